Context: an optimization exercise on an open-source flow, tuned for a short achievable clock period and few clock cycles. The choices shown serve that exercise and are no tape-out recipe. Where RTL was checked, it was by simulation tests only, not by an equivalence proof against the original. The runs stand in the order in which they began. Some may have run side by side, so a run need not build on the results above it, and the first need not be the original design. Some runs may be left out. An edit can pass the tests and still lose a function that they never use. For runs 1 to 3, only the layout was checked, not whether the RTL still works. Power figures rest on the tool's default switching activity, not on a simulated workload.

$ cat config.mk
export PLATFORM = sky130hd
export DESIGN_NAME = MULTI_CYCLE_PROCESSOR
export DESIGN_NICKNAME = MULTI_CYCLE_PROCESSOR
export VERILOG_FILES = /design/flow/design.v
export SDC_FILE = /design/flow/constraint.sdc
export NUM_CORES = 4
export LEC_CHECK = 0
export CAP_MARGIN = 20
export CORE_MARGIN = 2
export CORE_UTILIZATION = 40
export SLEW_MARGIN = 20
$ cat constraint.sdc
create_clock -name core_clock -period 8.0 [get_ports {clk}]
set_input_delay 1.6000 -clock core_clock [delete_from_list [all_inputs] [get_ports {clk}]]
set_output_delay 1.6000 -clock core_clock [all_outputs]
set_load 0.01 [all_outputs]
$ cat design.v
module ALU#(parameter DATA_LEN = 16)(input clk, input rst, input [1:0] ALU_OP, input tr1_wr_en, input alu_en, input tr2_wr_en, input [DATA_LEN-1:0] data_1, input [DATA_LEN-1:0] data_2, output [DATA_LEN-1:0] tr1_out, output [DATA_LEN-1:0] tr2_out, output reg [DATA_LEN-1:0] alu_out, output negative);
	localparam add = 0;
	localparam sub = 1;
	localparam or_op = 2;
	localparam and_op = 3;
	reg [DATA_LEN-1:0] tr1;
	reg [DATA_LEN-1:0] tr2;
	assign tr1_out = tr1;
	assign tr2_out = tr2;
	assign negative = alu_out[DATA_LEN-1];
	always@(posedge clk or negedge rst)begin
		if(~rst)begin
			tr1 <= 'b0;
			tr2 <= 'b0;
		end
		else begin
			if(tr1_wr_en)begin
				tr1 <= data_1;
			end
			if(tr2_wr_en)begin
				tr2 <= data_2;
			end
		end
	end
	always@*begin
		case(ALU_OP)
			add: alu_out = tr1 + tr2;
			sub: alu_out = tr1 - tr2;
			or_op: alu_out = tr1 | tr2;
			default: alu_out = tr1 & tr2;
		endcase
	end
endmodule
module REGISTER_FILE#(parameter ADDRESS_LEN = 4, DATA_LEN = 16)(input clk, input rst, input rf_wr_en, input [ADDRESS_LEN-1:0] rd_addr, input [ADDRESS_LEN-1:0] wr_addr, input [DATA_LEN-1:0] wr_data, output [DATA_LEN-1:0] rd_data);
	wire [DATA_LEN-1:0] mem [(2**ADDRESS_LEN)-1:0];
	assign rd_data = mem[rd_addr];
	genvar g;
	generate
		for(g=0; g<(2**ADDRESS_LEN); g=g+1)begin : regs
			reg [DATA_LEN-1:0] r;
			assign mem[g] = r;
			if(g == 0)begin : r0
				always@(posedge clk or negedge rst)begin
					if(~rst)begin
						r <= 'b0;
					end
					else if(rf_wr_en && (wr_addr == g))begin
						r <= wr_data;
					end
				end
			end
			else begin : rn
				always@(posedge clk)begin
					if(rst && rf_wr_en && (wr_addr == g))begin
						r <= wr_data;
					end
				end
			end
		end
	endgenerate
endmodule
module PROGRAM_COUNTER#(parameter POINTER_LEN = 16, DATA_LEN = 16)(input clk, input rst, input pc_src, input pc_wr_en, input [DATA_LEN-1:0] data, output [POINTER_LEN-1:0] instruction_ptr);
	reg [POINTER_LEN-1:0] next_instruction_ptr;
	reg [POINTER_LEN-1:0] present_instruction_ptr;
	always@* begin
		if(pc_src)begin
			next_instruction_ptr = data;
		end
		else begin
			next_instruction_ptr = present_instruction_ptr + 1'b1;
		end
	end
	always@(posedge clk or negedge rst)begin
		if(~rst)begin
			present_instruction_ptr <= 'b0;
		end
		else if(pc_wr_en)begin
			present_instruction_ptr <= next_instruction_ptr;
		end
	end
	assign instruction_ptr = present_instruction_ptr;
endmodule
module INSTRUCTION_REGISTER#(parameter INSTRUCTION_LEN = 16)(input clk, input rst, input ir_wr_en, input [INSTRUCTION_LEN-1:0] instruction_in, output [INSTRUCTION_LEN-1:0] instruction);
	reg [INSTRUCTION_LEN-1:0] instruction_reg;
	assign instruction = instruction_reg;
	always@(posedge clk or negedge rst)begin
		if(~rst)begin
			instruction_reg <= 'b0;
		end
		else if(ir_wr_en)begin
			instruction_reg <= instruction_in;
		end
	end
endmodule
	module INSTRUCTION_MEM_#(parameter INSTRUCTION_LEN = 16, INSTRUCTION_MEM_SIZE = 8, IPR_SIZE = 8)(input clk, input rst, input ipr_write, input [INSTRUCTION_MEM_SIZE-1:0] instruction_ptr, output [INSTRUCTION_LEN-1:0] instruction,
	output [INSTRUCTION_MEM_SIZE-1:0] imem_addr, input [INSTRUCTION_LEN-1:0] imem_data);
	localparam IPR_PTR_SIZE = $clog2(IPR_SIZE);
	reg [INSTRUCTION_LEN-1:0] ipr_mem [IPR_SIZE-1:0];	 
	reg [INSTRUCTION_MEM_SIZE-IPR_PTR_SIZE-1:0] ipr_mem_offset [IPR_SIZE-1:0];	 
	reg [IPR_SIZE-1:0] ipr_mem_valid;	 
	wire [INSTRUCTION_LEN-1:0] instruction_ipr, instruction_i_mem;
	wire [INSTRUCTION_LEN-1:0] spo;
	reg [INSTRUCTION_MEM_SIZE-1:0] instruction_mem_rd_ptr;
	wire [INSTRUCTION_MEM_SIZE-1:0] a;
	wire valid;
	reg a_sel;
	reg [15:0] count,total;
	assign imem_addr = a;
	assign spo = imem_data;
	integer i,j;
	wire [IPR_PTR_SIZE-1:0] ipr_rd_ptr;
	wire [INSTRUCTION_MEM_SIZE-IPR_PTR_SIZE-1:0] offset_addr, ins_ptr_msb;
	wire [IPR_PTR_SIZE-1:0] ipr_wr_ptr;
	assign offset_addr = ipr_mem_offset[instruction_ptr[IPR_PTR_SIZE-1:0]];
	assign ins_ptr_msb = instruction_ptr[INSTRUCTION_MEM_SIZE-1:IPR_PTR_SIZE];
	assign ipr_rd_ptr = instruction_ptr[IPR_PTR_SIZE-1:0];
	assign ipr_wr_ptr = instruction_mem_rd_ptr[IPR_PTR_SIZE-1:0];
	assign a = ipr_write?instruction_mem_rd_ptr:instruction_ptr;
	always@(posedge clk or negedge rst)begin
		if(~rst)begin
			count <= 'b0;
		end
		else if(valid)begin
			count<=count+1'b1;
		end
	end
	always@(posedge clk or negedge rst)begin
		if(~rst)begin
			total <= 'b0;
		end
		else begin
			total<=total+1'b1;
		end
	end
	always@(posedge clk or negedge rst)begin
		if(~rst)begin
			a_sel <= 1'b0;
			ipr_mem_valid <= 'b0;
			instruction_mem_rd_ptr <= 'b0;
		end
		else if(ipr_write)begin
			a_sel <= 1'b0;
			ipr_mem_valid[ipr_wr_ptr] <= 1'b1;
			if(valid)begin
				instruction_mem_rd_ptr <= instruction_mem_rd_ptr+1'b1;
			end
			else begin
				instruction_mem_rd_ptr <= instruction_ptr+1'b1;
			end
		end
		else begin
			a_sel <= 1'b1;
		end
	end
	always@(posedge clk)begin
		if(rst & ipr_write)begin
			ipr_mem[ipr_wr_ptr] <= spo;
			ipr_mem_offset[ipr_wr_ptr] <= instruction_mem_rd_ptr[INSTRUCTION_MEM_SIZE-1:IPR_PTR_SIZE];
		end
	end
	assign instruction_i_mem = spo;
	assign instruction_ipr = ipr_mem[ipr_rd_ptr];
	assign valid = (ipr_mem_valid[ipr_rd_ptr] && (offset_addr == ins_ptr_msb))?1'b1:1'b0;
	assign instruction = valid?instruction_ipr:instruction_i_mem;
endmodule
module CONTROLLER_#(parameter INSTRUCTION_LEN = 16)(input clk, input rst, input neg, input [INSTRUCTION_LEN-1:0] instruction, output reg pc_wr_en, output reg pc_src, output reg ir_wr_en, output reg ipr_wr_en, output reg rf_wr_en, output reg tr1_wr_en, output reg tr2_wr_en, output reg alu_en, output reg [3:0] db_0_s, output reg [3:0] db_1_s, output reg [1:0] alu_op, output reg dm_wr_en);
	localparam reset_state = 50;
	localparam s0 = 0;
	localparam s1 = 1;
	localparam s1_ = 23;
	localparam s2 = 2;
	localparam s2_ = 24;
	localparam s3 = 3;
	localparam s4 = 4;
	localparam s4_ = 27;
	localparam s5 = 5;
	localparam s6 = 6;
	localparam s7 = 7;
	localparam s8 = 8;
	localparam s7_ = 25;
	localparam s8_ = 26;
	localparam s9 = 9;
	localparam s10 = 10;
	localparam s11 = 11;
	localparam s12 = 12;
	localparam s13 = 13;
	localparam s14 = 14;
	localparam s15 = 15;
	localparam s16 = 16;
	localparam s17 = 17;
	localparam s18 = 18;
	localparam s19 = 19;
	localparam s20 = 20;
	localparam s21 = 21;
	localparam s22 = 22;
	localparam r_format = 0;
	localparam beq = 1;
	localparam ld = 2;
	localparam sd = 3;
	localparam add = 0;
	localparam sub = 1;
	localparam or_op = 2;
	localparam and_op = 3;
	wire [1:0] opcode;
	wire [1:0] alu_op_ins;
	wire [3:0] rd;
	wire [3:0] rs1;
	wire [3:0] rs2;
	wire [3:0] offset;
	reg [5:0] present_state, next_state;
	assign opcode = instruction[INSTRUCTION_LEN-1:INSTRUCTION_LEN-2];
	assign alu_op_ins = instruction[INSTRUCTION_LEN-3:INSTRUCTION_LEN-4];
	assign rd = ((opcode == r_format) | (opcode == ld))?instruction[INSTRUCTION_LEN-5:INSTRUCTION_LEN-8] : 'b0;
	assign rs1 = ((opcode == r_format) | (opcode == beq) | (opcode == sd))?instruction[INSTRUCTION_LEN-9:INSTRUCTION_LEN-12] : instruction[INSTRUCTION_LEN-13:INSTRUCTION_LEN-16];
	assign rs2 = ((opcode == r_format) | (opcode == beq) | (opcode == sd))?instruction[INSTRUCTION_LEN-13:INSTRUCTION_LEN-16] : 'b0;
	assign offset = ((opcode == beq) | (opcode == ld) | (opcode == sd))?(((opcode == beq) | (opcode == sd))?instruction[INSTRUCTION_LEN-5:INSTRUCTION_LEN-8] : instruction[INSTRUCTION_LEN-9:INSTRUCTION_LEN-12]) : 'b0;
	always@* begin
		case(present_state)
			reset_state: begin
					pc_wr_en = 1'b0;
					pc_src = 'b0;
					ipr_wr_en = 1'b1;
					ir_wr_en = 1'b0;
					rf_wr_en = 1'b0;
					tr1_wr_en = 1'b0;
					tr2_wr_en = 1'b0;
					alu_en = 1'b0;
					db_0_s = 4'b0000;
					db_1_s = 4'b0000;
					alu_op = 'b0;
					dm_wr_en = 1'b0;
				end
			s0: begin
					pc_wr_en = 1'b0;
					pc_src = 'b0;
					ipr_wr_en = 1'b0;
					ir_wr_en = 1'b1;
					rf_wr_en = 1'b0;
					tr1_wr_en = 1'b0;
					tr2_wr_en = 1'b0;
					alu_en = 1'b0;
					db_0_s = 4'b0000; 
					db_1_s = 4'b0001; 
					alu_op = 'b0;
					dm_wr_en = 1'b0;
				end
			s1: begin
					pc_wr_en = 1'b0;
					pc_src = 'b0;
					ipr_wr_en = 1'b0;
					ir_wr_en = 1'b0;
					rf_wr_en = 1'b0;
					tr1_wr_en = 1'b0;
					tr2_wr_en = 1'b0;
					alu_en = 1'b0;
					db_0_s = 4'b0010; 
					db_1_s = 4'b0000;
					alu_op = 'b0;
					dm_wr_en = 1'b0;
				end
			s2: begin
					pc_wr_en = 1'b0;
					pc_src = 'b0;
					ipr_wr_en = 1'b0;
					ir_wr_en = 1'b0;
					rf_wr_en = 1'b0;
					tr1_wr_en = 1'b1;
					tr2_wr_en = 1'b0;
					alu_en = 1'b0;
					db_0_s = 4'b0000;
					db_1_s = 4'b0010; 
					alu_op = 'b0;
					dm_wr_en = 1'b0;
				end
			s1_: begin
					pc_wr_en = 1'b0;
					pc_src = 'b0;
					ipr_wr_en = 1'b0;
					ir_wr_en = 1'b0;
					rf_wr_en = 1'b0;
					tr1_wr_en = 1'b0;
					tr2_wr_en = 1'b0;
					alu_en = 1'b0;
					db_0_s = 4'b0011; 
					db_1_s = 4'b0000;
					alu_op = 'b0;
					dm_wr_en = 1'b0;
				end
			s2_: begin
					pc_wr_en = 1'b0;
					pc_src = 'b0;
					ipr_wr_en = 1'b0;
					ir_wr_en = 1'b0;
					rf_wr_en = 1'b0;
					tr1_wr_en = 1'b0;
					tr2_wr_en = 1'b1;
					alu_en = 1'b0;
					db_0_s = 4'b0000;
					db_1_s = 4'b0011; 
					alu_op = 'b0;
					dm_wr_en = 1'b0;
				end
			s3: begin
					pc_wr_en = 1'b0;
					pc_src = 'b0;
					ipr_wr_en = 1'b0;
					ir_wr_en = 1'b0;
					rf_wr_en = 1'b0;
					tr1_wr_en = 1'b0;
					tr2_wr_en = 1'b0;
					alu_en = 1'b1;
					db_0_s = 4'b0000;
					db_1_s = 4'b0000;
					alu_op = sub;
					dm_wr_en = 1'b0;
				end
			s4: begin
					pc_wr_en = 1'b0;
					pc_src = 'b0;
					ipr_wr_en = 1'b0;
					ir_wr_en = 1'b0;
					rf_wr_en = 1'b0;
					tr1_wr_en = 1'b1;
					tr2_wr_en = 1'b0;
					alu_en = 1'b0;
					db_0_s = 4'b0000;
					db_1_s = 4'b0000; 
					alu_op = 'b0;
					dm_wr_en = 1'b0;
				end
			s4_: begin
					pc_wr_en = 1'b0;
					pc_src = 'b0;
					ipr_wr_en = 1'b0;
					ir_wr_en = 1'b0;
					rf_wr_en = 1'b0;
					tr1_wr_en = 1'b0;
					tr2_wr_en = 1'b1;
					alu_en = 1'b0;
					db_0_s = 4'b0000;
					db_1_s = 4'b0100; 
					alu_op = 'b0;
					dm_wr_en = 1'b0;
				end
			s5: begin
					pc_wr_en = 1'b1;
					pc_src = 1'b1;
					ipr_wr_en = 1'b1;
					ir_wr_en = 1'b0;
					rf_wr_en = 1'b0;
					tr1_wr_en = 1'b0;
					tr2_wr_en = 1'b1;
					alu_en = 1'b1;
					db_0_s = 4'b0110; 
					db_1_s = 4'b0101; 
					alu_op = alu_op_ins;
					dm_wr_en = 1'b0;
				end
			s6: begin
					pc_wr_en = 1'b1;
					pc_src = 1'b0;
					ipr_wr_en = 1'b1;
					ir_wr_en = 1'b0;
					rf_wr_en = 1'b0;
					tr1_wr_en = 1'b0;
					tr2_wr_en = 1'b0;
					alu_en = 1'b0;
					db_0_s = 4'b0110; 
					db_1_s = 4'b0000; 
					alu_op = 'b0;
					dm_wr_en = 1'b0;
				end
			s7: begin
					pc_wr_en = 1'b0;
					pc_src = 'b0;
					ipr_wr_en = 1'b0;
					ir_wr_en = 1'b0;
					rf_wr_en = 1'b0;
					tr1_wr_en = 1'b0;
					tr2_wr_en = 1'b0;
					alu_en = 1'b0;
					db_0_s = 4'b0010; 
					db_1_s = 4'b0000;
					alu_op = 'b0;
					dm_wr_en = 1'b0;
				end
			s8: begin
					pc_wr_en = 1'b0;
					pc_src = 'b0;
					ipr_wr_en = 1'b0;
					ir_wr_en = 1'b0;
					rf_wr_en = 1'b0;
					tr1_wr_en = 1'b1;
					tr2_wr_en = 1'b0;
					alu_en = 1'b0;
					db_0_s = 4'b0000;
					db_1_s = 4'b0010; 
					alu_op = 'b0;
					dm_wr_en = 1'b0;
				end
			s7_: begin
					pc_wr_en = 1'b0;
					pc_src = 'b0;
					ipr_wr_en = 1'b0;
					ir_wr_en = 1'b0;
					rf_wr_en = 1'b0;
					tr1_wr_en = 1'b0;
					tr2_wr_en = 1'b0;
					alu_en = 1'b0;
					db_0_s = 4'b0011; 
					db_1_s = 4'b0000;
					alu_op = 'b0;
					dm_wr_en = 1'b0;
				end
			s8_: begin
					pc_wr_en = 1'b0;
					pc_src = 'b0;
					ipr_wr_en = 1'b0;
					ir_wr_en = 1'b0;
					rf_wr_en = 1'b0;
					tr1_wr_en = 1'b0;
					tr2_wr_en = 1'b1;
					alu_en = 1'b0;
					db_0_s = 4'b0000;
					db_1_s = 4'b0011; 
					alu_op = 'b0;
					dm_wr_en = 1'b0;
				end
			s9: begin
					pc_wr_en = 1'b0;
					pc_src = 'b0;
					ipr_wr_en = 1'b0;
					ir_wr_en = 1'b0;
					rf_wr_en = 1'b0;
					tr1_wr_en = 1'b0;
					tr2_wr_en = 1'b1;
					alu_en = 1'b1;
					db_0_s = 4'b0111; 
					db_1_s = 4'b0101; 
					alu_op = alu_op_ins;
					dm_wr_en = 1'b0;
				end
			s10: begin
					pc_wr_en = 1'b0;
					pc_src = 'b0;
					ipr_wr_en = 1'b0;
					ir_wr_en = 1'b0;
					rf_wr_en = 1'b1;
					tr1_wr_en = 1'b0;
					tr2_wr_en = 1'b0;
					alu_en = 1'b0;
					db_0_s = 4'b0000;
					db_1_s = 4'b1010; 
					alu_op = 'b0;
					dm_wr_en = 1'b0;
				end
			s11: begin
					pc_wr_en = 1'b0;
					pc_src = 'b0;
					ipr_wr_en = 1'b0;
					ir_wr_en = 1'b0;
					rf_wr_en = 1'b0;
					tr1_wr_en = 1'b1;
					tr2_wr_en = 1'b0;
					alu_en = 1'b0;
					db_0_s = 4'b0000;
					db_1_s = 4'b0100; 
					alu_op = 'b0;
					dm_wr_en = 1'b0;
				end
			s12: begin
					pc_wr_en = 1'b0;
					pc_src = 'b0;
					ipr_wr_en = 1'b0;
					ir_wr_en = 1'b0;
					rf_wr_en = 1'b0;
					tr1_wr_en = 1'b0;
					tr2_wr_en = 1'b0;
					alu_en = 1'b0;
					db_0_s = 4'b0010; 
					db_1_s = 4'b0000;
					alu_op = 'b0;
					dm_wr_en = 1'b0;
				end
			s13: begin
					pc_wr_en = 1'b0;
					pc_src = 'b0;
					ipr_wr_en = 1'b0;
					ir_wr_en = 1'b0;
					rf_wr_en = 1'b0;
					tr1_wr_en = 1'b0;
					tr2_wr_en = 1'b1;
					alu_en = 1'b0;
					db_0_s = 4'b0000;
					db_1_s = 4'b0010; 
					alu_op = 'b0;
					dm_wr_en = 1'b0;
				end
			s14: begin
					pc_wr_en = 1'b0;
					pc_src = 'b0;
					ipr_wr_en = 1'b0;
					ir_wr_en = 1'b0;
					rf_wr_en = 1'b0;
					tr1_wr_en = 1'b0;
					tr2_wr_en = 1'b1;
					alu_en = 1'b1;
					db_0_s = 4'b0101; 
					db_1_s = 4'b0000; 
					alu_op = alu_op_ins;
					dm_wr_en = 1'b0;
				end
			s15: begin
					pc_wr_en = 1'b0;
					pc_src = 'b0;
					ipr_wr_en = 1'b0;
					ir_wr_en = 1'b0;
					rf_wr_en = 1'b0;
					tr1_wr_en = 1'b1;
					tr2_wr_en = 1'b0;
					alu_en = 1'b0;
					db_0_s = 4'b0000;
					db_1_s = 4'b1110; 
					alu_op = 'b0;
					dm_wr_en = 1'b0;
				end
			s16: begin
					pc_wr_en = 1'b0;
					pc_src = 'b0;
					ipr_wr_en = 1'b0;
					ir_wr_en = 1'b0;
					rf_wr_en = 1'b0;
					tr1_wr_en = 1'b0;
					tr2_wr_en = 1'b0;
					alu_en = 1'b0;
					db_0_s = 4'b0111; 
					db_1_s = 4'b0000;
					alu_op = 'b0;
					dm_wr_en = 1'b0;
				end
			s17: begin
					pc_wr_en = 1'b0;
					pc_src = 'b0;
					ipr_wr_en = 1'b0;
					ir_wr_en = 1'b0;
					rf_wr_en = 1'b1;
					tr1_wr_en = 1'b0;
					tr2_wr_en = 1'b0;
					alu_en = 1'b0;
					db_0_s = 4'b0000; 
					db_1_s = 4'b1011; 
					alu_op = 'b0;
					dm_wr_en = 1'b0;
				end
			s18: begin
					pc_wr_en = 1'b0;
					pc_src = 'b0;
					ipr_wr_en = 1'b0;
					ir_wr_en = 1'b0;
					rf_wr_en = 1'b0;
					tr1_wr_en = 1'b1;
					tr2_wr_en = 1'b0;
					alu_en = 1'b1;
					db_0_s = 4'b0000;
					db_1_s = 4'b0101; 
					alu_op = alu_op_ins;
					dm_wr_en = 1'b0;
				end
			s19: begin
					pc_wr_en = 1'b0;
					pc_src = 'b0;
					ipr_wr_en = 1'b0;
					ir_wr_en = 1'b0;
					rf_wr_en = 1'b0;
					tr1_wr_en = 1'b0;
					tr2_wr_en = 1'b0;
					alu_en = 1'b0;
					db_0_s = 4'b0011; 
					db_1_s = 4'b0000;
					alu_op = 'b0;
					dm_wr_en = 1'b0;
				end
			s20: begin
					pc_wr_en = 1'b0;
					pc_src = 'b0;
					ipr_wr_en = 1'b0;
					ir_wr_en = 1'b0;
					rf_wr_en = 1'b0;
					tr1_wr_en = 1'b0;
					tr2_wr_en = 1'b1;
					alu_en = 1'b0;
					db_0_s = 4'b0000;
					db_1_s = 4'b0011; 
					alu_op = 'b0;
					dm_wr_en = 1'b0;
				end
			s21: begin
					pc_wr_en = 1'b0;
					pc_src = 'b0;
					ipr_wr_en = 1'b0;
					ir_wr_en = 1'b0;
					rf_wr_en = 1'b0;
					tr1_wr_en = 1'b1;
					tr2_wr_en = 1'b0;
					alu_en = 1'b1;
					db_0_s = 4'b1011;
					db_1_s = 4'b0000; 
					alu_op = 'b0;
					dm_wr_en = 1'b0;
				end
			s22: begin
					pc_wr_en = 1'b0;
					pc_src = 'b0;
					ipr_wr_en = 1'b0;
					ir_wr_en = 1'b0;
					rf_wr_en = 1'b0;
					tr1_wr_en = 1'b0;
					tr2_wr_en = 1'b1;
					alu_en = 1'b0;
					db_0_s = 4'b0000; 
					db_1_s = 4'b1010; 
					alu_op = 'b0;
					dm_wr_en = 1'b1;
				end
			default: begin
					pc_wr_en = 1'b0;
					pc_src = 'b0;
					ipr_wr_en = 1'b0;
					ir_wr_en = 1'b0;
					rf_wr_en = 1'b0;
					tr1_wr_en = 1'b0;
					tr2_wr_en = 1'b0;
					alu_en = 1'b0;
					db_0_s = 4'b0000;
					db_1_s = 4'b0000;
					alu_op = 'b0;
					dm_wr_en = 1'b0;
				end
		endcase
	end
	always@* begin
		case(present_state)
			reset_state: next_state = s0;
			s0: begin
				case(opcode)
					beq: next_state = s1;
					r_format: next_state = s7;
					ld: next_state = s11;
					sd: next_state = s11;
					default: next_state = reset_state;
				endcase
				end
			s1: next_state = s2;
			s2: next_state = s1_;
			s1_: next_state = s2_;
			s2_: next_state = s3;
			s3: begin
					if(neg)begin
						next_state = s4;
					end
					else begin
						next_state = s6;
					end
				end
			s4: next_state = s4_;
			s4_: next_state = s5;
			s5: next_state = s0;
			s6: next_state = s0;
			s7: next_state = s8;
			s8: next_state = s7_;
			s7_: next_state = s8_;
			s8_: next_state = s9;
			s9: next_state = s10;
			s10: next_state = s6;
			s11: next_state = s12;
			s12: next_state = s13;
			s13: begin
					if(opcode == ld)begin
						next_state = s14;
					end
					else if(opcode==sd)begin
						next_state = s18;
					end
					else begin
						next_state = reset_state;
					end
				end
			s14: next_state = s15;
			s15: next_state = s16;
			s16: next_state = s17;
			s17: next_state = s6;
			s18: next_state = s19;
			s19: next_state = s20;
			s20: next_state = s21;
			s21: next_state = s22;
			s22: next_state = s6;
			default: next_state = reset_state;
		endcase
	end
	always@(posedge clk or negedge rst)begin
		if(~rst)begin
			present_state <= reset_state;
		end
		else begin
			present_state <= next_state;
		end
	end
endmodule
module MULTI_CYCLE_PROCESSOR#(parameter INSTRUCTION_LEN = 16, INSTRUCTION_MEM_SIZE = 8, DATA_LEN = 16)(input clk ,input reset, output reg [DATA_LEN-1:0] res,
	output [INSTRUCTION_MEM_SIZE-1:0] imem_addr, input [INSTRUCTION_LEN-1:0] imem_data,
	output [4:0] dmem_addr, input [DATA_LEN-1:0] dmem_rdata, output [DATA_LEN-1:0] dmem_wdata, output dmem_we);
	localparam IPR_SIZE = 8;
	localparam ADDRESS_LEN = 4;
	localparam DATA_MEM_SIZE = 5;
	localparam r_format = 0;
	localparam beq = 1;
	localparam ld = 2;
	localparam sd = 3;
	localparam add = 0;
	localparam sub = 1;
	localparam or_op = 2;
	localparam and_op = 3;
	wire [1:0] opcode;
	wire [1:0] alu_op_ins;
	wire [3:0] rd;
	wire [3:0] rs1;
	wire [3:0] rs2;
	wire [3:0] offset;
	reg [1:0] reset_sync;
	reg [DATA_LEN-1:0] data_bus_0;
	reg [DATA_LEN-1:0] data_bus_1;
	wire [DATA_LEN-1:0] data_1;
	wire [DATA_LEN-1:0] data_2;
	reg [DATA_MEM_SIZE-1:0] dm_rd_ptr;
	reg [DATA_MEM_SIZE-1:0] dm_wr_ptr;
	reg [ADDRESS_LEN-1:0] rf_rd_addr;
	reg [ADDRESS_LEN-1:0] rf_wr_addr;
	wire [DATA_LEN-1:0] rf_wr_data;
	wire [DATA_LEN-1:0] dm_wr_data;
	wire rst;
	wire [DATA_LEN-1:0] alu_out;
	wire [INSTRUCTION_MEM_SIZE-1:0] instruction_ptr;
	wire [INSTRUCTION_LEN-1:0] instruction;
	wire [INSTRUCTION_LEN-1:0] instruction_ir;
	wire if_zero;
	wire pc_wr_en;
	wire pc_src;
	wire ir_wr_en;
	wire ipr_wr_en;
	wire rf_wr_en;
	wire tr1_wr_en;
	wire tr2_wr_en;
	wire alu_en;
	wire [3:0] db_0_s;
	wire [3:0] db_1_s;
	wire [1:0] alu_op;
	wire dm_wr_en;
	wire negative;
	wire [DATA_LEN-1:0] rf_rd_data;
	wire [DATA_LEN-1:0] dm_rd_data;
	wire [DATA_LEN-1:0] tr1;
	wire [DATA_LEN-1:0] tr2;
	wire [INSTRUCTION_LEN-1:0] instruction_ctrl;
	assign instruction_ctrl = ir_wr_en ? instruction : instruction_ir;
	assign if_zero = (alu_out=='b0)?1'b0:1'b1;
	assign rst = reset_sync[0];
	assign opcode = instruction_ir[INSTRUCTION_LEN-1:INSTRUCTION_LEN-2];
	assign alu_op_ins = instruction_ir[INSTRUCTION_LEN-3:INSTRUCTION_LEN-4];
	assign rd = ((opcode == r_format) | (opcode == ld))?instruction_ir[INSTRUCTION_LEN-5:INSTRUCTION_LEN-8] : 'b0;
	assign rs1 = ((opcode == r_format) | (opcode == beq) | (opcode == sd))?instruction_ir[INSTRUCTION_LEN-9:INSTRUCTION_LEN-12] : instruction_ir[INSTRUCTION_LEN-13:INSTRUCTION_LEN-16];
	assign rs2 = ((opcode == r_format) | (opcode == beq) | (opcode == sd))?instruction_ir[INSTRUCTION_LEN-13:INSTRUCTION_LEN-16] : 'b0;
	assign offset = ((opcode == beq) | (opcode == ld) | (opcode == sd))?(((opcode == beq) | (opcode == sd))?instruction_ir[INSTRUCTION_LEN-5:INSTRUCTION_LEN-8] : instruction_ir[INSTRUCTION_LEN-9:INSTRUCTION_LEN-12]) : 'b0;
	assign data_1 = data_bus_1;
	assign data_2 = data_bus_1;
	assign rf_wr_data = data_bus_1;
	assign dm_wr_data = data_bus_1;
	always@(posedge clk or negedge rst)begin
		if(~rst)begin
			rf_rd_addr <= 'b0;
			rf_wr_addr <= 'b0;
			dm_rd_ptr <= 'b0;
			dm_wr_ptr <= 'b0;
		end
		else begin
			rf_rd_addr <= data_bus_0;
			rf_wr_addr <= data_bus_0;
			dm_rd_ptr <= data_bus_0;
			dm_wr_ptr <= data_bus_0;
		end
	end
	always@(posedge clk or negedge reset)begin
		if(~reset)begin
			reset_sync <= 'b0;
		end
		else begin
			reset_sync[1] <= 1'b1;
			reset_sync[0] <= reset_sync[1];
		end
	end
	always@(posedge clk or negedge rst)begin
		if(~rst)begin
			res <= 'b0;
		end
		else if((opcode == r_format) && alu_en)begin
			res <= alu_out;
		end
	end
	always@*begin
		case(db_0_s)
			4'b0000: data_bus_0 = instruction_ptr;
			4'b0001: data_bus_0 = instruction;
			4'b0010: data_bus_0 = rs1;
			4'b0011: data_bus_0 = rs2;
			4'b0100: data_bus_0 = offset;
			4'b0101: data_bus_0 = alu_out;
			4'b0110: data_bus_0 = instruction_ptr;  
			4'b0111: data_bus_0 = rd;
			4'b1110: data_bus_0 = dm_rd_data;
			4'b1011: data_bus_0 = tr1;
			4'b1010: data_bus_0 = tr2;
			default: data_bus_0 = 'b0;
		endcase
		case(db_1_s)
			4'b0000: data_bus_1 = instruction_ptr;
			4'b0001: data_bus_1 = instruction;
			4'b0010: data_bus_1 = rf_rd_data;
			4'b0011: data_bus_1 = rf_rd_data;
			4'b0100: data_bus_1 = offset;
			4'b0101: data_bus_1 = alu_out;
			4'b0110: data_bus_1 = instruction_ptr;  
			4'b0111: data_bus_1 = rd;
			4'b1110: data_bus_1 = dm_rd_data;
			4'b1011: data_bus_1 = tr1;
			4'b1010: data_bus_1 = tr2;
			default: data_bus_1 = 'b0;
		endcase
	end			
	PROGRAM_COUNTER#(.POINTER_LEN(INSTRUCTION_MEM_SIZE), .DATA_LEN(DATA_LEN)) program_counter(.clk(clk),.rst(rst),.pc_src(pc_src),.pc_wr_en(pc_wr_en),.data(data_bus_1),.instruction_ptr(instruction_ptr));
	INSTRUCTION_MEM_#(.INSTRUCTION_LEN(INSTRUCTION_LEN),.INSTRUCTION_MEM_SIZE(INSTRUCTION_MEM_SIZE),.IPR_SIZE(IPR_SIZE)) instruction_memory(.clk(clk),.rst(rst),.ipr_write(ipr_wr_en),.instruction_ptr(instruction_ptr),.instruction(instruction),.imem_addr(imem_addr),.imem_data(imem_data));
	INSTRUCTION_REGISTER#(.INSTRUCTION_LEN(INSTRUCTION_LEN)) instruction_register(.clk(clk),.rst(rst),.ir_wr_en(ir_wr_en),.instruction_in(instruction),.instruction(instruction_ir));
	CONTROLLER_#(.INSTRUCTION_LEN(INSTRUCTION_LEN)) controller(.clk(clk),.rst(rst),.neg(negative),.instruction(instruction_ctrl),.pc_wr_en(pc_wr_en),.pc_src(pc_src),.ir_wr_en(ir_wr_en),.ipr_wr_en(ipr_wr_en),.rf_wr_en(rf_wr_en),.tr1_wr_en(tr1_wr_en),.tr2_wr_en(tr2_wr_en),.alu_en(alu_en),.db_0_s(db_0_s),.db_1_s(db_1_s),.alu_op(alu_op),.dm_wr_en(dm_wr_en));
	ALU#(.DATA_LEN(DATA_LEN)) alu(.clk(clk),.rst(rst),.ALU_OP(alu_op),.tr1_wr_en(tr1_wr_en),.alu_en(alu_en),.tr2_wr_en(tr2_wr_en),.data_1(data_1),.data_2(data_2),.tr1_out(tr1),.tr2_out(tr2),.alu_out(alu_out), .negative(negative));
	REGISTER_FILE#(.ADDRESS_LEN(ADDRESS_LEN),.DATA_LEN(DATA_LEN)) register_file(.clk(clk),.rst(rst),.rf_wr_en(rf_wr_en),.rd_addr(rf_rd_addr),.wr_addr(rf_wr_addr),.wr_data(rf_wr_data),.rd_data(rf_rd_data));
	assign dmem_addr = dm_wr_ptr;
	assign dmem_wdata = dm_wr_data;
	assign dmem_we = dm_wr_en;
	assign dm_rd_data = dmem_rdata;
endmodule
$ cat run.sh
#!/bin/bash
# synth_recipe.tcl (not shown) runs the flow's synth.tcl, then flattens the netlist and writes it again
# the make line also repeats each setting of config.mk as NAME=value (left out here)
make -C /OpenROAD-flow-scripts/flow DESIGN_CONFIG=/design/flow/config.mk WORK_HOME=/design/flow/orfs CLKGATE_MAP_FILE= SYNTH_SCRIPT=/design/flow/synth_recipe.tcl finish
==> flow_summary.ini, run 1 <==
[timing]
setup_viol = 0
final_hold_viol_count = 0
rsz0062_at_grt = yes
finalCriticalPeriod_ps = 7730
fin_skew_ps = 36.0
fmax_ghz = 0.129
setup_slack_ps = 274
finalCritPeriodShare_pct = 96.6
worst_pin_slew_ps = 1150
slew_headroom_pct = 23.1
tns_ps = 0
drv_slew = 0

[yosys]
synth_nets = 1840
yosysTopAreaCellShare_pct = 51.7
yosys.cell_count.top_type = edfxtp_1
synthTopCellsByCount = 408 x edfxtp_1, 155 x nand2_1, 114 x dfrtp_1
synth_cell_types = 89
synth_edf_count = 408
synth_ff_type = edfxtp_1
ys_seq_area_share_pct = 64.0
yosys_warnings = 7
syn_area_mm2 = 0.0237
yosys-top-cells-area = edfxtp_1 52%, dfrtp_1 12%, mux4_2 4.1%
syn_inst = 1782
yosys.area.top_type = edfxtp_1
synthArstFlopShare_pct = 22.3
ys_ff_latch = 525
postSynthAreaPerCell_um2 = 13.3

[routing]
drt-vias-per-instance = 6.03
vias = 16288
wl_per_cell_um = 26.7
antenna_left = 0
drt-pass1-iter-count = 6
wl_um = 72100
drc = 0
drtIter0Drc = 1948

[cts]
root_buffer = clkbuf_16
clock_latency_ps = 620
clkTransAtPathRegs_ps = 70
clock_path_buffers = 3
cts_max_level = 2
cts_made_buffers = 53
cts.sinks = 525
cts_tree = done
hold_buffers = 0
post-cts-setup-buffer-count = 0

[place]
place_area_mm2 = 0.0257
preCtsSetupSlack_ps = 812
dp_hpwl_um = 48000
gp_congestion = 0.932
dp_cells = 2600
portBuffers = 79

[power]
swShare_pct = 40.3
clock_power_share_pct = 21.2
power_mw = 12.1
p_seq_share_pct = 35.2
p_sw_mw = 4.88
powerDensity_mw_per_mm2 = 439
p_comb_share_pct = 43.6
vdd_ir_drop_max_v = 0.000248
p_leak_nw = 9.74
intPower_mw = 7.22

[grt]
use_met2_pct = 38.2
gr-usage-met1_pct = 32.4
overflow = 0
grt_use_total_pct = 23.7
grt_first_pass_wirelength_um = 107000
met3_usage_pct = 3.78
grt.busiest_layer = met2
antenna_found_initial = 2
grt_max_degree = 129
grt_pass1_vias = 16067

[finish]
largest-register = register_file.regs.r
nets = 1940
drive_gt1_share_pct = 15.4
reg_top3 = register_file.regs.r (256), instruction_memory.ipr_mem (128), instruction_memory.ipr_mem_offset (40)
area_delta_synth_final_pct = 16.3
layout.cells.non_filler = 2700
largest_reg_flops = 256
post-route-cell-area_mm2 = 0.0276

[floorplanning]
start_util_pct = 40.3
fp.dieW_um = 247
dieArea_mm2 = 0.0612
fp-row-count = 89
core-area_mm2 = 0.0588
die_h_um = 247
num_io_pins = 80

[hold_path]
hold_path_class = reg -> reg

[critical_path]
start_kind = flop
crit_path_end_kind = primary output
crit_required_ps = 6400
rrSetupSlack_ps = 2710
path_class = reg -> out
crit_fanout = 18
arrival_ps = 6130

[outcome]
status = finished clean

[job]
maxCapViolations = 0
-- repair_timing --
item,in CTS,in global routing
setup endpoints to repair,0,5
hold endpoints to repair,0,0
resized for setup,0,4
-- power groups by stage --
stage / Sequential [mW] / Clock (mW) / Combinational (mW)
after floorplan: 4.04 / 0 / 3.27
after global placement: 4.30 / 0 / 5.17
after detailed placement: 4.31 / 0 / 5.20
after CTS: 4.26 / 2.61 / 5.23
after global routing: 4.32 / 2.72 / 5.66
final: 4.26 / 2.56 / 5.27
-- per-stage QoR --
stage               util, %  hold WS [ps]
floorplan                 -           331
global placement       43.7           340
detailed placement     43.8           337
CTS                    46.8           352
global route           46.9           354
finish                 46.9           352
-- critical path, stage by stage, from the launching register on --
cell and delay, ps:
dfrtp_1 560, or3b_1 510, a2111oi_1 460, a311oi_2 90
buf_4 200, nand2b_1 350, a21oi_1 320, ha_1 270
nor2b_1 140, o31ai_1 500, a211oi_2 200, o211ai_1 340
a31oi_1 180, xnor2_1 180, nand2_1 150, o2111ai_2 190
buf_4 260, clkdlybuf4s50_1 580
-- per-layer routing --
| metal | up-vias | wire length (um) |
|---|---|---|
| met3 | 128 | 5090 |
| met5 | - | 0 |
| met2 | 716 | 34100 |
| met4 | 0 | 2750 |
| met1 | 8277 | 30200 |
| li1 | 7167 | - |
-- placed cells by master (no fill, tap or decap), types with 20 or more instances in the layout --
| cell | netlist | layout |
|---|---|---|
| clkdlybuf4s50_1 | 0 | 79 |
| buf_4 | 3 | 80 |
| ha_1 | 23 | 23 |
| a22oi_1 | 52 | 52 |
| nor3_1 | 28 | 20 |
| edfxtp_1 | 408 | 408 |
| a21o_1 | 26 | 26 |
| nand3_1 | 37 | 37 |
| inv_1 | 29 | 29 |
| mux4_2 | 43 | 43 |
| nor2_1 | 104 | 100 |
| xnor2_1 | 22 | 22 |
| nand2_1 | 155 | 155 |
| mux2_2 | 26 | 26 |
| a21oi_1 | 96 | 94 |
| a221oi_1 | 24 | 24 |
| a31oi_1 | 23 | 23 |
| dfrtp_1 | 114 | 109 |
| o21ai_0 | 94 | 94 |
| a22o_1 | 25 | 25 |
| clkbuf_16 | 0 | 54 |
| mux2i_1 | 37 | 37 |
-- final timing paths --
check,from,to,depth (start not counted)
setup / recovery,controller.present_state[2],dmem_wdata[15],17
min in group asynchronous,reset_sync[0],program_counter.present_instruction_ptr[1],1
hold / removal,reset_sync[1],reset_sync[0],0
max in group asynchronous,reset,reset_sync[0],1
setup reg to reg,controller.present_state[2],alu.tr2[13],17
hold reg to reg,reset_sync[1],reset_sync[0],0
-- logic make-up after synthesis --
logic type	share of synthesized area (%)
AOI/OAI and AO/OA	14.4
xor gates and xnor gates	1.51
adders and majority gates	1.68
buffers and inverters	2.62
DFF	64.0
muxes	6.88
other	0.0158
and+or+nand+nor	8.90
-- area by class of cell --
type	instances	area (um2)
fill	5244	31200
sequential	525	15200
multi-input combinational	1110	8050
timing repair buffer	161	1440
clock buffer	63	1390
tap	773	967
clock inverter	36	413
inverter	31	116
antenna	1	2.50
==> run 2: changes to the inputs <==
==> design.v (replaced) <==
module MULTI_CYCLE_PROCESSOR#(parameter INSTRUCTION_LEN = 16, INSTRUCTION_MEM_SIZE = 8, DATA_LEN = 16)(input clk ,input reset, output reg [DATA_LEN-1:0] res,
	output [INSTRUCTION_MEM_SIZE-1:0] imem_addr, input [INSTRUCTION_LEN-1:0] imem_data,
	output [4:0] dmem_addr, input [DATA_LEN-1:0] dmem_rdata, output [DATA_LEN-1:0] dmem_wdata, output dmem_we);
	reg [7:0]  pc_f;           
	reg [15:0] ir;             
	reg [7:0]  pc_x;           
	reg        v_x;            
	reg        pred_x;         
	reg        m_ld;           
	reg        m_we;           
	reg [3:0]  m_rd;           
	reg [4:0]  m_addr;         
	reg [15:0] m_wdata;        
	reg [15:0] rf [0:15];      
	assign imem_addr  = pc_f;
	assign dmem_addr  = m_addr;
	assign dmem_wdata = m_wdata;
	assign dmem_we    = m_we;
	wire [1:0] opc = ir[15:14];
	wire [1:0] fn  = ir[13:12];
	wire [3:0] f1  = ir[11:8];
	wire [3:0] f2  = ir[7:4];
	wire [3:0] f3  = ir[3:0];
	wire is_r  = (opc == 2'd0);
	wire is_br = (opc == 2'd1);
	wire is_ld = (opc == 2'd2);
	wire is_st = (opc == 2'd3);
	wire [15:0] ra = rf[f2];
	wire [15:0] rb = rf[f3];
	wire fwd_a = m_ld & (m_rd == f2);
	wire fwd_b = m_ld & (m_rd == f3);
	wire [15:0] fa = fwd_a ? dmem_rdata : ra;
	wire [15:0] fb = fwd_b ? dmem_rdata : rb;
	wire stall = v_x & (is_r | is_br) & (fwd_a | fwd_b);
	wire ex = v_x & ~stall;
	reg [15:0] alu;
	always @* begin
		case (fn)
			2'd0: alu = ra + rb;
			2'd1: alu = ra - rb;
			2'd2: alu = ra | rb;
			default: alu = ra & rb;
		endcase
	end
	wire [15:0] diff = ra - rb;
	wire cond = diff[15];
	reg [7:0] tgt;
	always @* begin
		case (fn)
			2'd0: tgt = pc_x + {4'd0, f1};
			2'd1: tgt = pc_x - {4'd0, f1};
			2'd2: tgt = pc_x | {4'd0, f1};
			default: tgt = pc_x & {4'd0, f1};
		endcase
	end
	wire [7:0] pc_x1 = pc_x + 8'd1;
	wire redirect = ex & is_br & (cond ^ pred_x);
	wire [7:0] pc_fix = cond ? tgt : pc_x1;
	wire [4:0] a_off  = is_ld ? {1'b0, f2} : {1'b0, f1};
	wire [4:0] a_base = is_ld ? fb[4:0] : fa[4:0];
	reg  [4:0] maddr;
	always @* begin
		case (fn)
			2'd0: maddr = a_off + a_base;
			2'd1: maddr = a_off - a_base;
			2'd2: maddr = a_off | a_base;
			default: maddr = a_off & a_base;
		endcase
	end
	wire pred_f = (imem_data[15:12] == 4'b0101);
	wire [7:0] pc_pred = pred_f ? (pc_f - {4'd0, imem_data[11:8]}) : (pc_f + 8'd1);
	always @(posedge clk or negedge reset) begin
		if (~reset) begin
			pc_f <= 8'd0;
			v_x  <= 1'b0;
			m_ld <= 1'b0;
			m_we <= 1'b0;
			res  <= 16'd0;
		end else begin
			if (redirect) begin
				pc_f <= pc_fix;
				v_x  <= 1'b0;
			end else if (!stall) begin
				pc_f <= pc_pred;
				v_x  <= 1'b1;
			end
			m_ld <= ex & is_ld;
			m_we <= ex & is_st;
			if (ex & is_r)
				res <= alu;
		end
	end
	always @(posedge clk) begin
		if (!stall && !redirect) begin
			ir     <= imem_data;
			pc_x   <= pc_f;
			pred_x <= pred_f;
		end
		m_rd    <= f1;
		m_addr  <= maddr;
		m_wdata <= fb;
	end
	always @(posedge clk or negedge reset) begin
		if (~reset)
			rf[0] <= 16'd0;
		else if (ex & is_r & (f1 == 4'd0))
			rf[0] <= alu;
		else if (m_ld & (m_rd == 4'd0))
			rf[0] <= dmem_rdata;
	end
	genvar g;
	generate
		for (g = 1; g < 16; g = g + 1) begin : rfw
			always @(posedge clk) begin
				if (ex & is_r & (f1 == g))
					rf[g] <= alu;
				else if (m_ld & (m_rd == g))
					rf[g] <= dmem_rdata;
			end
		end
	endgenerate
endmodule
==> run 2 against run 1 <==
- synthesized cell count is 21% higher
- maximum frequency grew 20%
- first-iteration DRC count rose by 68%
- cell count increased by 6.4%
- setup slack better by 1300 ps
- critical path type is now reg -> reg
- die area decreased by 13%
- non-clock buffer count fell by 11
- clock-buffer cell count down 9
- sequential share of layout area fell by 15 points
- area after synthesis down 14%
==> flow_summary.ini, run 2 <==
[routing]
vias = 18971
drt-pass1-iter-count = 9
wl_per_cell_um = 31.0
drt-vias-per-instance = 6.61
wl_um = 89100
antenna_left = 0
drc = 0
drtIter0Drc = 3271

[critical_path]
worstReg2RegEnd = ir[11]
critPathMostFrequentCell = buf_4
crit_chain = nand2_1 -> nor2_1 -> buf_4 -> a22oi_1 -> nand3_1 -> o22a_1 -> ha_1 -> or4_1 -> nor2b_1 -> nor3_1 -> a21oi_1 -> o211a_1 -> xnor2_4 -> a21oi_2 -> buf_4
start_kind = flop
reg2reg_depth = 15
startpoint = ir[6]
rrSetupSlack_ps = 1540
r2r_start = ir[6]
slowest_delay_ps = 1020
crit_required_ps = 8250
worst-path-buf-inv = 2
cp_top_family = simple AND/OR/NAND/NOR gates
path_class = reg -> reg
cp.depth = 15
arrival_ps = 6710
crit_fanout = 24
critical_path.endpoint = ir[11]
critPathSlowestCell = nor2_1
crit_path_end_kind = flop

[floorplanning]
fp.dieW_um = 230
die_h_um = 230
core-area_mm2 = 0.0504
start_util_pct = 40.7
num_io_pins = 80
dieArea_mm2 = 0.0531
fp-row-count = 82

[yosys]
synth_ff_type = edfxtp_1
yosys.area.top_type = edfxtp_1
synth_nets = 2268
syn_inst = 2153
ys_seq_area_share_pct = 46.5
synth_edf_count = 265
yosys-top-cells-area = edfxtp_1 39%, o21ai_0 6.2%, dfrtp_1 5.2%
syn_area_mm2 = 0.0205
synth_cell_types = 84
ys_ff_latch = 333
yosysTopAreaCellShare_pct = 38.8
yosys_warnings = 2
synthArstFlopShare_pct = 12.9
yosys.cell_count.top_type = nand2_1
synthTopCellsByCount = 280 x nand2_1, 265 x edfxtp_1, 253 x o21ai_0
postSynthAreaPerCell_um2 = 9.52

[cts]
cts_tree = done
post_cts_resized = 0
root_buffer = clkbuf_16
cts_max_level = 2
cts.sinks = 333
clock_latency_ps = 600
cts_made_buffers = 39
post-cts-setup-buffer-count = 0
hold_buffers = 0
clkTransAtPathRegs_ps = 60
clock_path_buffers = 3

[finish]
drive_gt1_share_pct = 11.3
antennaDiodeCount = 0
final_util_pct = 46.8
area_delta_synth_final_pct = 14.9
largest_reg_flops = 256
largest-register = rf
mostFrequentLayoutCells = 280 x nand2_1, 265 x edfxtp_1, 238 x o21ai_0
post-route-cell-area_mm2 = 0.0236
final_common_cell = nand2_1
nets = 2284

[outcome]
status = finished clean

[timing]
worst_pin_slew_ps = 1270
rsz0062_at_grt = no
whs_ps = 480
tns_ps = 0
drv_slew = 0
finalCriticalPeriod_ps = 6460
finalCritPeriodShare_pct = 80.7
final_hold_viol_count = 0
setup_viol = 0
fin_skew_ps = 25.3
slew_headroom_pct = 14.9
fmax_ghz = 0.155

[hold_path]
hold_path_class = reg -> reg
hp-start = res[4]

[place]
gp_congestion = 1.01
place_area_mm2 = 0.0222
portBuffers = 79
dp_hpwl_um = 57800

[grt]
grt_pass1_vias = 17942
grt_first_pass_wirelength_um = 126000
antenna_found_initial = 1
grt_use_total_pct = 32.9
grt_max_degree = 57
overflow = 0

[job]
maxCapViolations = 0
run 2: worst min-delay path: stages (launching register included):
cell and delay [ps]:
dfrtp_1 340, nand2_1 50, o21ai_0 60
run 2: kinds of logic after synthesis:
group | Yosys count | synth area share, %
xor+xnor | 41 | 1.93
simple gates | 609 | 13.3
fa+ha+maj | 83 | 5.19
buf+inv | 250 | 4.89
compound gates | 751 | 23.5
mux | 86 | 4.67
flops | 333 | 46.5
run 2: through the flow:
| step | setup slack, ps | std cells |
|---|---|---|
| after floorplan | 2580 | 2153 |
| after global placement | 1670 | 2799 |
| after detailed placement | 1670 | 2799 |
| after CTS | 1630 | 2871 |
| after global routing | 1340 | 2872 |
| final | 1540 | 2872 |
run 2: layout make-up:
cell class | count | area [um2]
fill | 4709 | 26800
tap | 672 | 841
inverter | 75 | 282
timing repair buffer | 150 | 1340
multi-input combinational | 1570 | 10300
clock inverter | 18 | 211
sequential | 333 | 9530
clock buffer | 54 | 1100
run 2: worst min-delay path by stage:
stage / to / slack, ps / depth (start not counted)
global route: res[4] / 520 / 2
global placement: res[4] / 470 / 2
detailed placement: res[4] / 470 / 2
CTS: res[4] / 490 / 2
finish: res[4] / 480 / 2
floorplan: m_rd[2] / 350 / 0
run 2: per-layer routing:
| layer | track usage (%) | vias to the layer above | share of wire (%) |
|---|---|---|---|
| met3 | 9.73 | 398 | 12 |
| met1 | 42.9 | 9099 | 39 |
| met5 | 0 | - | 0 |
| li1 | - | 8047 | - |
| met4 | 17.7 | 0 | 6.7 |
| met2 | 49.3 | 1427 | 43 |
Power of run 2 is not shown: default switching activity piles up to over one toggle a cycle in this logic, so the estimate is an artifact.
==> run 3: changes to the inputs <==
==> design.v (replaced) <==
module MULTI_CYCLE_PROCESSOR#(parameter INSTRUCTION_LEN = 16, INSTRUCTION_MEM_SIZE = 8, DATA_LEN = 16)(input clk ,input reset, output reg [DATA_LEN-1:0] res,
	output [INSTRUCTION_MEM_SIZE-1:0] imem_addr, input [INSTRUCTION_LEN-1:0] imem_data,
	output [4:0] dmem_addr, input [DATA_LEN-1:0] dmem_rdata, output [DATA_LEN-1:0] dmem_wdata, output dmem_we);
	reg [7:0]  pc_f;                  
	reg [15:0] ir_d;                  
	reg [7:0]  pc_d;
	reg        v_d, pred_d;
	reg        v_e, pred_e;           
	reg [1:0]  fn_e;
	reg        r_e, br_e, ld_e, st_e;
	reg [3:0]  rd_e, off_e;
	reg [7:0]  pc_e;
	reg [15:0] a_e, b_e;              
	reg        la_e, lb_e;            
	reg        m_ld, m_we;            
	reg [3:0]  m_rd;
	reg [4:0]  m_addr;
	reg [15:0] m_wdata;
	reg [15:0] rf [0:15];
	assign imem_addr  = pc_f;
	assign dmem_addr  = m_addr;
	assign dmem_wdata = m_wdata;
	assign dmem_we    = m_we;
	wire [15:0] s_add = a_e + b_e;
	wire [15:0] s_sub = a_e - b_e;
	reg  [15:0] alu;
	always @* begin
		case (fn_e)
			2'd0: alu = s_add;
			2'd1: alu = s_sub;
			2'd2: alu = a_e | b_e;
			default: alu = a_e & b_e;
		endcase
	end
	wire w_e = v_e & r_e;             
	wire cond = s_sub[15];
	reg [7:0] tgt;
	always @* begin
		case (fn_e)
			2'd0: tgt = pc_e + {4'd0, off_e};
			2'd1: tgt = pc_e - {4'd0, off_e};
			2'd2: tgt = pc_e | {4'd0, off_e};
			default: tgt = pc_e & {4'd0, off_e};
		endcase
	end
	wire [7:0] pc_e1 = pc_e + 8'd1;
	wire mispredict = v_e & br_e & (cond ^ pred_e);
	wire [7:0] pc_fix = cond ? tgt : pc_e1;
	wire [15:0] xa = la_e ? dmem_rdata : a_e;
	wire [15:0] xb = lb_e ? dmem_rdata : b_e;
	wire [4:0] base = ld_e ? xb[4:0] : xa[4:0];
	reg  [4:0] maddr;
	always @* begin
		case (fn_e)
			2'd0: maddr = {1'b0, off_e} + base;
			2'd1: maddr = {1'b0, off_e} - base;
			2'd2: maddr = {1'b0, off_e} | base;
			default: maddr = {1'b0, off_e} & base;
		endcase
	end
	wire [1:0] opc_d = ir_d[15:14];
	wire [3:0] f1_d = ir_d[11:8];
	wire [3:0] f2_d = ir_d[7:4];
	wire [3:0] f3_d = ir_d[3:0];
	wire r_d  = (opc_d == 2'd0);
	wire br_d = (opc_d == 2'd1);
	wire ld_d = (opc_d == 2'd2);
	wire st_d = (opc_d == 2'd3);
	wire ea_d = w_e & (rd_e == f2_d);           
	wire eb_d = w_e & (rd_e == f3_d);
	wire ma_d = m_ld & (m_rd == f2_d);          
	wire mb_d = m_ld & (m_rd == f3_d);
	wire la_d = v_e & ld_e & (rd_e == f2_d);    
	wire lb_d = v_e & ld_e & (rd_e == f3_d);
	wire stall = v_d & (r_d | br_d) & (la_d | lb_d);
	wire [15:0] ra = ma_d ? dmem_rdata : rf[f2_d];
	wire [15:0] rb = mb_d ? dmem_rdata : rf[f3_d];
	wire [15:0] fa = ea_d ? alu : ra;
	wire [15:0] fb = eb_d ? alu : rb;
	wire pred_f = (imem_data[15:12] == 4'b0101);
	wire [7:0] pc_pred = pred_f ? (pc_f - {4'd0, imem_data[11:8]}) : (pc_f + 8'd1);
	always @(posedge clk or negedge reset) begin
		if (~reset) begin
			pc_f <= 8'd0;
			v_d  <= 1'b0;
			v_e  <= 1'b0;
			m_ld <= 1'b0;
			m_we <= 1'b0;
			res  <= 16'd0;
		end else begin
			if (mispredict)
				pc_f <= pc_fix;
			else if (!stall)
				pc_f <= pc_pred;
			if (mispredict)
				v_d <= 1'b0;
			else if (!stall)
				v_d <= 1'b1;
			v_e  <= v_d & ~stall & ~mispredict;
			m_ld <= v_e & ld_e;
			m_we <= v_e & st_e;
			if (w_e)
				res <= alu;
		end
	end
	always @(posedge clk) begin
		if (!stall) begin
			ir_d   <= imem_data;
			pc_d   <= pc_f;
			pred_d <= pred_f;
		end
		pred_e <= pred_d;
		fn_e   <= ir_d[13:12];
		r_e    <= r_d;
		br_e   <= br_d;
		ld_e   <= ld_d;
		st_e   <= st_d;
		rd_e   <= f1_d;
		off_e  <= ld_d ? f2_d : f1_d;
		pc_e   <= pc_d;
		a_e    <= fa;
		b_e    <= fb;
		la_e   <= la_d;
		lb_e   <= lb_d;
		m_rd    <= rd_e;
		m_addr  <= maddr;
		m_wdata <= xb;
	end
	always @(posedge clk or negedge reset) begin
		if (~reset)
			rf[0] <= 16'd0;
		else if (w_e & (rd_e == 4'd0))
			rf[0] <= alu;
		else if (m_ld & (m_rd == 4'd0))
			rf[0] <= dmem_rdata;
	end
	genvar g;
	generate
		for (g = 1; g < 16; g = g + 1) begin : rfw
			always @(posedge clk) begin
				if (w_e & (rd_e == g))
					rf[g] <= alu;
				else if (m_ld & (m_rd == g))
					rf[g] <= dmem_rdata;
			end
		end
	endgenerate
endmodule
--- a/config.mk
+++ b/config.mk
@@ -5,7 +5,10 @@
 export SDC_FILE = /design/flow/constraint.sdc
 export NUM_CORES = 4
 export LEC_CHECK = 0
+export ABC_CLOCK_PERIOD_IN_PS = 2000
 export CAP_MARGIN = 20
 export CORE_MARGIN = 2
 export CORE_UTILIZATION = 40
+export SETUP_SLACK_MARGIN = 5
 export SLEW_MARGIN = 20
+export TNS_END_PERCENT = 100
==> run 3 against run 2 <==
- register-to-register slack gained 3400 ps
- critical path depth down 4
- non-clock buffer count grew 99
- flip-flop and latch count up 58
- clock skew grew 11 ps
- final area increased by 13%
- cell count rose by 8.0%
- wire length up 1.1%
- area after synthesis grew 6.6%
- via count rose by 7.7%
- die area rose by 6.4%
- maximum frequency increased by 110%
- critical path type is now in -> reg
- highest routed layer unchanged
==> flow_summary.ini, run 3 <==
[timing]
rsz0062_at_grt = yes
fmax_ghz = 0.321
fin_skew_ps = 36.5
finalCriticalPeriod_ps = 3110
final_hold_viol_count = 0
drv_slew = 0
setup_slack_ps = 4890
worst_pin_slew_ps = 1260
tns_ps = 0
slew_headroom_pct = 15.8
setup_viol = 0
finalCritPeriodShare_pct = 38.9

[critical_path]
path_class = in -> reg
crit_fanout = 20
crit_path_end_kind = flop
start_kind = input port
arrival_ps = 3600
crit_required_ps = 8480
rrSetupSlack_ps = 4920

[yosys]
postSynthAreaPerCell_um2 = 9.60
synth_mux_area_share_pct = 4.65
synthXorXnorAreaFrac_pct = 2.01
yosys_warnings = 2
yosys-top-cells-area = edfxtp_1 36%, dfxtp_1 7.5%, o21ai_0 7.4%
synth_ff_type = edfxtp_1
synthTopCellsByCount = 329 x nand2_1, 321 x o21ai_0, 265 x edfxtp_1
yosys.area.top_type = edfxtp_1
ys_seq_area_share_pct = 49.0
yosysTopAreaCellShare_pct = 36.4
synth_edf_count = 265
syn_area_mm2 = 0.0218
synth_nets = 2387
synthArstFlopShare_pct = 11.3
synth_fa_ha_area_share_pct = 4.78
synth_cell_types = 77
syn_inst = 2275
synth_compound_area_share_pct = 22.4
yosys.cell_count.top_type = nand2_1
synth_top_family_by_area = compound AO/OA/AOI/OAI gates
synthSimpleGateAreaFrac_pct = 12.6
ys_ff_latch = 391

[grt]
grt_use_total_pct = 30.3
grt_first_pass_wirelength_um = 126000
grt_max_degree = 53
antenna_found_initial = 1
overflow = 0
grt_pass1_vias = 19211

[power]
p_seq_share_pct = 36.6
p_leak_nw = 10.2
p_sw_mw = 2.56
vdd_ir_drop_max_v = 0.000185
swShare_pct = 35.3
clock_power_share_pct = 27.5
powerDensity_mw_per_mm2 = 271
p_comb_share_pct = 36.0
intPower_mw = 4.68

[cts]
clock_latency_ps = 600
cts_made_buffers = 44
cts_tree = done
root_buffer = clkbuf_16
cts.sinks = 391
clkTransAtPathRegs_ps = 60
cts_max_level = 2
clock_path_buffers = 3

[floorplanning]
fp.dieW_um = 238
die_h_um = 238
num_io_pins = 80
core-area_mm2 = 0.0539
fp-row-count = 85
start_util_pct = 40.5
dieArea_mm2 = 0.0565

[finish]
post-route-cell-area_mm2 = 0.0267
antennaDiodeCount = 0
mostFrequentLayoutCells = 325 x nand2_1, 291 x o21ai_0, 265 x edfxtp_1
nets = 2485
largest-register = rf
final_common_cell = nand2_1
nFillCells = 4819
area_delta_synth_final_pct = 22.3
drive_gt1_share_pct = 19.5
largest_reg_flops = 256

[place]
dp_hpwl_um = 52600
gp_congestion = 0.955
portBuffers = 79
place_area_mm2 = 0.0238
preCtsSetupSlack_ps = 3340

[hold_path]
hold_path_class = reg -> reg

[routing]
drtIter0Drc = 3485
vias = 20438
drt-vias-per-instance = 6.59
wl_um = 90000
antenna_left = 0
wl_per_cell_um = 29.0
drt-pass1-iter-count = 8
drc = 0

[job]
maxCapViolations = 0

[outcome]
status = finished clean
-- run 3: cell families after synthesis --
kind of cell,after synthesis
buffers and inverters,269
muxes,93
xor gates and xnor gates,48
DFF,391
AOI/OAI and AO/OA,787
adders and majority gates,81
and+or+nand+nor,606
-- run 3: path summary, 6_finish.rpt --
path,from,end,depth (start not counted)
setup / recovery,dmem_rdata[2],m_addr[4],11
hold / removal,pc_d[7],pc_e[7],0
setup reg to reg,a_e[0],rf[1][14],13
hold reg to reg,pc_d[7],pc_e[7],0
max in group asynchronous,reset,pc_f[7],2
min in group asynchronous,reset,res[2],2
-- run 3: power by group through the flow --
stage / Combinational [mW] / Sequential [mW] / Clock, mW
floorplan: 1.34 / 2.65 / 0
global placement: 2.07 / 2.69 / 0
detailed placement: 2.12 / 2.69 / 0
CTS: 2.22 / 2.64 / 1.99
global route: 2.78 / 2.67 / 2.08
finish: 2.60 / 2.65 / 1.99
-- run 3: routing by layer --
layer  global-route usage [%]  part of all wire (%)  vias up
li1                         -                     -     8632
met5                    0.260                     0        -
met4                     15.9                   6.5        0
met2                     46.0                    43     1650
met3                     8.29                    14      461
met1                     39.5                    37     9695
-- run 3: timing repair --
item                                    4_1_cts  5_1_grt
hold buffers                                  0        0
pin swaps                                    22       44
buffers inserted                             42       35
endpoints found under the setup margin      242      232
gates cloned                                  1       11
resized for setup                           145      135
-- run 3: metrics by stage --
step | power [mW] | cells | utilization [%] | hold WS, ps
4_1_cts | 6.85 | 3056 | 47.7 | 340
3_5_place_dp | 4.81 | 2933 | 44.1 | 327
2_1_floorplan | 3.99 | 2275 | - | 323
6_report | 7.24 | 3103 | 49.6 | 339
5_1_grt | 7.54 | 3103 | 49.6 | 344
3_3_place_gp | 4.76 | 2933 | 44.1 | 323
-- run 3: critical path, cell delays in order --
cell and delay (ps):
clkbuf_4 220, nand2_1 100, o21ai_0 130, a21oi_2 310
a31oi_1 170, xor2_1 170, ha_1 320, a21oi_2 210
xor2_1 180, o21ai_1 80, o32ai_1 110
-- run 3: final cells by class --
class | instances | area, um2 | share of cell area [%]
multi-input combinational | 1615 | 11100 | 41.6
sequential | 391 | 10700 | 40.2
timing repair buffer | 249 | 2330 | 8.70
clock buffer | 64 | 1200 | 4.50
tap | 696 | 871 | 3.26
inverter | 72 | 297 | 1.11
clock inverter | 16 | 161 | 0.604
==> run 4: changes to the inputs <==
==> design.v (replaced) <==
module MULTI_CYCLE_PROCESSOR#(parameter INSTRUCTION_LEN = 16, INSTRUCTION_MEM_SIZE = 8, DATA_LEN = 16)(input clk ,input reset, output reg [DATA_LEN-1:0] res,
	output [INSTRUCTION_MEM_SIZE-1:0] imem_addr, input [INSTRUCTION_LEN-1:0] imem_data,
	output [4:0] dmem_addr, input [DATA_LEN-1:0] dmem_rdata, output [DATA_LEN-1:0] dmem_wdata, output dmem_we);
	reg [7:0]  pc_f;                  
	reg        v_e, pred_e;           
	reg [1:0]  fn_e;
	reg        sub_e;                 
	reg        r_e, br_e, ld_e, st_e;
	reg [3:0]  rd_e, off_e;
	reg [15:0] wr_e, lw_e;            
	reg [7:0]  pc_e;
	reg [15:0] a_e, b_e;              
	reg        lb_e;                  
	reg        w_pend;                
	reg [3:0]  rd_w;
	reg [15:0] wr_w;
	reg        m_we;                  
	reg        m_ld;                  
	reg [3:0]  m_rd;
	reg [15:0] m_lw;
	reg [4:0]  m_addr;
	reg [15:0] m_wdata;
	reg [15:0] rf [0:15];
	assign imem_addr  = pc_f;
	assign dmem_addr  = m_addr;
	assign dmem_wdata = m_wdata;
	assign dmem_we    = m_we;
	wire [15:0] g0 = a_e & b_e;
	wire [15:0] p0 = a_e ^ b_e;
	wire [15:0] gk0 = {g0[15:1], g0[0] | (p0[0] & sub_e)};
	wire [15:0] gk1, pk1, gk2, pk2, gk3, pk3, gk4;
	genvar k;
	generate
		for (k = 0; k < 16; k = k + 1) begin : ks
			if (k >= 1) begin : l1
				assign gk1[k] = gk0[k] | (p0[k] & gk0[k-1]);
				assign pk1[k] = p0[k] & p0[k-1];
			end else begin : l1n
				assign gk1[k] = gk0[k];
				assign pk1[k] = p0[k];
			end
			if (k >= 2) begin : l2
				assign gk2[k] = gk1[k] | (pk1[k] & gk1[k-2]);
				assign pk2[k] = pk1[k] & pk1[k-2];
			end else begin : l2n
				assign gk2[k] = gk1[k];
				assign pk2[k] = pk1[k];
			end
			if (k >= 4) begin : l3
				assign gk3[k] = gk2[k] | (pk2[k] & gk2[k-4]);
				assign pk3[k] = pk2[k] & pk2[k-4];
			end else begin : l3n
				assign gk3[k] = gk2[k];
				assign pk3[k] = pk2[k];
			end
			if (k >= 8) begin : l4
				assign gk4[k] = gk3[k] | (pk3[k] & gk3[k-8]);
			end else begin : l4n
				assign gk4[k] = gk3[k];
			end
		end
	endgenerate
	wire [15:0] sum = p0 ^ {gk4[14:0], sub_e};
	wire [15:0] alu = fn_e[1] ? (fn_e[0] ? (a_e & b_e) : (a_e | b_e)) : sum;
	wire w_e = v_e & r_e;             
	wire cond = sum[15];
	reg [7:0] tgt;
	always @* begin
		case (fn_e)
			2'd0: tgt = pc_e + {4'd0, off_e};
			2'd1: tgt = pc_e - {4'd0, off_e};
			2'd2: tgt = pc_e | {4'd0, off_e};
			default: tgt = pc_e & {4'd0, off_e};
		endcase
	end
	wire [7:0] pc_e1 = pc_e + 8'd1;
	wire chk = v_e & br_e;            
	wire [4:0] base = ld_e ? b_e[4:0] : a_e[4:0];
	reg  [4:0] maddr;
	always @* begin
		case (fn_e)
			2'd0: maddr = {1'b0, off_e} + base;
			2'd1: maddr = {1'b0, off_e} - base;
			2'd2: maddr = {1'b0, off_e} | base;
			default: maddr = {1'b0, off_e} & base;
		endcase
	end
	wire [15:0] ins = imem_data;
	wire [1:0] opc_f = ins[15:14];
	wire [3:0] f1_f = ins[11:8];
	wire [3:0] f2_f = ins[7:4];
	wire [3:0] f3_f = ins[3:0];
	wire r_f  = (opc_f == 2'd0);
	wire br_f = (opc_f == 2'd1);
	wire ld_f = (opc_f == 2'd2);
	wire st_f = (opc_f == 2'd3);
	wire sub_f = br_f | (r_f & (ins[13:12] == 2'd1));
	wire ea_f = w_e & (rd_e == f2_f);           
	wire eb_f = w_e & (rd_e == f3_f);
	wire wa_f = w_pend & (rd_w == f2_f);        
	wire wb_f = w_pend & (rd_w == f3_f);
	wire ma_f = m_ld & (m_rd == f2_f);          
	wire mb_f = m_ld & (m_rd == f3_f);
	wire la_f = v_e & ld_e & (rd_e == f2_f);    
	wire lb_f = v_e & ld_e & (rd_e == f3_f);
	wire stall = la_f | (lb_f & ~st_f);
	wire [15:0] ra = (wa_f | ma_f) ? (wa_f ? res : dmem_rdata) : rf[f2_f];
	wire [15:0] rb = (wb_f | mb_f) ? (wb_f ? res : dmem_rdata) : rf[f3_f];
	wire [15:0] fa = ea_f ? alu : ra;
	wire [15:0] fb = eb_f ? alu : rb;
	wire pred_f = (ins[15:12] == 4'b0101);
	wire [4:0] lo_m = {1'b0, pc_f[3:0]} - {1'b0, f1_f};
	wire [3:0] hi_m1 = pc_f[7:4] - 4'd1;
	wire [7:0] pc_back = {lo_m[4] ? hi_m1 : pc_f[7:4], lo_m[3:0]};
	wire [7:0] pc_f1 = pc_f + 8'd1;
	wire [7:0] pc_seq = stall ? pc_f : (pred_f ? pc_back : pc_f1);
	wire [7:0] pc_if_t  = (chk & ~pred_e) ? tgt   : pc_seq;
	wire [7:0] pc_if_nt = (chk &  pred_e) ? pc_e1 : pc_seq;
	wire [7:0] pc_next  = cond ? pc_if_t : pc_if_nt;
	wire mispredict = chk & (cond ^ pred_e);
	always @(posedge clk or negedge reset) begin
		if (~reset) begin
			pc_f   <= 8'd0;
			v_e    <= 1'b0;
			w_pend <= 1'b0;
			m_ld   <= 1'b0;
			m_we   <= 1'b0;
			res    <= 16'd0;
		end else begin
			pc_f   <= pc_next;
			v_e    <= ~stall & ~mispredict;
			w_pend <= w_e;
			m_ld   <= v_e & ld_e;
			m_we   <= v_e & st_e;
			if (w_e)
				res <= alu;
		end
	end
	integer i;
	always @(posedge clk) begin
		pred_e <= pred_f;
		fn_e   <= ins[13:12];
		sub_e  <= sub_f;
		r_e    <= r_f;
		br_e   <= br_f;
		ld_e   <= ld_f;
		st_e   <= st_f;
		rd_e   <= f1_f;
		for (i = 0; i < 16; i = i + 1) begin
			wr_e[i] <= r_f  & (f1_f == i);
			lw_e[i] <= ld_f & (f1_f == i);
			m_lw[i] <= v_e & lw_e[i];
		end
		off_e  <= ld_f ? f2_f : f1_f;
		pc_e   <= pc_f;
		a_e    <= fa;
		b_e    <= sub_f ? ~fb : fb;
		lb_e   <= lb_f;
		rd_w   <= rd_e;
		wr_w   <= wr_e;
		m_rd    <= rd_e;
		m_addr  <= maddr;
		m_wdata <= lb_e ? dmem_rdata : b_e;
	end
	always @(posedge clk or negedge reset) begin
		if (~reset)
			rf[0] <= 16'd0;
		else if (w_pend & wr_w[0])
			rf[0] <= res;
		else if (m_lw[0])
			rf[0] <= dmem_rdata;
	end
	genvar g;
	generate
		for (g = 1; g < 16; g = g + 1) begin : rfw
			always @(posedge clk) begin
				if (w_pend & wr_w[g])
					rf[g] <= res;
				else if (m_lw[g])
					rf[g] <= dmem_rdata;
			end
		end
	endgenerate
endmodule
--- a/config.mk
+++ b/config.mk
@@ -5,10 +5,9 @@
 export SDC_FILE = /design/flow/constraint.sdc
 export NUM_CORES = 4
 export LEC_CHECK = 0
-export ABC_CLOCK_PERIOD_IN_PS = 2000
 export CAP_MARGIN = 20
 export CORE_MARGIN = 2
-export CORE_UTILIZATION = 40
+export CORE_UTILIZATION = 30
 export SETUP_SLACK_MARGIN = 5
 export SLEW_MARGIN = 20
 export TNS_END_PERCENT = 100
==> run 4 against run 3 <==
- still clean on timing, DRC and antenna
- combinational power fell by 5%
- sequential share of layout area fell by 4.2 points
- wire length rose by 25%
- sequential power rose by 3%
- clock-buffer cell count fell by 9
- flip-flop and latch count rose by 39
- global-route usage fell by 4.9 points
- final area rose by 18%
- setup slack got worse by 39 ps
- die area rose by 50%
- cell count rose by 16%
- first-iteration DRC count fell by 2.6%
==> flow_summary.ini, run 4 <==
[timing]
finalCritPeriodShare_pct = 39.4
worst_pin_slew_ps = 1190
setup_viol = 0
fmax_ghz = 0.317
drv_slew = 0
rsz0062_at_grt = yes
slew_headroom_pct = 20.7
whs_ps = 322
tns_ps = 0
finalCriticalPeriod_ps = 3150
final_hold_viol_count = 0
fin_skew_ps = 46.9

[finish]
mostFrequentLayoutCells = 274 x mux2_2, 240 x edfxtp_1, 164 x nand2_1
largest-register = rf
largest_reg_flops = 256
multi_input_area_mm2 = 0.0135
nets = 2581
nFillCells = 7969
antennaDiodeCount = 0
post-route-cell-area_mm2 = 0.0315
area_delta_synth_final_pct = 26.9
area.sequential_mm2 = 0.0113
final_util_pct = 38.4
final_common_cell = mux2_2
drive_gt1_share_pct = 33.5

[critical_path]
critPathSlowestCell = mux2i_4
crit_fanout = 7
slowest_delay_ps = 360
reg2reg_depth = 9
worstReg2RegEnd = b_e[13]
crit_path_end_kind = flop
arrival_ps = 3670
cp_top_family = multiplexers
crit_chain = buf_16 -> buf_12 -> xor2_4 -> nor4_4 -> buf_6 -> and2_4 -> mux2i_4 -> o41ai_4 -> mux2i_1 -> xnor2_1
worst-path-buf-inv = 3
start_kind = input port
path_class = in -> reg
r2r_start = b_e[1]
rrSetupSlack_ps = 5070
crit_required_ps = 8520

[floorplanning]
num_io_pins = 80
die_h_um = 291
core-area_mm2 = 0.0820
fp-row-count = 105
dieArea_mm2 = 0.0849
start_util_pct = 30.2
fp.dieW_um = 291

[place]
dp_hpwl_um = 68700
portBuffers = 79
place_area_mm2 = 0.0268
gp_congestion = 0.987

[yosys]
yosys.cell_count.top_type = mux2_2
postSynthAreaPerCell_um2 = 10.5
yosys_warnings = 2
yosysTopAreaCellShare_pct = 29.1
synthTopCellsByCount = 279 x mux2_2, 240 x edfxtp_1, 176 x nand2_1
ys_ff_latch = 430
syn_area_mm2 = 0.0248
synth_cell_types = 89
synth_nets = 2447
synth_edf_count = 240
syn_inst = 2350
yosys.area.top_type = edfxtp_1
ys_seq_area_share_pct = 45.3
synthArstFlopShare_pct = 10.2
yosys-top-cells-area = edfxtp_1 29%, mux2_2 13%, dfxtp_1 12%
synth_ff_type = edfxtp_1

[routing]
wl_um = 113000
drc = 0
antenna_left = 0
wl_per_cell_um = 31.4
drtIter0Drc = 3395
vias = 22091
drt-pass1-iter-count = 6
drt-vias-per-instance = 6.15

[grt]
grt_use_total_pct = 25.4
grt_pass1_vias = 21101
overflow = 0
grt_max_degree = 50
antenna_found_initial = 4
grt_first_pass_wirelength_um = 156000

[cts]
clock_path_buffers = 3
clock_latency_ps = 630
clkTransAtPathRegs_ps = 70
cts_max_level = 2
hold_buffers = 0
cts.sinks = 430
cts_tree = done
root_buffer = clkbuf_16
cts_made_buffers = 47

[power]
powerDensity_mw_per_mm2 = 240
p_sw_mw = 2.65
p_comb_share_pct = 32.7
clock_power_share_pct = 31.2
p_seq_share_pct = 36.1
power_mw = 7.54
vdd_ir_drop_max_v = 0.000175
swShare_pct = 35.2
p_leak_nw = 11.6
intPower_mw = 4.89

[hold_path]
hold_path_class = reg -> reg
hp-start = wr_e[8]
whs_endpoint = wr_w[8]
hold_path_depth = 0

[outcome]
status = finished clean

[job]
maxCapViolations = 0
[run 4: area by class of cell]
type | count | area share [%]
multi-input cells | 1632 | 42.8
flip-flops and latches | 430 | 35.9
repair buffers | 294 | 10.6
well taps | 1070 | 4.26
clock buffers | 55 | 4.04
clock inverters | 32 | 1.27
inverters | 79 | 1.07
[run 4: worst max-delay path by stage]
stage	slack, ps	from	cells after the start	to
2_1_floorplan	4650	imem_data[8]	9	pc_f[5]
3_3_place_gp	3060	imem_data[1]	9	b_e[13]
3_5_place_dp	2990	imem_data[1]	9	b_e[13]
4_1_cts	4820	dmem_rdata[13]	6	b_e[13]
5_1_grt	4870	imem_data[1]	10	b_e[13]
6_report	4850	imem_data[1]	10	b_e[13]
[run 4: per-layer routing]
layer / global-route usage [%] / up-vias / part of all wire [%]
met4: 13.7 / 6 / 6.2
li1: - / 9104 / -
met1: 34.3 / 10886 / 40
met2: 37.7 / 1699 / 42
met5: 0 / - / 0.030
met3: 5.76 / 396 / 12
[run 4: timing repair]
action / 4_1_cts / 5_1_grt
gates resized for setup: 322 / 97
pin swaps: 28 / 38
cloned: 19 / 7
setup buffers: 77 / 50
setup endpoints to repair: 93 / 37
[run 4: logic make-up (layout without fill, tap and decap cells)]
kind of cell / Yosys count / in the layout / share of synthesized area [%]
DFF: 430 / 430 / 45.3
AOI/OAI and AO/OA: 599 / 599 / 16.8
xor gates and xnor gates: 51 / 51 / 1.80
adders and majority gates: 67 / 67 / 3.49
buffers and inverters: 290 / 460 / 4.75
muxes: 382 / 382 / 17.5
and+or+nand+nor: 531 / 533 / 10.3
[run 4: metrics by stage]
stage / cells / worst slack (ps)
after global placement: 3352 / 3060
after detailed placement: 3352 / 2990
after CTS: 3535 / 4820
after floorplan: 2350 / 4650
final: 3592 / 4850
after global routing: 3592 / 4870
[run 4: power by group through the flow]
stage	Sequential, mW	Combinational (mW)	Clock (mW)
6_report	2.73	2.46	2.35
5_1_grt	2.75	2.59	2.46
4_1_cts	2.72	2.30	2.37
3_5_place_dp	2.93	1.78	0
3_3_place_gp	2.92	1.74	0
2_1_floorplan	2.72	1.27	0
Testbench counts for the RTL of run 4, summed over its fixed seeds: cycles 58,057.
==> run 5: changes to the inputs <==
--- a/design.v
+++ b/design.v
@@ -10,14 +10,14 @@
 	reg [15:0] wr_e, lw_e;            
 	reg [7:0]  pc_e;
 	reg [15:0] a_e, b_e;              
+	reg        pa_e, pb_e;            
 	reg        lb_e;                  
+	reg [15:0] res_n;                 
 	reg        w_pend;                
-	reg [3:0]  rd_w;
-	reg [15:0] wr_w;
+	reg [15:0] wr_w;                  
 	reg        m_we;                  
 	reg        m_ld;                  
-	reg [3:0]  m_rd;
-	reg [15:0] m_lw;
+	reg [15:0] m_lw;                  
 	reg [4:0]  m_addr;
 	reg [15:0] m_wdata;
 	reg [15:0] rf [0:15];
@@ -25,8 +25,10 @@
 	assign dmem_addr  = m_addr;
 	assign dmem_wdata = m_wdata;
 	assign dmem_we    = m_we;
-	wire [15:0] g0 = a_e & b_e;
-	wire [15:0] p0 = a_e ^ b_e;
+	wire [15:0] a_op = pa_e ? res : a_e;
+	wire [15:0] b_op = pb_e ? (sub_e ? res_n : res) : b_e;
+	wire [15:0] g0 = a_op & b_op;
+	wire [15:0] p0 = a_op ^ b_op;
 	wire [15:0] gk0 = {g0[15:1], g0[0] | (p0[0] & sub_e)};
 	wire [15:0] gk1, pk1, gk2, pk2, gk3, pk3, gk4;
 	genvar k;
@@ -61,7 +63,7 @@
 		end
 	endgenerate
 	wire [15:0] sum = p0 ^ {gk4[14:0], sub_e};
-	wire [15:0] alu = fn_e[1] ? (fn_e[0] ? (a_e & b_e) : (a_e | b_e)) : sum;
+	wire [15:0] alu = fn_e[1] ? (fn_e[0] ? (a_op & b_op) : (a_op | b_op)) : sum;
 	wire w_e = v_e & r_e;             
 	wire cond = sum[15];
 	reg [7:0] tgt;
@@ -75,7 +77,7 @@
 	end
 	wire [7:0] pc_e1 = pc_e + 8'd1;
 	wire chk = v_e & br_e;            
-	wire [4:0] base = ld_e ? b_e[4:0] : a_e[4:0];
+	wire [4:0] base = ld_e ? b_op[4:0] : a_op[4:0];
 	reg  [4:0] maddr;
 	always @* begin
 		case (fn_e)
@@ -97,17 +99,18 @@
 	wire sub_f = br_f | (r_f & (ins[13:12] == 2'd1));
 	wire ea_f = w_e & (rd_e == f2_f);           
 	wire eb_f = w_e & (rd_e == f3_f);
-	wire wa_f = w_pend & (rd_w == f2_f);        
-	wire wb_f = w_pend & (rd_w == f3_f);
-	wire ma_f = m_ld & (m_rd == f2_f);          
-	wire mb_f = m_ld & (m_rd == f3_f);
 	wire la_f = v_e & ld_e & (rd_e == f2_f);    
 	wire lb_f = v_e & ld_e & (rd_e == f3_f);
 	wire stall = la_f | (lb_f & ~st_f);
-	wire [15:0] ra = (wa_f | ma_f) ? (wa_f ? res : dmem_rdata) : rf[f2_f];
-	wire [15:0] rb = (wb_f | mb_f) ? (wb_f ? res : dmem_rdata) : rf[f3_f];
-	wire [15:0] fa = ea_f ? alu : ra;
-	wire [15:0] fb = eb_f ? alu : rb;
+	wire [15:0] rv [0:15];
+	genvar g;
+	generate
+		for (g = 0; g < 16; g = g + 1) begin : rvw
+			assign rv[g] = (w_pend & wr_w[g]) ? res : (m_lw[g] ? dmem_rdata : rf[g]);
+		end
+	endgenerate
+	wire [15:0] ra = rv[f2_f];
+	wire [15:0] rb = rv[f3_f];
 	wire pred_f = (ins[15:12] == 4'b0101);
 	wire [4:0] lo_m = {1'b0, pc_f[3:0]} - {1'b0, f1_f};
 	wire [3:0] hi_m1 = pc_f[7:4] - 4'd1;
@@ -138,6 +141,8 @@
 	end
 	integer i;
 	always @(posedge clk) begin
+		if (w_e)
+			res_n <= ~alu;
 		pred_e <= pred_f;
 		fn_e   <= ins[13:12];
 		sub_e  <= sub_f;
@@ -153,14 +158,14 @@
 		end
 		off_e  <= ld_f ? f2_f : f1_f;
 		pc_e   <= pc_f;
-		a_e    <= fa;
-		b_e    <= sub_f ? ~fb : fb;
+		a_e    <= ra;
+		b_e    <= sub_f ? ~rb : rb;
+		pa_e   <= ea_f;
+		pb_e   <= eb_f;
 		lb_e   <= lb_f;
-		rd_w   <= rd_e;
 		wr_w   <= wr_e;
-		m_rd    <= rd_e;
 		m_addr  <= maddr;
-		m_wdata <= lb_e ? dmem_rdata : b_e;
+		m_wdata <= lb_e ? dmem_rdata : b_op;
 	end
 	always @(posedge clk or negedge reset) begin
 		if (~reset)
@@ -170,7 +175,6 @@
 		else if (m_lw[0])
 			rf[0] <= dmem_rdata;
 	end
-	genvar g;
 	generate
 		for (g = 1; g < 16; g = g + 1) begin : rfw
 			always @(posedge clk) begin
==> run 5 against run 4 <==
- highest routed layer unchanged
- setup slack gained 42 ps
- critical path depth grew 1
- final area fell by 11%
- clock skew fell by 14 ps
- wire length fell by 15%
- sequential share of layout area is 2.8 points lower
- flip-flop and latch count grew 13
==> flow_summary.ini, run 5 <==
[place]
dp_hpwl_um = 60000
gp_congestion = 0.968
portBuffers = 79
preCtsSetupSlack_ps = 3190
place_area_mm2 = 0.0250

[critical_path]
path_class = reg -> reg
crit_fanout = 8
start_kind = flop
crit_path_end_kind = flop
crit_required_ps = 8340
arrival_ps = 3450

[yosys]
synth_edf_count = 16
syn_area_mm2 = 0.0233
ys_seq_area_share_pct = 39.7
synth_cell_types = 66
yosys-top-cells-area = dfxtp_1 33%, mux2i_1 12%, mux2_2 6.3%
syn_inst = 2712
yosys.area.top_type = dfxtp_1
yosys_warnings = 2
yosys.cell_count.top_type = dfxtp_1
synth_ff_type = dfxtp_1
ys_ff_latch = 443
synthTopCellsByCount = 384 x dfxtp_1, 292 x inv_1, 287 x mux2i_1
synthArstFlopShare_pct = 9.71
synth_nets = 2809
yosysTopAreaCellShare_pct = 33.0
postSynthAreaPerCell_um2 = 8.58

[grt]
grt_pass1_vias = 19860
antenna_found_initial = 8
use_met2_pct = 36.9
grt.busiest_layer = met2
gr-usage-met1_pct = 31.0
met3_usage_pct = 5.42
grt_use_total_pct = 23.5
grt_first_pass_wirelength_um = 137000
overflow = 0
grt_max_degree = 54

[timing]
tns_ps = 0
finalCriticalPeriod_ps = 3110
final_hold_viol_count = 0
finalCritPeriodShare_pct = 38.9
fmax_ghz = 0.321
setup_slack_ps = 4890
setup_viol = 0
rsz0062_at_grt = yes
worst_pin_slew_ps = 1080
fin_skew_ps = 32.5
drv_slew = 0
slew_headroom_pct = 28.1

[finish]
mostFrequentLayoutCells = 378 x dfxtp_1, 285 x inv_1, 274 x mux2i_1
largest_reg_flops = 256
drive_gt1_share_pct = 19.7
nets = 2880
post-route-cell-area_mm2 = 0.0281
final_common_cell = dfxtp_1
final_util_pct = 36.4
area_delta_synth_final_pct = 20.7
largest-register = rf

[cts]
root_buffer = clkbuf_16
cts_tree = done
clock_latency_ps = 610
cts_max_level = 2
cts.sinks = 443
clkTransAtPathRegs_ps = 60
clock_path_buffers = 3
cts_made_buffers = 49

[power]
vdd_ir_drop_max_v = 0.000178
power_mw = 8.88
p_seq_share_pct = 35.4
clock_power_share_pct = 25.1
powerDensity_mw_per_mm2 = 316
intPower_mw = 5.51
p_comb_share_pct = 39.4
p_sw_mw = 3.37
p_leak_nw = 12.9
swShare_pct = 37.9

[routing]
drt-vias-per-instance = 5.46
drt-pass1-iter-count = 7
antenna_left = 0
wl_um = 96300
drtIter0Drc = 2460
drc = 0
wl_per_cell_um = 24.9
vias = 21093

[floorplanning]
fp-row-count = 102
dieArea_mm2 = 0.0798
core-area_mm2 = 0.0771
start_util_pct = 30.2
die_h_um = 282
fp.dieW_um = 282
num_io_pins = 80

[job]
maxCapViolations = 0

[outcome]
status = finished clean

[hold_path]
hold_path_class = reg -> reg
[run 5: worst paths after layout]
kind | cells after the start | to | slack (ps) | startpoint
worst max-delay path | 11 | res_n[15] | 4890 | sub_e
worst min-delay path | 0 | wr_w[3] | 310 | wr_e[3]
worst max register to register | 11 | res_n[15] | 4890 | sub_e
worst min register to register | 0 | wr_w[3] | 310 | wr_e[3]
max in group asynchronous | 2 | res[0] | 6340 | reset
min in group asynchronous | 2 | res[8] | 1140 | reset
[run 5: cells by family (layout without fill, tap and decap cells)]
logic type | Yosys count | count (layout) | synth area share (%)
flops | 443 | 443 | 39.7
other cells | 0 | 1 | 0
xor+xnor | 54 | 54 | 2.03
buf+inv | 503 | 610 | 8.45
fa+ha+maj | 66 | 66 | 3.68
simple gates | 606 | 606 | 11.7
mux | 419 | 419 | 18.8
compound gates | 621 | 624 | 15.6
[run 5: power by group through the flow]
| stage | combinational (mW) | sequential, mW | clock [mW] |
|---|---|---|---|
| 6_report | 3.50 | 3.15 | 2.23 |
| 3_5_place_dp | 2.71 | 3.34 | 0 |
| 2_1_floorplan | 2.02 | 3.07 | 0 |
| 5_1_grt | 3.77 | 3.19 | 2.35 |
| 4_1_cts | 3.30 | 3.13 | 2.25 |
| 3_3_place_gp | 2.69 | 3.34 | 0 |
[run 5: area by class of cell]
cell class,instances,area [um2]
sequential,443,9310
inverter,295,1110
tap,1040,1300
clock buffer,71,1450
fill,7940,49000
clock inverter,19,119
timing repair buffer,225,1930
antenna,1,2.50
multi-input combinational,1769,12800
[run 5: repair_timing]
action                                  4_1_cts  5_1_grt
hold endpoints to repair                      0        0
hold buffers                                  0        0
pin swaps                                    21       19
gates resized for setup                     285      100
setup buffers                                79       17
endpoints found under the setup margin      115       60
gates cloned                                  3        2
[run 5: worst max-delay path, cell delays in order, from the launching register on]
cell	delay, ps
dfxtp_4	350
buf_12	140
mux2i_1	110
nand2_1	110
o21ai_4	90
fa_2	430
nand2b_4	160
a211o_1	330
a31o_1	270
nor2b_4	160
o311a_4	410
mux2_4	300
[run 5: per-stage QoR]
step                hold slack (ps)  cells
detailed placement              313   3671
global route                    334   3863
CTS                             315   3843
global placement                311   3671
finish                          307   3863
floorplan                       310   2712
[run 5: per-layer routing]
metal  wire, um  up-vias
li1           -     9536
met1      40500    10058
met2      42100     1190
met3       9140      303
met4       4550        6
met5         40        -
Testbench counts for the RTL of run 5, summed over its fixed seeds: cycles 58,057.
==> run 6: changes to the inputs <==
==> flow/run.sh (new file) <==
#!/bin/bash
set -euo pipefail
export BUFFER_PORTS_ARGS="-buffer_cell sky130_fd_sc_hd__buf_4"
export SETUP_SLACK_MARGIN=5.5
bash standard.sh > standard.log 2>&1
==> standard.sh (new file) <==
#!/bin/bash
# synth_recipe.tcl (not shown) runs the flow's synth.tcl, then flattens the netlist and writes it again
# the make line also repeats each setting of config.mk as NAME=value (left out here)
make -C /OpenROAD-flow-scripts/flow DESIGN_CONFIG=/design/flow/config.mk WORK_HOME=/design/flow/orfs CLKGATE_MAP_FILE= SYNTH_SCRIPT=/design/flow/synth_recipe.tcl "${@:-finish}"
--- a/config.mk
+++ b/config.mk
@@ -8,6 +8,5 @@
 export CAP_MARGIN = 20
 export CORE_MARGIN = 2
 export CORE_UTILIZATION = 30
-export SETUP_SLACK_MARGIN = 5
 export SLEW_MARGIN = 20
 export TNS_END_PERCENT = 100
removed: run.sh
==> run 6 against run 5 <==
- total power rose by 14%
- worst hold slack improved by 20 ps
- core utilization rose by 6.8 points
- sequential power rose by 2%
- non-clock buffer count rose by 163
- highest routed layer unchanged
- via count rose by 9.2%
==> flow_summary.ini, run 6 <==
[timing]
worst_pin_slew_ps = 982
setup_viol = 0
fin_skew_ps = 26.1
slew_headroom_pct = 33.9
drv_slew = 0
final_hold_viol_count = 0
fmax_ghz = 0.339
finalCriticalPeriod_ps = 2950
rsz0062_at_grt = yes
tns_ps = 0
finalCritPeriodShare_pct = 36.9

[routing]
drt-vias-per-instance = 5.71
drc = 0
wl_um = 108000
wl_per_cell_um = 26.9
drt-pass1-iter-count = 10
vias = 23041
drtIter0Drc = 2768
antenna_left = 0

[yosys]
yosys_warnings = 2
synth_nets = 2809
yosys.area.top_type = dfxtp_1
ys_ff_latch = 443
synth_edf_count = 16
syn_inst = 2712
syn_area_mm2 = 0.0233
yosys.cell_count.top_type = dfxtp_1
synthTopCellsByCount = 384 x dfxtp_1, 292 x inv_1, 287 x mux2i_1
yosys-top-cells-area = dfxtp_1 33%, mux2i_1 12%, mux2_2 6.3%
ys_seq_area_share_pct = 39.7
synth_cell_types = 66
postSynthAreaPerCell_um2 = 8.58
yosysTopAreaCellShare_pct = 33.0
synth_ff_type = dfxtp_1
synthArstFlopShare_pct = 9.71

[finish]
mostFrequentLayoutCells = 347 x dfxtp_1, 279 x inv_1, 210 x buf_4
drive_gt1_share_pct = 37.5
largest-register = rf
largest_reg_flops = 256
final_common_cell = dfxtp_1
area_delta_synth_final_pct = 43.2
nets = 3047

[critical_path]
crit_chain = bufbuf_16 -> o21ai_0 -> ha_1 -> inv_1 -> nand2_1 -> o311a_4 -> mux2_4
crit_fanout = 16
crit_required_ps = 8360
critPathSlowestCell = o21ai_0
start_kind = flop
slowest_delay_ps = 540
crit_path_end_kind = flop
arrival_ps = 3310
path_class = reg -> reg

[outcome]
status = finished clean

[place]
portBuffers = 79
dp_hpwl_um = 58800
gp_congestion = 0.970

[floorplanning]
die_h_um = 282
core-area_mm2 = 0.0771
fp.dieW_um = 282
dieArea_mm2 = 0.0798
fp-row-count = 102
num_io_pins = 80
start_util_pct = 30.2

[cts]
hold_buffers = 0
cts_max_level = 2
root_buffer = clkbuf_16
cts_made_buffers = 49
clock_path_buffers = 3
cts_tree = done
clock_latency_ps = 630
cts.sinks = 443
clkTransAtPathRegs_ps = 70

[grt]
grt_pass1_vias = 21278
grt_max_degree = 55
grt_first_pass_wirelength_um = 147000
overflow = 0
grt_use_total_pct = 25.3
antenna_found_initial = 4

[power]
p_leak_nw = 14.1
powerDensity_mw_per_mm2 = 304
power_mw = 10.1
vdd_ir_drop_max_v = 0.000244

[hold_path]
hold_path_class = reg -> reg

[job]
maxCapViolations = 0
-- run 6: changes by cell type in the layout (fill, tap and decap cells not counted), sizes merged, moves of 2 or more --
cell,delta
buf,+219
dlygate4sd2,-39
clkdlybuf4s15,-13
clkbuf,-5
nand2,+5
bufbuf,+3
bufinv,+3
clkinv,-3
inv,+3
clkdlybuf4s50,-2
-- run 6: path summary, 6_finish.rpt --
kind                                from   endpoint  slack [ps]  cells past startpoint
max in group asynchronous          reset    res[11]        6280                      1
min in group asynchronous          reset    pc_f[6]        1070                      1
worst min-delay path            wr_e[11]   wr_w[11]         330                      0
worst max register to register      pb_e  res_n[15]        5050                      7
worst max-delay path                pb_e  res_n[15]        5050                      7
worst min register to register  wr_e[11]   wr_w[11]         330                      0
-- run 6: critical path, delay by kind of cell (launching register included) --
family / cells / cell delay, ps
compound gates: 2 / 1020
buf+inv: 2 / 420
simple gates: 1 / 180
fa+ha+maj: 1 / 360
mux: 1 / 300
flops: 1 / 400
-- run 6: final cells by class --
| type | count | area [um2] |
|---|---|---|
| clock buffers | 71 | 1450 |
| well taps | 1040 | 1300 |
| inverters | 295 | 1120 |
| clock inverters | 21 | 256 |
| diodes | 2 | 5.00 |
| multi-input cells | 1773 | 15600 |
| flip-flops and latches | 443 | 9360 |
| repair buffers | 388 | 4230 |
| fillers | 7284 | 43800 |
-- run 6: kinds of logic after synthesis --
logic type               Yosys count  share of synthesized area (%)
AO/OA/AOI/OAI                    621                           15.6
XOR/XNOR                          54                           2.03
adder cells (fa/ha/maj)           66                           3.68
buffers and inverters            503                           8.45
flip-flops                       443                           39.7
multiplexers                     419                           18.8
AND/OR/NAND/NOR                  606                           11.7
-- run 6: stage by stage --
step / instance area, um2 / utilization, % / setup slack (ps) / hold slack (ps) / std cells
global placement: 25300 / 32.8 / 3940 / 312 / 3662
global route: 33300 / 43.2 / 4970 / 332 / 4031
finish: 33300 / 43.2 / 5050 / 326 / 4033
floorplan: 24600 / - / 4900 / 310 / 2712
detailed placement: 25300 / 32.8 / 3900 / 312 / 3662
CTS: 30600 / 39.7 / 5080 / 326 / 3953
-- run 6: what timing repair did --
item	4_1_cts	5_1_grt
gates resized for setup	400	399
buffers inserted	192	69
setup endpoints to repair	122	113
gates cloned	7	9
pin swaps	78	127
-- run 6: metal layers --
layer / GRT usage (%) / vias up / wire length, um
li1: - / 9927 / -
met2: 38.8 / 1614 / 45900
met3: 7.38 / 524 / 12900
met1: 31.9 / 10968 / 41100
met5: 0 / - / 71
met4: 14.0 / 8 / 8450
-- run 6: report_power, final --
group / total, mW / internal, mW / switching, mW
logic: 4.52 / 1.98 / 2.54
clock network: 2.40 / 1.38 / 1.02
registers: 3.21 / 2.85 / 0.357
==> run 7: changes to the inputs <==
--- a/design.v
+++ b/design.v
@@ -12,7 +12,7 @@
 	reg [15:0] a_e, b_e;              
 	reg        pa_e, pb_e;            
 	reg        lb_e;                  
-	reg [15:0] res_n;                 
+	reg [15:0] fw_p, fw_n;            
 	reg        w_pend;                
 	reg [15:0] wr_w;                  
 	reg        m_we;                  
@@ -25,8 +25,8 @@
 	assign dmem_addr  = m_addr;
 	assign dmem_wdata = m_wdata;
 	assign dmem_we    = m_we;
-	wire [15:0] a_op = pa_e ? res : a_e;
-	wire [15:0] b_op = pb_e ? (sub_e ? res_n : res) : b_e;
+	wire [15:0] a_op = pa_e ? fw_p : a_e;
+	wire [15:0] b_op = pb_e ? (sub_e ? fw_n : fw_p) : b_e;
 	wire [15:0] g0 = a_op & b_op;
 	wire [15:0] p0 = a_op ^ b_op;
 	wire [15:0] gk0 = {g0[15:1], g0[0] | (p0[0] & sub_e)};
@@ -77,16 +77,19 @@
 	end
 	wire [7:0] pc_e1 = pc_e + 8'd1;
 	wire chk = v_e & br_e;            
-	wire [4:0] base = ld_e ? b_op[4:0] : a_op[4:0];
-	reg  [4:0] maddr;
-	always @* begin
-		case (fn_e)
-			2'd0: maddr = {1'b0, off_e} + base;
-			2'd1: maddr = {1'b0, off_e} - base;
-			2'd2: maddr = {1'b0, off_e} | base;
-			default: maddr = {1'b0, off_e} & base;
+	function [4:0] mop(input [1:0] fn, input [3:0] off, input [4:0] base);
+		case (fn)
+			2'd0: mop = {1'b0, off} + base;
+			2'd1: mop = {1'b0, off} - base;
+			2'd2: mop = {1'b0, off} | base;
+			default: mop = {1'b0, off} & base;
 		endcase
-	end
+	endfunction
+	wire [4:0] base_r = ld_e ? b_e[4:0] : a_e[4:0];
+	wire       base_f = ld_e ? pb_e : pa_e;
+	wire [4:0] maddr_r = mop(fn_e, off_e, base_r);
+	wire [4:0] maddr_f = mop(fn_e, off_e, fw_p[4:0]);
+	wire [4:0] maddr = base_f ? maddr_f : maddr_r;
 	wire [15:0] ins = imem_data;
 	wire [1:0] opc_f = ins[15:14];
 	wire [3:0] f1_f = ins[11:8];
@@ -141,8 +144,8 @@
 	end
 	integer i;
 	always @(posedge clk) begin
-		if (w_e)
-			res_n <= ~alu;
+		fw_p   <= alu;
+		fw_n   <= ~alu;
 		pred_e <= pred_f;
 		fn_e   <= ins[13:12];
 		sub_e  <= sub_f;
==> run 7 against run 6 <==
- area after synthesis up 1.1%
- sequential share of layout area increased by 1.5 points
- cell count is 2.5% higher
- clock skew up 9.9 ps
- register-to-register slack lost 260 ps
- core utilization fell by 1.9 points
- clock power up 3%
- combinational power fell by 9.3%
- synthesized cell count grew 5.8%
==> flow_summary.ini, run 7 <==
[routing]
wl_um = 108000
antenna_left = 0
drt-vias-per-instance = 5.60
drtIter0Drc = 2689
wl_per_cell_um = 26.2
drt-pass1-iter-count = 7
drc = 0
vias = 23148

[finish]
area.sequential_mm2 = 0.00949
drive_gt1_share_pct = 27.4
post-route-cell-area_mm2 = 0.0320
mostFrequentLayoutCells = 380 x dfxtp_1, 298 x mux2i_1, 279 x inv_1
multi_input_area_mm2 = 0.0144
nFillCells = 7598
area_delta_synth_final_pct = 36.2
final_common_cell = dfxtp_1
largest-register = rf
nets = 3162
largest_reg_flops = 256

[critical_path]
crit_path_end_kind = flop
crit_chain = buf_4 -> mux2i_1 -> nand2_1 -> o21ai_0 -> ha_1 -> a21o_1 -> a21o_1 -> a31o_1 -> o31ai_4 -> xnor2_4 -> buf_12 -> buf_6 -> a211oi_2 -> a31o_1
arrival_ps = 3680
slowest_delay_ps = 430
cp_top_family = compound AO/OA/AOI/OAI gates
path_class = reg -> reg
crit_fanout = 7
critPathSlowestCell = dfxtp_4
crit_required_ps = 8470
start_kind = flop
worst-path-buf-inv = 3

[grt]
met3_usage_pct = 5.37
gr-usage-met1_pct = 31.9
grt_first_pass_wirelength_um = 150000
antenna_found_initial = 3
grt_pass1_vias = 21315
grt_use_total_pct = 25.2
grt_max_degree = 44
overflow = 0
grt.busiest_layer = met2
use_met2_pct = 38.6

[yosys]
synth_compound_area_share_pct = 18.4
synthArstFlopShare_pct = 9.37
syn_inst = 2869
ys_ff_latch = 459
synth_cell_types = 73
syn_area_mm2 = 0.0235
synth_mux_area_share_pct = 13.6
yosys.area.top_type = dfxtp_1
yosys.cell_count.top_type = dfxtp_1
yosys-top-cells-area = dfxtp_1 35%, mux2i_1 13%, o21ai_0 5.3%
synthTopCellsByCount = 416 x dfxtp_1, 305 x mux2i_1, 286 x inv_1
synth_ff_type = dfxtp_1
synth_fa_ha_area_share_pct = 4.05
synth_top_family_by_area = compound AO/OA/AOI/OAI gates
synth_nets = 2974
ys_seq_area_share_pct = 40.0
postSynthAreaPerCell_um2 = 8.20
yosys_warnings = 2
synthSimpleGateAreaFrac_pct = 13.3
yosysTopAreaCellShare_pct = 35.4
synth_edf_count = 0
synthXorXnorAreaFrac_pct = 2.30

[timing]
final_hold_viol_count = 0
finalCriticalPeriod_ps = 3210
setup_slack_ps = 4790
tns_ps = 0
finalCritPeriodShare_pct = 40.1
worst_pin_slew_ps = 1010
drv_slew = 0
setup_viol = 0
fin_skew_ps = 36.0
fmax_ghz = 0.312
slew_headroom_pct = 32.1
rsz0062_at_grt = yes
whs_ps = 327

[cts]
cts.sinks = 459
cts_made_buffers = 49
cts_max_level = 2
root_buffer = clkbuf_16
clock_latency_ps = 620
clkTransAtPathRegs_ps = 60
cts_tree = done
clock_path_buffers = 3
hold_buffers = 0

[floorplanning]
dieArea_mm2 = 0.0807
fp-row-count = 102
core-area_mm2 = 0.0776
die_h_um = 284
start_util_pct = 30.3
num_io_pins = 80
fp.dieW_um = 284

[power]
powerDensity_mw_per_mm2 = 309
p_leak_nw = 13.7
power_mw = 9.91
vdd_ir_drop_max_v = 0.000185

[place]
preCtsSetupSlack_ps = 3990
gp_congestion = 0.970
dp_hpwl_um = 64000
place_area_mm2 = 0.0258
portBuffers = 79

[outcome]
status = finished clean

[job]
maxCapViolations = 0

[hold_path]
hold_path_class = reg -> reg
-- run 7: per-layer routing --
layer | up-vias | wire [um]
met5 | - | 8
met3 | 460 | 11200
li1 | 10280 | -
met1 | 10933 | 41900
met4 | 2 | 8740
met2 | 1473 | 46500
-- run 7: kinds of logic (layout without fill, tap and decap cells) --
logic type	after synthesis	in the layout
multiplexers	317	317
buffers and inverters	509	732
AO/OA/AOI/OAI	740	740
XOR/XNOR	61	61
adder cells (fa/ha/maj)	73	73
other	0	1
flip-flops	459	459
AND/OR/NAND/NOR	710	712
-- run 7: worst register-to-register path, delay by kind of cell (launching register included) --
| kind | cells | cell delay [ps] |
|---|---|---|
| muxes | 1 | 190 |
| xor gates and xnor gates | 1 | 180 |
| buffers and inverters | 3 | 450 |
| adders and majority gates | 1 | 350 |
| AOI/OAI and AO/OA | 7 | 1430 |
| and+or+nand+nor | 1 | 60 |
| DFF | 1 | 430 |
-- run 7: area by class of cell --
type / count / area share, %
multi-input cells: 1903 / 45.0
flip-flops and latches: 459 / 29.6
repair buffers: 355 / 12.5
clock buffers: 72 / 4.60
well taps: 1040 / 4.06
inverters: 289 / 3.44
clock inverters: 16 / 0.797
diodes: 1 / 0.00781
-- run 7: metrics by stage --
stage               cells  util (%)
floorplan            2869         -
global placement     3835      33.2
detailed placement   3835      33.2
CTS                  4077      39.3
global route         4134      41.3
finish               4135      41.3
-- run 7: what timing repair did --
action | in CTS | in global routing
cloned | 7 | 5
pin swaps | 72 | 89
gates resized for setup | 376 | 201
buffers inserted | 147 | 52
endpoints found under the setup margin | 136 | 128
-- run 7: path summary, 6_finish.rpt --
check | startpoint | endpoint | slack [ps] | depth (start not counted)
max in group asynchronous | reset | res[14] | 6450 | 1
worst min-delay path | wr_e[8] | wr_w[8] | 330 | 0
min in group asynchronous | reset | res[12] | 1010 | 1
worst min register to register | wr_e[8] | wr_w[8] | 330 | 0
worst max register to register | sub_e | pc_f[7] | 4790 | 14
worst max-delay path | sub_e | pc_f[7] | 4790 | 14
-- run 7: power breakdown --
| group | total [mW] | internal [mW] | switching [mW] |
|---|---|---|---|
| combinational | 4.10 | 1.75 | 2.36 |
| sequential | 3.34 | 2.95 | 0.385 |
| clock | 2.47 | 1.47 | 1.00 |
Testbench counts for the RTL of run 7, summed over its fixed seeds: cycles 58,057.
==> run 8: changes to the inputs <==
--- a/design.v
+++ b/design.v
@@ -11,6 +11,8 @@
 	reg [7:0]  pc_e;
 	reg [15:0] a_e, b_e;              
 	reg        pa_e, pb_e;            
+	reg        sa_f, sa_r;            
+	reg        sb_p, sb_n, sb_r;      
 	reg        lb_e;                  
 	reg [15:0] fw_p, fw_n;            
 	reg        w_pend;                
@@ -25,44 +27,47 @@
 	assign dmem_addr  = m_addr;
 	assign dmem_wdata = m_wdata;
 	assign dmem_we    = m_we;
-	wire [15:0] a_op = pa_e ? fw_p : a_e;
-	wire [15:0] b_op = pb_e ? (sub_e ? fw_n : fw_p) : b_e;
-	wire [15:0] g0 = a_op & b_op;
-	wire [15:0] p0 = a_op ^ b_op;
-	wire [15:0] gk0 = {g0[15:1], g0[0] | (p0[0] & sub_e)};
-	wire [15:0] gk1, pk1, gk2, pk2, gk3, pk3, gk4;
+	wire [15:0] a_op = ({16{sa_f}} & fw_p) | ({16{sa_r}} & a_e);
+	wire [15:0] b_op = ({16{sb_p}} & fw_p) | ({16{sb_n}} & fw_n) | ({16{sb_r}} & b_e);
+	wire [15:0] gg = a_op & b_op;
+	wire [15:0] t = a_op | b_op;
+	wire [15:0] p = a_op ^ b_op;
+	wire [15:0] x0 = {gg[15:1], gg[0] | sub_e};
+	wire [15:0] y0 = {t[14:0], 1'b0};
+	wire [15:0] x1, y1, x2, y2, x3, y3, x4;
 	genvar k;
 	generate
-		for (k = 0; k < 16; k = k + 1) begin : ks
+		for (k = 0; k < 16; k = k + 1) begin : lp
 			if (k >= 1) begin : l1
-				assign gk1[k] = gk0[k] | (p0[k] & gk0[k-1]);
-				assign pk1[k] = p0[k] & p0[k-1];
+				assign x1[k] = x0[k] | (y0[k] & x0[k-1]);
+				assign y1[k] = y0[k] & y0[k-1];
 			end else begin : l1n
-				assign gk1[k] = gk0[k];
-				assign pk1[k] = p0[k];
+				assign x1[k] = x0[k];
+				assign y1[k] = y0[k];
 			end
 			if (k >= 2) begin : l2
-				assign gk2[k] = gk1[k] | (pk1[k] & gk1[k-2]);
-				assign pk2[k] = pk1[k] & pk1[k-2];
+				assign x2[k] = x1[k] | (y1[k] & x1[k-2]);
+				assign y2[k] = y1[k] & y1[k-2];
 			end else begin : l2n
-				assign gk2[k] = gk1[k];
-				assign pk2[k] = pk1[k];
+				assign x2[k] = x1[k];
+				assign y2[k] = y1[k];
 			end
 			if (k >= 4) begin : l3
-				assign gk3[k] = gk2[k] | (pk2[k] & gk2[k-4]);
-				assign pk3[k] = pk2[k] & pk2[k-4];
+				assign x3[k] = x2[k] | (y2[k] & x2[k-4]);
+				assign y3[k] = y2[k] & y2[k-4];
 			end else begin : l3n
-				assign gk3[k] = gk2[k];
-				assign pk3[k] = pk2[k];
+				assign x3[k] = x2[k];
+				assign y3[k] = y2[k];
 			end
 			if (k >= 8) begin : l4
-				assign gk4[k] = gk3[k] | (pk3[k] & gk3[k-8]);
+				assign x4[k] = x3[k] | (y3[k] & x3[k-8]);
 			end else begin : l4n
-				assign gk4[k] = gk3[k];
+				assign x4[k] = x3[k];
 			end
 		end
 	endgenerate
-	wire [15:0] sum = p0 ^ {gk4[14:0], sub_e};
+	wire [15:0] cy = t & x4;          
+	wire [15:0] sum = p ^ {cy[14:0], sub_e};
 	wire [15:0] alu = fn_e[1] ? (fn_e[0] ? (a_op & b_op) : (a_op | b_op)) : sum;
 	wire w_e = v_e & r_e;             
 	wire cond = sum[15];
@@ -165,6 +170,11 @@
 		b_e    <= sub_f ? ~rb : rb;
 		pa_e   <= ea_f;
 		pb_e   <= eb_f;
+		sa_f   <= ea_f;
+		sa_r   <= ~ea_f;
+		sb_p   <= eb_f & ~sub_f;
+		sb_n   <= eb_f & sub_f;
+		sb_r   <= ~eb_f;
 		lb_e   <= lb_f;
 		wr_w   <= wr_e;
 		m_addr  <= maddr;
==> run 8 against run 7 <==
- global-route usage is 0.38 points lower
- highest routed layer unchanged
- critical path depth fell by 12
- flip-flop and latch count up 4
- first-iteration DRC count grew 12%
- critical path type is now reg -> out
- core utilization is 0.55 points higher
- sequential power about the same
- via count up 2.0%
- register-to-register slack improved by 390 ps
- sequential share of layout area down 0.61 points
- still clean on timing, DRC and antenna
- clock skew is essentially flat
- largest cell class unchanged
- cell count increased by 1.2%
- worst hold slack got worse by 1.2 ps
==> flow_summary.ini, run 8 <==
[outcome]
status = finished clean

[yosys]
synth_nets = 3004
syn_inst = 2888
synthArstFlopShare_pct = 9.29
yosys.cell_count.top_type = dfxtp_1
postSynthAreaPerCell_um2 = 8.28
yosysTopAreaCellShare_pct = 35.2
ys_ff_latch = 463
yosys_warnings = 2
synth_cell_types = 74
ys_seq_area_share_pct = 39.7
yosys.area.top_type = dfxtp_1
synth_ff_type = dfxtp_1
synthTopCellsByCount = 420 x dfxtp_1, 297 x inv_1, 275 x mux2i_1
synth_edf_count = 0
syn_area_mm2 = 0.0239
yosys-top-cells-area = dfxtp_1 35%, mux2i_1 12%, o22ai_1 4.9%

[routing]
drc = 0
drt-vias-per-instance = 5.64
drtIter0Drc = 3023
wl_um = 109000
wl_per_cell_um = 26.1
vias = 23615
antenna_left = 0
drt-pass1-iter-count = 7

[finish]
nFillCells = 7447
final_common_cell = dfxtp_1
mostFrequentLayoutCells = 378 x dfxtp_1, 280 x inv_1, 263 x mux2i_1
area_delta_synth_final_pct = 38.3
post-route-cell-area_mm2 = 0.0331
layout.cells.non_filler = 4184
largest_reg_flops = 256
nets = 3210
drive_gt1_share_pct = 30.7
largest-register = rf

[grt]
antenna_found_initial = 1
grt_max_degree = 44
grt_pass1_vias = 21795
overflow = 0
grt_first_pass_wirelength_um = 150000
grt_use_total_pct = 24.8

[power]
p_seq_share_pct = 32.7
powerDensity_mw_per_mm2 = 310
power_mw = 10.3
p_sw_mw = 3.90
intPower_mw = 6.36
p_leak_nw = 14.2
p_comb_share_pct = 42.8
swShare_pct = 38.0
vdd_ir_drop_max_v = 0.000214
clock_power_share_pct = 24.5

[cts]
cts_tree = done
cts_made_buffers = 49
clock_latency_ps = 620
cts.sinks = 463
root_buffer = clkbuf_16
clock_path_buffers = 3
hold_buffers = 0
clkTransAtPathRegs_ps = 60
cts_max_level = 2

[place]
portBuffers = 79
dp_cells = 3851
dp_hpwl_um = 63200
gp_congestion = 0.996
place_area_mm2 = 0.0259

[timing]
finalCriticalPeriod_ps = 2900
setup_viol = 0
rsz0062_at_grt = yes
final_hold_viol_count = 0
finalCritPeriodShare_pct = 36.2
whs_ps = 326
slew_headroom_pct = 27.8
worst_pin_slew_ps = 1080
tns_ps = 0
fin_skew_ps = 36.4
drv_slew = 0
fmax_ghz = 0.345

[critical_path]
path_class = reg -> out
crit_path_end_kind = primary output
arrival_ps = 1300
r2r_start = off_e[3]
crit_fanout = 2
crit_required_ps = 6400
rrSetupSlack_ps = 5180
reg2reg_depth = 11
start_kind = flop
worstReg2RegEnd = pc_f[7]

[floorplanning]
dieArea_mm2 = 0.0820
fp-row-count = 103
num_io_pins = 80
die_h_um = 286
fp.dieW_um = 286
core-area_mm2 = 0.0790
start_util_pct = 30.3

[hold_path]
hold_path_depth = 0
whs_endpoint = wr_w[0]
hold_path_class = reg -> reg
hp-start = wr_e[0]

[job]
maxCapViolations = 0
run 8: cell count changes in the layout (fill, tap and decap cells not counted), sizes merged, moves of 11 or more:
| cell | before | now |
|---|---|---|
| a21oi | 171 | 156 |
| a22o | 3 | 22 |
| a22oi | 8 | 23 |
| and2 | 27 | 43 |
| buf | 347 | 362 |
| ha | 65 | 76 |
| inv | 290 | 301 |
| mux2 | 12 | 36 |
| mux2i | 305 | 275 |
| nand2 | 268 | 254 |
| nor2 | 231 | 244 |
| o211ai | 27 | 13 |
| o21ai | 250 | 226 |
run 8: cell type report:
class / count / area (um2) / share of cell area, %
diodes: 1 / 2.50 / 0.00757
clock buffers: 63 / 1380 / 4.18
clock inverters: 27 / 375 / 1.14
inverters: 300 / 1150 / 3.47
multi-input cells: 1906 / 15100 / 45.7
flip-flops and latches: 463 / 9590 / 29.0
well taps: 1050 / 1310 / 3.97
repair buffers: 374 / 4150 / 12.6
run 8: worst max-delay path by stage:
stage                  start  slack, ps  endpoint  cells after the start
5_1_grt             off_e[0]       5030   pc_f[7]                     12
6_report              res[8]       5100    res[8]                      2
2_1_floorplan  dmem_rdata[8]       4890    a_e[8]                      9
4_1_cts               res[0]       5100    res[0]                      2
3_3_place_gp    imem_data[2]       4240   b_e[15]                      7
3_5_place_dp    imem_data[5]       4180    a_e[8]                      7
run 8: what timing repair did:
| item | 4_1_cts | 5_1_grt |
|---|---|---|
| buffers inserted | 161 | 68 |
| setup endpoints to repair | 136 | 116 |
| gates resized for setup | 436 | 285 |
| pin swaps | 96 | 126 |
| gates cloned | 6 | 7 |
run 8: critical path: stages (launching register included):
cell     delay [ps]
dfrtp_1         400
buf_12          150
buf_6           120
run 8: kinds of logic (layout without fill, tap and decap cells):
logic type / after synthesis / after routing / share of synthesized area (%)
AOI/OAI and AO/OA: 723 / 723 / 18.2
buffers and inverters: 520 / 764 / 8.51
xor gates and xnor gates: 56 / 56 / 2.05
other: 0 / 1 / 0
and+or+nand+nor: 729 / 730 / 13.7
muxes: 311 / 311 / 13.2
adders and majority gates: 86 / 86 / 4.65
DFF: 463 / 463 / 39.7
run 8: power groups by stage:
stage	registers [mW]	logic, mW	clock network (mW)
floorplan	3.29	2.14	0
global placement	3.38	3.05	0
detailed placement	3.39	3.09	0
CTS	3.33	3.94	2.54
global route	3.41	4.69	2.64
finish	3.36	4.39	2.51
run 8: stage by stage:
| stage | utilization (%) | worst slack, ps |
|---|---|---|
| 2_1_floorplan | - | 4890 |
| 3_3_place_gp | 32.8 | 4240 |
| 3_5_place_dp | 32.8 | 4180 |
| 4_1_cts | 39.2 | 5100 |
| 5_1_grt | 41.8 | 5030 |
| 6_report | 41.8 | 5100 |
run 8: metal layers:
layer	part of all wire, %	track usage [%]
met2	43	37.8
met3	11	6.72
met5	0.058	0
met4	7.9	15.8
met1	38	31.0
Testbench counts for the RTL of run 8, summed over its fixed seeds: cycles 58,057.
==> run 9: changes to the inputs <==
--- a/design.v
+++ b/design.v
@@ -20,6 +20,7 @@
 	reg        m_we;                  
 	reg        m_ld;                  
 	reg [15:0] m_lw;                  
+	reg [3:0]  m_rd;
 	reg [4:0]  m_addr;
 	reg [15:0] m_wdata;
 	reg [15:0] rf [0:15];
@@ -114,11 +115,13 @@
 	genvar g;
 	generate
 		for (g = 0; g < 16; g = g + 1) begin : rvw
-			assign rv[g] = (w_pend & wr_w[g]) ? res : (m_lw[g] ? dmem_rdata : rf[g]);
+			assign rv[g] = (w_pend & wr_w[g]) ? res : rf[g];
 		end
 	endgenerate
-	wire [15:0] ra = rv[f2_f];
-	wire [15:0] rb = rv[f3_f];
+	wire ma_f = m_ld & (m_rd == f2_f);
+	wire mb_f = m_ld & (m_rd == f3_f);
+	wire [15:0] ra = ma_f ? dmem_rdata : rv[f2_f];
+	wire [15:0] rb = mb_f ? dmem_rdata : rv[f3_f];
 	wire pred_f = (ins[15:12] == 4'b0101);
 	wire [4:0] lo_m = {1'b0, pc_f[3:0]} - {1'b0, f1_f};
 	wire [3:0] hi_m1 = pc_f[7:4] - 4'd1;
@@ -177,6 +180,7 @@
 		sb_r   <= ~eb_f;
 		lb_e   <= lb_f;
 		wr_w   <= wr_e;
+		m_rd   <= rd_e;
 		m_addr  <= maddr;
 		m_wdata <= lb_e ? dmem_rdata : b_op;
 	end
==> run 9 against run 8 <==
- worst hold slack worse by 3.3 ps
- core utilization is 0.80 points higher
- synthesized cell count is 6.6% lower
- via count is 10% higher
- sequential share of layout area is 3.8 points higher
- first-iteration DRC count is 28% higher
- critical endpoint is now res[0]
- largest power group is now registers
==> flow_summary.ini, run 9 <==
[hold_path]
hold_path_class = reg -> reg
hp-start = wr_e[2]
hold_path_depth = 0
whs_endpoint = wr_w[2]

[power]
p_comb_share_pct = 34.9
clock_power_share_pct = 29.6
p_seq_share_pct = 35.5
swShare_pct = 34.3
power_mw = 8.62
powerDensity_mw_per_mm2 = 234
p_sw_mw = 2.96
p_leak_nw = 15.3
intPower_mw = 5.66
vdd_ir_drop_max_v = 0.000214

[timing]
final_hold_viol_count = 0
finalCriticalPeriod_ps = 2940
setup_viol = 0
rsz0062_at_grt = yes
finalCritPeriodShare_pct = 36.7
fmax_ghz = 0.340
tns_ps = 0
setup_slack_ps = 5060
fin_skew_ps = 23.0
worst_pin_slew_ps = 1120
slew_headroom_pct = 24.9
drv_slew = 0

[finish]
post-route-cell-area_mm2 = 0.0369
drive_gt1_share_pct = 36.7
area_delta_synth_final_pct = 41.5
layout.cells.non_filler = 4148
nFillCells = 8008
nets = 3061
largest_reg_flops = 256
final_common_cell = edfxtp_1
multi_input_area_mm2 = 0.0163
largest-register = rf
mostFrequentLayoutCells = 240 x edfxtp_1, 223 x a21o_1, 221 x and3_1
area.sequential_mm2 = 0.0121

[critical_path]
reg2reg_depth = 13
critPathSlowestCell = dfrtp_4
start_kind = flop
crit_fanout = 2
rrSetupSlack_ps = 5160
r2r_start = sa_f
crit_required_ps = 6400
worstReg2RegEnd = pc_f[7]
worst-path-buf-inv = 1
cp_top_family = flip-flops
crit_path_end_kind = primary output
crit_chain = buf_6
slowest_delay_ps = 540
path_class = reg -> out
arrival_ps = 1340

[yosys]
syn_area_mm2 = 0.0261
ys_ff_latch = 468
synthTopCellsByCount = 257 x a21oi_1, 240 x edfxtp_1, 228 x o22ai_1
yosys.area.top_type = edfxtp_1
synthArstFlopShare_pct = 9.40
yosys-top-cells-area = edfxtp_1 28%, dfxtp_1 14%, a21o_1 6.4%
synth_ff_type = edfxtp_1
yosys.cell_count.top_type = a21oi_1
syn_inst = 2696
yosysTopAreaCellShare_pct = 27.7
yosys_warnings = 2
postSynthAreaPerCell_um2 = 9.67
ys_seq_area_share_pct = 46.0
synth_nets = 2812
synth_cell_types = 81
synth_edf_count = 240

[job]
maxCapViolations = 0

[grt]
grt_pass1_vias = 24326
overflow = 0
antenna_found_initial = 5
grt_max_degree = 49
grt_use_total_pct = 27.1
grt_first_pass_wirelength_um = 177000

[routing]
vias = 25976
drtIter0Drc = 3870
drt-vias-per-instance = 6.26
drt-pass1-iter-count = 14
antenna_left = 0
wl_um = 129000
wl_per_cell_um = 31.0
drc = 0

[cts]
root_buffer = clkbuf_16
cts_made_buffers = 51
clock_path_buffers = 3
hold_buffers = 0
cts_tree = done
cts.sinks = 468
clkTransAtPathRegs_ps = 60
clock_latency_ps = 650
cts_max_level = 2

[place]
dp_hpwl_um = 70200
dp_cells = 3763
gp_congestion = 0.977
preCtsSetupSlack_ps = 4010
place_area_mm2 = 0.0279
portBuffers = 79

[floorplanning]
fp-row-count = 108
dieArea_mm2 = 0.0892
start_util_pct = 30.1
die_h_um = 299
num_io_pins = 80
fp.dieW_um = 299
core-area_mm2 = 0.0865

[outcome]
status = finished clean
## run 9: cell types whose count changed in the layout (fill, tap and decap cells not counted), moves of 90 or more
cell      delta
nor2_1     -150
a21o_1     +214
a21oi_1     +90
dfxtp_1    -232
inv_1      -221
edfxtp_1   +240
nand2_1     -97
mux2i_1    -195
and3_1     +217
## run 9: worst max path at each step
stage	slack (ps)	to	start	cells past startpoint
5_1_grt	5040	res[9]	res[9]	2
3_5_place_dp	4010	b_e[13]	imem_data[3]	8
4_1_cts	5060	res[9]	res[9]	2
3_3_place_gp	4070	b_e[13]	imem_data[3]	8
6_report	5060	res[0]	res[0]	1
2_1_floorplan	4900	pc_f[7]	imem_data[15]	9
## run 9: final cells by class
class                   instances  share of cell area [%]
diodes                          5                  0.0339
flip-flops and latches        468                    32.8
repair buffers                413                    13.5
inverters                      81                   0.889
clock buffers                  76                    4.02
well taps                    1155                    3.92
multi-input cells            1930                    44.1
clock inverters                20                   0.743
## run 9: power by group through the flow
stage               clock [mW]  combinational (mW)  sequential [mW]
finish                    2.55                3.01             3.06
global route              2.65                3.17             3.08
CTS                       2.55                2.66             3.04
detailed placement           0                1.86             3.10
global placement             0                1.85             3.11
floorplan                    0                1.21             3.03
## run 9: kinds of logic after synthesis
family | share of synthesized area (%)
AOI/OAI and AO/OA | 23.3
muxes | 5.31
DFF | 46.0
xor gates and xnor gates | 2.18
adders and majority gates | 4.19
buffers and inverters | 4.79
and+or+nand+nor | 14.3
## run 9: timing repair
action,4_1_cts,5_1_grt
pin swaps,167,144
cloned,25,2
buffers inserted,191,65
setup endpoints to repair,445,167
resized for setup,649,267
## run 9: per-stage QoR
step                hold slack, ps  utilization [%]
finish                         322             42.6
global route                   314             42.6
CTS                            319             40.3
detailed placement             312             32.3
global placement               310             32.3
floorplan                      310                -
## run 9: per-layer routing
| metal | track usage (%) | routed length [um] |
|---|---|---|
| met4 | 17.2 | 10900 |
| met2 | 40.0 | 54300 |
| met3 | 9.63 | 15900 |
| met5 | 0.952 | 113 |
| met1 | 33.6 | 47400 |
Testbench counts for the RTL of run 9, summed over its fixed seeds: cycles 58,057.
==> run 10: changes to the inputs <==
--- a/design.v
+++ b/design.v
@@ -2,6 +2,7 @@
 	output [INSTRUCTION_MEM_SIZE-1:0] imem_addr, input [INSTRUCTION_LEN-1:0] imem_data,
 	output [4:0] dmem_addr, input [DATA_LEN-1:0] dmem_rdata, output [DATA_LEN-1:0] dmem_wdata, output dmem_we);
 	reg [7:0]  pc_f;                  
+	reg [7:0]  pc_o;                  
 	reg        v_e, pred_e;           
 	reg [1:0]  fn_e;
 	reg        sub_e;                 
@@ -24,7 +25,7 @@
 	reg [4:0]  m_addr;
 	reg [15:0] m_wdata;
 	reg [15:0] rf [0:15];
-	assign imem_addr  = pc_f;
+	assign imem_addr  = pc_o;
 	assign dmem_addr  = m_addr;
 	assign dmem_wdata = m_wdata;
 	assign dmem_we    = m_we;
@@ -115,7 +116,7 @@
 	genvar g;
 	generate
 		for (g = 0; g < 16; g = g + 1) begin : rvw
-			assign rv[g] = (w_pend & wr_w[g]) ? res : rf[g];
+			assign rv[g] = (w_pend & wr_w[g]) ? fw_p : rf[g];
 		end
 	endgenerate
 	wire ma_f = m_ld & (m_rd == f2_f);
@@ -146,10 +147,12 @@
 			w_pend <= w_e;
 			m_ld   <= v_e & ld_e;
 			m_we   <= v_e & st_e;
-			if (w_e)
-				res <= alu;
-		end
-	end
+			if (w_pend)
+				res <= fw_p;
+		end
+	end
+	always @(posedge clk)
+		pc_o <= reset ? pc_next : 8'd0;
 	integer i;
 	always @(posedge clk) begin
 		fw_p   <= alu;
@@ -188,7 +191,7 @@
 		if (~reset)
 			rf[0] <= 16'd0;
 		else if (w_pend & wr_w[0])
-			rf[0] <= res;
+			rf[0] <= fw_p;
 		else if (m_lw[0])
 			rf[0] <= dmem_rdata;
 	end
@@ -196,7 +199,7 @@
 		for (g = 1; g < 16; g = g + 1) begin : rfw
 			always @(posedge clk) begin
 				if (w_pend & wr_w[g])
-					rf[g] <= res;
+					rf[g] <= fw_p;
 				else if (m_lw[g])
 					rf[g] <= dmem_rdata;
 			end
==> run 10 against run 9 <==
- largest power group unchanged
- non-clock buffer count shrank 19
- flip-flop and latch count grew 8
- die area grew 2.0%
- global-route usage shrank 3.4 points
- combinational power shrank 7.0%
- synthesized cell count shrank 4.9%
- sequential share of layout area grew 0.55 points
- critical endpoint is now b_e[3]
==> flow_summary.ini, run 10 <==
[job]
maxCapViolations = 0

[yosys]
syn_area_mm2 = 0.0266
synth_cell_types = 69
ys_seq_area_share_pct = 45.7
yosys.cell_count.top_type = mux2i_1
synthTopCellsByCount = 275 x mux2i_1, 240 x edfxtp_1, 231 x mux2_2
yosys_warnings = 2
synth_ff_type = edfxtp_1
yosysTopAreaCellShare_pct = 27.1
synth_nets = 2680
syn_inst = 2564
synthArstFlopShare_pct = 9.24
postSynthAreaPerCell_um2 = 10.4
yosys-top-cells-area = edfxtp_1 27%, dfxtp_1 14%, mux2i_1 10%
synth_edf_count = 240
ys_ff_latch = 476
yosys.area.top_type = edfxtp_1

[cts]
cts_made_buffers = 50
clock_latency_ps = 620
cts.sinks = 476
cts_max_level = 2
hold_buffers = 0
root_buffer = clkbuf_16
clock_path_buffers = 3
cts_tree = done
clkTransAtPathRegs_ps = 70

[timing]
worst_pin_slew_ps = 1070
fmax_ghz = 0.336
finalCriticalPeriod_ps = 2980
finalCritPeriodShare_pct = 37.2
final_hold_viol_count = 0
setup_slack_ps = 5020
rsz0062_at_grt = yes
setup_viol = 0
fin_skew_ps = 20.5
tns_ps = 0
slew_headroom_pct = 28.4
drv_slew = 0

[critical_path]
arrival_ps = 3440
reg2reg_depth = 12
start_kind = input port
crit_path_end_kind = flop
path_class = in -> reg
crit_fanout = 7
crit_required_ps = 8460

[floorplanning]
die_h_um = 302
num_io_pins = 80
fp.dieW_um = 302
core-area_mm2 = 0.0881
fp-row-count = 109
start_util_pct = 30.2
dieArea_mm2 = 0.0910

[grt]
antenna_found_initial = 2
grt_use_total_pct = 23.7
grt_pass1_vias = 22500
overflow = 0
grt_first_pass_wirelength_um = 158000
grt_max_degree = 54

[power]
p_comb_share_pct = 33.2
swShare_pct = 33.7
p_seq_share_pct = 37.7
power_mw = 8.45
clock_power_share_pct = 29.1
p_leak_nw = 15.3
intPower_mw = 5.60
vdd_ir_drop_max_v = 0.000259
powerDensity_mw_per_mm2 = 230
p_sw_mw = 2.85

[routing]
vias = 24032
wl_per_cell_um = 29.0
antenna_left = 0
drt-vias-per-instance = 6.00
drt-pass1-iter-count = 19
drc = 0
drtIter0Drc = 3623
wl_um = 116000

[place]
dp_hpwl_um = 57000
place_area_mm2 = 0.0286
gp_congestion = 0.923
preCtsSetupSlack_ps = 3760
portBuffers = 79

[finish]
final_common_cell = mux2i_1
area_delta_synth_final_pct = 38.2
nets = 2909
largest-register = rf
mostFrequentLayoutCells = 253 x mux2i_1, 240 x edfxtp_1, 226 x mux2_2
largest_reg_flops = 256
post-route-cell-area_mm2 = 0.0367
drive_gt1_share_pct = 39.4

[hold_path]
hold_path_depth = 0
hold_path_class = reg -> reg

[outcome]
status = finished clean
[run 10: final cells by class]
type	instances	area, um2
Fill cell	8095	51400
Multi-Input combinational cell	1796	16000
Sequential cell	476	12300
Timing Repair Buffer	394	5000
Clock buffer	83	1580
Tap cell	1165	1460
Inverter	75	310
Clock inverter	11	108
Antenna cell	5	12.5
[run 10: cells by family after synthesis]
family | Yosys count | share of synthesized area, %
compound gates | 565 | 13.0
simple gates | 564 | 10.2
mux | 506 | 20.1
flops | 476 | 45.7
buf+inv | 299 | 4.52
fa+ha+maj | 85 | 4.14
xor+xnor | 69 | 2.27
[run 10: layer usage]
metal / track usage (%) / wire length [um]
met1: 31.0 / 43600
met2: 33.9 / 47500
met5: 0 / 13
met4: 12.2 / 7840
met3: 9.00 / 17100
[run 10: repair_timing]
item | in CTS | in global routing
setup endpoints to repair | 374 | 132
pin swaps | 136 | 130
setup buffers | 199 | 58
cloned | 20 | 3
resized for setup | 448 | 231
[run 10: worst max-delay path, stage by stage]
cell and delay (ps):
buf_16 110, buf_12 130, buf_4 140, nand3_4 90
buf_4 280, o22ai_1 160, nor4_1 450, a21oi_1 150
mux2i_1 220, xnor2_1 90
[run 10: final timing paths]
kind,from,end,slack [ps]
worst min register to register,wr_e[2],wr_w[2],320
min in group asynchronous,reset,rf[0][3],1090
worst min-delay path,wr_e[2],wr_w[2],320
worst max register to register,sb_n,pc_o[5],5030
max in group asynchronous,reset,res[12],6250
worst max-delay path,imem_data[2],b_e[3],5020
[run 10: power by group through the flow]
stage / sequential, mW / clock (mW) / combinational (mW)
6_report: 3.19 / 2.46 / 2.80
5_1_grt: 3.22 / 2.55 / 2.98
4_1_cts: 3.17 / 2.46 / 2.53
3_5_place_dp: 3.21 / 0 / 1.97
3_3_place_gp: 3.21 / 0 / 1.96
2_1_floorplan: 3.09 / 0 / 1.47
[run 10: through the flow]
stage          hold WS [ps]  util [%]  cells
2_1_floorplan           310         -   2564
3_3_place_gp            310      32.5   3626
3_5_place_dp            312      32.5   3626
4_1_cts                 327      39.6   3939
5_1_grt                 329      41.7   4000
6_report                323      41.7   4005
Testbench counts for the RTL of run 10, summed over its fixed seeds: cycles 58,057.
==> run 11: changes to the inputs <==
--- a/design.v
+++ b/design.v
@@ -20,6 +20,7 @@
 	reg [15:0] wr_w;                  
 	reg        m_we;                  
 	reg        m_ld;                  
+	reg        el_e;                  
 	reg [15:0] m_lw;                  
 	reg [3:0]  m_rd;
 	reg [4:0]  m_addr;
@@ -109,9 +110,10 @@
 	wire sub_f = br_f | (r_f & (ins[13:12] == 2'd1));
 	wire ea_f = w_e & (rd_e == f2_f);           
 	wire eb_f = w_e & (rd_e == f3_f);
-	wire la_f = v_e & ld_e & (rd_e == f2_f);    
-	wire lb_f = v_e & ld_e & (rd_e == f3_f);
-	wire stall = la_f | (lb_f & ~st_f);
+	wire ld_late = v_e & ld_e & ~el_e;
+	wire la_f = ld_late & (rd_e == f2_f);
+	wire lb_f = ld_late & (rd_e == f3_f);
+	wire stall = (la_f & ~ld_f) | (lb_f & ~st_f);
 	wire [15:0] rv [0:15];
 	genvar g;
 	generate
@@ -123,6 +125,29 @@
 	wire mb_f = m_ld & (m_rd == f3_f);
 	wire [15:0] ra = ma_f ? dmem_rdata : rv[f2_f];
 	wire [15:0] rb = mb_f ? dmem_rdata : rv[f3_f];
+	wire el_f = ld_f & (ins[13:12] == 2'd0) & ~eb_f & ~stall & ~(v_e & (st_e | (ld_e & ~el_e)));
+	function [4:0] add5(input [4:0] x, input [3:0] y);
+		reg [3:0] gg, tt, pp;
+		reg [3:0] c;
+		begin
+			gg = x[3:0] & y;
+			tt = x[3:0] | y;
+			pp = x[3:0] ^ y;
+			c[0] = gg[0];
+			c[1] = gg[1] | (tt[1] & gg[0]);
+			c[2] = gg[2] | (tt[2] & gg[1]) | (tt[2] & tt[1] & gg[0]);
+			c[3] = gg[3] | (tt[3] & gg[2]) | (tt[3] & tt[2] & gg[1]) | (tt[3] & tt[2] & tt[1] & gg[0]);
+			add5 = {x[4] ^ c[3], pp ^ {c[2:0], 1'b0}};
+		end
+	endfunction
+	wire [4:0] ea [0:15];
+	generate
+		for (g = 0; g < 16; g = g + 1) begin : eaw
+			assign ea[g] = add5(rv[g][4:0], f2_f);
+		end
+	endgenerate
+	wire [4:0] ea_m = add5(dmem_rdata[4:0], f2_f);
+	wire [4:0] maddr_el = mb_f ? ea_m : ea[f3_f];
 	wire pred_f = (ins[15:12] == 4'b0101);
 	wire [4:0] lo_m = {1'b0, pc_f[3:0]} - {1'b0, f1_f};
 	wire [3:0] hi_m1 = pc_f[7:4] - 4'd1;
@@ -145,7 +170,7 @@
 			pc_f   <= pc_next;
 			v_e    <= ~stall & ~mispredict;
 			w_pend <= w_e;
-			m_ld   <= v_e & ld_e;
+			m_ld   <= (v_e & ld_e & ~el_e) | (el_f & ~mispredict);
 			m_we   <= v_e & st_e;
 			if (w_pend)
 				res <= fw_p;
@@ -168,7 +193,7 @@
 		for (i = 0; i < 16; i = i + 1) begin
 			wr_e[i] <= r_f  & (f1_f == i);
 			lw_e[i] <= ld_f & (f1_f == i);
-			m_lw[i] <= v_e & lw_e[i];
+			m_lw[i] <= el_f ? (~mispredict & (f1_f == i)) : (v_e & ~el_e & lw_e[i]);
 		end
 		off_e  <= ld_f ? f2_f : f1_f;
 		pc_e   <= pc_f;
@@ -183,25 +208,26 @@
 		sb_r   <= ~eb_f;
 		lb_e   <= lb_f;
 		wr_w   <= wr_e;
-		m_rd   <= rd_e;
-		m_addr  <= maddr;
+		m_rd   <= el_f ? f1_f : rd_e;
+		m_addr  <= el_f ? maddr_el : maddr;
+		el_e   <= el_f;
 		m_wdata <= lb_e ? dmem_rdata : b_op;
 	end
 	always @(posedge clk or negedge reset) begin
 		if (~reset)
 			rf[0] <= 16'd0;
+		else if (m_lw[0])
+			rf[0] <= dmem_rdata;
 		else if (w_pend & wr_w[0])
 			rf[0] <= fw_p;
-		else if (m_lw[0])
-			rf[0] <= dmem_rdata;
 	end
 	generate
 		for (g = 1; g < 16; g = g + 1) begin : rfw
 			always @(posedge clk) begin
-				if (w_pend & wr_w[g])
+				if (m_lw[g])
+					rf[g] <= dmem_rdata;
+				else if (w_pend & wr_w[g])
 					rf[g] <= fw_p;
-				else if (m_lw[g])
-					rf[g] <= dmem_rdata;
 			end
 		end
 	endgenerate
==> run 11 against run 10 <==
- non-clock buffer count rose by 195
- critical path depth up 4
- final area rose by 15%
- sequential power grew 18%
- combinational power grew 130%
- still clean
- clock-buffer cell count decreased by 12
- flip-flop and latch count rose by 1
- via count rose by 25%
- largest cell class unchanged
- critical endpoint is now m_addr[2]
- cell count grew 23%
==> flow_summary.ini, run 11 <==
[timing]
drv_slew = 0
setup_viol = 0
tns_ps = 0
finalCriticalPeriod_ps = 3690
slew_headroom_pct = 27.2
rsz0062_at_grt = yes
worst_pin_slew_ps = 1090
fin_skew_ps = 67.1
final_hold_viol_count = 0
fmax_ghz = 0.271
finalCritPeriodShare_pct = 46.2

[yosys]
synth_ff_type = dfxtp_1
synth_cell_types = 87
postSynthAreaPerCell_um2 = 8.85
yosys.cell_count.top_type = dfxtp_1
yosys_warnings = 2
yosys-top-cells-area = dfxtp_1 30%, mux2i_1 14%, ha_1 8.0%
synth_edf_count = 0
synthTopCellsByCount = 433 x dfxtp_1, 392 x mux2i_1, 261 x nor2_1
syn_inst = 3216
synthArstFlopShare_pct = 9.22
ys_ff_latch = 477
synth_nets = 3454
yosysTopAreaCellShare_pct = 30.5
yosys.area.top_type = dfxtp_1
syn_area_mm2 = 0.0284
ys_seq_area_share_pct = 34.3

[cts]
clkTransAtPathRegs_ps = 70
clock_latency_ps = 660
cts_tree = done
cts.sinks = 477
root_buffer = clkbuf_16
cts_max_level = 2
clock_path_buffers = 3
hold_buffers = 0
cts_made_buffers = 52

[finish]
largest_reg_flops = 256
nets = 3877
drive_gt1_share_pct = 38.7
mostFrequentLayoutCells = 376 x dfxtp_1, 347 x buf_4, 309 x mux2i_1
final_common_cell = dfxtp_1
largest-register = rf
area_delta_synth_final_pct = 47.9

[critical_path]
crit_required_ps = 8490
crit_fanout = 6
critPathSlowestCell = nor4_4
start_kind = flop
worstReg2RegEnd = m_addr[2]
rrSetupSlack_ps = 4310
critPathMostFrequentCell = buf_12
startpoint = w_pend
r2r_start = w_pend
worst-path-buf-inv = 5
path_class = reg -> reg
slowest_delay_ps = 560
crit_path_end_kind = flop
reg2reg_depth = 14
arrival_ps = 4180
crit_chain = buf_12 -> buf_16 -> buf_4 -> buf_12 -> nand2_8 -> mux2i_4 -> inv_1 -> fa_1 -> xnor2_2 -> o22ai_1 -> nor4_4 -> a22oi_1 -> o21ai_1 -> a21oi_1
cp_top_family = buffers and inverters

[floorplanning]
fp.dieW_um = 312
core-area_mm2 = 0.0936
fp-row-count = 112
num_io_pins = 80
start_util_pct = 30.4
dieArea_mm2 = 0.0973
die_h_um = 312

[job]
maxCapViolations = 0

[power]
p_leak_nw = 17.7
powerDensity_mw_per_mm2 = 305
vdd_ir_drop_max_v = 0.000177
power_mw = 12.8

[hold_path]
hold_path_class = reg -> reg
whs_endpoint = wr_w[13]
hp-start = wr_e[13]
hold_path_depth = 0

[grt]
grt_max_degree = 55
grt_first_pass_wirelength_um = 202000
overflow = 0
grt_pass1_vias = 27732
grt_use_total_pct = 28.5
antenna_found_initial = 10

[routing]
vias = 30123
wl_um = 150000
drt-vias-per-instance = 6.10
drtIter0Drc = 4473
antenna_left = 0
wl_per_cell_um = 30.3
drt-pass1-iter-count = 17
drc = 0

[outcome]
status = finished clean

[place]
dp_hpwl_um = 83500
portBuffers = 79
gp_congestion = 1.01
[run 11: stage by stage]
stage | utilization [%] | std cells | hold WS (ps) | setup slack (ps) | cell area [um2]
after global placement | 32.7 | 4376 | 312 | 3050 | 30700
after CTS | 41.9 | 4800 | 327 | 4530 | 39200
after detailed placement | 32.7 | 4376 | 314 | 3020 | 30700
final | 45.0 | 4941 | 325 | 4310 | 42100
after floorplan | - | 3216 | 310 | 4400 | 29600
after global routing | 44.9 | 4937 | 331 | 4410 | 42100
[run 11: repair_timing]
item,in CTS,in global routing
resized for setup,778,341
buffers inserted,303,133
endpoints found under the setup margin,271,144
pin swaps,162,156
endpoints found under the hold margin,0,0
gates cloned,24,3
[run 11: kinds of logic after synthesis]
group | count (synthesis) | share of synthesized area (%)
DFF | 477 | 34.3
AOI/OAI and AO/OA | 784 | 17.5
adders and majority gates | 204 | 9.58
muxes | 452 | 16.2
and+or+nand+nor | 792 | 13.5
buffers and inverters | 402 | 5.47
xor gates and xnor gates | 105 | 3.36
[run 11: worst max path at each step]
| stage | to | slack (ps) | cells after the start |
|---|---|---|---|
| finish | m_addr[2] | 4310 | 14 |
| global placement | m_addr[2] | 3050 | 11 |
| CTS | m_addr[2] | 4530 | 12 |
| detailed placement | m_addr[2] | 3020 | 11 |
| global route | m_addr[2] | 4410 | 14 |
| floorplan | m_addr[3] | 4400 | 10 |
[run 11: worst reg2reg max path, delay by kind of cell, from the launching register on]
family                   cells  cell delay (ps)
buffers and inverters        5              760
AND/OR/NAND/NOR              2              660
AO/OA/AOI/OAI                4              630
flip-flops                   1              500
adder cells (fa/ha/maj)      1              420
multiplexers                 1              300
XOR/XNOR                     1              240
[run 11: layout make-up]
class,count,area [um2]
clock buffer,71,1500
sequential,477,9900
fill,8655,51500
clock inverter,26,312
inverter,173,677
multi-input combinational,2346,21600
tap,1254,1570
timing repair buffer,589,6520
antenna,5,12.5
[run 11: routing by layer]
layer / wire length (um) / GRT usage, %
met1: 56000 / 36.1
met2: 59800 / 40.0
met3: 21600 / 11.4
met4: 12400 / 17.7
met5: 136 / 0.532
[run 11: report_power, final]
group | internal (mW) | switching (mW) | leakage, nW
logic | 2.86 | 3.58 | 12.7
registers | 3.22 | 0.556 | 4.12
clock network | 1.49 | 1.13 | 0.885
total | 7.57 | 5.26 | 17.7
Testbench counts for the RTL of run 11, summed over its fixed seeds: cycles 57,326.
==> run 12: changes to the inputs <==
--- a/design.v
+++ b/design.v
@@ -2,7 +2,6 @@
 	output [INSTRUCTION_MEM_SIZE-1:0] imem_addr, input [INSTRUCTION_LEN-1:0] imem_data,
 	output [4:0] dmem_addr, input [DATA_LEN-1:0] dmem_rdata, output [DATA_LEN-1:0] dmem_wdata, output dmem_we);
 	reg [7:0]  pc_f;                  
-	reg [7:0]  pc_o;                  
 	reg        v_e, pred_e;           
 	reg [1:0]  fn_e;
 	reg        sub_e;                 
@@ -20,13 +19,12 @@
 	reg [15:0] wr_w;                  
 	reg        m_we;                  
 	reg        m_ld;                  
-	reg        el_e;                  
 	reg [15:0] m_lw;                  
 	reg [3:0]  m_rd;
 	reg [4:0]  m_addr;
 	reg [15:0] m_wdata;
 	reg [15:0] rf [0:15];
-	assign imem_addr  = pc_o;
+	assign imem_addr  = pc_f;
 	assign dmem_addr  = m_addr;
 	assign dmem_wdata = m_wdata;
 	assign dmem_we    = m_we;
@@ -110,10 +108,9 @@
 	wire sub_f = br_f | (r_f & (ins[13:12] == 2'd1));
 	wire ea_f = w_e & (rd_e == f2_f);           
 	wire eb_f = w_e & (rd_e == f3_f);
-	wire ld_late = v_e & ld_e & ~el_e;
-	wire la_f = ld_late & (rd_e == f2_f);
-	wire lb_f = ld_late & (rd_e == f3_f);
-	wire stall = (la_f & ~ld_f) | (lb_f & ~st_f);
+	wire la_f = v_e & ld_e & (rd_e == f2_f);    
+	wire lb_f = v_e & ld_e & (rd_e == f3_f);
+	wire stall = la_f | (lb_f & ~st_f);
 	wire [15:0] rv [0:15];
 	genvar g;
 	generate
@@ -125,29 +122,6 @@
 	wire mb_f = m_ld & (m_rd == f3_f);
 	wire [15:0] ra = ma_f ? dmem_rdata : rv[f2_f];
 	wire [15:0] rb = mb_f ? dmem_rdata : rv[f3_f];
-	wire el_f = ld_f & (ins[13:12] == 2'd0) & ~eb_f & ~stall & ~(v_e & (st_e | (ld_e & ~el_e)));
-	function [4:0] add5(input [4:0] x, input [3:0] y);
-		reg [3:0] gg, tt, pp;
-		reg [3:0] c;
-		begin
-			gg = x[3:0] & y;
-			tt = x[3:0] | y;
-			pp = x[3:0] ^ y;
-			c[0] = gg[0];
-			c[1] = gg[1] | (tt[1] & gg[0]);
-			c[2] = gg[2] | (tt[2] & gg[1]) | (tt[2] & tt[1] & gg[0]);
-			c[3] = gg[3] | (tt[3] & gg[2]) | (tt[3] & tt[2] & gg[1]) | (tt[3] & tt[2] & tt[1] & gg[0]);
-			add5 = {x[4] ^ c[3], pp ^ {c[2:0], 1'b0}};
-		end
-	endfunction
-	wire [4:0] ea [0:15];
-	generate
-		for (g = 0; g < 16; g = g + 1) begin : eaw
-			assign ea[g] = add5(rv[g][4:0], f2_f);
-		end
-	endgenerate
-	wire [4:0] ea_m = add5(dmem_rdata[4:0], f2_f);
-	wire [4:0] maddr_el = mb_f ? ea_m : ea[f3_f];
 	wire pred_f = (ins[15:12] == 4'b0101);
 	wire [4:0] lo_m = {1'b0, pc_f[3:0]} - {1'b0, f1_f};
 	wire [3:0] hi_m1 = pc_f[7:4] - 4'd1;
@@ -170,14 +144,12 @@
 			pc_f   <= pc_next;
 			v_e    <= ~stall & ~mispredict;
 			w_pend <= w_e;
-			m_ld   <= (v_e & ld_e & ~el_e) | (el_f & ~mispredict);
+			m_ld   <= v_e & ld_e;
 			m_we   <= v_e & st_e;
 			if (w_pend)
 				res <= fw_p;
 		end
 	end
-	always @(posedge clk)
-		pc_o <= reset ? pc_next : 8'd0;
 	integer i;
 	always @(posedge clk) begin
 		fw_p   <= alu;
@@ -193,7 +165,7 @@
 		for (i = 0; i < 16; i = i + 1) begin
 			wr_e[i] <= r_f  & (f1_f == i);
 			lw_e[i] <= ld_f & (f1_f == i);
-			m_lw[i] <= el_f ? (~mispredict & (f1_f == i)) : (v_e & ~el_e & lw_e[i]);
+			m_lw[i] <= v_e & lw_e[i];
 		end
 		off_e  <= ld_f ? f2_f : f1_f;
 		pc_e   <= pc_f;
@@ -208,26 +180,25 @@
 		sb_r   <= ~eb_f;
 		lb_e   <= lb_f;
 		wr_w   <= wr_e;
-		m_rd   <= el_f ? f1_f : rd_e;
-		m_addr  <= el_f ? maddr_el : maddr;
-		el_e   <= el_f;
+		m_rd   <= rd_e;
+		m_addr  <= maddr;
 		m_wdata <= lb_e ? dmem_rdata : b_op;
 	end
 	always @(posedge clk or negedge reset) begin
 		if (~reset)
 			rf[0] <= 16'd0;
+		else if (w_pend & wr_w[0])
+			rf[0] <= fw_p;
 		else if (m_lw[0])
 			rf[0] <= dmem_rdata;
-		else if (w_pend & wr_w[0])
-			rf[0] <= fw_p;
 	end
 	generate
 		for (g = 1; g < 16; g = g + 1) begin : rfw
 			always @(posedge clk) begin
-				if (m_lw[g])
+				if (w_pend & wr_w[g])
+					rf[g] <= fw_p;
+				else if (m_lw[g])
 					rf[g] <= dmem_rdata;
-				else if (w_pend & wr_w[g])
-					rf[g] <= fw_p;
 			end
 		end
 	endgenerate
==> run 12 against run 11 <==
- still clean
- setup slack gained 730 ps
- critical path depth shrank 1
- sequential power fell by 19%
- flip-flop and latch count shrank 9
- highest routed layer unchanged
==> flow_summary.ini, run 12 <==
[cts]
clkTransAtPathRegs_ps = 70
cts_tree = done
cts_made_buffers = 50
clock_path_buffers = 3
root_buffer = clkbuf_16
hold_buffers = 0
cts_max_level = 2
cts.sinks = 468
clock_latency_ps = 630

[critical_path]
start_kind = flop
worst-path-buf-inv = 2
path_class = reg -> reg
crit_fanout = 5
cp_top_family = simple AND/OR/NAND/NOR gates
crit_required_ps = 8520
crit_chain = clkbuf_16 -> a22oi_2 -> and2_4 -> inv_4 -> ha_4 -> nor2_4 -> o311a_4 -> o41ai_4 -> and3_4 -> or3_4 -> nand3_4 -> mux2_1 -> and3_1
cp.depth = 13
slowest_delay_ps = 450
reg2reg_depth = 13
critPathSlowestCell = or3_4
crit_path_end_kind = flop
arrival_ps = 3480

[routing]
drt-vias-per-instance = 6.11
drc = 0
antenna_left = 0
drtIter0Drc = 3957
wl_per_cell_um = 29.5
wl_um = 119000
vias = 24698
drt-pass1-iter-count = 9

[yosys]
syn_area_mm2 = 0.0264
yosys.area.top_type = edfxtp_1
synth_ff_type = edfxtp_1
yosys.cell_count.top_type = mux2i_1
syn_inst = 2551
synthArstFlopShare_pct = 9.40
synth_nets = 2667
yosys-top-cells-area = edfxtp_1 27%, dfxtp_1 14%, mux2i_1 10%
synth_edf_count = 240
synth_cell_types = 71
yosysTopAreaCellShare_pct = 27.3
ys_ff_latch = 468
ys_seq_area_share_pct = 45.4
synthTopCellsByCount = 274 x mux2i_1, 240 x edfxtp_1, 240 x mux2_2
postSynthAreaPerCell_um2 = 10.4
yosys_warnings = 2

[finish]
nets = 2954
largest-register = rf
final_common_cell = mux2i_1
area_delta_synth_final_pct = 42.2
drive_gt1_share_pct = 43.6
largest_reg_flops = 256
mostFrequentLayoutCells = 244 x mux2i_1, 240 x edfxtp_1, 239 x mux2_2

[floorplanning]
fp-row-count = 108
dieArea_mm2 = 0.0905
core-area_mm2 = 0.0870
start_util_pct = 30.4
fp.dieW_um = 301
die_h_um = 301
num_io_pins = 80

[place]
gp_congestion = 0.935
portBuffers = 79
dp_hpwl_um = 58000

[power]
powerDensity_mw_per_mm2 = 230
p_leak_nw = 15.4
vdd_ir_drop_max_v = 0.000174

[timing]
final_hold_viol_count = 0
worst_pin_slew_ps = 1090
finalCriticalPeriod_ps = 2960
drv_slew = 0
setup_viol = 0
finalCritPeriodShare_pct = 37.0
slew_headroom_pct = 27.6
fmax_ghz = 0.337
whs_ps = 321
tns_ps = 0
fin_skew_ps = 22.1
rsz0062_at_grt = yes

[hold_path]
hold_path_class = reg -> reg
hold_path_depth = 0

[grt]
overflow = 0
grt_use_total_pct = 23.9
grt_pass1_vias = 22732
antenna_found_initial = 4
grt_max_degree = 45
grt_first_pass_wirelength_um = 159000

[outcome]
status = finished clean

[job]
maxCapViolations = 0
-- run 12: cell count changes after synthesis, sizes merged, moves of 40 or more --
| cell | before | now |
|---|---|---|
| inv | 158 | 79 |
| dfxtp | 433 | 184 |
| a21boi | 45 | 0 |
| edfxtp | 0 | 240 |
| a21oi | 165 | 74 |
| mux2i | 393 | 274 |
| ha | 181 | 76 |
| nor3 | 53 | 13 |
| mux2 | 59 | 241 |
| nor2 | 261 | 125 |
-- run 12: stage by stage --
step / instance area [um2] / setup WS (ps) / total power [mW] / instances / utilization (%)
final: 37600 / 5040 / 8.65 / 4039 / 43.2
after global placement: 28600 / 4250 / 5.09 / 3603 / 32.9
after global routing: 37600 / 4990 / 8.91 / 4035 / 43.2
after floorplan: 27800 / 4700 / 4.50 / 2551 / -
after CTS: 35200 / 5070 / 8.15 / 3941 / 40.4
after detailed placement: 28600 / 4210 / 5.11 / 3603 / 32.9
-- run 12: metal layers --
| metal | GRT usage (%) | up-vias | wire (um) |
|---|---|---|---|
| li1 | - | 9997 | - |
| met1 | 32.0 | 12038 | 44900 |
| met2 | 33.5 | 2038 | 48200 |
| met3 | 8.49 | 621 | 17100 |
| met4 | 12.1 | 4 | 8740 |
| met5 | 1.22 | - | 142 |
-- run 12: worst reg2reg max path, delay by kind of cell (launching register included) --
| kind | cells | cell delay [ps] |
|---|---|---|
| DFF | 1 | 400 |
| and+or+nand+nor | 6 | 1330 |
| adders and majority gates | 1 | 160 |
| AOI/OAI and AO/OA | 3 | 460 |
| buffers and inverters | 2 | 210 |
| muxes | 1 | 320 |
-- run 12: final cells by class --
| type | instances | area (um2) |
|---|---|---|
| antenna | 4 | 10.0 |
| clock buffer | 66 | 1460 |
| fill | 7816 | 49400 |
| sequential | 468 | 12100 |
| multi-input combinational | 1791 | 16500 |
| timing repair buffer | 447 | 5460 |
| clock inverter | 28 | 253 |
| tap | 1155 | 1450 |
| inverter | 80 | 319 |
-- run 12: logic make-up after synthesis --
group	synth area share [%]
adder cells (fa/ha/maj)	4.17
multiplexers	20.6
AND/OR/NAND/NOR	9.98
XOR/XNOR	2.32
buffers and inverters	4.62
AO/OA/AOI/OAI	12.9
flip-flops	45.4
-- run 12: final timing paths --
kind                       endpoint     from  slack, ps
min in group asynchronous   res[12]    reset       1020
max in group asynchronous   pc_f[0]    reset       6460
hold reg to reg             wr_w[4]  wr_e[4]        320
setup / recovery            pc_f[7]     sb_n       5040
hold / removal              wr_w[4]  wr_e[4]        320
setup reg to reg            pc_f[7]     sb_n       5040
-- run 12: power breakdown --
| group | switching (mW) | internal, mW |
|---|---|---|
| logic | 1.69 | 1.42 |
| clock network | 1.09 | 1.39 |
| registers | 0.248 | 2.81 |
| total | 3.03 | 5.62 |
-- run 12: timing repair --
action / 4_1_cts / 5_1_grt
gates resized for setup: 469 / 317
gates cloned: 22 / 9
setup buffers: 222 / 85
setup endpoints to repair: 197 / 111
pin swaps: 137 / 170
Testbench counts for the RTL of run 12, summed over its fixed seeds: cycles 58,057.
==> run 13: changes to the inputs <==
--- a/design.v
+++ b/design.v
@@ -9,10 +9,10 @@
 	reg [3:0]  rd_e, off_e;
 	reg [15:0] wr_e, lw_e;            
 	reg [7:0]  pc_e;
-	reg [15:0] a_e, b_e;              
+	reg [15:0] a_e, b_e, bn_e;        
 	reg        pa_e, pb_e;            
 	reg        sa_f, sa_r;            
-	reg        sb_p, sb_n, sb_r;      
+	reg        sb_p, sb_n, sb_r, sb_rn;  
 	reg        lb_e;                  
 	reg [15:0] fw_p, fw_n;            
 	reg        w_pend;                
@@ -29,7 +29,7 @@
 	assign dmem_wdata = m_wdata;
 	assign dmem_we    = m_we;
 	wire [15:0] a_op = ({16{sa_f}} & fw_p) | ({16{sa_r}} & a_e);
-	wire [15:0] b_op = ({16{sb_p}} & fw_p) | ({16{sb_n}} & fw_n) | ({16{sb_r}} & b_e);
+	wire [15:0] b_op = ({16{sb_p}} & fw_p) | ({16{sb_n}} & fw_n) | ({16{sb_r}} & b_e) | ({16{sb_rn}} & bn_e);
 	wire [15:0] gg = a_op & b_op;
 	wire [15:0] t = a_op | b_op;
 	wire [15:0] p = a_op ^ b_op;
@@ -170,14 +170,16 @@
 		off_e  <= ld_f ? f2_f : f1_f;
 		pc_e   <= pc_f;
 		a_e    <= ra;
-		b_e    <= sub_f ? ~rb : rb;
+		b_e    <= rb;
+		bn_e   <= ~rb;
 		pa_e   <= ea_f;
 		pb_e   <= eb_f;
 		sa_f   <= ea_f;
 		sa_r   <= ~ea_f;
 		sb_p   <= eb_f & ~sub_f;
 		sb_n   <= eb_f & sub_f;
-		sb_r   <= ~eb_f;
+		sb_r   <= ~eb_f & ~sub_f;
+		sb_rn  <= ~eb_f & sub_f;
 		lb_e   <= lb_f;
 		wr_w   <= wr_e;
 		m_rd   <= rd_e;
==> run 13 against run 12 <==
- worst hold slack about the same
- critical path depth is the same
- maximum frequency down 3.8%
- sequential power is 2% higher
- clock power is essentially flat
- global-route usage up 0.62 points
- flip-flop and latch count up 17
==> flow_summary.ini, run 13 <==
[timing]
worst_pin_slew_ps = 1340
rsz0062_at_grt = yes
whs_ps = 321
fmax_ghz = 0.325
slew_headroom_pct = 10.3
tns_ps = 0
setup_viol = 0
finalCritPeriodShare_pct = 38.5
drv_slew = 0
fin_skew_ps = 18.9
finalCriticalPeriod_ps = 3080
final_hold_viol_count = 0
setup_slack_ps = 4920

[power]
intPower_mw = 5.58
vdd_ir_drop_max_v = 0.000189
p_comb_share_pct = 33.8
swShare_pct = 34.1
p_leak_nw = 15.6
p_seq_share_pct = 37.0
power_mw = 8.46
clock_power_share_pct = 29.2
p_sw_mw = 2.89
powerDensity_mw_per_mm2 = 223

[finish]
drive_gt1_share_pct = 46.7
area_delta_synth_final_pct = 42.1
final_common_cell = mux2i_1
largest-register = rf
nets = 2891
mostFrequentLayoutCells = 252 x mux2i_1, 247 x mux2_2, 240 x edfxtp_1
layout.cells.non_filler = 3985
final_util_pct = 43.0
largest_reg_flops = 256
post-route-cell-area_mm2 = 0.0380

[yosys]
synthTopCellsByCount = 276 x mux2i_1, 266 x mux2_2, 240 x edfxtp_1
synth_ff_type = edfxtp_1
syn_area_mm2 = 0.0268
synth_nets = 2624
yosys_warnings = 2
yosys-top-cells-area = edfxtp_1 27%, dfxtp_1 15%, mux2_2 11%
synthArstFlopShare_pct = 9.07
syn_inst = 2508
yosys.area.top_type = edfxtp_1
yosysTopAreaCellShare_pct = 26.9
synth_cell_types = 72
yosys.cell_count.top_type = mux2i_1
ys_seq_area_share_pct = 46.1
ys_ff_latch = 485
synth_edf_count = 240
postSynthAreaPerCell_um2 = 10.7

[hold_path]
hp-start = wr_e[1]
hold_path_depth = 0
whs_endpoint = wr_w[1]
hold_path_class = reg -> reg

[place]
portBuffers = 79
gp_congestion = 0.918
dp_cells = 3577
preCtsSetupSlack_ps = 3680
dp_hpwl_um = 58000
place_area_mm2 = 0.0291

[cts]
cts_made_buffers = 50
cts.sinks = 485
clock_latency_ps = 640
cts_max_level = 2
hold_buffers = 0
clock_path_buffers = 3
clkTransAtPathRegs_ps = 70
cts_tree = done
root_buffer = clkbuf_16

[routing]
routed.top_layer = met5
drc = 0
wl_met1_um = 45500
met2WireLength_um = 48800
wl_met3_um = 17600
drt-vias-per-instance = 6.12
drtIter0Drc = 3419
wl_um = 121000
vias = 24372
wl_per_cell_um = 30.5
antenna_left = 0
drt-pass1-iter-count = 12

[critical_path]
cp_top_family = compound AO/OA/AOI/OAI gates
crit_chain = buf_16 -> a22oi_2 -> nand2_2 -> fa_2 -> nor2_4 -> o31ai_4 -> a211oi_2 -> nor3_2 -> o41ai_2 -> buf_4 -> a311oi_4 -> xnor2_1 -> mux2_2
worstReg2RegEnd = fw_n[14]
path_class = reg -> reg
r2r_start = sb_p
rrSetupSlack_ps = 4920
crit_path_end_kind = flop
crit_required_ps = 8520
crit_fanout = 7
critPathSlowestCell = fa_2
arrival_ps = 3600
start_kind = flop
worst-path-buf-inv = 2
slowest_delay_ps = 420
reg2reg_depth = 13

[grt]
overflow = 0
grt_first_pass_wirelength_um = 163000
grt_use_total_pct = 24.5
grt_pass1_vias = 22991
grt_max_degree = 45
antenna_found_initial = 9

[floorplanning]
num_io_pins = 80
fp.dieW_um = 303
die_h_um = 303
fp-row-count = 109
start_util_pct = 30.3
core-area_mm2 = 0.0884
dieArea_mm2 = 0.0916

[job]
maxCapViolations = 0

[outcome]
status = finished clean
==> run 13: changes by cell type in the layout (fill, tap and decap cells not counted), moves of 17 or more <==
cell and change:
a21oi_1 -30, mux2_4 +18, o21ai_1 -30, nand2_1 -43, dfxtp_1 +22, nor4_2 +18, xnor2_1 -17, nor2_1 -21
buf_6 -22
==> run 13: final cells by class <==
class / count / area (um2)
Sequential cell: 485 / 12400
Clock buffer: 75 / 1560
Multi-Input combinational cell: 1709 / 16700
Antenna cell: 3 / 7.51
Inverter: 98 / 403
Timing Repair Buffer: 431 / 5350
Fill cell: 7953 / 50300
Clock inverter: 19 / 136
Tap cell: 1165 / 1460
==> run 13: repair_timing <==
action,4_1_cts,5_1_grt
endpoints found under the hold margin,0,0
pin swaps,148,124
setup endpoints to repair,182,122
gates resized for setup,536,271
setup buffers,189,101
cloned,16,5
==> run 13: kinds of logic (layout without fill, tap and decap cells) <==
kind of cell    Yosys count  in the layout  synth area share (%)
other cells               0              3                     0
mux                     542            542                  21.5
compound gates          541            541                  13.1
simple gates            477            486                  8.56
fa+ha+maj                85             85                  4.11
xor+xnor                 55             55                  1.80
flops                   485            485                  46.1
buf+inv                 323            623                  4.83
==> run 13: worst max path at each step <==
stage | from | end | slack (ps) | cells after the start
after global placement | fn_e[0] | pc_f[7] | 3750 | 14
after floorplan | imem_data[8] | pc_f[6] | 4710 | 10
after detailed placement | fn_e[0] | pc_f[7] | 3680 | 14
final | sb_p | fw_n[14] | 4920 | 13
after CTS | off_e[2] | pc_f[7] | 5070 | 12
after global routing | sb_p | fw_n[14] | 4890 | 13
==> run 13: worst register-to-register path: cells and delay by family (launching register included) <==
| family | cells | cell delay [ps] |
|---|---|---|
| compound gates | 5 | 950 |
| buf+inv | 2 | 390 |
| xor+xnor | 1 | 170 |
| simple gates | 3 | 360 |
| flops | 1 | 400 |
| mux | 1 | 270 |
| fa+ha+maj | 1 | 420 |
==> run 13: per-layer routing <==
| layer | track usage (%) | up-vias |
|---|---|---|
| met2 | 34.5 | 1994 |
| met1 | 31.9 | 11754 |
| met4 | 12.8 | 14 |
| met3 | 9.97 | 661 |
| met5 | 0 | - |
| li1 | - | 9949 |
==> run 13: power groups by stage <==
stage	logic, mW	registers [mW]	clock network [mW]
floorplan	1.40	3.10	0
global placement	1.87	3.19	0
detailed placement	1.88	3.19	0
CTS	2.51	3.11	2.47
global route	3.01	3.15	2.57
finish	2.86	3.13	2.47
Testbench counts for the RTL of run 13, summed over its fixed seeds: cycles 58,057.
==> run 14: changes to the inputs <==
--- a/design.v
+++ b/design.v
@@ -123,7 +123,26 @@
 	wire [15:0] ra = ma_f ? dmem_rdata : rv[f2_f];
 	wire [15:0] rb = mb_f ? dmem_rdata : rv[f3_f];
 	wire pred_f = (ins[15:12] == 4'b0101);
-	wire [4:0] lo_m = {1'b0, pc_f[3:0]} - {1'b0, f1_f};
+	function [4:0] sub4(input [3:0] x, input [3:0] y);    
+		reg [4:0] b;
+		integer j;
+		begin
+			b[0] = 1'b0;
+			for (j = 0; j < 4; j = j + 1) begin
+				sub4[j] = x[j] ^ y[j] ^ b[j];
+				b[j+1] = (~x[j] & y[j]) | (~(x[j] ^ y[j]) & b[j]);
+			end
+			sub4[4] = b[4];
+		end
+	endfunction
+	wire [4:0] lo_sel [0:16];
+	assign lo_sel[0] = 5'd0;
+	generate
+		for (g = 0; g < 16; g = g + 1) begin : lot
+			assign lo_sel[g+1] = lo_sel[g] | ({5{f1_f == g}} & sub4(pc_f[3:0], g));
+		end
+	endgenerate
+	wire [4:0] lo_m = lo_sel[16];
 	wire [3:0] hi_m1 = pc_f[7:4] - 4'd1;
 	wire [7:0] pc_back = {lo_m[4] ? hi_m1 : pc_f[7:4], lo_m[3:0]};
 	wire [7:0] pc_f1 = pc_f + 8'd1;
==> run 14 against run 13 <==
- critical path type is now in -> reg
- sequential power about the same
- global-route usage decreased by 0.96 points
- worst hold slack got worse by 1.9 ps
==> flow_summary.ini, run 14 <==
[routing]
drt-pass1-iter-count = 9
drc = 0
antenna_left = 0
wl_um = 120000
drt-vias-per-instance = 6.14
vias = 25004
drtIter0Drc = 3697
wl_per_cell_um = 29.5

[cts]
cts.sinks = 485
hold_buffers = 0
clock_path_buffers = 3
clkTransAtPathRegs_ps = 60
clock_latency_ps = 640
cts_max_level = 2
cts_made_buffers = 51
root_buffer = clkbuf_16
cts_tree = done

[critical_path]
critPathSlowestCell = a32oi_2
slowest_delay_ps = 380
arrival_ps = 3470
critPathMostFrequentCell = buf_12
rrSetupSlack_ps = 5220
crit_chain = buf_16 -> buf_12 -> nor2b_4 -> buf_12 -> buf_12 -> nand2_8 -> o22ai_4 -> nor4_4 -> a32oi_2 -> mux2_4 -> inv_2
crit_required_ps = 8540
start_kind = input port
crit_fanout = 8
path_class = in -> reg
crit_path_end_kind = flop

[timing]
worst_pin_slew_ps = 1220
setup_viol = 0
setup_slack_ps = 5080
slew_headroom_pct = 18.3
tns_ps = 0
fmax_ghz = 0.342
fin_skew_ps = 25.6
final_hold_viol_count = 0
drv_slew = 0
finalCritPeriodShare_pct = 36.6
finalCriticalPeriod_ps = 2920
rsz0062_at_grt = yes

[yosys]
yosysTopAreaCellShare_pct = 26.3
yosys.area.top_type = edfxtp_1
syn_area_mm2 = 0.0274
synthTopCellsByCount = 279 x mux2i_1, 267 x mux2_2, 240 x edfxtp_1
yosys_warnings = 2
yosys.cell_count.top_type = mux2i_1
synth_edf_count = 240
synth_cell_types = 75
synthArstFlopShare_pct = 9.07
ys_seq_area_share_pct = 44.9
synth_nets = 2723
postSynthAreaPerCell_um2 = 10.6
synth_ff_type = edfxtp_1
syn_inst = 2586
ys_ff_latch = 485
yosys-top-cells-area = edfxtp_1 26%, dfxtp_1 15%, mux2_2 11%

[grt]
overflow = 0
grt_first_pass_wirelength_um = 163000
antenna_found_initial = 3
grt_max_degree = 45
grt_use_total_pct = 23.5
grt_pass1_vias = 23462

[outcome]
status = finished clean

[floorplanning]
start_util_pct = 30.4
die_h_um = 306
core-area_mm2 = 0.0903
num_io_pins = 80
fp-row-count = 110
dieArea_mm2 = 0.0939
fp.dieW_um = 306

[power]
p_leak_nw = 15.5
vdd_ir_drop_max_v = 0.000154
powerDensity_mw_per_mm2 = 226

[finish]
final_common_cell = mux2_2
antennaDiodeCount = 0
nets = 2991
drive_gt1_share_pct = 46.7
area_delta_synth_final_pct = 40.6
largest-register = rf
mostFrequentLayoutCells = 246 x mux2_2, 240 x edfxtp_1, 226 x buf_4
largest_reg_flops = 256

[place]
gp_congestion = 0.911
dp_hpwl_um = 59500
preCtsSetupSlack_ps = 4030
portBuffers = 79

[job]
maxCapViolations = 0

[hold_path]
hold_path_class = reg -> reg
==> run 14: cell types whose count changed in the layout (fill, tap and decap cells not counted), sizes merged, moves of 5 or more <==
cell,before,now
ha,76,98
nand2,184,203
o21ai,124,147
clkbuf,80,75
xor2,21,33
buf,421,426
nor3,18,12
xnor2,34,26
==> run 14: repair_timing <==
action / in CTS / in global routing
gates cloned: 13 / 7
gates resized for setup: 553 / 374
endpoints found under the setup margin: 264 / 132
pin swaps: 160 / 139
buffers inserted: 248 / 56
==> run 14: through the flow <==
stage                     hold WS [ps]  cells  power, mW  area [um2]  util, %
after global routing               324   4073       9.03       38600     42.7
after CTS                          320   4010       8.31       36100     40.0
after detailed placement           312   3653       5.15       29300     32.5
after floorplan                    310   2586       4.52       28400        -
after global placement             311   3653       5.13       29300     32.5
final                              319   4073       8.73       38600     42.7
==> run 14: power by group <==
part,leakage (nW),internal [mW],switching [mW],total (mW)
Combinational,10.3,1.45,1.68,3.14
Clock,0.842,1.38,1.10,2.48
Sequential,4.34,2.88,0.234,3.11
Total,15.5,5.72,3.02,8.73
==> run 14: logic make-up after synthesis <==
group	share of synthesized area [%]
AOI/OAI and AO/OA	13.0
xor gates and xnor gates	1.88
adders and majority gates	4.98
buffers and inverters	5.01
DFF	44.9
muxes	21.2
and+or+nand+nor	8.97
==> run 14: layout make-up <==
| cell class | count | area, um2 |
|---|---|---|
| Sequential cell | 485 | 12400 |
| Tap cell | 1176 | 1470 |
| Fill cell | 8107 | 51700 |
| Timing Repair inverter | 1 | 7.51 |
| Timing Repair Buffer | 437 | 5010 |
| Inverter | 99 | 417 |
| Clock inverter | 25 | 229 |
| Multi-Input combinational cell | 1779 | 17500 |
| Clock buffer | 71 | 1460 |
==> run 14: worst paths after layout <==
check,from,endpoint,cells after the start
worst min-delay path,wr_e[9],wr_w[9],0
worst min register to register,wr_e[9],wr_w[9],0
worst max-delay path,imem_data[2],bn_e[2],11
max in group asynchronous,reset,pc_f[2],1
worst max register to register,sa_f,pc_f[6],11
min in group asynchronous,reset,m_we,1
==> run 14: routing by layer <==
layer	wire, um	GRT usage (%)	vias up	part of all wire, %
li1	-	-	10189	-
met1	45800	31.4	12165	38
met2	49300	34.1	2020	41
met3	16900	8.25	624	14
met4	7850	10.4	6	6.5
met5	80	0	-	0.067
==> run 14: critical path: cells and delay by family <==
| kind | cells | cell delay (ps) |
|---|---|---|
| simple gates | 3 | 450 |
| buf+inv | 5 | 550 |
| mux | 1 | 240 |
| compound gates | 2 | 600 |
Testbench counts for the RTL of run 14, summed over its fixed seeds: cycles 58,057.
==> run 15: changes to the inputs <==
--- a/design.v
+++ b/design.v
@@ -9,12 +9,14 @@
 	reg [3:0]  rd_e, off_e;
 	reg [15:0] wr_e, lw_e;            
 	reg [7:0]  pc_e;
-	reg [15:0] a_e, b_e, bn_e;        
+	reg [15:0] a_e, b_e;              
 	reg        pa_e, pb_e;            
-	reg        sa_f, sa_r;            
-	reg        sb_p, sb_n, sb_r, sb_rn;  
+	reg        sa_s, sa_l, sa_r;      
+	reg        sb_sp, sb_sn, sb_lp, sb_ln, sb_r;  
 	reg        lb_e;                  
-	reg [15:0] fw_p, fw_n;            
+	reg [15:0] fs_p, fs_n;            
+	reg [15:0] fl_p, fl_n;            
+	reg        wl_w;                  
 	reg        w_pend;                
 	reg [15:0] wr_w;                  
 	reg        m_we;                  
@@ -28,8 +30,10 @@
 	assign dmem_addr  = m_addr;
 	assign dmem_wdata = m_wdata;
 	assign dmem_we    = m_we;
-	wire [15:0] a_op = ({16{sa_f}} & fw_p) | ({16{sa_r}} & a_e);
-	wire [15:0] b_op = ({16{sb_p}} & fw_p) | ({16{sb_n}} & fw_n) | ({16{sb_r}} & b_e) | ({16{sb_rn}} & bn_e);
+	wire [15:0] a_op = ({16{sa_s}} & fs_p) | ({16{sa_l}} & fl_p) | ({16{sa_r}} & a_e);
+	wire [15:0] b_op = ({16{sb_sp}} & fs_p) | ({16{sb_sn}} & fs_n) |
+	                   ({16{sb_lp}} & fl_p) | ({16{sb_ln}} & fl_n) | ({16{sb_r}} & b_e);
+	wire [15:0] fw_p = wl_w ? fl_p : fs_p;
 	wire [15:0] gg = a_op & b_op;
 	wire [15:0] t = a_op | b_op;
 	wire [15:0] p = a_op ^ b_op;
@@ -69,7 +73,7 @@
 	endgenerate
 	wire [15:0] cy = t & x4;          
 	wire [15:0] sum = p ^ {cy[14:0], sub_e};
-	wire [15:0] alu = fn_e[1] ? (fn_e[0] ? (a_op & b_op) : (a_op | b_op)) : sum;
+	wire [15:0] lgc = fn_e[0] ? (a_op & b_op) : (a_op | b_op);
 	wire w_e = v_e & r_e;             
 	wire cond = sum[15];
 	reg [7:0] tgt;
@@ -123,26 +127,7 @@
 	wire [15:0] ra = ma_f ? dmem_rdata : rv[f2_f];
 	wire [15:0] rb = mb_f ? dmem_rdata : rv[f3_f];
 	wire pred_f = (ins[15:12] == 4'b0101);
-	function [4:0] sub4(input [3:0] x, input [3:0] y);    
-		reg [4:0] b;
-		integer j;
-		begin
-			b[0] = 1'b0;
-			for (j = 0; j < 4; j = j + 1) begin
-				sub4[j] = x[j] ^ y[j] ^ b[j];
-				b[j+1] = (~x[j] & y[j]) | (~(x[j] ^ y[j]) & b[j]);
-			end
-			sub4[4] = b[4];
-		end
-	endfunction
-	wire [4:0] lo_sel [0:16];
-	assign lo_sel[0] = 5'd0;
-	generate
-		for (g = 0; g < 16; g = g + 1) begin : lot
-			assign lo_sel[g+1] = lo_sel[g] | ({5{f1_f == g}} & sub4(pc_f[3:0], g));
-		end
-	endgenerate
-	wire [4:0] lo_m = lo_sel[16];
+	wire [4:0] lo_m = {1'b0, pc_f[3:0]} - {1'b0, f1_f};
 	wire [3:0] hi_m1 = pc_f[7:4] - 4'd1;
 	wire [7:0] pc_back = {lo_m[4] ? hi_m1 : pc_f[7:4], lo_m[3:0]};
 	wire [7:0] pc_f1 = pc_f + 8'd1;
@@ -171,8 +156,11 @@
 	end
 	integer i;
 	always @(posedge clk) begin
-		fw_p   <= alu;
-		fw_n   <= ~alu;
+		fs_p   <= sum;
+		fs_n   <= ~sum;
+		fl_p   <= lgc;
+		fl_n   <= ~lgc;
+		wl_w   <= fn_e[1];
 		pred_e <= pred_f;
 		fn_e   <= ins[13:12];
 		sub_e  <= sub_f;
@@ -189,16 +177,17 @@
 		off_e  <= ld_f ? f2_f : f1_f;
 		pc_e   <= pc_f;
 		a_e    <= ra;
-		b_e    <= rb;
-		bn_e   <= ~rb;
+		b_e    <= sub_f ? ~rb : rb;
 		pa_e   <= ea_f;
 		pb_e   <= eb_f;
-		sa_f   <= ea_f;
+		sa_s   <= ea_f & ~fn_e[1];
+		sa_l   <= ea_f & fn_e[1];
 		sa_r   <= ~ea_f;
-		sb_p   <= eb_f & ~sub_f;
-		sb_n   <= eb_f & sub_f;
-		sb_r   <= ~eb_f & ~sub_f;
-		sb_rn  <= ~eb_f & sub_f;
+		sb_sp  <= eb_f & ~fn_e[1] & ~sub_f;
+		sb_sn  <= eb_f & ~fn_e[1] & sub_f;
+		sb_lp  <= eb_f & fn_e[1] & ~sub_f;
+		sb_ln  <= eb_f & fn_e[1] & sub_f;
+		sb_r   <= ~eb_f;
 		lb_e   <= lb_f;
 		wr_w   <= wr_e;
 		m_rd   <= rd_e;
==> run 15 against run 14 <==
- still clean
- non-clock buffer count grew 46
- cell count is 14% higher
- core utilization down 1.2 points
- area after synthesis rose by 2.7%
- critical path type is now reg -> reg
==> flow_summary.ini, run 15 <==
[power]
p_comb_share_pct = 31.5
powerDensity_mw_per_mm2 = 231
p_seq_share_pct = 37.1
p_leak_nw = 14.2
clock_power_share_pct = 31.5
swShare_pct = 33.0
power_mw = 8.95
intPower_mw = 6.00
vdd_ir_drop_max_v = 0.000197
p_sw_mw = 2.96

[routing]
drt-vias-per-instance = 6.13
drt-pass1-iter-count = 12
wl_um = 130000
drtIter0Drc = 4732
vias = 28448
antenna_left = 0
drc = 0
wl_per_cell_um = 28.1

[yosys]
synthTopCellsByCount = 348 x nand2_1, 306 x o21ai_0, 240 x edfxtp_1
ys_seq_area_share_pct = 45.2
yosysTopAreaCellShare_pct = 25.6
yosys.area.top_type = edfxtp_1
synth_ff_type = edfxtp_1
yosys_warnings = 2
syn_inst = 3048
synth_cell_types = 71
postSynthAreaPerCell_um2 = 9.25
synthArstFlopShare_pct = 8.71
ys_ff_latch = 505
synth_edf_count = 240
synth_nets = 3164
yosys.cell_count.top_type = nand2_1
yosys-top-cells-area = edfxtp_1 26%, dfxtp_1 16%, o21a_1 6.0%
syn_area_mm2 = 0.0282

[timing]
fin_skew_ps = 26.0
setup_slack_ps = 5020
tns_ps = 0
worst_pin_slew_ps = 1130
rsz0062_at_grt = yes
drv_slew = 0
fmax_ghz = 0.335
setup_viol = 0
finalCritPeriodShare_pct = 37.3
slew_headroom_pct = 24.9
final_hold_viol_count = 0
finalCriticalPeriod_ps = 2980

[grt]
grt_pass1_vias = 25830
grt_use_total_pct = 24.9
grt_first_pass_wirelength_um = 179000
overflow = 0
grt_max_degree = 66
antenna_found_initial = 1

[finish]
nFillCells = 8650
drive_gt1_share_pct = 29.6
mostFrequentLayoutCells = 332 x nand2_1, 283 x o21ai_0, 252 x buf_4
antennaDiodeCount = 0
area_delta_synth_final_pct = 37.4
nets = 3453
multi_input_area_mm2 = 0.0162
largest_reg_flops = 256
largest-register = rf
final_common_cell = nand2_1
area.sequential_mm2 = 0.0128

[cts]
hold_buffers = 0
clock_path_buffers = 3
clock_latency_ps = 650
root_buffer = clkbuf_16
clkTransAtPathRegs_ps = 60
cts.sinks = 505
cts_tree = done
cts_max_level = 2
cts_made_buffers = 56

[critical_path]
arrival_ps = 3500
rrSetupSlack_ps = 5020
crit_fanout = 7
crit_required_ps = 8520
crit_path_end_kind = flop
path_class = reg -> reg
start_kind = flop

[floorplanning]
core-area_mm2 = 0.0932
num_io_pins = 80
fp-row-count = 112
fp.dieW_um = 311
dieArea_mm2 = 0.0964
die_h_um = 311
start_util_pct = 30.2

[place]
portBuffers = 79
preCtsSetupSlack_ps = 3940
gp_congestion = 0.916
dp_hpwl_um = 68800

[outcome]
status = finished clean

[hold_path]
hold_path_class = reg -> reg

[job]
maxCapViolations = 0
## run 15: cell types whose count changed in the layout (fill, tap and decap cells not counted), moves of 31 or more
cell / before / now
o21a_1: 5 / 227
mux2_2: 246 / 27
o211ai_1: 11 / 225
mux2i_1: 214 / 19
nand2_1: 149 / 332
o21ai_0: 105 / 283
a21oi_1: 25 / 108
o22ai_1: 110 / 43
mux2i_2: 58 / 4
nand4_1: 8 / 62
nor2_1: 81 / 118
a222oi_1: 0 / 32
inv_1: 63 / 94
## run 15: path summary, 6_finish.rpt
check	from	to	cells after the start
setup / recovery	sb_sp	pc_f[0]	13
hold / removal	wr_e[1]	wr_w[1]	0
setup reg to reg	sb_sp	pc_f[0]	13
hold reg to reg	wr_e[1]	wr_w[1]	0
max in group asynchronous	reset	pc_f[3]	1
min in group asynchronous	reset	m_we	1
## run 15: worst max-delay path: stages (launching register included)
cell and delay (ps):
dfxtp_4 400, buf_6 150, a222oi_1 120, nand2_2 110, inv_1 50, ha_1 230
or4_4 540, nor3_4 140, nand4_1 130, o21a_4 200, and3_4 190, nor2_8 180
clkinv_4 110, mux2_4 310
## run 15: timing repair
action	CTS	global route
setup buffers	244	99
pin swaps	166	101
endpoints found under the setup margin	336	119
gates cloned	25	4
resized for setup	423	180
## run 15: metrics by stage
stage / hold slack (ps) / cell area, um2 / std cells / util, %
3_5_place_dp: 313 / 30100 / 4161 / 32.3
3_3_place_gp: 310 / 30100 / 4160 / 32.3
5_1_grt: 330 / 38700 / 4639 / 41.6
4_1_cts: 324 / 36800 / 4536 / 39.4
2_1_floorplan: 310 / 29200 / 3048 / -
6_report: 321 / 38700 / 4639 / 41.6
## run 15: final cells by class
type	instances	share of cell area [%]
Multi-Input combinational cell	2185	41.9
Tap cell	1254	4.05
Timing Repair Buffer	483	14.7
Timing Repair inverter	1	0.0129
Sequential cell	505	33.1
Inverter	105	1.10
Clock buffer	82	4.54
Clock inverter	24	0.598
## run 15: logic make-up after synthesis
group	share of synthesized area, %
AO/OA/AOI/OAI	26.9
AND/OR/NAND/NOR	13.5
multiplexers	3.03
buffers and inverters	5.64
flip-flops	45.2
XOR/XNOR	1.86
adder cells (fa/ha/maj)	3.87
## run 15: power groups by stage
stage	clock network [mW]	logic (mW)	registers, mW
2_1_floorplan	0	1.31	3.26
3_3_place_gp	0	1.87	3.32
3_5_place_dp	0	1.89	3.32
4_1_cts	2.81	2.51	3.30
5_1_grt	2.92	2.97	3.34
6_report	2.82	2.82	3.32
## run 15: routing by layer
metal	vias up	GRT usage (%)	wire (um)
met5	-	0	66
met4	2	15.3	10900
met3	691	6.65	17000
met2	2270	38.5	55800
met1	13456	30.9	46400
li1	12029	-	-
Testbench counts for the RTL of run 15, summed over its fixed seeds: cycles 58,057.
==> run 16: changes to the inputs <==
--- a/design.v
+++ b/design.v
@@ -127,7 +127,26 @@
 	wire [15:0] ra = ma_f ? dmem_rdata : rv[f2_f];
 	wire [15:0] rb = mb_f ? dmem_rdata : rv[f3_f];
 	wire pred_f = (ins[15:12] == 4'b0101);
-	wire [4:0] lo_m = {1'b0, pc_f[3:0]} - {1'b0, f1_f};
+	function [4:0] sub4(input [3:0] x, input [3:0] y);    
+		reg [4:0] b;
+		integer j;
+		begin
+			b[0] = 1'b0;
+			for (j = 0; j < 4; j = j + 1) begin
+				sub4[j] = x[j] ^ y[j] ^ b[j];
+				b[j+1] = (~x[j] & y[j]) | (~(x[j] ^ y[j]) & b[j]);
+			end
+			sub4[4] = b[4];
+		end
+	endfunction
+	wire [4:0] lo_sel [0:16];
+	assign lo_sel[0] = 5'd0;
+	generate
+		for (g = 0; g < 16; g = g + 1) begin : lot
+			assign lo_sel[g+1] = lo_sel[g] | ({5{f1_f == g}} & sub4(pc_f[3:0], g));
+		end
+	endgenerate
+	wire [4:0] lo_m = lo_sel[16];
 	wire [3:0] hi_m1 = pc_f[7:4] - 4'd1;
 	wire [7:0] pc_back = {lo_m[4] ? hi_m1 : pc_f[7:4], lo_m[3:0]};
 	wire [7:0] pc_f1 = pc_f + 8'd1;
==> run 16 against run 15 <==
- synthesized cell count is 3.5% higher
- first-iteration DRC count down 8.5%
- clock power fell by 7.4%
- flip-flop and latch count unchanged
- clock skew up 6.9 ps
- total power is 2.7% higher
- area after synthesis grew 0.86%
- sequential share of layout area shrank 0.63 points
==> flow_summary.ini, run 16 <==
[critical_path]
reg2reg_depth = 13
cp.depth = 13
arrival_ps = 3670
crit_path_end_kind = flop
crit_fanout = 8
r2r_start = sb_sp
path_class = reg -> reg
startpoint = sb_sp
critPathMostFrequentCell = buf_4
critPathSlowestCell = ha_1
start_kind = flop
cp_top_family = compound AO/OA/AOI/OAI gates
slowest_delay_ps = 550
crit_chain = buf_8 -> buf_4 -> a222oi_1 -> nand2_1 -> ha_1 -> nor3_1 -> a31oi_1 -> o221ai_2 -> a311oi_4 -> buf_4 -> buf_12 -> a21oi_1 -> a32o_1
crit_required_ps = 8540
worst-path-buf-inv = 4

[timing]
setup_slack_ps = 4870
fin_skew_ps = 32.8
tns_ps = 0
fmax_ghz = 0.320
slew_headroom_pct = 26.7
finalCriticalPeriod_ps = 3130
whs_ps = 327
drv_slew = 0
finalCritPeriodShare_pct = 39.1
rsz0062_at_grt = yes
worst_pin_slew_ps = 1100
setup_viol = 0
final_hold_viol_count = 0

[place]
preCtsSetupSlack_ps = 3440
dp_cells = 4280
gp_congestion = 1.01
dp_hpwl_um = 85000
portBuffers = 79
place_area_mm2 = 0.0304

[outcome]
status = finished clean

[power]
vdd_ir_drop_max_v = 0.000220
p_seq_share_pct = 36.0
powerDensity_mw_per_mm2 = 233
intPower_mw = 5.94
swShare_pct = 35.4
power_mw = 9.19
p_comb_share_pct = 35.6
clock_power_share_pct = 28.4
p_leak_nw = 15.1
p_sw_mw = 3.25

[finish]
area.sequential_mm2 = 0.0128
multi_input_area_mm2 = 0.0169
drive_gt1_share_pct = 33.6
nFillCells = 9004
area_delta_synth_final_pct = 38.9
post-route-cell-area_mm2 = 0.0395
largest_reg_flops = 256
final_util_pct = 42.2
mostFrequentLayoutCells = 360 x a21oi_1, 324 x nor2_1, 282 x buf_4
largest-register = rf
layout.cells.non_filler = 4772
nets = 3604
final_common_cell = a21oi_1

[grt]
gr-usage-met1_pct = 36.7
grt_pass1_vias = 26838
grt_max_degree = 65
overflow = 0
antenna_found_initial = 6
grt.busiest_layer = met2
grt_use_total_pct = 28.0
use_met2_pct = 40.6
grt_first_pass_wirelength_um = 199000
met3_usage_pct = 9.20

[yosys]
ys_seq_area_share_pct = 44.8
synthTopCellsByCount = 400 x a21oi_1, 361 x nor2_1, 250 x o21ai_0
yosys.cell_count.top_type = a21oi_1
syn_inst = 3154
synth_edf_count = 240
ys_ff_latch = 505
yosysTopAreaCellShare_pct = 25.4
yosys_warnings = 2
synth_cell_types = 100
synthArstFlopShare_pct = 8.71
synth_ff_type = edfxtp_1
yosys.area.top_type = edfxtp_1
yosys-top-cells-area = edfxtp_1 25%, dfxtp_1 16%, a21oi_1 7.0%
synth_nets = 3291
postSynthAreaPerCell_um2 = 9.01
syn_area_mm2 = 0.0284

[routing]
drt-pass1-iter-count = 7
vias = 28866
drtIter0Drc = 4330
wl_per_cell_um = 30.1
drt-vias-per-instance = 6.05
drc = 0
wl_um = 143000
antenna_left = 0

[floorplanning]
dieArea_mm2 = 0.0972
start_util_pct = 30.4
fp.dieW_um = 312
num_io_pins = 80
core-area_mm2 = 0.0936
fp-row-count = 112
die_h_um = 312

[hold_path]
hold_path_depth = 0
hp-start = wr_e[10]
hold_path_class = reg -> reg

[cts]
cts_max_level = 2
hold_buffers = 0
cts_made_buffers = 55
clock_path_buffers = 3
cts_tree = done
clock_latency_ps = 660
root_buffer = clkbuf_16
clkTransAtPathRegs_ps = 60
cts.sinks = 505

[job]
maxCapViolations = 0
-- run 16: changes by cell type after synthesis, sizes merged, moves of 22 or more --
cell / previous run / this run
a21oi: 123 / 400
a22oi: 21 / 69
ha: 76 / 98
mux2i: 39 / 94
nand2: 348 / 199
nand3: 27 / 49
nand4: 62 / 22
nor2: 139 / 367
o211ai: 225 / 12
o21a: 228 / 46
o21ai: 323 / 257
o22ai: 112 / 86
-- run 16: worst register-to-register path: stages (launching register included) --
cell and delay [ps]:
dfxtp_4 370, buf_8 140, buf_4 150, a222oi_1 330, nand2_1 160, ha_1 550, nor3_1 120, a31oi_1 180
o221ai_2 130, a311oi_4 260, buf_4 180, buf_12 130, a21oi_1 80, a32o_1 230
-- run 16: path summary, 6_finish.rpt --
kind                            end  slack, ps
max                         pc_f[7]       4870
min                        wr_w[10]        330
max reg2reg                 pc_f[7]       4870
min reg2reg                wr_w[10]        330
max in group asynchronous   pc_f[0]       6500
min in group asynchronous      m_we        970
-- run 16: kinds of logic after synthesis --
group / Yosys count / synth area share [%]
buf+inv: 398 / 5.77
flops: 505 / 44.8
compound gates: 1054 / 22.5
simple gates: 871 / 14.5
fa+ha+maj: 109 / 4.88
mux: 141 / 5.21
xor+xnor: 76 / 2.34
-- run 16: repair_timing --
action / in CTS / in global routing
setup buffers: 293 / 62
setup endpoints to repair: 229 / 112
cloned: 25 / 4
gates resized for setup: 639 / 252
pin swaps: 183 / 185
-- run 16: power groups by stage --
stage	Combinational [mW]	Clock (mW)	Sequential [mW]
floorplan	1.64	0	3.28
global placement	2.36	0	3.35
detailed placement	2.38	0	3.35
CTS	2.97	2.60	3.30
global route	3.48	2.72	3.33
finish	3.28	2.61	3.31
-- run 16: area by class of cell --
cell class / instances / share of cell area [%]
well taps: 1254 / 3.97
clock buffers: 80 / 4.03
clock inverters: 23 / 0.488
repair buffers: 523 / 14.9
diodes: 5 / 0.0317
multi-input cells: 2258 / 42.9
inverters: 124 / 1.23
flip-flops and latches: 505 / 32.5
-- run 16: layer usage --
| layer | part of all wire (%) | vias up | routed length (um) |
|---|---|---|---|
| met5 | 0.043 | - | 62 |
| met4 | 6.7 | 6 | 9670 |
| met3 | 13 | 593 | 18400 |
| met2 | 41 | 2122 | 59300 |
| met1 | 39 | 13982 | 55900 |
| li1 | - | 12163 | - |
Testbench counts for the RTL of run 16, summed over its fixed seeds: cycles 58,057.
==> run 17: changes to the inputs <==
==> design.v: back to that of run 14 <==
--- a/config.mk
+++ b/config.mk
@@ -7,6 +7,6 @@
 export LEC_CHECK = 0
 export CAP_MARGIN = 20
 export CORE_MARGIN = 2
-export CORE_UTILIZATION = 30
+export CORE_UTILIZATION = 45
 export SLEW_MARGIN = 20
 export TNS_END_PERCENT = 100
==> run 17 against run 16 <==
- wire length is 14% lower
- sequential power down 5%
- largest cell class unchanged
- sequential share of layout area down 0.17 points
- worst hold slack worse by 13 ps
- non-clock buffer count fell by 113
- synthesized cell count down 18%
==> flow_summary.ini, run 17 <==
[timing]
drv_slew = 0
fin_skew_ps = 32.3
setup_viol = 0
rsz0062_at_grt = yes
finalCritPeriodShare_pct = 37.0
whs_ps = 314
finalCriticalPeriod_ps = 2960
worst_pin_slew_ps = 1130
slew_headroom_pct = 24.7
tns_ps = 0
fmax_ghz = 0.338
final_hold_viol_count = 0

[critical_path]
slowest_delay_ps = 330
critPathMostFrequentCell = buf_12
crit_required_ps = 8520
r2r_start = w_pend
rrSetupSlack_ps = 5130
worstReg2RegEnd = b_e[0]
critPathSlowestCell = a32oi_4
arrival_ps = 3480
startpoint = imem_data[3]
critical_path.endpoint = bn_e[12]
start_kind = input port
crit_chain = buf_16 -> buf_12 -> nor2b_4 -> buf_12 -> buf_12 -> nand2_8 -> buf_4 -> buf_4 -> o22ai_2 -> nor4_4 -> a32oi_4 -> mux2_4 -> inv_2
path_class = in -> reg
reg2reg_depth = 7
crit_fanout = 6
crit_path_end_kind = flop

[finish]
post-route-cell-area_mm2 = 0.0385
area_delta_synth_final_pct = 40.4
largest_reg_flops = 256
drive_gt1_share_pct = 46.6
mostFrequentLayoutCells = 249 x mux2_2, 241 x mux2i_1, 240 x edfxtp_1
largest-register = rf
nFillCells = 4317
final_common_cell = mux2_2
nets = 2969

[grt]
grt_max_degree = 45
antenna_found_initial = 3
grt_pass1_vias = 23864
grt_first_pass_wirelength_um = 163000
grt_use_total_pct = 35.5
overflow = 0

[yosys]
yosys-top-cells-area = edfxtp_1 26%, dfxtp_1 15%, mux2_2 11%
ys_seq_area_share_pct = 44.9
synthTopCellsByCount = 279 x mux2i_1, 267 x mux2_2, 240 x edfxtp_1
synthXorXnorAreaFrac_pct = 1.88
synth_cell_types = 75
synth_fa_ha_area_share_pct = 4.98
synth_ff_type = edfxtp_1
synth_mux_area_share_pct = 21.2
ys_ff_latch = 485
yosys.cell_count.top_type = mux2i_1
synth_top_family_by_area = multiplexers
yosys_warnings = 2
synth_compound_area_share_pct = 13.0
yosysTopAreaCellShare_pct = 26.3
synthArstFlopShare_pct = 9.07
synth_edf_count = 240
synth_nets = 2723
syn_inst = 2586
synthSimpleGateAreaFrac_pct = 8.97
postSynthAreaPerCell_um2 = 10.6
yosys.area.top_type = edfxtp_1
syn_area_mm2 = 0.0274

[job]
maxCapViolations = 0

[cts]
cts.sinks = 485
clkTransAtPathRegs_ps = 70
cts_made_buffers = 53
clock_path_buffers = 3
hold_buffers = 0
cts_max_level = 2
clock_latency_ps = 640
cts_tree = done
root_buffer = clkbuf_16

[routing]
drt-pass1-iter-count = 13
met2WireLength_um = 51800
vias = 25215
drc = 0
antenna_left = 0
wl_met3_um = 17500
wl_met1_um = 43700
drtIter0Drc = 3695
drt-vias-per-instance = 6.89
wl_per_cell_um = 33.6
wl_um = 123000
routed.top_layer = met5

[power]
vdd_ir_drop_max_v = 0.000195
p_sw_mw = 3.02
clock_power_share_pct = 29.5
intPower_mw = 5.77
powerDensity_mw_per_mm2 = 228
p_seq_share_pct = 35.7
p_leak_nw = 15.7
swShare_pct = 34.3
power_mw = 8.79
p_comb_share_pct = 34.8

[floorplanning]
start_util_pct = 45.5
num_io_pins = 80
die_h_um = 251
core-area_mm2 = 0.0604
dieArea_mm2 = 0.0630
fp.dieW_um = 251
fp-row-count = 90

[place]
portBuffers = 79
place_area_mm2 = 0.0288
dp_hpwl_um = 58300
gp_congestion = 0.947

[hold_path]
hold_path_class = reg -> reg

[outcome]
status = finished clean
-- run 17: per-layer routing --
layer / vias up / GRT usage, %
met4: 4 / 20.1
met3: 743 / 12.3
met1: 12122 / 44.7
met5: - / 0.541
li1: 10156 / -
met2: 2190 / 53.0
-- run 17: power by group through the flow --
stage / combinational, mW / sequential [mW] / clock [mW]
after floorplan: 1.41 / 3.11 / 0
after global placement: 1.89 / 3.21 / 0
after detailed placement: 1.93 / 3.21 / 0
after CTS: 2.65 / 3.11 / 2.57
after global routing: 3.21 / 3.16 / 2.68
final: 3.06 / 3.14 / 2.59
-- run 17: worst max-delay path, delay by kind of cell --
family                 cells  cell delay, ps
AO/OA/AOI/OAI              2             480
AND/OR/NAND/NOR            3             300
buffers and inverters      7             840
multiplexers               1             250
-- run 17: logic make-up after synthesis --
group                    Yosys count
XOR/XNOR                          59
buffers and inverters            330
AND/OR/NAND/NOR                  499
AO/OA/AOI/OAI                    559
multiplexers                     547
adder cells (fa/ha/maj)          107
flip-flops                       485
-- run 17: repair_timing --
| action | 4_1_cts | 5_1_grt |
|---|---|---|
| gates cloned | 22 | 8 |
| pin swaps | 133 | 145 |
| endpoints found under the setup margin | 231 | 123 |
| resized for setup | 543 | 409 |
| setup buffers | 191 | 84 |
-- run 17: cell type report --
type                            instances  area [um2]  share of cell area (%)
Antenna cell                            3        7.51                  0.0195
Clock inverter                         22         199                   0.516
Inverter                               99         412                    1.07
Sequential cell                       485       12400                    32.3
Timing Repair Buffer                  410        4940                    12.8
Clock buffer                           78        1610                    4.17
Tap cell                              782         978                    2.54
Multi-Input combinational cell       1783       18000                    46.6
-- run 17: how the worst min path moves through the flow --
stage,from,to,slack (ps),cells past startpoint
global route,wr_e[6],wr_w[6],330,0
finish,wr_e[9],wr_w[9],310,0
CTS,wr_e[14],wr_w[14],320,0
floorplan,wr_e[0],wr_w[0],310,0
detailed placement,wr_e[13],wr_w[13],310,0
global placement,wr_e[5],wr_w[5],310,0
-- run 17: metrics by stage --
stage	util [%]	instances	setup WS, ps
floorplan	-	2586	4890
global placement	47.7	3254	4060
detailed placement	47.7	3254	3920
CTS	58.8	3567	5190
global route	63.8	3660	5060
finish	63.9	3662	5040
Testbench counts for the RTL of run 17, summed over its fixed seeds: cycles 58,057.
==> run 18: changes to the inputs <==
==> design.v: back to that of run 9 <==
==> run 18 against run 17 <==
- still clean
- sequential power decreased by 2%
- global-route usage up 7.3 points
- synthesized cell count is 4.3% higher
- cell count is 5.0% higher
- wire length rose by 12%
- total power grew 0.34%
- area after synthesis is 5.0% lower
- first-iteration DRC count is 3.9% higher
- largest cell class unchanged
- largest power group is now combinational cells
==> flow_summary.ini, run 18 <==
[place]
portBuffers = 79
gp_congestion = 0.958
dp_hpwl_um = 73600
place_area_mm2 = 0.0274

[cts]
cts_tree = done
cts_max_level = 2
clkTransAtPathRegs_ps = 60
root_buffer = clkbuf_16
clock_latency_ps = 630
cts.sinks = 468
cts_made_buffers = 53
hold_buffers = 0
clock_path_buffers = 3

[routing]
wl_per_cell_um = 35.8
vias = 26777
drtIter0Drc = 3840
drc = 0
antenna_left = 0
wl_um = 138000
drt-pass1-iter-count = 14
drt-vias-per-instance = 6.96

[floorplanning]
core-area_mm2 = 0.0575
num_io_pins = 80
die_h_um = 245
fp.dieW_um = 245
start_util_pct = 45.3
fp-row-count = 88
dieArea_mm2 = 0.0599

[timing]
rsz0062_at_grt = yes
finalCritPeriodShare_pct = 36.7
setup_viol = 0
final_hold_viol_count = 0
finalCriticalPeriod_ps = 2940
slew_headroom_pct = 25.7
whs_ps = 326
fin_skew_ps = 23.3
fmax_ghz = 0.340
drv_slew = 0
tns_ps = 0
worst_pin_slew_ps = 1110

[critical_path]
crit_chain = buf_6
path_class = reg -> out
crit_required_ps = 6400
r2r_start = off_e[0]
cp_top_family = flip-flops
critPathSlowestCell = dfrtp_4
slowest_delay_ps = 550
startpoint = res[4]
arrival_ps = 1340
crit_path_end_kind = primary output
rrSetupSlack_ps = 5080
worst-path-buf-inv = 1
crit_fanout = 2
start_kind = flop

[power]
powerDensity_mw_per_mm2 = 229
vdd_ir_drop_max_v = 0.000254
p_leak_nw = 16.1

[finish]
largest-register = rf
nets = 3156
drive_gt1_share_pct = 42.4
area_delta_synth_final_pct = 47.5
post-route-cell-area_mm2 = 0.0384
largest_reg_flops = 256
final_common_cell = buf_4
mostFrequentLayoutCells = 259 x buf_4, 240 x edfxtp_1, 223 x a21o_1

[yosys]
ys_ff_latch = 468
yosys.area.top_type = edfxtp_1
syn_area_mm2 = 0.0261
ys_seq_area_share_pct = 46.0
synth_cell_types = 81
yosys.cell_count.top_type = a21oi_1
yosysTopAreaCellShare_pct = 27.7
synthTopCellsByCount = 257 x a21oi_1, 240 x edfxtp_1, 228 x o22ai_1
synth_edf_count = 240
postSynthAreaPerCell_um2 = 9.67
yosys-top-cells-area = edfxtp_1 28%, dfxtp_1 14%, a21o_1 6.4%
synth_nets = 2812
yosys_warnings = 2
syn_inst = 2696
synth_ff_type = edfxtp_1
synthArstFlopShare_pct = 9.40

[grt]
antenna_found_initial = 4
grt_use_total_pct = 42.8
grt_max_degree = 60
grt_first_pass_wirelength_um = 182000
overflow = 0
grt_pass1_vias = 25518

[hold_path]
hp-start = wr_e[14]
hold_path_class = reg -> reg

[job]
maxCapViolations = 0

[outcome]
status = finished clean
[run 18: changes by cell type in the layout (fill, tap and decap cells not counted), sizes merged, moves of 33 or more]
cell	change
a21o	+217
a21oi	+226
and3	+217
buf	+91
mux2	-217
mux2i	-198
nand2	-33
[run 18: where the power goes]
part	leakage [nW]	total [mW]	switching (mW)	internal, mW
Clock	0.852	2.50	1.06	1.44
Sequential	4.19	3.08	0.272	2.80
Combinational	11.1	3.25	1.77	1.48
Total	16.1	8.82	3.10	5.72
[run 18: kinds of logic (layout without fill, tap and decap cells)]
group	count (synthesis)	count (layout)	share of synthesized area, %
flip-flops	468	468	46.0
AND/OR/NAND/NOR	689	702	14.3
AO/OA/AOI/OAI	951	951	23.3
adder cells (fa/ha/maj)	84	84	4.19
buffers and inverters	308	678	4.79
multiplexers	131	131	5.31
other	0	2	0
XOR/XNOR	65	65	2.18
[run 18: layout make-up]
type | instances | area (um2)
Sequential cell | 468 | 12100
Inverter | 81 | 328
Antenna cell | 2 | 5.00
Clock buffer | 74 | 1570
Multi-Input combinational cell | 1933 | 17300
Tap cell | 765 | 957
Timing Repair Buffer | 503 | 6000
Fill cell | 4318 | 19000
Clock inverter | 20 | 178
[run 18: repair_timing]
action	CTS	global route
pin swaps	174	174
cloned	29	10
gates resized for setup	742	384
setup buffers	247	106
setup endpoints to repair	435	181
[run 18: per-layer routing]
metal	part of all wire (%)	track usage, %	wire [um]
met4	10	35.2	14200
met2	43	65.0	59400
met1	35	49.2	47800
met3	11	14.1	15700
met5	0.29	0.572	398
[run 18: path summary, 6_finish.rpt]
kind	cells after the start	endpoint
min in group asynchronous	1	m_we
min	0	wr_w[14]
min reg2reg	0	wr_w[14]
max	1	res[4]
max in group asynchronous	1	res[8]
max reg2reg	10	pc_f[7]
[run 18: stage by stage]
| stage | cells | utilization, % | power, mW | setup WS [ps] |
|---|---|---|---|---|
| 3_3_place_gp | 3358 | 47.6 | 4.89 | 3980 |
| 5_1_grt | 3845 | 66.9 | 9.06 | 5030 |
| 3_5_place_dp | 3358 | 47.6 | 4.93 | 4000 |
| 4_1_cts | 3728 | 61.6 | 8.31 | 5070 |
| 6_report | 3846 | 66.9 | 8.82 | 5060 |
| 2_1_floorplan | 2696 | - | 4.24 | 4900 |
Testbench counts for the RTL of run 18, summed over its fixed seeds: cycles 58,057.
==> run 19: changes to the inputs <==
--- a/design.v
+++ b/design.v
@@ -11,10 +11,12 @@
 	reg [7:0]  pc_e;
 	reg [15:0] a_e, b_e;              
 	reg        pa_e, pb_e;            
-	reg        sa_f, sa_r;            
-	reg        sb_p, sb_n, sb_r;      
+	reg        sa_s, sa_l, sa_r;      
+	reg        sb_sp, sb_sn, sb_lp, sb_ln, sb_r;  
 	reg        lb_e;                  
-	reg [15:0] fw_p, fw_n;            
+	reg [15:0] fs_p, fs_n;            
+	reg [15:0] fl_p, fl_n;            
+	reg        wl_w;                  
 	reg        w_pend;                
 	reg [15:0] wr_w;                  
 	reg        m_we;                  
@@ -28,8 +30,10 @@
 	assign dmem_addr  = m_addr;
 	assign dmem_wdata = m_wdata;
 	assign dmem_we    = m_we;
-	wire [15:0] a_op = ({16{sa_f}} & fw_p) | ({16{sa_r}} & a_e);
-	wire [15:0] b_op = ({16{sb_p}} & fw_p) | ({16{sb_n}} & fw_n) | ({16{sb_r}} & b_e);
+	wire [15:0] a_op = ({16{sa_s}} & fs_p) | ({16{sa_l}} & fl_p) | ({16{sa_r}} & a_e);
+	wire [15:0] b_op = ({16{sb_sp}} & fs_p) | ({16{sb_sn}} & fs_n) |
+	                   ({16{sb_lp}} & fl_p) | ({16{sb_ln}} & fl_n) | ({16{sb_r}} & b_e);
+	wire [15:0] fw_p = wl_w ? fl_p : fs_p;
 	wire [15:0] gg = a_op & b_op;
 	wire [15:0] t = a_op | b_op;
 	wire [15:0] p = a_op ^ b_op;
@@ -69,7 +73,8 @@
 	endgenerate
 	wire [15:0] cy = t & x4;          
 	wire [15:0] sum = p ^ {cy[14:0], sub_e};
-	wire [15:0] alu = fn_e[1] ? (fn_e[0] ? (a_op & b_op) : (a_op | b_op)) : sum;
+	wire [15:0] lgc = fn_e[0] ? (a_op & b_op) : (a_op | b_op);
+	wire [15:0] alu = fn_e[1] ? lgc : sum;
 	wire w_e = v_e & r_e;             
 	wire cond = sum[15];
 	reg [7:0] tgt;
@@ -152,8 +157,11 @@
 	end
 	integer i;
 	always @(posedge clk) begin
-		fw_p   <= alu;
-		fw_n   <= ~alu;
+		fs_p   <= sum;
+		fs_n   <= ~sum;
+		fl_p   <= lgc;
+		fl_n   <= ~lgc;
+		wl_w   <= fn_e[1];
 		pred_e <= pred_f;
 		fn_e   <= ins[13:12];
 		sub_e  <= sub_f;
@@ -173,10 +181,13 @@
 		b_e    <= sub_f ? ~rb : rb;
 		pa_e   <= ea_f;
 		pb_e   <= eb_f;
-		sa_f   <= ea_f;
+		sa_s   <= ea_f & ~fn_e[1];
+		sa_l   <= ea_f & fn_e[1];
 		sa_r   <= ~ea_f;
-		sb_p   <= eb_f & ~sub_f;
-		sb_n   <= eb_f & sub_f;
+		sb_sp  <= eb_f & ~fn_e[1] & ~sub_f;
+		sb_sn  <= eb_f & ~fn_e[1] & sub_f;
+		sb_lp  <= eb_f & fn_e[1] & ~sub_f;
+		sb_ln  <= eb_f & fn_e[1] & sub_f;
 		sb_r   <= ~eb_f;
 		lb_e   <= lb_f;
 		wr_w   <= wr_e;
--- a/config.mk
+++ b/config.mk
@@ -7,6 +7,6 @@
 export LEC_CHECK = 0
 export CAP_MARGIN = 20
 export CORE_MARGIN = 2
-export CORE_UTILIZATION = 45
+export CORE_UTILIZATION = 30
 export SLEW_MARGIN = 20
 export TNS_END_PERCENT = 100
==> run 19 against run 18 <==
- still clean
- register-to-register slack better by 50 ps
- final area increased by 1.5%
- via count up 1.9%
- first-iteration DRC count increased by 6.6%
- sequential share of layout area is 1.4 points higher
- clock-buffer cell count up 6
- sequential power up 8.1%
==> flow_summary.ini, run 19 <==
[yosys]
yosys.area.top_type = edfxtp_1
yosys.cell_count.top_type = a21oi_1
ys_ff_latch = 505
yosysTopAreaCellShare_pct = 26.7
synth_nets = 2919
synth_ff_type = edfxtp_1
syn_area_mm2 = 0.0270
synth_edf_count = 240
syn_inst = 2802
synth_cell_types = 82
synthArstFlopShare_pct = 8.71
ys_seq_area_share_pct = 47.1
yosys-top-cells-area = edfxtp_1 27%, dfxtp_1 16%, a21o_1 6.5%
postSynthAreaPerCell_um2 = 9.65
synthTopCellsByCount = 292 x a21oi_1, 240 x edfxtp_1, 234 x a21o_1
yosys_warnings = 2

[finish]
post-route-cell-area_mm2 = 0.0390
nets = 3286
final_common_cell = buf_4
nFillCells = 8156
mostFrequentLayoutCells = 303 x buf_4, 240 x edfxtp_1, 234 x a21o_1
area_delta_synth_final_pct = 44.4
largest_reg_flops = 256
drive_gt1_share_pct = 37.2
largest-register = rf

[grt]
antenna_found_initial = 6
grt_use_total_pct = 26.1
grt_pass1_vias = 25788
met3_usage_pct = 8.16
grt.busiest_layer = met2
gr-usage-met1_pct = 32.2
use_met2_pct = 38.9
overflow = 0
grt_first_pass_wirelength_um = 179000
grt_max_degree = 91

[floorplanning]
core-area_mm2 = 0.0896
dieArea_mm2 = 0.0925
fp-row-count = 110
start_util_pct = 30.2
fp.dieW_um = 304
num_io_pins = 80
die_h_um = 304

[timing]
rsz0062_at_grt = yes
drv_slew = 0
slew_headroom_pct = 20.4
finalCriticalPeriod_ps = 2980
finalCritPeriodShare_pct = 37.2
worst_pin_slew_ps = 1190
final_hold_viol_count = 0
fin_skew_ps = 41.1
setup_viol = 0
fmax_ghz = 0.336
tns_ps = 0

[critical_path]
slowest_delay_ps = 560
path_class = reg -> out
worst-path-buf-inv = 1
crit_required_ps = 6400
crit_chain = buf_6
cp_top_family = flip-flops
critPathSlowestCell = dfrtp_4
start_kind = flop
crit_fanout = 2
arrival_ps = 1380
crit_path_end_kind = primary output

[place]
portBuffers = 79
dp_hpwl_um = 70200
place_area_mm2 = 0.0291
gp_congestion = 0.955

[cts]
clkTransAtPathRegs_ps = 80
cts_tree = done
clock_latency_ps = 680
clock_path_buffers = 3
hold_buffers = 0
root_buffer = clkbuf_16
cts.sinks = 505
cts_max_level = 2
cts_made_buffers = 55

[outcome]
status = finished clean

[routing]
antenna_left = 0
vias = 27299
drt-vias-per-instance = 6.22
drtIter0Drc = 4093
wl_per_cell_um = 29.8
wl_um = 131000
drt-pass1-iter-count = 14
drc = 0

[hold_path]
hold_path_class = reg -> reg

[power]
powerDensity_mw_per_mm2 = 237
vdd_ir_drop_max_v = 0.000188
p_leak_nw = 16.6

[job]
maxCapViolations = 0
## run 19: cell types whose count changed after synthesis, moves of 19 or more
| cell | change |
|---|---|
| nor2_1 | +19 |
| a21oi_1 | +35 |
| mux2i_1 | -23 |
| dfxtp_1 | +37 |
| a222oi_1 | +32 |
## run 19: final cells by class
| cell class | count | area (um2) | area share, % |
|---|---|---|---|
| Multi-Input combinational cell | 1978 | 16500 | 42.2 |
| Sequential cell | 505 | 12900 | 33.0 |
| Timing Repair Buffer | 532 | 5950 | 15.3 |
| Clock buffer | 80 | 1640 | 4.19 |
| Tap cell | 1176 | 1470 | 3.77 |
| Inverter | 94 | 400 | 1.03 |
| Clock inverter | 22 | 200 | 0.513 |
| Timing Repair inverter | 3 | 31.3 | 0.0801 |
| Antenna cell | 2 | 5.00 | 0.0128 |
## run 19: final timing paths
path | from | end | slack (ps) | depth (start not counted)
worst max-delay path | res[3] | res[3] | 5020 | 1
worst max register to register | sb_sp | pc_f[4] | 5130 | 13
max in group asynchronous | reset | res[14] | 6440 | 1
worst min-delay path | wr_e[2] | wr_w[2] | 320 | 0
min in group asynchronous | reset | pc_f[5] | 970 | 1
worst min register to register | wr_e[2] | wr_w[2] | 320 | 0
## run 19: routing by layer
metal	share of wire, %	wire length, um
met5	0.17	223
met4	8.3	10900
met3	12	16300
met2	43	55700
met1	36	47700
## run 19: metrics by stage
stage               instances  utilization (%)  power (mW)  worst slack (ps)  hold slack, ps
floorplan                2802                -        4.59              4860             310
global placement         3870             32.5        5.28              4190             310
detailed placement       3871             32.5        5.30              4170             312
CTS                      4260             40.6        8.83              5070             327
global route             4390             43.6        9.57              4990             335
finish                   4392             43.6        9.26              5020             320
## run 19: logic make-up after synthesis
| family | after synthesis | synth area share [%] |
|---|---|---|
| multiplexers | 93 | 3.61 |
| AND/OR/NAND/NOR | 712 | 14.0 |
| adder cells (fa/ha/maj) | 86 | 4.12 |
| AO/OA/AOI/OAI | 1014 | 24.1 |
| XOR/XNOR | 66 | 2.17 |
| buffers and inverters | 326 | 4.91 |
| flip-flops | 505 | 47.1 |
## run 19: power breakdown
part / leakage (nW) / switching [mW] / internal (mW)
Clock: 0.896 / 1.15 / 1.52
Combinational: 11.2 / 1.80 / 1.46
Sequential: 4.51 / 0.288 / 3.04
Total: 16.6 / 3.24 / 6.02
## run 19: timing repair
item | in CTS | in global routing
buffers inserted | 265 | 127
resized for setup | 571 | 290
cloned | 22 | 3
pin swaps | 169 | 173
setup endpoints to repair | 462 | 121
Testbench counts for the RTL of run 19, summed over its fixed seeds: cycles 58,057.
==> run 20: changes to the inputs <==
--- a/design.v
+++ b/design.v
@@ -11,12 +11,10 @@
 	reg [7:0]  pc_e;
 	reg [15:0] a_e, b_e;              
 	reg        pa_e, pb_e;            
-	reg        sa_s, sa_l, sa_r;      
-	reg        sb_sp, sb_sn, sb_lp, sb_ln, sb_r;  
+	reg        sa_f, sa_r;            
+	reg        sb_p, sb_n, sb_r;      
 	reg        lb_e;                  
-	reg [15:0] fs_p, fs_n;            
-	reg [15:0] fl_p, fl_n;            
-	reg        wl_w;                  
+	reg [15:0] fw_p, fw_n;            
 	reg        w_pend;                
 	reg [15:0] wr_w;                  
 	reg        m_we;                  
@@ -30,10 +28,8 @@
 	assign dmem_addr  = m_addr;
 	assign dmem_wdata = m_wdata;
 	assign dmem_we    = m_we;
-	wire [15:0] a_op = ({16{sa_s}} & fs_p) | ({16{sa_l}} & fl_p) | ({16{sa_r}} & a_e);
-	wire [15:0] b_op = ({16{sb_sp}} & fs_p) | ({16{sb_sn}} & fs_n) |
-	                   ({16{sb_lp}} & fl_p) | ({16{sb_ln}} & fl_n) | ({16{sb_r}} & b_e);
-	wire [15:0] fw_p = wl_w ? fl_p : fs_p;
+	wire [15:0] a_op = ({16{sa_f}} & fw_p) | ({16{sa_r}} & a_e);
+	wire [15:0] b_op = ({16{sb_p}} & fw_p) | ({16{sb_n}} & fw_n) | ({16{sb_r}} & b_e);
 	wire [15:0] gg = a_op & b_op;
 	wire [15:0] t = a_op | b_op;
 	wire [15:0] p = a_op ^ b_op;
@@ -73,8 +69,7 @@
 	endgenerate
 	wire [15:0] cy = t & x4;          
 	wire [15:0] sum = p ^ {cy[14:0], sub_e};
-	wire [15:0] lgc = fn_e[0] ? (a_op & b_op) : (a_op | b_op);
-	wire [15:0] alu = fn_e[1] ? lgc : sum;
+	wire [15:0] alu = fn_e[1] ? (fn_e[0] ? (a_op & b_op) : (a_op | b_op)) : sum;
 	wire w_e = v_e & r_e;             
 	wire cond = sum[15];
 	reg [7:0] tgt;
@@ -128,7 +123,26 @@
 	wire [15:0] ra = ma_f ? dmem_rdata : rv[f2_f];
 	wire [15:0] rb = mb_f ? dmem_rdata : rv[f3_f];
 	wire pred_f = (ins[15:12] == 4'b0101);
-	wire [4:0] lo_m = {1'b0, pc_f[3:0]} - {1'b0, f1_f};
+	function [4:0] sub4(input [3:0] x, input [3:0] y);    
+		reg [4:0] b;
+		integer j;
+		begin
+			b[0] = 1'b0;
+			for (j = 0; j < 4; j = j + 1) begin
+				sub4[j] = x[j] ^ y[j] ^ b[j];
+				b[j+1] = (~x[j] & y[j]) | (~(x[j] ^ y[j]) & b[j]);
+			end
+			sub4[4] = b[4];
+		end
+	endfunction
+	wire [4:0] lo_sel [0:16];
+	assign lo_sel[0] = 5'd0;
+	generate
+		for (g = 0; g < 16; g = g + 1) begin : lot
+			assign lo_sel[g+1] = lo_sel[g] | ({5{f1_f == g}} & sub4(pc_f[3:0], g));
+		end
+	endgenerate
+	wire [4:0] lo_m = lo_sel[16];
 	wire [3:0] hi_m1 = pc_f[7:4] - 4'd1;
 	wire [7:0] pc_back = {lo_m[4] ? hi_m1 : pc_f[7:4], lo_m[3:0]};
 	wire [7:0] pc_f1 = pc_f + 8'd1;
@@ -157,11 +171,8 @@
 	end
 	integer i;
 	always @(posedge clk) begin
-		fs_p   <= sum;
-		fs_n   <= ~sum;
-		fl_p   <= lgc;
-		fl_n   <= ~lgc;
-		wl_w   <= fn_e[1];
+		fw_p   <= alu;
+		fw_n   <= ~alu;
 		pred_e <= pred_f;
 		fn_e   <= ins[13:12];
 		sub_e  <= sub_f;
@@ -181,13 +192,10 @@
 		b_e    <= sub_f ? ~rb : rb;
 		pa_e   <= ea_f;
 		pb_e   <= eb_f;
-		sa_s   <= ea_f & ~fn_e[1];
-		sa_l   <= ea_f & fn_e[1];
+		sa_f   <= ea_f;
 		sa_r   <= ~ea_f;
-		sb_sp  <= eb_f & ~fn_e[1] & ~sub_f;
-		sb_sn  <= eb_f & ~fn_e[1] & sub_f;
-		sb_lp  <= eb_f & fn_e[1] & ~sub_f;
-		sb_ln  <= eb_f & fn_e[1] & sub_f;
+		sb_p   <= eb_f & ~sub_f;
+		sb_n   <= eb_f & sub_f;
 		sb_r   <= ~eb_f;
 		lb_e   <= lb_f;
 		wr_w   <= wr_e;
==> run 20 against run 19 <==
- critical path type is now in -> reg
- sequential share of layout area decreased by 1.9 points
- cell count decreased by 2.0%
- register-to-register slack is essentially flat
- largest power group is now combinational cells
- still clean
- clock power about the same
==> flow_summary.ini, run 20 <==
[finish]
largest_reg_flops = 256
area_delta_synth_final_pct = 45.4
layout.cells.non_filler = 4304
largest-register = rf
nets = 3230
post-route-cell-area_mm2 = 0.0389
mostFrequentLayoutCells = 247 x buf_4, 240 x edfxtp_1, 227 x a21o_1
final_common_cell = buf_4
drive_gt1_share_pct = 38.6

[yosys]
yosys.cell_count.top_type = a21oi_1
postSynthAreaPerCell_um2 = 9.62
syn_area_mm2 = 0.0268
synthArstFlopShare_pct = 9.40
synth_edf_count = 240
yosys-top-cells-area = edfxtp_1 27%, dfxtp_1 14%, a21o_1 6.4%
synthTopCellsByCount = 255 x a21oi_1, 240 x edfxtp_1, 227 x a21o_1
synth_cell_types = 90
yosys.area.top_type = edfxtp_1
synth_nets = 2919
yosys_warnings = 2
yosysTopAreaCellShare_pct = 26.9
synth_ff_type = edfxtp_1
syn_inst = 2782
ys_seq_area_share_pct = 44.8
ys_ff_latch = 468

[floorplanning]
num_io_pins = 80
fp.dieW_um = 303
dieArea_mm2 = 0.0916
core-area_mm2 = 0.0884
start_util_pct = 30.3
fp-row-count = 109
die_h_um = 303

[timing]
worst_pin_slew_ps = 1100
final_hold_viol_count = 0
finalCritPeriodShare_pct = 36.7
tns_ps = 0
finalCriticalPeriod_ps = 2940
slew_headroom_pct = 26.7
fmax_ghz = 0.341
setup_viol = 0
drv_slew = 0
whs_ps = 324
fin_skew_ps = 57.8
rsz0062_at_grt = yes

[power]
power_mw = 9.04
vdd_ir_drop_max_v = 0.000204
p_leak_nw = 16.2
powerDensity_mw_per_mm2 = 232

[cts]
root_buffer = clkbuf_16
cts_max_level = 2
clock_latency_ps = 650
clock_path_buffers = 3
hold_buffers = 0
cts.sinks = 468
cts_made_buffers = 52
cts_tree = done
clkTransAtPathRegs_ps = 70

[routing]
wl_um = 134000
drtIter0Drc = 4514
drc = 0
wl_per_cell_um = 31.2
drt-vias-per-instance = 6.37
vias = 27406
antenna_left = 0
drt-pass1-iter-count = 13

[place]
dp_cells = 3841
portBuffers = 79
gp_congestion = 0.980
dp_hpwl_um = 71900
place_area_mm2 = 0.0290

[critical_path]
start_kind = input port
crit_required_ps = 8490
crit_fanout = 7
path_class = in -> reg
crit_path_end_kind = flop
arrival_ps = 3430

[outcome]
status = finished clean

[grt]
overflow = 0
grt_pass1_vias = 25705
grt_first_pass_wirelength_um = 182000
grt_max_degree = 45
grt_use_total_pct = 27.2
antenna_found_initial = 4

[hold_path]
hold_path_class = reg -> reg

[job]
maxCapViolations = 0
run 20: stage by stage:
step	setup WS (ps)	utilization (%)
after global routing	5040	44.0
after global placement	4110	32.8
after floorplan	4580	-
after CTS	5080	41.0
after detailed placement	4160	32.8
final	5060	44.0
run 20: logic make-up after synthesis:
logic type / synth area share, %
adders and majority gates: 5.11
muxes: 5.05
DFF: 44.8
AOI/OAI and AO/OA: 23.6
xor gates and xnor gates: 2.16
buffers and inverters: 4.76
and+or+nand+nor: 14.5
run 20: layer usage:
| metal | GRT usage [%] | routed length, um |
|---|---|---|
| met5 | 0.673 | 442 |
| met4 | 19.0 | 11700 |
| met3 | 9.83 | 18100 |
| met2 | 39.9 | 56300 |
| met1 | 33.2 | 48000 |
run 20: worst paths after layout:
| kind | from | to | slack [ps] | depth (start not counted) |
|---|---|---|---|---|
| setup / recovery | imem_data[0] | b_e[8] | 5060 | 10 |
| hold / removal | wr_e[3] | wr_w[3] | 320 | 0 |
| setup reg to reg | pa_e | pc_f[0] | 5130 | 12 |
| hold reg to reg | wr_e[3] | wr_w[3] | 320 | 0 |
| max in group asynchronous | reset | res[11] | 6360 | 1 |
| min in group asynchronous | reset | pc_f[2] | 1020 | 1 |
run 20: final cells by class:
| type | count | area, um2 |
|---|---|---|
| multi-input combinational | 1998 | 17300 |
| antenna | 2 | 5.00 |
| clock buffer | 68 | 1490 |
| timing repair buffer | 484 | 5810 |
| tap | 1165 | 1460 |
| inverter | 89 | 370 |
| sequential | 468 | 12100 |
| fill | 8038 | 49500 |
| clock inverter | 30 | 364 |
run 20: worst max-delay path: stages:
cell and delay (ps):
buf_16 100, buf_6 130, nand4_1 180, buf_12 190, buf_12 140, o22ai_2 540, nor4_2 110, a32oi_1 160
mux2i_1 100, xnor2_1 150
run 20: repair_timing:
| action | 4_1_cts | 5_1_grt |
|---|---|---|
| resized for setup | 563 | 360 |
| setup endpoints to repair | 378 | 191 |
| buffers inserted | 247 | 88 |
| cloned | 21 | 7 |
| pin swaps | 144 | 142 |
run 20: report_power, final:
group,internal [mW],leakage (nW),switching [mW],total (mW)
Clock,1.54,0.909,1.12,2.66
Combinational,1.51,11.1,1.80,3.32
Sequential,2.79,4.19,0.273,3.06
Testbench counts for the RTL of run 20, summed over its fixed seeds: cycles 58,057.

==> what the ideal ports hide <==
In the flow no input, the clock included, has a driving cell. The finished layouts below were timed again as built, in two steps.
Step 1 (the two cells are an assumption about what drives the block):
set clk [get_ports {clk}]
set_driving_cell -lib_cell sky130_fd_sc_hd__clkbuf_16 $clk
set_driving_cell -lib_cell sky130_fd_sc_hd__buf_2 [delete_from_list [all_inputs] $clk]
Step 2, shift: input delay + t, output delay - t, t = (earliest + latest rising clock arrival at the registers) / 2. This alone moves slack from input paths to output paths.
Slacks: ideal / step 1 / step 2; pairs: ideal / step 1.
run	t, ns	setup WS [ns]	worst register clock-pin slew, ns	worst data-port slew with drivers (ns)
run 1	0.658	0.274 / 0.214 / 0.872	0.07 / 0.07	0.06
run 2	0.643	1.542 / 1.542 / 1.542	0.06 / 0.06	0.04
run 3	0.641	4.885 / 4.870 / 4.229	0.07 / 0.07	0.17
run 4	0.669	4.847 / 4.747 / 4.078	0.07 / 0.07	0.24
run 5	0.659	4.888 / 4.888 / 4.325	0.07 / 0.07	0.15
run 6	0.678	5.050 / 5.015 / 4.542	0.07 / 0.07	0.19
run 7	0.669	4.794 / 4.794 / 4.359	0.07 / 0.07	0.23
run 8	0.670	5.103 / 5.040 / 4.412	0.07 / 0.07	0.22
run 9	0.710	5.063 / 4.991 / 4.420	0.07 / 0.07	0.14
run 10	0.676	5.023 / 5.025 / 4.349	0.07 / 0.07	0.10
run 11	0.698	4.306 / 4.306 / 3.787	0.07 / 0.07	0.26
run 12	0.675	5.037 / 5.019 / 4.344	0.08 / 0.08	0.12
run 13	0.699	4.919 / 4.919 / 4.330	0.08 / 0.08	0.14
run 14	0.702	5.076 / 5.078 / 4.377	0.07 / 0.07	0.15
run 15	0.712	5.019 / 5.019 / 4.407	0.07 / 0.07	0.17
run 16	0.708	4.872 / 4.848 / 4.140	0.08 / 0.08	0.39
run 17	0.691	5.039 / 4.997 / 4.306	0.07 / 0.07	0.20
run 18	0.688	5.061 / 4.998 / 4.497	0.07 / 0.07	0.14
run 19	0.724	5.021 / 4.954 / 4.392	0.08 / 0.08	0.12
run 20	0.692	5.063 / 4.996 / 4.360	0.08 / 0.08	0.14
After both steps setup and hold are still met in every run listed. For run 4, which loses most, drivers alone change the setup slack by -0.100 ns; drivers and shift together by -0.769 ns.
